What follows belongs to an exercise in optimizing a design on an open flow for small area; a production flow would make more cautious choices.
Only simulation tests tie the RTL to the original design; equivalence was not proved.
Runs are listed by start time; runs that overlapped did not see each other's results, and the first one shown may already differ from the original design.
Some runs may be left out. An edit can pass the tests and still lose a function that they never use.
No activity file was given, so power comes from the tool's default toggle rates.

==> flow/config.mk <==
export PLATFORM = sky130hd
export DESIGN_NAME = VGATopModule
export DESIGN_NICKNAME = VGATopModule
export VERILOG_FILES = /design/flow/design.v
export SDC_FILE = /design/flow/constraint.sdc
export NUM_CORES = 4
export LEC_CHECK = 0
export CAP_MARGIN = 20
export CORE_MARGIN = 2
export CORE_UTILIZATION = 40
export PLACE_DENSITY = 0.6
export SLEW_MARGIN = 20
==> flow/constraint.sdc <==
create_clock -name core_clock -period 20.0 [get_ports {clk}]
set_input_delay 4.0000 -clock core_clock [delete_from_list [all_inputs] [get_ports {clk}]]
set_output_delay 4.0000 -clock core_clock [all_outputs]
set_load 0.01 [all_outputs]
==> flow/design.v <==
`timescale 1ns / 1ps
module clk_div (clk, rst, clk_d, clk_en);
parameter div_value = 1;
input clk;
input rst;
output clk_d;
output clk_en;
reg clk_d; reg count;
assign clk_en = (count == div_value) & ~clk_d;
always @(posedge clk)
begin
if (rst)
count <= 0;
else if (count ==div_value)
count <= 0; 
else
count <= count + 1; 
end
always @(posedge clk)
begin
if (rst)
clk_d <= 0;
else if (count == div_value)
clk_d <= ~ clk_d; 
end endmodule
`timescale 1ns / 1ps
module h_counter(clk,rst,en,count,trig_v_signal);
input clk;
input rst;
input en;
output [9:0] count;
output trig_v_signal;
reg [9:0] count;
reg trig_v_signal;
always @(posedge clk)
begin
    if (rst)
    begin
        count <= 0;
        trig_v_signal <= 0;
    end
    else if (en)
    begin
    if (count < 799)
    begin
        count <= count + 1;
        trig_v_signal <= 0;
    end
    else
    begin
        count <= 0;
        trig_v_signal <= 1;
    end
    end
end 
endmodule
`timescale 1ns / 1ps
module v_counter(clk, rst, en, enable_v, v_count);
input clk;
input rst;
input en;
input enable_v;
output [9:0] v_count;
reg [9:0] v_count;
always @ (posedge clk)
begin
if (rst)
v_count <= 0;
else if (en && enable_v == 1)
begin
if (v_count < 524)
begin
v_count <= v_count + 1;
end
else
begin 
v_count <= 0;
end
end
end
endmodule
`timescale 1ns / 1ps
module vga_sync(
    input [9:0] h_count,
    input [9:0] v_count,
    output h_sync,
    output v_sync,
    output video_on,
    output [9:0]x_loc,
    output [9:0]y_loc
    );
    localparam HF = 16; 
    localparam HB = 48; 
    localparam HR = 96; 
    localparam HD = 640;  
    localparam VD = 480; 
    localparam VF = 10; 
    localparam VB = 33; 
    localparam VR = 2; 
    assign x_loc = h_count;
    assign y_loc = v_count;
    assign h_sync = ~((h_count >= HD + HF) & (h_count < HD + HF + HR));
    assign v_sync = ~((v_count >= VD + VF) & (v_count < VD + VF + VR));
    assign video_on = (v_count < VD & h_count < HD);
endmodule
`timescale 1ns / 1ps
module TopLevelModule(
input clk,
input rst,
output [9:0] h_count,
output [9:0] v_count
    );
    wire trig_v;
    wire clk_d;
    wire clk_en;
    clk_div c1(clk, rst, clk_d, clk_en);
    h_counter c2(clk, rst, clk_en, h_count, trig_v);
    v_counter c3(clk, rst, clk_en, trig_v, v_count);
endmodule
`timescale 1ns / 1ps
module TOPLEVEL(
input clk,
input rst,
output h_sync,
output v_sync,
output video_on,
output [9:0] x_loc,
output [9:0] y_loc 
    );
wire [9:0] h_count;
wire [9:0] v_count;
TopLevelModule t1(clk, rst, h_count, v_count);
vga_sync t2(h_count, v_count, h_sync, v_sync, video_on, x_loc, y_loc);
endmodule
module new_binary_clock #(
    parameter TICK_CYCLES = 5000    
) (
    input  clk_100MHz,
    input  reset,           
    input  enable,          
    output reg tick_1Hz,        
    output reg [3:0] sec_1s,
    output reg [3:0] sec_10s,
    output reg [3:0] min_1s,
    output reg [3:0] min_10s,
    output reg clock_stopped
);
    reg [12:0] cnt;
    always @(posedge clk_100MHz) begin
        if (reset) begin
            cnt <= 0;
            tick_1Hz <= 0;
        end else if (enable && !clock_stopped) begin
            if (cnt == TICK_CYCLES - 1) begin   
                cnt <= 0;
                tick_1Hz <= 1;
            end else begin
                cnt <= cnt + 1;
                tick_1Hz <= 0;
            end
        end else begin
            tick_1Hz <= 0;
        end
    end
    always @(posedge clk_100MHz) begin
        if (reset) begin
            sec_1s  <= 4'd9;
            sec_10s <= 4'd5;
            min_1s  <= 4'd1;
            min_10s <= 4'd0;
            clock_stopped <= 1'b0;
        end
        else if (enable && tick_1Hz && !clock_stopped) begin
            if (min_10s == 0 && min_1s == 0 && sec_10s == 0 && sec_1s == 0) begin
                clock_stopped <= 1'b1;   
            end
            else begin
                if (sec_1s == 0) begin
                    sec_1s <= 4'd9;
                    if (sec_10s == 0) begin
                        sec_10s <= 4'd5;
                        if (min_1s == 0) begin
                            min_1s <= 4'd9;
                            if (min_10s > 0) begin
                                min_10s <= min_10s - 1;
                            end
                        end else begin
                            min_1s <= min_1s - 1;
                        end
                    end else begin
                        sec_10s <= sec_10s - 1;
                    end
                end else begin
                    sec_1s <= sec_1s - 1;
                end
            end
        end
    end
endmodule
`timescale 1ns / 1ps
module clock_digit_rom(
    input clk,
    input en,
    input rst,
    input [10:0] addr,
    output reg [7:0] data
);
    always @(posedge clk) begin
        if (rst)
            data <= 8'b00000000;
        else if (en)
        case(addr[10:4])   
            7'h30: case(addr[3:0])
                4'h0: data <= 8'b00111100;
                4'h1: data <= 8'b01100110;
                4'h2: data <= 8'b01101110;
                4'h3: data <= 8'b01110110;
                4'h4: data <= 8'b01100110;
                4'h5: data <= 8'b01100110;
                4'h6: data <= 8'b00111100;
                4'h7: data <= 8'b00000000;
                4'h8: data <= 8'b00000000;
                4'h9: data <= 8'b00000000;
                4'ha: data <= 8'b00000000;
                4'hb: data <= 8'b00000000;
                4'hc: data <= 8'b00000000;
                4'hd: data <= 8'b00000000;
                4'he: data <= 8'b00000000;
                4'hf: data <= 8'b00000000;
            endcase
            7'h31: case(addr[3:0])
                4'h0: data <= 8'b00011000;
                4'h1: data <= 8'b00111000;
                4'h2: data <= 8'b00011000;
                4'h3: data <= 8'b00011000;
                4'h4: data <= 8'b00011000;
                4'h5: data <= 8'b00011000;
                4'h6: data <= 8'b01111110;
                4'h7: data <= 8'b00000000;
                4'h8: data <= 8'b00000000;
                4'h9: data <= 8'b00000000;
                4'ha: data <= 8'b00000000;
                4'hb: data <= 8'b00000000;
                4'hc: data <= 8'b00000000;
                4'hd: data <= 8'b00000000;
                4'he: data <= 8'b00000000;
                4'hf: data <= 8'b00000000;
            endcase
            7'h32: case(addr[3:0])
                4'h0: data <= 8'b00111100;
                4'h1: data <= 8'b01100110;
                4'h2: data <= 8'b00000110;
                4'h3: data <= 8'b00001100;
                4'h4: data <= 8'b00011000;
                4'h5: data <= 8'b00110000;
                4'h6: data <= 8'b01111110;
                4'h7: data <= 8'b00000000;
                4'h8: data <= 8'b00000000;
                4'h9: data <= 8'b00000000;
                4'ha: data <= 8'b00000000;
                4'hb: data <= 8'b00000000;
                4'hc: data <= 8'b00000000;
                4'hd: data <= 8'b00000000;
                4'he: data <= 8'b00000000;
                4'hf: data <= 8'b00000000;
            endcase
            7'h33: case(addr[3:0])
                4'h0: data <= 8'b00111100;
                4'h1: data <= 8'b01100110;
                4'h2: data <= 8'b00000110;
                4'h3: data <= 8'b00011100;
                4'h4: data <= 8'b00000110;
                4'h5: data <= 8'b01100110;
                4'h6: data <= 8'b00111100;
                4'h7: data <= 8'b00000000;
                4'h8: data <= 8'b00000000;
                4'h9: data <= 8'b00000000;
                4'ha: data <= 8'b00000000;
                4'hb: data <= 8'b00000000;
                4'hc: data <= 8'b00000000;
                4'hd: data <= 8'b00000000;
                4'he: data <= 8'b00000000;
                4'hf: data <= 8'b00000000;
            endcase
            7'h34: case(addr[3:0])
                4'h0: data <= 8'b00001100;
                4'h1: data <= 8'b00011100;
                4'h2: data <= 8'b00111100;
                4'h3: data <= 8'b01101100;
                4'h4: data <= 8'b01111110;
                4'h5: data <= 8'b00001100;
                4'h6: data <= 8'b00001100;
                4'h7: data <= 8'b00000000;
                4'h8: data <= 8'b00000000;
                4'h9: data <= 8'b00000000;
                4'ha: data <= 8'b00000000;
                4'hb: data <= 8'b00000000;
                4'hc: data <= 8'b00000000;
                4'hd: data <= 8'b00000000;
                4'he: data <= 8'b00000000;
                4'hf: data <= 8'b00000000;
            endcase
            7'h35: case(addr[3:0])
                4'h0: data <= 8'b01111110;
                4'h1: data <= 8'b01100000;
                4'h2: data <= 8'b01111100;
                4'h3: data <= 8'b00000110;
                4'h4: data <= 8'b00000110;
                4'h5: data <= 8'b01100110;
                4'h6: data <= 8'b00111100;
                4'h7: data <= 8'b00000000;
                4'h8: data <= 8'b00000000;
                4'h9: data <= 8'b00000000;
                4'ha: data <= 8'b00000000;
                4'hb: data <= 8'b00000000;
                4'hc: data <= 8'b00000000;
                4'hd: data <= 8'b00000000;
                4'he: data <= 8'b00000000;
                4'hf: data <= 8'b00000000;
            endcase
            7'h36: case(addr[3:0])
                4'h0: data <= 8'b00111100;
                4'h1: data <= 8'b01100000;
                4'h2: data <= 8'b01111100;
                4'h3: data <= 8'b01100110;
                4'h4: data <= 8'b01100110;
                4'h5: data <= 8'b01100110;
                4'h6: data <= 8'b00111100;
                4'h7: data <= 8'b00000000;
                4'h8: data <= 8'b00000000;
                4'h9: data <= 8'b00000000;
                4'ha: data <= 8'b00000000;
                4'hb: data <= 8'b00000000;
                4'hc: data <= 8'b00000000;
                4'hd: data <= 8'b00000000;
                4'he: data <= 8'b00000000;
                4'hf: data <= 8'b00000000;
            endcase
            7'h37: case(addr[3:0])
                4'h0: data <= 8'b01111110;
                4'h1: data <= 8'b00000110;
                4'h2: data <= 8'b00001100;
                4'h3: data <= 8'b00011000;
                4'h4: data <= 8'b00110000;
                4'h5: data <= 8'b00110000;
                4'h6: data <= 8'b00110000;
                4'h7: data <= 8'b00000000;
                4'h8: data <= 8'b00000000;
                4'h9: data <= 8'b00000000;
                4'ha: data <= 8'b00000000;
                4'hb: data <= 8'b00000000;
                4'hc: data <= 8'b00000000;
                4'hd: data <= 8'b00000000;
                4'he: data <= 8'b00000000;
                4'hf: data <= 8'b00000000;
            endcase
            7'h38: case(addr[3:0])
                4'h0: data <= 8'b00111100;
                4'h1: data <= 8'b01100110;
                4'h2: data <= 8'b01100110;
                4'h3: data <= 8'b00111100;
                4'h4: data <= 8'b01100110;
                4'h5: data <= 8'b01100110;
                4'h6: data <= 8'b00111100;
                4'h7: data <= 8'b00000000;
                4'h8: data <= 8'b00000000;
                4'h9: data <= 8'b00000000;
                4'ha: data <= 8'b00000000;
                4'hb: data <= 8'b00000000;
                4'hc: data <= 8'b00000000;
                4'hd: data <= 8'b00000000;
                4'he: data <= 8'b00000000;
                4'hf: data <= 8'b00000000;
            endcase
            7'h39: case(addr[3:0])
                4'h0: data <= 8'b00111100;
                4'h1: data <= 8'b01100110;
                4'h2: data <= 8'b01100110;
                4'h3: data <= 8'b00111110;
                4'h4: data <= 8'b00000110;
                4'h5: data <= 8'b00001100;
                4'h6: data <= 8'b00111100;
                4'h7: data <= 8'b00000000;
                4'h8: data <= 8'b00000000;
                4'h9: data <= 8'b00000000;
                4'ha: data <= 8'b00000000;
                4'hb: data <= 8'b00000000;
                4'hc: data <= 8'b00000000;
                4'hd: data <= 8'b00000000;
                4'he: data <= 8'b00000000;
                4'hf: data <= 8'b00000000;
            endcase
            7'h3a: case(addr[3:0])
                4'h0: data <= 8'b00000000;
                4'h1: data <= 8'b00000000;
                4'h2: data <= 8'b00011000;
                4'h3: data <= 8'b00011000;
                4'h4: data <= 8'b00000000;
                4'h5: data <= 8'b00011000;
                4'h6: data <= 8'b00011000;
                4'h7: data <= 8'b00000000;
                4'h8: data <= 8'b00000000;
                4'h9: data <= 8'b00000000;
                4'ha: data <= 8'b00000000;
                4'hb: data <= 8'b00000000;
                4'hc: data <= 8'b00000000;
                4'hd: data <= 8'b00000000;
                4'he: data <= 8'b00000000;
                4'hf: data <= 8'b00000000;
            endcase
            default: data <= 8'b00000000;
        endcase
    end
endmodule
`timescale 1ns / 1ps
module pixel_main #(
    parameter FLASH_DURATION = 5000  
) (
    input [2:0] ir_sensor_p1,    
    input [2:0] ir_sensor_p2,    
    input clk,
    input pix_en,                
    input reset,                 
    input video_on,
    input [9:0] x, y,
    input [3:0] sec_1s, sec_10s,
    input [3:0] min_1s, min_10s,
    input [5:0] score_p1,        
    input [5:0] score_p2,        
    output reg [3:0] red,
    output reg [3:0] green,
    output reg [3:0] blue
    );
    localparam M10_X_L = 256;
    localparam M10_X_R = 287;
    localparam M10_Y_T = 30;
    localparam M10_Y_B = 93;
    localparam M1_X_L = 288;
    localparam M1_X_R = 319;
    localparam M1_Y_T = 30;
    localparam M1_Y_B = 93;
    localparam COLON_X_L = 320;
    localparam COLON_X_R = 351;
    localparam COLON_Y_T = 30;
    localparam COLON_Y_B = 93;
    localparam S10_X_L = 352;
    localparam S10_X_R = 383;
    localparam S10_Y_T = 30;
    localparam S10_Y_B = 93;
    localparam S1_X_L = 384;
    localparam S1_X_R = 415;
    localparam S1_Y_T = 30;
    localparam S1_Y_B = 93;
    localparam SCORE1_10_X_L = 160;
    localparam SCORE1_10_X_R = 191;
    localparam SCORE1_10_Y_T = 192;
    localparam SCORE1_10_Y_B = 255;
    localparam SCORE1_1_X_L = 192;
    localparam SCORE1_1_X_R = 223;
    localparam SCORE1_1_Y_T = 192;
    localparam SCORE1_1_Y_B = 255;
    localparam SCORE2_10_X_L = 416;
    localparam SCORE2_10_X_R = 447;
    localparam SCORE2_10_Y_T = 192;
    localparam SCORE2_10_Y_B = 255;
    localparam SCORE2_1_X_L = 448;
    localparam SCORE2_1_X_R = 479;
    localparam SCORE2_1_Y_T = 192;
    localparam SCORE2_1_Y_B = 255;
    localparam CIRCLE_RADIUS = 30;
    localparam P1_CIRCLE1_X = 130;
    localparam P1_CIRCLE1_Y = 350;
    localparam P1_CIRCLE2_X = 190;
    localparam P1_CIRCLE2_Y = 350;
    localparam P1_CIRCLE3_X = 160;
    localparam P1_CIRCLE3_Y = 280;
    localparam P2_CIRCLE1_X = 450;
    localparam P2_CIRCLE1_Y = 350;
    localparam P2_CIRCLE2_X = 510;
    localparam P2_CIRCLE2_Y = 350;
    localparam P2_CIRCLE3_X = 480;
    localparam P2_CIRCLE3_Y = 280;
    reg p1_circle1_green;
    reg p1_circle2_green;
    reg p1_circle3_green;
    reg p2_circle1_green;
    reg p2_circle2_green;
    reg p2_circle3_green;
    reg [12:0] p1_circle1_timer;
    reg [12:0] p1_circle2_timer;
    reg [12:0] p1_circle3_timer;
    reg [12:0] p2_circle1_timer;
    reg [12:0] p2_circle2_timer;
    reg [12:0] p2_circle3_timer;
    reg [2:0] ir_sensor_p1_prev;
    reg [2:0] ir_sensor_p2_prev;
    always @(posedge clk) begin
        if (reset) begin
            p1_circle1_green <= 0;
            p1_circle2_green <= 0;
            p1_circle3_green <= 0;
            p2_circle1_green <= 0;
            p2_circle2_green <= 0;
            p2_circle3_green <= 0;
            p1_circle1_timer <= 0;
            p1_circle2_timer <= 0;
            p1_circle3_timer <= 0;
            p2_circle1_timer <= 0;
            p2_circle2_timer <= 0;
            p2_circle3_timer <= 0;
            ir_sensor_p1_prev <= 0;
            ir_sensor_p2_prev <= 0;
        end else if (pix_en) begin
            ir_sensor_p1_prev <= ir_sensor_p1;
            ir_sensor_p2_prev <= ir_sensor_p2;
            if (ir_sensor_p1[0] && !ir_sensor_p1_prev[0]) begin
                p1_circle1_green <= 1;
                p1_circle1_timer <= FLASH_DURATION;
            end else if (p1_circle1_timer > 0) begin
                p1_circle1_timer <= p1_circle1_timer - 1;
            end else begin
                p1_circle1_green <= 0;
            end
            if (ir_sensor_p1[1] && !ir_sensor_p1_prev[1]) begin
                p1_circle2_green <= 1;
                p1_circle2_timer <= FLASH_DURATION;
            end else if (p1_circle2_timer > 0) begin
                p1_circle2_timer <= p1_circle2_timer - 1;
            end else begin
                p1_circle2_green <= 0;
            end
            if (ir_sensor_p1[2] && !ir_sensor_p1_prev[2]) begin
                p1_circle3_green <= 1;
                p1_circle3_timer <= FLASH_DURATION;
            end else if (p1_circle3_timer > 0) begin
                p1_circle3_timer <= p1_circle3_timer - 1;
            end else begin
                p1_circle3_green <= 0;
            end
            if (ir_sensor_p2[0] && !ir_sensor_p2_prev[0]) begin
                p2_circle1_green <= 1;
                p2_circle1_timer <= FLASH_DURATION;
            end else if (p2_circle1_timer > 0) begin
                p2_circle1_timer <= p2_circle1_timer - 1;
            end else begin
                p2_circle1_green <= 0;
            end
            if (ir_sensor_p2[1] && !ir_sensor_p2_prev[1]) begin
                p2_circle2_green <= 1;
                p2_circle2_timer <= FLASH_DURATION;
            end else if (p2_circle2_timer > 0) begin
                p2_circle2_timer <= p2_circle2_timer - 1;
            end else begin
                p2_circle2_green <= 0;
            end
            if (ir_sensor_p2[2] && !ir_sensor_p2_prev[2]) begin
                p2_circle3_green <= 1;
                p2_circle3_timer <= FLASH_DURATION;
            end else if (p2_circle3_timer > 0) begin
                p2_circle3_timer <= p2_circle3_timer - 1;
            end else begin
                p2_circle3_green <= 0;
            end
        end
    end
    wire COLON_on, M10_on, M1_on, S10_on, S1_on;
    wire SCORE1_10_on, SCORE1_1_on, SCORE2_10_on, SCORE2_1_on;
    wire [10:0] rom_addr;
    reg [6:0] char_addr;
    wire [6:0] char_addr_m10, char_addr_m1, char_addr_s10, char_addr_s1;
    wire [6:0] char_addr_score1_10, char_addr_score1_1;
    wire [6:0] char_addr_score2_10, char_addr_score2_1;
    wire [6:0] char_addr_colon;
    reg [3:0] row_addr;
    wire [3:0] row_addr_m10, row_addr_m1, row_addr_s10, row_addr_s1;
    wire [3:0] row_addr_score1_10, row_addr_score1_1;
    wire [3:0] row_addr_score2_10, row_addr_score2_1;
    wire [3:0] row_addr_colon;
    reg [2:0] bit_addr;
    wire [2:0] bit_addr_m10, bit_addr_m1, bit_addr_s10, bit_addr_s1;
    wire [2:0] bit_addr_score1_10, bit_addr_score1_1;
    wire [2:0] bit_addr_score2_10, bit_addr_score2_1;
    wire [2:0] bit_addr_colon;
    wire [7:0] digit_word;
    wire digit_bit;
    wire [3:0] score1_ones = score_p1 % 10;
    wire [3:0] score1_tens = score_p1 / 10;
    wire [3:0] score2_ones = score_p2 % 10;
    wire [3:0] score2_tens = score_p2 / 10;
    assign char_addr_m10 = {3'b011, min_10s};
    assign row_addr_m10 = y[5:2];
    assign bit_addr_m10 = x[4:2];
    assign char_addr_m1 = {3'b011, min_1s};
    assign row_addr_m1 = y[5:2];
    assign bit_addr_m1 = x[4:2];
    assign char_addr_colon = 7'h3a;
    assign row_addr_colon = y[5:2];
    assign bit_addr_colon = x[4:2];
    assign char_addr_s10 = {3'b011, sec_10s};
    assign row_addr_s10 = y[5:2];
    assign bit_addr_s10 = x[4:2];
    assign char_addr_s1 = {3'b011, sec_1s};
    assign row_addr_s1 = y[5:2];
    assign bit_addr_s1 = x[4:2];
    assign char_addr_score1_10 = {3'b011, score1_tens};
    assign row_addr_score1_10 = y[5:2];
    assign bit_addr_score1_10 = x[4:2];
    assign char_addr_score1_1 = {3'b011, score1_ones};
    assign row_addr_score1_1 = y[5:2];
    assign bit_addr_score1_1 = x[4:2];
    assign char_addr_score2_10 = {3'b011, score2_tens};
    assign row_addr_score2_10 = y[5:2];
    assign bit_addr_score2_10 = x[4:2];
    assign char_addr_score2_1 = {3'b011, score2_ones};
    assign row_addr_score2_1 = y[5:2];
    assign bit_addr_score2_1 = x[4:2];
    clock_digit_rom cdr(.clk(clk), .en(pix_en), .rst(reset), .addr(rom_addr), .data(digit_word));
    assign COLON_on = (COLON_X_L <= x) && (x <= COLON_X_R) &&
                      (COLON_Y_T <= y) && (y <= COLON_Y_B);
    assign M10_on = (M10_X_L <= x) && (x <= M10_X_R) &&
                    (M10_Y_T <= y) && (y <= M10_Y_B);
    assign M1_on =  (M1_X_L <= x) && (x <= M1_X_R) &&
                    (M1_Y_T <= y) && (y <= M1_Y_B);
    assign S10_on = (S10_X_L <= x) && (x <= S10_X_R) &&
                    (S10_Y_T <= y) && (y <= S10_Y_B);
    assign S1_on =  (S1_X_L <= x) && (x <= S1_X_R) &&
                    (S1_Y_T <= y) && (y <= S1_Y_B);
    assign SCORE1_10_on = (SCORE1_10_X_L <= x) && (x <= SCORE1_10_X_R) &&
                          (SCORE1_10_Y_T <= y) && (y <= SCORE1_10_Y_B);
    assign SCORE1_1_on =  (SCORE1_1_X_L <= x) && (x <= SCORE1_1_X_R) &&
                          (SCORE1_1_Y_T <= y) && (y <= SCORE1_1_Y_B);
    assign SCORE2_10_on = (SCORE2_10_X_L <= x) && (x <= SCORE2_10_X_R) &&
                          (SCORE2_10_Y_T <= y) && (y <= SCORE2_10_Y_B);
    assign SCORE2_1_on =  (SCORE2_1_X_L <= x) && (x <= SCORE2_1_X_R) &&
                          (SCORE2_1_Y_T <= y) && (y <= SCORE2_1_Y_B);
    function in_circle_fixed;
        input signed [10:0] px, py, cx, cy;
        input [10:0] radius;
        reg signed [10:0] dx, dy;
        reg [21:0] dist_sq, radius_sq;
        begin
            dx = px - cx;
            dy = py - cy;
            dist_sq = (dx * dx) + (dy * dy);
            radius_sq = radius * radius;
            in_circle_fixed = (dist_sq <= radius_sq);
        end
    endfunction
    wire p1_circle1 = in_circle_fixed(x, y, P1_CIRCLE1_X, P1_CIRCLE1_Y, CIRCLE_RADIUS);
    wire p1_circle2 = in_circle_fixed(x, y, P1_CIRCLE2_X, P1_CIRCLE2_Y, CIRCLE_RADIUS);
    wire p1_circle3 = in_circle_fixed(x, y, P1_CIRCLE3_X, P1_CIRCLE3_Y, CIRCLE_RADIUS);
    wire p2_circle1 = in_circle_fixed(x, y, P2_CIRCLE1_X, P2_CIRCLE1_Y, CIRCLE_RADIUS);
    wire p2_circle2 = in_circle_fixed(x, y, P2_CIRCLE2_X, P2_CIRCLE2_Y, CIRCLE_RADIUS);
    wire p2_circle3 = in_circle_fixed(x, y, P2_CIRCLE3_X, P2_CIRCLE3_Y, CIRCLE_RADIUS);
    reg [11:0] rgb_reg;
    always @* begin
        rgb_reg = 12'h0FF;      
        char_addr = 7'h00;
        row_addr = 4'h0;
        bit_addr = 3'h0;
        if(M10_on) begin
            char_addr = char_addr_m10;
            row_addr = row_addr_m10;
            bit_addr = bit_addr_m10;
            if(digit_bit)
                rgb_reg = 12'hFA0;
        end
        else if(M1_on) begin
            char_addr = char_addr_m1;
            row_addr = row_addr_m1;
            bit_addr = bit_addr_m1;
            if(digit_bit)
                rgb_reg = 12'hFA0;
        end
        else if(COLON_on) begin
            char_addr = char_addr_colon;
            row_addr = row_addr_colon;
            bit_addr = bit_addr_colon;
            if(digit_bit)
                rgb_reg = 12'hFA0;
        end
        else if(S10_on) begin
            char_addr = char_addr_s10;
            row_addr = row_addr_s10;
            bit_addr = bit_addr_s10;
            if(digit_bit)
                rgb_reg = 12'hFA0;
        end
        else if(S1_on) begin
            char_addr = char_addr_s1;
            row_addr = row_addr_s1;
            bit_addr = bit_addr_s1;
            if(digit_bit)
                rgb_reg = 12'hFA0;
        end 
        else if(SCORE1_10_on) begin
            char_addr = char_addr_score1_10;
            row_addr = row_addr_score1_10;
            bit_addr = bit_addr_score1_10;
            if(digit_bit)
                rgb_reg = 12'hFA0;
        end
        else if(SCORE1_1_on) begin
            char_addr = char_addr_score1_1;
            row_addr = row_addr_score1_1;
            bit_addr = bit_addr_score1_1;
            if(digit_bit)
                rgb_reg = 12'hFA0;
        end
        else if(SCORE2_10_on) begin
            char_addr = char_addr_score2_10;
            row_addr = row_addr_score2_10;
            bit_addr = bit_addr_score2_10;
            if(digit_bit)
                rgb_reg = 12'hFA0;
        end
        else if(SCORE2_1_on) begin
            char_addr = char_addr_score2_1;
            row_addr = row_addr_score2_1;
            bit_addr = bit_addr_score2_1;
            if(digit_bit)
                rgb_reg = 12'hFA0;
        end
        else begin 
            rgb_reg = 12'h0FF;   
            if (
                (x >= 100 && x <= 120 && y >= 120 && y <= 130)||
                (x >= 100 && x <= 105 && y >= 130 && y <= 160)||
                (x >= 115 && x <= 120 && y >= 130 && y <= 145)||
                (x >= 100 && x <= 115 && y >= 145 && y <= 150)||
                (x >= 125 && x <= 140 && y >= 120 && y <= 160)
            ) begin
                rgb_reg = 12'hFA0;   
            end
            else if (
                (x >= 500 && x <= 520 && y >= 120 && y <= 130)||
                (x >= 500 && x <= 505 && y >= 130 && y <= 160)||
                (x >= 515 && x <= 520 && y >= 130 && y <= 145)||
                (x >= 500 && x <= 515 && y >= 145 && y <= 150)||
                (x >= 525 && x <= 545 && y >= 120 && y <= 130)||
                (x >= 540 && x <= 545 && y >= 130 && y <= 145)||
                (x >= 525 && x <= 545 && y >= 145 && y <= 150)||
                (x >= 525 && x <= 530 && y >= 150 && y <= 160)||
                (x >= 525 && x <= 545 && y >= 155 && y <= 160)
            ) begin
                rgb_reg = 12'hFA0;   
            end
            else if (p1_circle1) rgb_reg = p1_circle1_green ? 12'h0F0 : 12'hF00;
            else if (p1_circle2) rgb_reg = p1_circle2_green ? 12'h0F0 : 12'hF00;
            else if (p1_circle3) rgb_reg = p1_circle3_green ? 12'h0F0 : 12'hF00;
            else if (p2_circle1) rgb_reg = p2_circle1_green ? 12'h0F0 : 12'hF00;
            else if (p2_circle2) rgb_reg = p2_circle2_green ? 12'h0F0 : 12'hF00;
            else if (p2_circle3) rgb_reg = p2_circle3_green ? 12'h0F0 : 12'hF00;
        end
    end
    always @* begin
        if (video_on) begin
            red = rgb_reg[11:8];
            green = rgb_reg[7:4];
            blue = rgb_reg[3:0];
        end else begin
            red = 4'h0;
            green = 4'h0;
            blue = 4'h0;
        end
    end
    assign rom_addr = {char_addr, row_addr};
    assign digit_bit = digit_word[~bit_addr];    
endmodule
`timescale 1ns / 1ps
module buzzer #(
    parameter HALF_PERIOD = 10
) (
    input clk_100MHz,
    input rst,
    input enable,
    output reg buzzer_out
);
    reg [7:0] tone_cnt;
    always @(posedge clk_100MHz) begin
        if (rst || !enable) begin
            tone_cnt <= 0;
            buzzer_out <= 1'b0;
        end else if (tone_cnt == 0) begin
            tone_cnt <= HALF_PERIOD - 1;
            buzzer_out <= ~buzzer_out;
        end else begin
            tone_cnt <= tone_cnt - 1;
        end
    end
endmodule
module game_screen #(
    parameter TICK_CYCLES = 5000,
    parameter FLASH_DURATION = 5000,
    parameter BUZZER_HALF_PERIOD = 10
) (
    input clk,
    input clk_25MHz,               
    input reset,               
    input enable,              
    input [2:0] ir_sensor_p1,  
    input [2:0] ir_sensor_p2,  
    input [5:0] score_p1,      
    input [5:0] score_p2,      
    input video_on,
    input [9:0] x_loc,
    input [9:0] y_loc,
    output [3:0] red,
    output [3:0] green,
    output [3:0] blue,
    output clock_stopped,      
    output buzzer_out          
);
    wire [3:0] sec_1s;
    wire [3:0] sec_10s;
    wire [3:0] min_1s;
    wire [3:0] min_10s;
    wire tick_1Hz;
    reg timer_enable;
    always @(posedge clk) begin
        if (reset) begin
            timer_enable <= 1'b0;
        end else begin
            if (!clock_stopped) begin
                timer_enable <= 1'b1;   
            end else begin
                timer_enable <= 1'b0;   
            end
        end
    end
    new_binary_clock #(.TICK_CYCLES(TICK_CYCLES)) timer(
        .clk_100MHz(clk),
        .reset(reset),
        .enable(timer_enable),   
        .tick_1Hz(tick_1Hz),
        .sec_1s(sec_1s),
        .sec_10s(sec_10s),
        .min_1s(min_1s),
        .min_10s(min_10s),
        .clock_stopped(clock_stopped)
    );
    pixel_main #(.FLASH_DURATION(FLASH_DURATION)) pixel_gen(
        .ir_sensor_p1(ir_sensor_p1),
        .ir_sensor_p2(ir_sensor_p2),
        .clk(clk),
        .pix_en(clk_25MHz),
        .reset(reset),
        .video_on(video_on),
        .x(x_loc),
        .y(y_loc),
        .sec_1s(sec_1s),
        .sec_10s(sec_10s),
        .min_1s(min_1s),
        .min_10s(min_10s),
        .score_p1(score_p1),
        .score_p2(score_p2),
        .red(red),
        .green(green),
        .blue(blue)
    );
    buzzer #(.HALF_PERIOD(BUZZER_HALF_PERIOD)) game_buzzer(
        .clk_100MHz(clk),
        .rst(reset),
        .enable(clock_stopped),
        .buzzer_out(buzzer_out)
    );
endmodule
`timescale 1ns / 1ps
module ir_score_counter_multi #(
    parameter LOCKOUT_DURATION = 25000,   
    parameter DEBOUNCE_DELAY = 50         
) (
    input clk_100MHz,
    input sys_rst,              
    input reset,
    input [2:0] ir_sensors,     
    output [6:0] seg,
    output [3:0] an,
    output [5:0] score_out
    );
    wire [2:0] ir_stable;
    wire [2:0] ir_edge;
    reg [14:0] lockout_counter;      
    reg is_locked;                   
    genvar i;
    generate
        for (i = 0; i < 3; i = i + 1) begin : sensor_processing
            debounce #(.DELAY(DEBOUNCE_DELAY)) db(
                .clk(clk_100MHz),
                .rst(sys_rst),
                .btn_in(ir_sensors[i]),
                .btn_out(ir_stable[i])
            );
            edge_detector ed(
                .clk(clk_100MHz),
                .rst(sys_rst),
                .signal_in(ir_stable[i]),
                .edge_out(ir_edge[i])
            );
        end
    endgenerate
    reg [5:0] score;
    wire valid_trigger = (|ir_edge) && !is_locked;
    always @(posedge clk_100MHz) begin
        if (reset) begin
            score <= 6'd0;
            lockout_counter <= 0;
            is_locked <= 0;
        end else begin
            if (is_locked) begin
                if (lockout_counter < LOCKOUT_DURATION) begin
                    lockout_counter <= lockout_counter + 1;
                end else begin
                    is_locked <= 0;
                    lockout_counter <= 0;
                end
            end else if (valid_trigger && score < 6'd50) begin
                score <= score + 1;
                is_locked <= 1;
                lockout_counter <= 0;
            end
        end
    end
    assign score_out = score;
    wire [3:0] ones, tens;
    assign ones = score % 10;
    assign tens = score / 10;
    seven_seg_controller ssc(
        .clk(clk_100MHz),
        .digit0(ones),
        .digit1(tens),
        .digit2(4'd0),
        .digit3(4'd0),
        .seg(seg),
        .an(an)
    );
endmodule
module debounce(
    input clk,
    input rst,
    input btn_in,
    output reg btn_out
    );
    parameter DELAY = 50;  
    reg [5:0] counter;
    reg btn_sync_0, btn_sync_1;
    always @(posedge clk) begin
        if (rst) begin
            btn_sync_0 <= 1'b0;
            btn_sync_1 <= 1'b0;
            btn_out <= 1'b0;
            counter <= 0;
        end else begin
        btn_sync_0 <= btn_in;
        btn_sync_1 <= btn_sync_0;
        if (btn_sync_1 == btn_out) begin
            counter <= 0;
        end else begin
            counter <= counter + 1;
            if (counter >= DELAY) begin
                btn_out <= btn_sync_1;
                counter <= 0;
            end
        end
        end
    end
endmodule
module edge_detector(
    input clk,
    input rst,
    input signal_in,
    output edge_out
    );
    reg signal_d;
    always @(posedge clk) begin
        if (rst)
            signal_d <= 1'b0;
        else
            signal_d <= signal_in;
    end
    assign edge_out = signal_in & ~signal_d;
endmodule
module seven_seg_controller(
    input clk,
    input [3:0] digit0,
    input [3:0] digit1,
    input [3:0] digit2,
    input [3:0] digit3,
    output reg [6:0] seg,
    output reg [3:0] an
    );
    reg [1:0] digit_select;
    reg [16:0] refresh_counter;
    reg [3:0] current_digit;
    always @(posedge clk) begin
        refresh_counter <= refresh_counter + 1;
        if (refresh_counter == 0) begin
            digit_select <= digit_select + 1;
        end
    end
    always @* begin
        case (digit_select)
            2'd0: begin an = 4'b1110; current_digit = digit0; end
            2'd1: begin an = 4'b1101; current_digit = digit1; end
            2'd2: begin an = 4'b1011; current_digit = digit2; end
            2'd3: begin an = 4'b0111; current_digit = digit3; end
            default: begin an = 4'b1111; current_digit = 4'd0; end
        endcase
    end
    always @* begin
        case (current_digit)
            4'd0: seg = 7'b1000000;
            4'd1: seg = 7'b1111001;
            4'd2: seg = 7'b0100100;
            4'd3: seg = 7'b0110000;
            4'd4: seg = 7'b0011001;
            4'd5: seg = 7'b0010010;
            4'd6: seg = 7'b0000010;
            4'd7: seg = 7'b1111000;
            4'd8: seg = 7'b0000000;
            4'd9: seg = 7'b0010000;
            default: seg = 7'b1111111;
        endcase
    end
endmodule
`timescale 1ns / 1ps
module start_screen(
    input clk,
    input rst,
    input en,     
    input [9:0] pixel_x,
    input [9:0] pixel_y,
    input video_on,
    output reg [3:0] red,
    output reg [3:0] green,
    output reg [3:0] blue
);
function in_cup;
    input [9:0] px, py;
    input [9:0] top_left, top_right, bottom_left, bottom_right, top_y, bottom_y;
    reg [9:0] left_edge, right_edge;
    begin
        if (py >= top_y && py <= bottom_y) begin
            left_edge = top_left + ((bottom_left - top_left) * (py - top_y)) / (bottom_y - top_y);
            right_edge = top_right + ((bottom_right - top_right) * (py - top_y)) / (bottom_y - top_y);
            in_cup = (px >= left_edge && px <= right_edge);
        end else begin
            in_cup = 0;
        end
    end
endfunction
always @(posedge clk) begin
    if (rst) begin
        red <= 4'h0;
        green <= 4'h0;
        blue <= 4'h0;
    end
    else if (!en) begin
    end
    else if (video_on) begin
        red <= 4'h0;
        green <= 4'hF;
        blue <= 4'hF;
        if (in_cup(pixel_x, pixel_y, 40, 90, 50, 80, 50, 150)) begin
            red <= 4'hF; 
            green <= 4'h0; 
            blue <= 4'h0;
        end
        else if (in_cup(pixel_x, pixel_y, 550, 600, 560, 590, 250, 350)) begin
            red <= 4'h0; 
            green <= 4'h5; 
            blue <= 4'hF;
        end
        else if (
            ((pixel_x - 575) * (pixel_x - 575) + (pixel_y - 220) * (pixel_y - 220) <= 225)
        ) begin
            red <= 4'hF; 
            green <= 4'hF; 
            blue <= 4'hF;
        end
        else if(
            (pixel_x >= 120 && pixel_x <= 140 && pixel_y >= 20 && pixel_y <= 190) || 
            (pixel_x >= 190 && pixel_x <= 210 && pixel_y >= 20 && pixel_y <= 95) || 
            (pixel_x >= 140 && pixel_x <= 190 && pixel_y >= 20 && pixel_y <= 40) || 
            (pixel_x >= 140 && pixel_x <= 190 && pixel_y >= 85 && pixel_y <= 95) || 
            (pixel_x >= 230 && pixel_x <= 250 && pixel_y >= 20 && pixel_y <= 190) || 
            (pixel_x >= 290 && pixel_x <= 310 && pixel_y >= 20 && pixel_y <= 190) || 
            (pixel_x >= 250 && pixel_x <= 290 && pixel_y >= 20 && pixel_y <= 40) || 
            (pixel_x >= 250 && pixel_x <= 290 && pixel_y >= 170 && pixel_y <= 190) || 
            (pixel_x >= 320 && pixel_x <= 340 && pixel_y >= 20 && pixel_y <= 190) || 
            (pixel_x >= 390 && pixel_x <= 410 && pixel_y >= 20 && pixel_y <= 190) || 
            (pixel_x >= 340 && pixel_x <= 390 && pixel_y >= 20 && pixel_y <= 40) || 
            (pixel_x >= 420 && pixel_x <= 440 && pixel_y >= 20 && pixel_y <= 190) || 
            (pixel_x >= 490 && pixel_x <= 510 && pixel_y >= 85 && pixel_y <= 190) || 
            (pixel_x >= 440 && pixel_x <= 490 && pixel_y >= 20 && pixel_y <= 40) || 
            (pixel_x >= 440 && pixel_x <= 490 && pixel_y >= 85 && pixel_y <= 95) || 
            (pixel_x >= 440 && pixel_x <= 490 && pixel_y >= 170 && pixel_y <= 190) || 
            (pixel_x >= 130 && pixel_x <= 190 && pixel_y >= 200 && pixel_y <= 220) || 
            (pixel_x >= 150 && pixel_x <= 170 && pixel_y >= 220 && pixel_y <= 390) || 
            (pixel_x >= 210 && pixel_x <= 230 && pixel_y >= 200 && pixel_y <= 390) || 
            (pixel_x >= 270 && pixel_x <= 290 && pixel_y >= 200 && pixel_y <= 390) || 
            (pixel_x >= 230 && pixel_x <= 270 && pixel_y >= 200 && pixel_y <= 220) || 
            (pixel_x >= 230 && pixel_x <= 270 && pixel_y >= 370 && pixel_y <= 390) || 
            (pixel_x >= 310 && pixel_x <= 370 && pixel_y >= 200 && pixel_y <= 220) || 
            (pixel_x >= 310 && pixel_x <= 330 && pixel_y >= 220 && pixel_y <= 300) || 
            (pixel_x >= 310 && pixel_x <= 370 && pixel_y >= 300 && pixel_y <= 320) || 
            (pixel_x >= 350 && pixel_x <= 370 && pixel_y >= 320 && pixel_y <= 390) || 
            (pixel_x >= 310 && pixel_x <= 370 && pixel_y >= 370 && pixel_y <= 390) || 
            (pixel_x >= 390 && pixel_x <= 450 && pixel_y >= 200 && pixel_y <= 220) || 
            (pixel_x >= 390 && pixel_x <= 410 && pixel_y >= 220 && pixel_y <= 300) || 
            (pixel_x >= 390 && pixel_x <= 450 && pixel_y >= 300 && pixel_y <= 320) || 
            (pixel_x >= 430 && pixel_x <= 450 && pixel_y >= 320 && pixel_y <= 390) || 
            (pixel_x >= 390 && pixel_x <= 450 && pixel_y >= 370 && pixel_y <= 390) ||
            (pixel_x >= 20 && pixel_x <= 80 && pixel_y >= 400 && pixel_y <= 410) ||
            (pixel_x >= 20 && pixel_x <= 30 && pixel_y >= 410 && pixel_y <= 425) ||
            (pixel_x >= 20 && pixel_x <= 80 && pixel_y >= 425 && pixel_y <= 435) ||
            (pixel_x >= 70 && pixel_x <= 80 && pixel_y >= 435 && pixel_y <= 450) ||
            (pixel_x >= 20 && pixel_x <= 80 && pixel_y >= 450 && pixel_y <= 460) ||
            (pixel_x >= 90 && pixel_x <= 130 && pixel_y >= 400 && pixel_y <= 410) ||
            (pixel_x >= 105 && pixel_x <= 115 && pixel_y >= 410 && pixel_y <= 460) ||
            (pixel_x >= 140 && pixel_x <= 150 && pixel_y >= 400 && pixel_y <= 460) ||
            (pixel_x >= 150 && pixel_x <= 180 && pixel_y >= 400 && pixel_y <= 410) ||
            (pixel_x >= 150 && pixel_x <= 180 && pixel_y >= 425 && pixel_y <= 435) ||
            (pixel_x >= 180 && pixel_x <= 190 && pixel_y >= 400 && pixel_y <= 460) ||
            (pixel_x >= 200 && pixel_x <= 210 && pixel_y >= 400 && pixel_y <= 460) ||
            (pixel_x >= 210 && pixel_x <= 250 && pixel_y >= 400 && pixel_y <= 410) ||
            (pixel_x >= 210 && pixel_x <= 250 && pixel_y >= 425 && pixel_y <= 435) ||
            (pixel_x >= 250 && pixel_x <= 260 && pixel_y >= 410 && pixel_y <= 425) ||
            (pixel_x >= 250 && pixel_x <= 260 && pixel_y >= 435 && pixel_y <= 460) ||
            (pixel_x >= 270 && pixel_x <= 310 && pixel_y >= 400 && pixel_y <= 410) ||
            (pixel_x >= 285 && pixel_x <= 295 && pixel_y >= 410 && pixel_y <= 460) ||
            (pixel_x >= 380 && pixel_x <= 430 && pixel_y >= 400 && pixel_y <= 410) ||
            (pixel_x >= 380 && pixel_x <= 430 && pixel_y >= 450 && pixel_y <= 460) ||
            (pixel_x >= 380 && pixel_x <= 390 && pixel_y >= 410 && pixel_y <= 450) ||
            (pixel_x >= 420 && pixel_x <= 430 && pixel_y >= 435 && pixel_y <= 450) ||
            (pixel_x >= 400 && pixel_x <= 430 && pixel_y >= 425 && pixel_y <= 435) ||
            (pixel_x >= 450 && pixel_x <= 460 && pixel_y >= 400 && pixel_y <= 460) ||
            (pixel_x >= 460 && pixel_x <= 480 && pixel_y >= 400 && pixel_y <= 410) ||
            (pixel_x >= 460 && pixel_x <= 480 && pixel_y >= 425 && pixel_y <= 435) ||
            (pixel_x >= 480 && pixel_x <= 490 && pixel_y >= 400 && pixel_y <= 460) ||
            (pixel_x >= 500 && pixel_x <= 560 && pixel_y >= 400 && pixel_y <= 410) ||
            (pixel_x >= 500 && pixel_x <= 510 && pixel_y >= 410 && pixel_y <= 460) ||
            (pixel_x >= 525 && pixel_x <= 535 && pixel_y >= 410 && pixel_y <= 460) ||
            (pixel_x >= 550 && pixel_x <= 560 && pixel_y >= 410 && pixel_y <= 460) ||
            (pixel_x >= 570 && pixel_x <= 580 && pixel_y >= 400 && pixel_y <= 460) ||
            (pixel_x >= 580 && pixel_x <= 620 && pixel_y >= 400 && pixel_y <= 410) ||
            (pixel_x >= 580 && pixel_x <= 620 && pixel_y >= 425 && pixel_y <= 435) ||
            (pixel_x >= 580 && pixel_x <= 620 && pixel_y >= 450 && pixel_y <= 460)
        ) begin
            red <= 4'hF; 
            green <= 4'hA; 
            blue <= 4'h0;
        end
    end
    else begin
        red <= 4'h0;
        green <= 4'h0;
        blue <= 4'h0;
    end
end
endmodule
`timescale 1ns / 1ps
module end_screen(
    input clk,
    input rst,
    input en,                  
    input [9:0] pixel_x,
    input [9:0] pixel_y,
    input video_on,
    input player1_win,         
    input player2_win,         
    input draw,                
    output reg [3:0] red,
    output reg [3:0] green,
    output reg [3:0] blue
);
    always @(posedge clk) begin
        if (rst) begin
            red <= 4'h0;
            green <= 4'h0;
            blue <= 4'h0;
        end
        else if (!en) begin
        end
        else if (video_on) begin
            red <= 4'h0;
            green <= 4'hF;
            blue <= 4'hF;
            if (player1_win) begin
                if (
                    (pixel_x >= 80 && pixel_x <= 100 && pixel_y >= 80 && pixel_y <= 210) ||
                    (pixel_x >= 100 && pixel_x <= 140 && pixel_y >= 80 && pixel_y <= 100) ||
                    (pixel_x >= 100 && pixel_x <= 140 && pixel_y >= 135 && pixel_y <= 145) ||
                    (pixel_x >= 140 && pixel_x <= 160 && pixel_y >= 100 && pixel_y <= 135) ||
                    (pixel_x >= 170 && pixel_x <= 190 && pixel_y >= 80 && pixel_y <= 210) ||
                    (pixel_x >= 170 && pixel_x <= 230 && pixel_y >= 190 && pixel_y <= 210) ||
                    (pixel_x >= 240 && pixel_x <= 260 && pixel_y >= 80 && pixel_y <= 210) ||
                    (pixel_x >= 300 && pixel_x <= 320 && pixel_y >= 80 && pixel_y <= 210) ||
                    (pixel_x >= 260 && pixel_x <= 300 && pixel_y >= 80 && pixel_y <= 100) ||
                    (pixel_x >= 260 && pixel_x <= 300 && pixel_y >= 135 && pixel_y <= 145) ||
                    (pixel_x >= 330 && pixel_x <= 350 && pixel_y >= 80 && pixel_y <= 135) ||
                    (pixel_x >= 390 && pixel_x <= 410 && pixel_y >= 80 && pixel_y <= 135) ||
                    (pixel_x >= 330 && pixel_x <= 410 && pixel_y >= 135 && pixel_y <= 145) ||
                    (pixel_x >= 360 && pixel_x <= 380 && pixel_y >= 145 && pixel_y <= 210) ||
                    (pixel_x >= 420 && pixel_x <= 440 && pixel_y >= 80 && pixel_y <= 210) ||
                    (pixel_x >= 420 && pixel_x <= 480 && pixel_y >= 80 && pixel_y <= 100) ||
                    (pixel_x >= 420 && pixel_x <= 480 && pixel_y >= 135 && pixel_y <= 145) ||
                    (pixel_x >= 420 && pixel_x <= 480 && pixel_y >= 190 && pixel_y <= 210) ||
                    (pixel_x >= 490 && pixel_x <= 510 && pixel_y >= 80 && pixel_y <= 210) ||
                    (pixel_x >= 490 && pixel_x <= 550 && pixel_y >= 80 && pixel_y <= 100) ||
                    (pixel_x >= 490 && pixel_x <= 550 && pixel_y >= 135 && pixel_y <= 145) ||
                    (pixel_x >= 530 && pixel_x <= 550 && pixel_y >= 100 && pixel_y <= 135) ||
                    (pixel_x >= 510 && pixel_x <= 550 && pixel_y >= 145 && pixel_y <= 210) ||
                    (pixel_x >= 580 && pixel_x <= 600 && pixel_y >= 80 && pixel_y <= 210) ||
                    (pixel_x >= 600 && pixel_x <= 620 && pixel_y >= 190 && pixel_y <= 210)
                ) begin
                    red <= 4'hF;
                    green <= 4'hA;
                    blue <= 4'h0;
                end
                else if (
                    (pixel_x >= 120 && pixel_x <= 140 && pixel_y >= 300 && pixel_y <= 400) ||
                    (pixel_x >= 160 && pixel_x <= 180 && pixel_y >= 300 && pixel_y <= 370) ||
                    (pixel_x >= 200 && pixel_x <= 220 && pixel_y >= 300 && pixel_y <= 400) ||
                    (pixel_x >= 120 && pixel_x <= 220 && pixel_y >= 380 && pixel_y <= 400) ||
                    (pixel_x >= 240 && pixel_x <= 300 && pixel_y >= 300 && pixel_y <= 310) ||
                    (pixel_x >= 270 && pixel_x <= 280 && pixel_y >= 310 && pixel_y <= 390) ||
                    (pixel_x >= 240 && pixel_x <= 300 && pixel_y >= 390 && pixel_y <= 400) ||
                    (pixel_x >= 320 && pixel_x <= 340 && pixel_y >= 300 && pixel_y <= 400) ||
                    (pixel_x >= 400 && pixel_x <= 420 && pixel_y >= 300 && pixel_y <= 400) ||
                    (pixel_x >= 340 && pixel_x <= 400 && pixel_y >= 300 && pixel_y <= 320) ||
                    (pixel_x >= 440 && pixel_x <= 500 && pixel_y >= 300 && pixel_y <= 310) ||
                    (pixel_x >= 440 && pixel_x <= 460 && pixel_y >= 300 && pixel_y <= 340) ||
                    (pixel_x >= 440 && pixel_x <= 500 && pixel_y >= 330 && pixel_y <= 340) ||
                    (pixel_x >= 480 && pixel_x <= 500 && pixel_y >= 340 && pixel_y <= 390) ||
                    (pixel_x >= 440 && pixel_x <= 500 && pixel_y >= 390 && pixel_y <= 400) ||
                    (pixel_x >= 520 && pixel_x <= 530 && pixel_y >= 300 && pixel_y <= 380) ||
                    (pixel_x >= 520 && pixel_x <= 530 && pixel_y >= 390 && pixel_y <= 400)
                ) begin
                    red <= 4'hF;
                    green <= 4'hA;
                    blue <= 4'h0;
                end
            end else if (player2_win) begin
                if (
                    (pixel_x >= 80 && pixel_x <= 100 && pixel_y >= 80 && pixel_y <= 210) ||
                    (pixel_x >= 100 && pixel_x <= 140 && pixel_y >= 80 && pixel_y <= 100) ||
                    (pixel_x >= 100 && pixel_x <= 140 && pixel_y >= 135 && pixel_y <= 145) ||
                    (pixel_x >= 140 && pixel_x <= 160 && pixel_y >= 100 && pixel_y <= 135) ||
                    (pixel_x >= 170 && pixel_x <= 190 && pixel_y >= 80 && pixel_y <= 210) ||
                    (pixel_x >= 170 && pixel_x <= 230 && pixel_y >= 190 && pixel_y <= 210) ||
                    (pixel_x >= 240 && pixel_x <= 260 && pixel_y >= 80 && pixel_y <= 210) ||
                    (pixel_x >= 300 && pixel_x <= 320 && pixel_y >= 80 && pixel_y <= 210) ||
                    (pixel_x >= 260 && pixel_x <= 300 && pixel_y >= 80 && pixel_y <= 100) ||
                    (pixel_x >= 260 && pixel_x <= 300 && pixel_y >= 135 && pixel_y <= 145) ||
                    (pixel_x >= 330 && pixel_x <= 350 && pixel_y >= 80 && pixel_y <= 135) ||
                    (pixel_x >= 390 && pixel_x <= 410 && pixel_y >= 80 && pixel_y <= 135) ||
                    (pixel_x >= 330 && pixel_x <= 410 && pixel_y >= 135 && pixel_y <= 145) ||
                    (pixel_x >= 360 && pixel_x <= 380 && pixel_y >= 145 && pixel_y <= 210) ||
                    (pixel_x >= 420 && pixel_x <= 440 && pixel_y >= 80 && pixel_y <= 210) ||
                    (pixel_x >= 420 && pixel_x <= 480 && pixel_y >= 80 && pixel_y <= 100) ||
                    (pixel_x >= 420 && pixel_x <= 480 && pixel_y >= 135 && pixel_y <= 145) ||
                    (pixel_x >= 420 && pixel_x <= 480 && pixel_y >= 190 && pixel_y <= 210) ||
                    (pixel_x >= 490 && pixel_x <= 510 && pixel_y >= 80 && pixel_y <= 210) ||
                    (pixel_x >= 490 && pixel_x <= 550 && pixel_y >= 80 && pixel_y <= 100) ||
                    (pixel_x >= 490 && pixel_x <= 550 && pixel_y >= 135 && pixel_y <= 145) ||
                    (pixel_x >= 530 && pixel_x <= 550 && pixel_y >= 100 && pixel_y <= 135) ||
                    (pixel_x >= 510 && pixel_x <= 550 && pixel_y >= 145 && pixel_y <= 210) ||
                    (pixel_x >= 580 && pixel_x <= 620 && pixel_y >= 80 && pixel_y <= 100) ||
                    (pixel_x >= 600 && pixel_x <= 620 && pixel_y >= 100 && pixel_y <= 145) ||
                    (pixel_x >= 580 && pixel_x <= 620 && pixel_y >= 135 && pixel_y <= 145) ||
                    (pixel_x >= 580 && pixel_x <= 600 && pixel_y >= 145 && pixel_y <= 190) ||
                    (pixel_x >= 580 && pixel_x <= 620 && pixel_y >= 190 && pixel_y <= 210)
                ) begin
                    red <= 4'hF;
                    green <= 4'hA;
                    blue <= 4'h0;
                end
                else if (
                    (pixel_x >= 120 && pixel_x <= 140 && pixel_y >= 300 && pixel_y <= 400) ||
                    (pixel_x >= 160 && pixel_x <= 180 && pixel_y >= 300 && pixel_y <= 370) ||
                    (pixel_x >= 200 && pixel_x <= 220 && pixel_y >= 300 && pixel_y <= 400) ||
                    (pixel_x >= 120 && pixel_x <= 220 && pixel_y >= 380 && pixel_y <= 400) ||
                    (pixel_x >= 240 && pixel_x <= 300 && pixel_y >= 300 && pixel_y <= 310) ||
                    (pixel_x >= 270 && pixel_x <= 280 && pixel_y >= 310 && pixel_y <= 390) ||
                    (pixel_x >= 240 && pixel_x <= 300 && pixel_y >= 390 && pixel_y <= 400) ||
                    (pixel_x >= 320 && pixel_x <= 340 && pixel_y >= 300 && pixel_y <= 400) ||
                    (pixel_x >= 400 && pixel_x <= 420 && pixel_y >= 300 && pixel_y <= 400) ||
                    (pixel_x >= 340 && pixel_x <= 400 && pixel_y >= 300 && pixel_y <= 320) ||
                    (pixel_x >= 440 && pixel_x <= 500 && pixel_y >= 300 && pixel_y <= 310) ||
                    (pixel_x >= 440 && pixel_x <= 460 && pixel_y >= 300 && pixel_y <= 340) ||
                    (pixel_x >= 440 && pixel_x <= 500 && pixel_y >= 330 && pixel_y <= 340) ||
                    (pixel_x >= 480 && pixel_x <= 500 && pixel_y >= 340 && pixel_y <= 390) ||
                    (pixel_x >= 440 && pixel_x <= 500 && pixel_y >= 390 && pixel_y <= 400) ||
                    (pixel_x >= 520 && pixel_x <= 530 && pixel_y >= 300 && pixel_y <= 380) ||
                    (pixel_x >= 520 && pixel_x <= 530 && pixel_y >= 390 && pixel_y <= 400)
                ) begin
                    red <= 4'hF;
                    green <= 4'hA;
                    blue <= 4'h0;
                end
            end else if (draw) begin
                if (
                    (pixel_x >= 80 && pixel_x <= 100 && pixel_y >= 180 && pixel_y <= 300) ||
                    (pixel_x >= 80 && pixel_x <= 160 && pixel_y >= 180 && pixel_y <= 200) ||
                    (pixel_x >= 80 && pixel_x <= 160 && pixel_y >= 280 && pixel_y <= 300) ||
                    (pixel_x >= 140 && pixel_x <= 160 && pixel_y >= 200 && pixel_y <= 280) ||
                    (pixel_x >= 180 && pixel_x <= 200 && pixel_y >= 180 && pixel_y <= 300) ||
                    (pixel_x >= 180 && pixel_x <= 260 && pixel_y >= 180 && pixel_y <= 200) ||
                    (pixel_x >= 180 && pixel_x <= 260 && pixel_y >= 230 && pixel_y <= 250) ||
                    (pixel_x >= 240 && pixel_x <= 260 && pixel_y >= 200 && pixel_y <= 230) ||
                    (pixel_x >= 240 && pixel_x <= 260 && pixel_y >= 250 && pixel_y <= 270) ||
                    (pixel_x >= 220 && pixel_x <= 240 && pixel_y >= 270 && pixel_y <= 290) ||
                    (pixel_x >= 200 && pixel_x <= 220 && pixel_y >= 290 && pixel_y <= 300) ||
                    (pixel_x >= 280 && pixel_x <= 300 && pixel_y >= 180 && pixel_y <= 300) ||
                    (pixel_x >= 360 && pixel_x <= 380 && pixel_y >= 180 && pixel_y <= 300) ||
                    (pixel_x >= 300 && pixel_x <= 360 && pixel_y >= 180 && pixel_y <= 200) ||
                    (pixel_x >= 300 && pixel_x <= 360 && pixel_y >= 230 && pixel_y <= 250) ||
                    (pixel_x >= 400 && pixel_x <= 420 && pixel_y >= 180 && pixel_y <= 300) ||
                    (pixel_x >= 440 && pixel_x <= 460 && pixel_y >= 180 && pixel_y <= 270) ||
                    (pixel_x >= 480 && pixel_x <= 500 && pixel_y >= 180 && pixel_y <= 300) ||
                    (pixel_x >= 400 && pixel_x <= 500 && pixel_y >= 280 && pixel_y <= 300) ||
                    (pixel_x >= 520 && pixel_x <= 540 && pixel_y >= 180 && pixel_y <= 260) ||
                    (pixel_x >= 520 && pixel_x <= 540 && pixel_y >= 280 && pixel_y <= 300)
                ) begin
                    red <= 4'hF;
                    green <= 4'hA;
                    blue <= 4'h0;
                end
            end
        end
        else begin
            red <= 4'h0;
            green <= 4'h0;
            blue <= 4'h0;
        end
    end
endmodule
`timescale 1ns / 1ps
module VGATopModule #(
    parameter TICK_CYCLES = 5000,          
    parameter LOCKOUT_DURATION = 25000,    
    parameter DEBOUNCE_DELAY = 50,         
    parameter FLASH_DURATION = 5000,       
    parameter BUZZER_DURATION = 15000,     
    parameter BUZZER_HALF_PERIOD = 10      
) (
    input clk,
    input sys_rst,             
    input reset,               
    input start_button,        
    input enable,              
    input [2:0] ir_sensor_p1,  
    input [2:0] ir_sensor_p2,  
    output h_sync,
    output v_sync,
    output [3:0] red,
    output [3:0] green,
    output [3:0] blue,
    output buzzer_out          
);
    wire video_on;
    wire [9:0] x_loc;
    wire [9:0] y_loc;
    wire c_div;
    wire pix_en;
    reg [1:0] game_state;
    localparam STATE_START = 2'b00;
    localparam STATE_GAME  = 2'b01;
    localparam STATE_END   = 2'b10;
    reg game_reset;        
    wire game_rst = game_reset | sys_rst;
    wire clock_stopped;
    wire [5:0] score_p1;
    wire [5:0] score_p2;
    reg player1_win;
    reg player2_win;
    reg draw;
    wire game_over;
    reg buzzer_enable;
    reg [13:0] buzzer_timer;
    assign game_over = clock_stopped;
    wire start_button_stable;
    wire start_button_edge;
    wire reset_stable;
    wire reset_edge;
    TOPLEVEL t1(
        .clk(clk),
        .rst(sys_rst),
        .h_sync(h_sync),
        .v_sync(v_sync),
        .video_on(video_on),
        .x_loc(x_loc),
        .y_loc(y_loc)
    );
    clk_div t2(clk, sys_rst, c_div, pix_en);
    debounce #(.DELAY(DEBOUNCE_DELAY)) start_db(
        .clk(clk),
        .rst(sys_rst),
        .btn_in(start_button),
        .btn_out(start_button_stable)
    );
    edge_detector start_ed(
        .clk(clk),
        .rst(sys_rst),
        .signal_in(start_button_stable),
        .edge_out(start_button_edge)
    );
    debounce #(.DELAY(DEBOUNCE_DELAY)) reset_db(
        .clk(clk),
        .rst(sys_rst),
        .btn_in(reset),
        .btn_out(reset_stable)
    );
    edge_detector reset_ed(
        .clk(clk),
        .rst(sys_rst),
        .signal_in(reset_stable),
        .edge_out(reset_edge)
    );
    always @(posedge clk) begin
        if (sys_rst || reset_edge || game_state == STATE_START || game_state == STATE_GAME) begin
            buzzer_timer <= 0;
            buzzer_enable <= 0;
        end else if (game_state == STATE_END) begin
            if (buzzer_timer < BUZZER_DURATION) begin
                buzzer_timer <= buzzer_timer + 1;
                buzzer_enable <= 1;
            end else begin
                buzzer_enable <= 0;
            end
        end
    end
    always @(posedge clk) begin
        if (sys_rst || reset_edge) begin
            game_state <= STATE_START;
            game_reset <= 1;   
            player1_win <= 0;
            player2_win <= 0;
            draw <= 0;
        end else begin
            case (game_state)
                STATE_START: begin
                    game_reset <= 1;   
                    if (start_button_edge) begin
                        game_state <= STATE_GAME;
                        game_reset <= 0;   
                    end
                end
                STATE_GAME: begin
                    game_reset <= 0;   
                    if (game_over) begin
                        game_state <= STATE_END;
                        if (score_p1 > score_p2) begin
                            player1_win <= 1;
                            player2_win <= 0;
                            draw <= 0;
                        end else if (score_p2 > score_p1) begin
                            player1_win <= 0;
                            player2_win <= 1;
                            draw <= 0;
                        end else begin
                            player1_win <= 0;
                            player2_win <= 0;
                            draw <= 1;
                        end
                    end
                end
                STATE_END: begin
                    game_reset <= 1;   
                end
                default: begin
                    game_state <= STATE_START;
                    game_reset <= 1;
                end
            endcase
        end
    end
    wire [3:0] start_red, start_green, start_blue;
    wire [3:0] game_red, game_green, game_blue;
    wire [3:0] end_red, end_green, end_blue;
    start_screen start_scr(
        .clk(clk),
        .rst(sys_rst),
        .en(pix_en),
        .pixel_x(x_loc),
        .pixel_y(y_loc),
        .video_on(video_on),
        .red(start_red),
        .green(start_green),
        .blue(start_blue)
    );
    game_screen #(
        .TICK_CYCLES(TICK_CYCLES),
        .FLASH_DURATION(FLASH_DURATION),
        .BUZZER_HALF_PERIOD(BUZZER_HALF_PERIOD)
    ) game_scr(
        .clk(clk),
        .clk_25MHz(pix_en),
        .reset(game_rst),
        .enable(1'b1),                  
        .ir_sensor_p1(ir_sensor_p1),
        .ir_sensor_p2(ir_sensor_p2),
        .score_p1(score_p1),            
        .score_p2(score_p2),            
        .video_on(video_on),
        .x_loc(x_loc),
        .y_loc(y_loc),
        .red(game_red),
        .green(game_green),
        .blue(game_blue),
        .clock_stopped(clock_stopped),
        .buzzer_out()                   
    );
    ir_score_counter_multi #(
        .LOCKOUT_DURATION(LOCKOUT_DURATION),
        .DEBOUNCE_DELAY(DEBOUNCE_DELAY)
    ) score_counter_p1(
        .clk_100MHz(clk),
        .sys_rst(sys_rst),
        .reset(game_rst),
        .ir_sensors(ir_sensor_p1),
        .seg(),
        .an(),
        .score_out(score_p1)
    );
    ir_score_counter_multi #(
        .LOCKOUT_DURATION(LOCKOUT_DURATION),
        .DEBOUNCE_DELAY(DEBOUNCE_DELAY)
    ) score_counter_p2(
        .clk_100MHz(clk),
        .sys_rst(sys_rst),
        .reset(game_rst),
        .ir_sensors(ir_sensor_p2),
        .seg(),
        .an(),
        .score_out(score_p2)
    );
    end_screen end_scr(
        .clk(clk),
        .rst(sys_rst),
        .en(pix_en),
        .pixel_x(x_loc),
        .pixel_y(y_loc),
        .video_on(video_on),
        .player1_win(player1_win),
        .player2_win(player2_win),
        .draw(draw),
        .red(end_red),
        .green(end_green),
        .blue(end_blue)
    );
    buzzer #(.HALF_PERIOD(BUZZER_HALF_PERIOD)) end_buzzer(
        .clk_100MHz(clk),
        .rst(sys_rst),
        .enable(buzzer_enable),
        .buzzer_out(buzzer_out)
    );
    assign red   = (game_state == STATE_START) ? start_red   :
                   (game_state == STATE_GAME)  ? game_red    :
                   (game_state == STATE_END)   ? end_red     : 4'h0;
    assign green = (game_state == STATE_START) ? start_green :
                   (game_state == STATE_GAME)  ? game_green  :
                   (game_state == STATE_END)   ? end_green   : 4'h0;
    assign blue  = (game_state == STATE_START) ? start_blue  :
                   (game_state == STATE_GAME)  ? game_blue   :
                   (game_state == STATE_END)   ? end_blue    : 4'h0;
endmodule
==> flow/run.sh <==
#!/bin/bash
# synth_recipe.tcl (not shown) runs the flow's synth.tcl, then flattens the netlist and writes it again
# the make line also repeats each setting of config.mk as NAME=value (left out here)
make -C /OpenROAD-flow-scripts/flow DESIGN_CONFIG=/design/flow/config.mk WORK_HOME=/design/flow/orfs CLKGATE_MAP_FILE= SYNTH_SCRIPT=/design/flow/synth_recipe.tcl finish
==> results of run 1 <==
-- synth_stat cells, drive strengths merged, types with 132 or more instances --
cell type | instances | area (µm²)
inv | 2170 | 8150
xnor2 | 375 | 3280
nor3 | 141 | 716
nor2 | 775 | 2920
dfxtp | 313 | 6270
xor2 | 132 | 1160
o21ai | 312 | 1560
a21oi | 372 | 1870
fa | 1459 | 29200
clkbuf | 180 | 676
ha | 794 | 9930
nand2 | 698 | 2620
-- worst max-delay path by stage --
stage              to  depth (start not counted)
2_1_floorplan  red[1]                         45
3_3_place_gp   red[2]                         44
3_5_place_dp   red[1]                         44
4_1_cts        red[1]                         44
5_1_grt        red[0]                         44
6_report       red[1]                         44
-- per-layer routing --
metal	routed length, µm	global-route usage [%]
met3	12400	2.51
met5	0	0
met4	7460	6.33
met1	104000	31.7
met2	110000	38.9
-- sequential cells by signal, summed over array words and instances, names as in the netlist, 14 cells and up --
name / flops
score_counter_p1.sensor_processing.db.counter: 18
score_counter_p2.sensor_processing.db.counter: 18
score_counter_p1.lockout_counter: 15
score_counter_p2.lockout_counter: 15
buzzer_timer: 14
-- cells by family after synthesis --
logic type	Yosys count	share of synthesized area, %
buffers and inverters	2458	11.8
and+or+nand+nor	2316	13.4
AOI/OAI and AO/OA	1342	11.0
muxes	61	0.786
adders and majority gates	2257	49.4
xor gates and xnor gates	512	5.74
DFF	313	7.89
-- final cells by class --
cell class,count,area share (%)
clock buffers,49,1.25
clock inverters,18,0.298
inverters,2194,9.79
well taps,2640,3.93
diodes,3,0.00893
repair buffers,139,1.33
flip-flops and latches,313,7.47
multi-input cells,6488,75.9
-- per-stage QoR --
stage	cell area [µm²]	setup WS (ns)	util [%]	hold WS [ns]	instances
5_1_grt	84100	0.215	42.6	0.458	11800
3_3_place_gp	82800	1.50	42.0	0.416	11800
6_report	84100	0.922	42.6	0.442	11800
2_1_floorplan	79400	4.03	-	0.414	9259
3_5_place_dp	82800	1.43	42.0	0.426	11800
4_1_cts	84100	0.764	42.6	0.446	11800
==> results.py, run 1 <==
metrics = {
    "outcome": {
        "run_status": "finished clean",
    },
    "synth": {
        "synth_ff_type": "dfxtp_1",
        "seq_area_frac_synth_pct": 7.89,
        "ys_warn_count": 15,
        "synth_area_um2": 79400,
        "synthArstFlopShare_pct": 0,
        "synth_cells": 9259,
        "ys_ff_latch": 313,
        "syn_nets": 11500,
        "synth_edf_count": 0,
        "synth_cell_types": 116,
        "avgSynthCellArea_um2": 8.57,
    },
    "route": {
        "drtAntennaViolNets": 0,
        "viasPerCell": 5.25,
        "wl_per_cell_um": 19.8,
        "first_pass_iters": 6,
        "route.detailed.drc": 0,
        "drtIter0Drc": 4174,
        "routed_wl_um": 234000,
        "num_vias": 62200,
    },
    "final_layout": {
        "multi_input_area_um2": 63900,
        "layout_common_cells": "2,166 x inv_1, 1,459 x fa_1, 794 x ha_1, 770 x nor2_1, 698 x nand2_1",
        "nFillCells": 19700,
        "layout.cells.most_common": "inv_1",
        "area_growth_pct": 5.94,
        "final_layout_size_suffix_gt1_share_pct": 3.21,
        "fin_nets": 11400,
        "regArea_um2": 6280,
    },
    "critical_path": {
        "slowest_stage": "dfxtp_1",
        "cp_data_required_time_ns": 16.00,
        "path_buf_inv": 8,
        "startpoint": "t1.t1.c3.v_count[3]",
        "cpLargestDelayFamily": "adder cells",
        "startpoint_type": "flop",
        "slowest_delay_ns": 0.83,
        "crit_type": "reg -> out",
        "reg2reg_from": "t1.t1.c2.count[6]",
        "r2r-end": "start_scr.red[2]",
        "r2r_setup_slack_ns": 5.79,
        "cp_common_cell": "fa_1",
        "crit_path_end_kind": "output port",
        "reg2regPathDepth": 35,
        "worst_ep_arrival_time_ns": 15.08,
        "worstPathMaxFanout": 14,
    },
    "place": {
        "port_buffers": 24,
        "routabilityCongestion": 1.01,
        "dp_hpwl_um": 195000,
    },
    "die": {
        "fp.dieW_um": 450,
        "fp-row-count": 163,
        "io_pins": 26,
        "fp.dieArea_um2": 202000,
        "core_area_um2": 197000,
        "die_h_um": 450,
        "initial_utilization_pct": 40.3,
    },
    "sta": {
        "finalSetupViolCount": 0,
        "fin_setup_tns_ns": 0,
        "hold_violations": 0,
        "fmax_mhz": 52.4,
        "rsz0062_at_grt": "false",
        "slew_headroom_pct": 19.6,
        "tightest_slew_ns": 1.20,
        "min_period_ns": 19.08,
        "skew_ns": 0.0202,
        "drv_slew": 0,
        "period_share_pct": 95.4,
    },
    "clock_tree": {
        "clock_sinks": 313,
        "cts_tree": "yes",
        "root_buffer": "clkbuf_16",
        "cts_hold_buf": 0,
        "clk_pin_slew_ns": 0.06,
        "cts-resized-gates": 0,
        "cts_setup_buffers": 0,
        "clk_path_buf_depth": 3,
        "insertion_delay_ns": 0.57,
        "htree_levels": 2,
        "cts_buffers": 37,
    },
    "grt": {
        "grt_overflow": 0,
        "grt_max_degree": 82,
        "track_usage_pct": 23.2,
        "grt_pass1_vias": 65100,
        "grt_first_pass_wirelength_um": 371000,
        "grt_antenna_before_repair": 2,
    },
    "min_path": {
        "hp-class": "reg -> reg",
        "whs_path_depth": 1,
    },
    "run": {
        "drv_cap": 0,
    },
}
Power of run 1 is not shown: the default activity estimate is doubtful for this run.
==> run 2: changes to the inputs <==
==> flow/design.v (replaced) <==
module pong_start_text(input [9:0] x, input [9:0] y, output text);
  assign text = ((x >= 10'd121) & (x <= 10'd141) & (y >= 10'd20) & (y <= 10'd190)) |
    ((x >= 10'd191) & (x <= 10'd211) & (y >= 10'd20) & (y <= 10'd95)) |
    ((x >= 10'd141) & (x <= 10'd191) & (y >= 10'd20) & (y <= 10'd40)) |
    ((x >= 10'd141) & (x <= 10'd191) & (y >= 10'd85) & (y <= 10'd95)) |
    ((x >= 10'd231) & (x <= 10'd251) & (y >= 10'd20) & (y <= 10'd190)) |
    ((x >= 10'd291) & (x <= 10'd311) & (y >= 10'd20) & (y <= 10'd190)) |
    ((x >= 10'd251) & (x <= 10'd291) & (y >= 10'd20) & (y <= 10'd40)) |
    ((x >= 10'd251) & (x <= 10'd291) & (y >= 10'd170) & (y <= 10'd190)) |
    ((x >= 10'd321) & (x <= 10'd341) & (y >= 10'd20) & (y <= 10'd190)) |
    ((x >= 10'd391) & (x <= 10'd411) & (y >= 10'd20) & (y <= 10'd190)) |
    ((x >= 10'd341) & (x <= 10'd391) & (y >= 10'd20) & (y <= 10'd40)) |
    ((x >= 10'd421) & (x <= 10'd441) & (y >= 10'd20) & (y <= 10'd190)) |
    ((x >= 10'd491) & (x <= 10'd511) & (y >= 10'd85) & (y <= 10'd190)) |
    ((x >= 10'd441) & (x <= 10'd491) & (y >= 10'd20) & (y <= 10'd40)) |
    ((x >= 10'd441) & (x <= 10'd491) & (y >= 10'd85) & (y <= 10'd95)) |
    ((x >= 10'd441) & (x <= 10'd491) & (y >= 10'd170) & (y <= 10'd190)) |
    ((x >= 10'd131) & (x <= 10'd191) & (y >= 10'd200) & (y <= 10'd220)) |
    ((x >= 10'd151) & (x <= 10'd171) & (y >= 10'd220) & (y <= 10'd390)) |
    ((x >= 10'd211) & (x <= 10'd231) & (y >= 10'd200) & (y <= 10'd390)) |
    ((x >= 10'd271) & (x <= 10'd291) & (y >= 10'd200) & (y <= 10'd390)) |
    ((x >= 10'd231) & (x <= 10'd271) & (y >= 10'd200) & (y <= 10'd220)) |
    ((x >= 10'd231) & (x <= 10'd271) & (y >= 10'd370) & (y <= 10'd390)) |
    ((x >= 10'd311) & (x <= 10'd371) & (y >= 10'd200) & (y <= 10'd220)) |
    ((x >= 10'd311) & (x <= 10'd331) & (y >= 10'd220) & (y <= 10'd300)) |
    ((x >= 10'd311) & (x <= 10'd371) & (y >= 10'd300) & (y <= 10'd320)) |
    ((x >= 10'd351) & (x <= 10'd371) & (y >= 10'd320) & (y <= 10'd390)) |
    ((x >= 10'd311) & (x <= 10'd371) & (y >= 10'd370) & (y <= 10'd390)) |
    ((x >= 10'd391) & (x <= 10'd451) & (y >= 10'd200) & (y <= 10'd220)) |
    ((x >= 10'd391) & (x <= 10'd411) & (y >= 10'd220) & (y <= 10'd300)) |
    ((x >= 10'd391) & (x <= 10'd451) & (y >= 10'd300) & (y <= 10'd320)) |
    ((x >= 10'd431) & (x <= 10'd451) & (y >= 10'd320) & (y <= 10'd390)) |
    ((x >= 10'd391) & (x <= 10'd451) & (y >= 10'd370) & (y <= 10'd390)) |
    ((x >= 10'd21) & (x <= 10'd81) & (y >= 10'd400) & (y <= 10'd410)) |
    ((x >= 10'd21) & (x <= 10'd31) & (y >= 10'd410) & (y <= 10'd425)) |
    ((x >= 10'd21) & (x <= 10'd81) & (y >= 10'd425) & (y <= 10'd435)) |
    ((x >= 10'd71) & (x <= 10'd81) & (y >= 10'd435) & (y <= 10'd450)) |
    ((x >= 10'd21) & (x <= 10'd81) & (y >= 10'd450) & (y <= 10'd460)) |
    ((x >= 10'd91) & (x <= 10'd131) & (y >= 10'd400) & (y <= 10'd410)) |
    ((x >= 10'd106) & (x <= 10'd116) & (y >= 10'd410) & (y <= 10'd460)) |
    ((x >= 10'd141) & (x <= 10'd151) & (y >= 10'd400) & (y <= 10'd460)) |
    ((x >= 10'd151) & (x <= 10'd181) & (y >= 10'd400) & (y <= 10'd410)) |
    ((x >= 10'd151) & (x <= 10'd181) & (y >= 10'd425) & (y <= 10'd435)) |
    ((x >= 10'd181) & (x <= 10'd191) & (y >= 10'd400) & (y <= 10'd460)) |
    ((x >= 10'd201) & (x <= 10'd211) & (y >= 10'd400) & (y <= 10'd460)) |
    ((x >= 10'd211) & (x <= 10'd251) & (y >= 10'd400) & (y <= 10'd410)) |
    ((x >= 10'd211) & (x <= 10'd251) & (y >= 10'd425) & (y <= 10'd435)) |
    ((x >= 10'd251) & (x <= 10'd261) & (y >= 10'd410) & (y <= 10'd425)) |
    ((x >= 10'd251) & (x <= 10'd261) & (y >= 10'd435) & (y <= 10'd460)) |
    ((x >= 10'd271) & (x <= 10'd311) & (y >= 10'd400) & (y <= 10'd410)) |
    ((x >= 10'd286) & (x <= 10'd296) & (y >= 10'd410) & (y <= 10'd460)) |
    ((x >= 10'd381) & (x <= 10'd431) & (y >= 10'd400) & (y <= 10'd410)) |
    ((x >= 10'd381) & (x <= 10'd431) & (y >= 10'd450) & (y <= 10'd460)) |
    ((x >= 10'd381) & (x <= 10'd391) & (y >= 10'd410) & (y <= 10'd450)) |
    ((x >= 10'd421) & (x <= 10'd431) & (y >= 10'd435) & (y <= 10'd450)) |
    ((x >= 10'd401) & (x <= 10'd431) & (y >= 10'd425) & (y <= 10'd435)) |
    ((x >= 10'd451) & (x <= 10'd461) & (y >= 10'd400) & (y <= 10'd460)) |
    ((x >= 10'd461) & (x <= 10'd481) & (y >= 10'd400) & (y <= 10'd410)) |
    ((x >= 10'd461) & (x <= 10'd481) & (y >= 10'd425) & (y <= 10'd435)) |
    ((x >= 10'd481) & (x <= 10'd491) & (y >= 10'd400) & (y <= 10'd460)) |
    ((x >= 10'd501) & (x <= 10'd561) & (y >= 10'd400) & (y <= 10'd410)) |
    ((x >= 10'd501) & (x <= 10'd511) & (y >= 10'd410) & (y <= 10'd460)) |
    ((x >= 10'd526) & (x <= 10'd536) & (y >= 10'd410) & (y <= 10'd460)) |
    ((x >= 10'd551) & (x <= 10'd561) & (y >= 10'd410) & (y <= 10'd460)) |
    ((x >= 10'd571) & (x <= 10'd581) & (y >= 10'd400) & (y <= 10'd460)) |
    ((x >= 10'd581) & (x <= 10'd621) & (y >= 10'd400) & (y <= 10'd410)) |
    ((x >= 10'd581) & (x <= 10'd621) & (y >= 10'd425) & (y <= 10'd435)) |
    ((x >= 10'd581) & (x <= 10'd621) & (y >= 10'd450) & (y <= 10'd460));
endmodule
module pong_end_shapes(input [9:0] x, input [9:0] y, output t1, output t2, output td);
  assign t1 = ((x >= 10'd81) & (x <= 10'd101) & (y >= 10'd80) & (y <= 10'd210)) |
    ((x >= 10'd101) & (x <= 10'd141) & (y >= 10'd80) & (y <= 10'd100)) |
    ((x >= 10'd101) & (x <= 10'd141) & (y >= 10'd135) & (y <= 10'd145)) |
    ((x >= 10'd141) & (x <= 10'd161) & (y >= 10'd100) & (y <= 10'd135)) |
    ((x >= 10'd171) & (x <= 10'd191) & (y >= 10'd80) & (y <= 10'd210)) |
    ((x >= 10'd171) & (x <= 10'd231) & (y >= 10'd190) & (y <= 10'd210)) |
    ((x >= 10'd241) & (x <= 10'd261) & (y >= 10'd80) & (y <= 10'd210)) |
    ((x >= 10'd301) & (x <= 10'd321) & (y >= 10'd80) & (y <= 10'd210)) |
    ((x >= 10'd261) & (x <= 10'd301) & (y >= 10'd80) & (y <= 10'd100)) |
    ((x >= 10'd261) & (x <= 10'd301) & (y >= 10'd135) & (y <= 10'd145)) |
    ((x >= 10'd331) & (x <= 10'd351) & (y >= 10'd80) & (y <= 10'd135)) |
    ((x >= 10'd391) & (x <= 10'd411) & (y >= 10'd80) & (y <= 10'd135)) |
    ((x >= 10'd331) & (x <= 10'd411) & (y >= 10'd135) & (y <= 10'd145)) |
    ((x >= 10'd361) & (x <= 10'd381) & (y >= 10'd145) & (y <= 10'd210)) |
    ((x >= 10'd421) & (x <= 10'd441) & (y >= 10'd80) & (y <= 10'd210)) |
    ((x >= 10'd421) & (x <= 10'd481) & (y >= 10'd80) & (y <= 10'd100)) |
    ((x >= 10'd421) & (x <= 10'd481) & (y >= 10'd135) & (y <= 10'd145)) |
    ((x >= 10'd421) & (x <= 10'd481) & (y >= 10'd190) & (y <= 10'd210)) |
    ((x >= 10'd491) & (x <= 10'd511) & (y >= 10'd80) & (y <= 10'd210)) |
    ((x >= 10'd491) & (x <= 10'd551) & (y >= 10'd80) & (y <= 10'd100)) |
    ((x >= 10'd491) & (x <= 10'd551) & (y >= 10'd135) & (y <= 10'd145)) |
    ((x >= 10'd531) & (x <= 10'd551) & (y >= 10'd100) & (y <= 10'd135)) |
    ((x >= 10'd511) & (x <= 10'd551) & (y >= 10'd145) & (y <= 10'd210)) |
    ((x >= 10'd581) & (x <= 10'd601) & (y >= 10'd80) & (y <= 10'd210)) |
    ((x >= 10'd601) & (x <= 10'd621) & (y >= 10'd190) & (y <= 10'd210)) |
    ((x >= 10'd121) & (x <= 10'd141) & (y >= 10'd300) & (y <= 10'd400)) |
    ((x >= 10'd161) & (x <= 10'd181) & (y >= 10'd300) & (y <= 10'd370)) |
    ((x >= 10'd201) & (x <= 10'd221) & (y >= 10'd300) & (y <= 10'd400)) |
    ((x >= 10'd121) & (x <= 10'd221) & (y >= 10'd380) & (y <= 10'd400)) |
    ((x >= 10'd241) & (x <= 10'd301) & (y >= 10'd300) & (y <= 10'd310)) |
    ((x >= 10'd271) & (x <= 10'd281) & (y >= 10'd310) & (y <= 10'd390)) |
    ((x >= 10'd241) & (x <= 10'd301) & (y >= 10'd390) & (y <= 10'd400)) |
    ((x >= 10'd321) & (x <= 10'd341) & (y >= 10'd300) & (y <= 10'd400)) |
    ((x >= 10'd401) & (x <= 10'd421) & (y >= 10'd300) & (y <= 10'd400)) |
    ((x >= 10'd341) & (x <= 10'd401) & (y >= 10'd300) & (y <= 10'd320)) |
    ((x >= 10'd441) & (x <= 10'd501) & (y >= 10'd300) & (y <= 10'd310)) |
    ((x >= 10'd441) & (x <= 10'd461) & (y >= 10'd300) & (y <= 10'd340)) |
    ((x >= 10'd441) & (x <= 10'd501) & (y >= 10'd330) & (y <= 10'd340)) |
    ((x >= 10'd481) & (x <= 10'd501) & (y >= 10'd340) & (y <= 10'd390)) |
    ((x >= 10'd441) & (x <= 10'd501) & (y >= 10'd390) & (y <= 10'd400)) |
    ((x >= 10'd521) & (x <= 10'd531) & (y >= 10'd300) & (y <= 10'd380)) |
    ((x >= 10'd521) & (x <= 10'd531) & (y >= 10'd390) & (y <= 10'd400));
  assign t2 = ((x >= 10'd81) & (x <= 10'd101) & (y >= 10'd80) & (y <= 10'd210)) |
    ((x >= 10'd101) & (x <= 10'd141) & (y >= 10'd80) & (y <= 10'd100)) |
    ((x >= 10'd101) & (x <= 10'd141) & (y >= 10'd135) & (y <= 10'd145)) |
    ((x >= 10'd141) & (x <= 10'd161) & (y >= 10'd100) & (y <= 10'd135)) |
    ((x >= 10'd171) & (x <= 10'd191) & (y >= 10'd80) & (y <= 10'd210)) |
    ((x >= 10'd171) & (x <= 10'd231) & (y >= 10'd190) & (y <= 10'd210)) |
    ((x >= 10'd241) & (x <= 10'd261) & (y >= 10'd80) & (y <= 10'd210)) |
    ((x >= 10'd301) & (x <= 10'd321) & (y >= 10'd80) & (y <= 10'd210)) |
    ((x >= 10'd261) & (x <= 10'd301) & (y >= 10'd80) & (y <= 10'd100)) |
    ((x >= 10'd261) & (x <= 10'd301) & (y >= 10'd135) & (y <= 10'd145)) |
    ((x >= 10'd331) & (x <= 10'd351) & (y >= 10'd80) & (y <= 10'd135)) |
    ((x >= 10'd391) & (x <= 10'd411) & (y >= 10'd80) & (y <= 10'd135)) |
    ((x >= 10'd331) & (x <= 10'd411) & (y >= 10'd135) & (y <= 10'd145)) |
    ((x >= 10'd361) & (x <= 10'd381) & (y >= 10'd145) & (y <= 10'd210)) |
    ((x >= 10'd421) & (x <= 10'd441) & (y >= 10'd80) & (y <= 10'd210)) |
    ((x >= 10'd421) & (x <= 10'd481) & (y >= 10'd80) & (y <= 10'd100)) |
    ((x >= 10'd421) & (x <= 10'd481) & (y >= 10'd135) & (y <= 10'd145)) |
    ((x >= 10'd421) & (x <= 10'd481) & (y >= 10'd190) & (y <= 10'd210)) |
    ((x >= 10'd491) & (x <= 10'd511) & (y >= 10'd80) & (y <= 10'd210)) |
    ((x >= 10'd491) & (x <= 10'd551) & (y >= 10'd80) & (y <= 10'd100)) |
    ((x >= 10'd491) & (x <= 10'd551) & (y >= 10'd135) & (y <= 10'd145)) |
    ((x >= 10'd531) & (x <= 10'd551) & (y >= 10'd100) & (y <= 10'd135)) |
    ((x >= 10'd511) & (x <= 10'd551) & (y >= 10'd145) & (y <= 10'd210)) |
    ((x >= 10'd581) & (x <= 10'd621) & (y >= 10'd80) & (y <= 10'd100)) |
    ((x >= 10'd601) & (x <= 10'd621) & (y >= 10'd100) & (y <= 10'd145)) |
    ((x >= 10'd581) & (x <= 10'd621) & (y >= 10'd135) & (y <= 10'd145)) |
    ((x >= 10'd581) & (x <= 10'd601) & (y >= 10'd145) & (y <= 10'd190)) |
    ((x >= 10'd581) & (x <= 10'd621) & (y >= 10'd190) & (y <= 10'd210)) |
    ((x >= 10'd121) & (x <= 10'd141) & (y >= 10'd300) & (y <= 10'd400)) |
    ((x >= 10'd161) & (x <= 10'd181) & (y >= 10'd300) & (y <= 10'd370)) |
    ((x >= 10'd201) & (x <= 10'd221) & (y >= 10'd300) & (y <= 10'd400)) |
    ((x >= 10'd121) & (x <= 10'd221) & (y >= 10'd380) & (y <= 10'd400)) |
    ((x >= 10'd241) & (x <= 10'd301) & (y >= 10'd300) & (y <= 10'd310)) |
    ((x >= 10'd271) & (x <= 10'd281) & (y >= 10'd310) & (y <= 10'd390)) |
    ((x >= 10'd241) & (x <= 10'd301) & (y >= 10'd390) & (y <= 10'd400)) |
    ((x >= 10'd321) & (x <= 10'd341) & (y >= 10'd300) & (y <= 10'd400)) |
    ((x >= 10'd401) & (x <= 10'd421) & (y >= 10'd300) & (y <= 10'd400)) |
    ((x >= 10'd341) & (x <= 10'd401) & (y >= 10'd300) & (y <= 10'd320)) |
    ((x >= 10'd441) & (x <= 10'd501) & (y >= 10'd300) & (y <= 10'd310)) |
    ((x >= 10'd441) & (x <= 10'd461) & (y >= 10'd300) & (y <= 10'd340)) |
    ((x >= 10'd441) & (x <= 10'd501) & (y >= 10'd330) & (y <= 10'd340)) |
    ((x >= 10'd481) & (x <= 10'd501) & (y >= 10'd340) & (y <= 10'd390)) |
    ((x >= 10'd441) & (x <= 10'd501) & (y >= 10'd390) & (y <= 10'd400)) |
    ((x >= 10'd521) & (x <= 10'd531) & (y >= 10'd300) & (y <= 10'd380)) |
    ((x >= 10'd521) & (x <= 10'd531) & (y >= 10'd390) & (y <= 10'd400));
  assign td = ((x >= 10'd81) & (x <= 10'd101) & (y >= 10'd180) & (y <= 10'd300)) |
    ((x >= 10'd81) & (x <= 10'd161) & (y >= 10'd180) & (y <= 10'd200)) |
    ((x >= 10'd81) & (x <= 10'd161) & (y >= 10'd280) & (y <= 10'd300)) |
    ((x >= 10'd141) & (x <= 10'd161) & (y >= 10'd200) & (y <= 10'd280)) |
    ((x >= 10'd181) & (x <= 10'd201) & (y >= 10'd180) & (y <= 10'd300)) |
    ((x >= 10'd181) & (x <= 10'd261) & (y >= 10'd180) & (y <= 10'd200)) |
    ((x >= 10'd181) & (x <= 10'd261) & (y >= 10'd230) & (y <= 10'd250)) |
    ((x >= 10'd241) & (x <= 10'd261) & (y >= 10'd200) & (y <= 10'd230)) |
    ((x >= 10'd241) & (x <= 10'd261) & (y >= 10'd250) & (y <= 10'd270)) |
    ((x >= 10'd221) & (x <= 10'd241) & (y >= 10'd270) & (y <= 10'd290)) |
    ((x >= 10'd201) & (x <= 10'd221) & (y >= 10'd290) & (y <= 10'd300)) |
    ((x >= 10'd281) & (x <= 10'd301) & (y >= 10'd180) & (y <= 10'd300)) |
    ((x >= 10'd361) & (x <= 10'd381) & (y >= 10'd180) & (y <= 10'd300)) |
    ((x >= 10'd301) & (x <= 10'd361) & (y >= 10'd180) & (y <= 10'd200)) |
    ((x >= 10'd301) & (x <= 10'd361) & (y >= 10'd230) & (y <= 10'd250)) |
    ((x >= 10'd401) & (x <= 10'd421) & (y >= 10'd180) & (y <= 10'd300)) |
    ((x >= 10'd441) & (x <= 10'd461) & (y >= 10'd180) & (y <= 10'd270)) |
    ((x >= 10'd481) & (x <= 10'd501) & (y >= 10'd180) & (y <= 10'd300)) |
    ((x >= 10'd401) & (x <= 10'd501) & (y >= 10'd280) & (y <= 10'd300)) |
    ((x >= 10'd521) & (x <= 10'd541) & (y >= 10'd180) & (y <= 10'd260)) |
    ((x >= 10'd521) & (x <= 10'd541) & (y >= 10'd280) & (y <= 10'd300));
endmodule
module pong_game_text(input [9:0] x, input [9:0] y, output text);
  assign text = ((x >= 10'd100) & (x <= 10'd120) & (y >= 10'd120) & (y <= 10'd130)) |
    ((x >= 10'd100) & (x <= 10'd105) & (y >= 10'd130) & (y <= 10'd160)) |
    ((x >= 10'd115) & (x <= 10'd120) & (y >= 10'd130) & (y <= 10'd145)) |
    ((x >= 10'd100) & (x <= 10'd115) & (y >= 10'd145) & (y <= 10'd150)) |
    ((x >= 10'd125) & (x <= 10'd140) & (y >= 10'd120) & (y <= 10'd160)) |
    ((x >= 10'd500) & (x <= 10'd520) & (y >= 10'd120) & (y <= 10'd130)) |
    ((x >= 10'd500) & (x <= 10'd505) & (y >= 10'd130) & (y <= 10'd160)) |
    ((x >= 10'd515) & (x <= 10'd520) & (y >= 10'd130) & (y <= 10'd145)) |
    ((x >= 10'd500) & (x <= 10'd515) & (y >= 10'd145) & (y <= 10'd150)) |
    ((x >= 10'd525) & (x <= 10'd545) & (y >= 10'd120) & (y <= 10'd130)) |
    ((x >= 10'd540) & (x <= 10'd545) & (y >= 10'd130) & (y <= 10'd145)) |
    ((x >= 10'd525) & (x <= 10'd545) & (y >= 10'd145) & (y <= 10'd150)) |
    ((x >= 10'd525) & (x <= 10'd530) & (y >= 10'd150) & (y <= 10'd160)) |
    ((x >= 10'd525) & (x <= 10'd545) & (y >= 10'd155) & (y <= 10'd160));
endmodule
module pong_circles(input [9:0] x, input [9:0] y, output [5:0] circ);
    wire up = (y >= 10'd250) & (y <= 10'd310);      
    wire lo = (y >= 10'd320) & (y <= 10'd380);      
    wire [5:0] d6 = y[5:0] - (up ? 6'd24 : 6'd30);  
    wire [4:0] dy = d6[5] ? (5'd0 - d6[4:0]) : d6[4:0];
    reg [4:0] w;
    always @* begin
        case (dy)
            5'd0: w = 5'd30;
            5'd1, 5'd2, 5'd3, 5'd4, 5'd5, 5'd6, 5'd7: w = 5'd29;
            5'd8, 5'd9, 5'd10: w = 5'd28;
            5'd11, 5'd12, 5'd13: w = 5'd27;
            5'd14: w = 5'd26;
            5'd15, 5'd16: w = 5'd25;
            5'd17, 5'd18: w = 5'd24;
            5'd19: w = 5'd23;
            5'd20: w = 5'd22;
            5'd21: w = 5'd21;
            5'd22: w = 5'd20;
            5'd23: w = 5'd19;
            5'd24: w = 5'd18;
            5'd25: w = 5'd16;
            5'd26: w = 5'd14;
            5'd27: w = 5'd13;
            5'd28: w = 5'd10;
            5'd29: w = 5'd7;
            default: w = 5'd0;
        endcase
    end
    wire r = (x >= 10'd320);
    wire [9:0] t = {x[9:5] - (r ? 5'd15 : 5'd5), x[4:0]};
    wire near = (t[9:6] == 4'b0000) | (t[9:6] == 4'b1111);
    wire [6:0] a = t[9] ? (7'd0 - t[6:0]) : t[6:0];
    wire le0 = t[9] | (t == 10'd0);
    wire hit_up = near & up & (a <= {2'b00, w});
    wire hit_lo = near & lo & (a + {2'b00, w} >= 7'd30) & (a <= 7'd30 + {2'b00, w});
    assign circ[0] = ~r & hit_lo & le0;
    assign circ[1] = ~r & hit_lo & ~le0;
    assign circ[2] = ~r & hit_up;
    assign circ[3] = r & hit_lo & le0;
    assign circ[4] = r & hit_lo & ~le0;
    assign circ[5] = r & hit_up;
endmodule
module pong_cups_ball(input [9:0] x, input [9:0] y, output cup_l, output cup_r, output ball);
    wire yl = (y >= 10'd50) & (y <= 10'd150);
    wire yr = (y >= 10'd250) & (y <= 10'd350);
    wire [6:0] d = y[6:0] - (yr ? 7'd122 : 7'd50);    
    reg [3:0] q1, q2;
    always @* begin
        q1 = 4'd10; q2 = 4'd10;
        if (d < 7'd10) q1 = 4'd0; else if (d < 7'd20) q1 = 4'd1; else if (d < 7'd30) q1 = 4'd2;
        else if (d < 7'd40) q1 = 4'd3; else if (d < 7'd50) q1 = 4'd4; else if (d < 7'd60) q1 = 4'd5;
        else if (d < 7'd70) q1 = 4'd6; else if (d < 7'd80) q1 = 4'd7; else if (d < 7'd90) q1 = 4'd8;
        else if (d < 7'd100) q1 = 4'd9;
        if (d == 7'd0) q2 = 4'd10; else if (d < 7'd3) q2 = 4'd0; else if (d < 7'd13) q2 = 4'd1;
        else if (d < 7'd23) q2 = 4'd2; else if (d < 7'd33) q2 = 4'd3; else if (d < 7'd43) q2 = 4'd4;
        else if (d < 7'd53) q2 = 4'd5; else if (d < 7'd63) q2 = 4'd6; else if (d < 7'd73) q2 = 4'd7;
        else if (d < 7'd83) q2 = 4'd8; else if (d < 7'd93) q2 = 4'd9;
    end
    wire [5:0] lo_t = (yr ? 6'd39 : 6'd41) + {2'b00, q1};
    wire [5:0] hi_t = (yr ? 6'd35 : 6'd37) - {2'b00, q2};
    wire x_lo = (x[5:0] >= lo_t);
    wire x_hi = (x[5:0] <= hi_t);
    assign cup_l = yl & (((x[9:6] == 4'd0) & x_lo) | ((x[9:6] == 4'd1) & x_hi));
    assign cup_r = yr & (((x[9:6] == 4'd8) & x_lo) | ((x[9:6] == 4'd9) & x_hi));
    wire [5:0] dy6 = y[5:0] - 6'd28;                  
    wire [4:0] dy = dy6[5] ? (5'd0 - dy6[4:0]) : dy6[4:0];
    wire yb = (y >= 10'd205) & (y <= 10'd235);
    reg [3:0] w;
    always @* begin
        case (dy)
            5'd0: w = 4'd15;
            5'd1, 5'd2, 5'd3, 5'd4, 5'd5: w = 4'd14;
            5'd6, 5'd7: w = 4'd13;
            5'd8, 5'd9: w = 4'd12;
            5'd10: w = 4'd11;
            5'd11: w = 4'd10;
            5'd12: w = 4'd9;
            5'd13: w = 4'd7;
            5'd14: w = 4'd5;
            default: w = 4'd0;
        endcase
    end
    wire [6:0] dx = x[6] ? {1'b0, x[5:0]} : (7'd64 - {1'b0, x[5:0]});
    assign ball = yb & (x[9:7] == 3'b100) & (dx <= {3'b000, w});
endmodule
module pong_glyph(input [3:0] ch, input [2:0] row, input [2:0] col, output bit_o);
  function glyph(input [3:0] ch, input [2:0] row, input [2:0] col);
    reg [7:0] d;
    begin
      case ({ch, row})
        7'h00: d = 8'b00111100;
        7'h01: d = 8'b01100110;
        7'h02: d = 8'b01101110;
        7'h03: d = 8'b01110110;
        7'h04: d = 8'b01100110;
        7'h05: d = 8'b01100110;
        7'h06: d = 8'b00111100;
        7'h08: d = 8'b00011000;
        7'h09: d = 8'b00111000;
        7'h0a: d = 8'b00011000;
        7'h0b: d = 8'b00011000;
        7'h0c: d = 8'b00011000;
        7'h0d: d = 8'b00011000;
        7'h0e: d = 8'b01111110;
        7'h10: d = 8'b00111100;
        7'h11: d = 8'b01100110;
        7'h12: d = 8'b00000110;
        7'h13: d = 8'b00001100;
        7'h14: d = 8'b00011000;
        7'h15: d = 8'b00110000;
        7'h16: d = 8'b01111110;
        7'h18: d = 8'b00111100;
        7'h19: d = 8'b01100110;
        7'h1a: d = 8'b00000110;
        7'h1b: d = 8'b00011100;
        7'h1c: d = 8'b00000110;
        7'h1d: d = 8'b01100110;
        7'h1e: d = 8'b00111100;
        7'h20: d = 8'b00001100;
        7'h21: d = 8'b00011100;
        7'h22: d = 8'b00111100;
        7'h23: d = 8'b01101100;
        7'h24: d = 8'b01111110;
        7'h25: d = 8'b00001100;
        7'h26: d = 8'b00001100;
        7'h28: d = 8'b01111110;
        7'h29: d = 8'b01100000;
        7'h2a: d = 8'b01111100;
        7'h2b: d = 8'b00000110;
        7'h2c: d = 8'b00000110;
        7'h2d: d = 8'b01100110;
        7'h2e: d = 8'b00111100;
        7'h30: d = 8'b00111100;
        7'h31: d = 8'b01100000;
        7'h32: d = 8'b01111100;
        7'h33: d = 8'b01100110;
        7'h34: d = 8'b01100110;
        7'h35: d = 8'b01100110;
        7'h36: d = 8'b00111100;
        7'h38: d = 8'b01111110;
        7'h39: d = 8'b00000110;
        7'h3a: d = 8'b00001100;
        7'h3b: d = 8'b00011000;
        7'h3c: d = 8'b00110000;
        7'h3d: d = 8'b00110000;
        7'h3e: d = 8'b00110000;
        7'h40: d = 8'b00111100;
        7'h41: d = 8'b01100110;
        7'h42: d = 8'b01100110;
        7'h43: d = 8'b00111100;
        7'h44: d = 8'b01100110;
        7'h45: d = 8'b01100110;
        7'h46: d = 8'b00111100;
        7'h48: d = 8'b00111100;
        7'h49: d = 8'b01100110;
        7'h4a: d = 8'b01100110;
        7'h4b: d = 8'b00111110;
        7'h4c: d = 8'b00000110;
        7'h4d: d = 8'b00001100;
        7'h4e: d = 8'b00111100;
        7'h52: d = 8'b00011000;
        7'h53: d = 8'b00011000;
        7'h55: d = 8'b00011000;
        7'h56: d = 8'b00011000;
        default: d = 8'b00000000;
      endcase
      glyph = d[~col];
    end
  endfunction
  assign bit_o = glyph(ch, row, col);
endmodule
`timescale 1ns / 1ps
module VGATopModule #(
    parameter TICK_CYCLES = 5000,          
    parameter LOCKOUT_DURATION = 25000,    
    parameter DEBOUNCE_DELAY = 50,         
    parameter FLASH_DURATION = 5000,       
    parameter BUZZER_DURATION = 15000,     
    parameter BUZZER_HALF_PERIOD = 10      
) (
    input clk,
    input sys_rst,             
    input reset,               
    input start_button,        
    input enable,              
    input [2:0] ir_sensor_p1,  
    input [2:0] ir_sensor_p2,  
    output h_sync,
    output v_sync,
    output [3:0] red,
    output [3:0] green,
    output [3:0] blue,
    output buzzer_out          
);
    function [31:0] lf_taps(input integer w);
        case (w)
            2: lf_taps = 32'h3;     3: lf_taps = 32'h5;     4: lf_taps = 32'h9;
            5: lf_taps = 32'h12;    6: lf_taps = 32'h21;    7: lf_taps = 32'h41;
            8: lf_taps = 32'hc3;    9: lf_taps = 32'h108;   10: lf_taps = 32'h204;
            11: lf_taps = 32'h402;  12: lf_taps = 32'h883;  13: lf_taps = 32'h1013;
            14: lf_taps = 32'h2803; 15: lf_taps = 32'h4001; 16: lf_taps = 32'h8805;
            17: lf_taps = 32'h10004; 18: lf_taps = 32'h20040; 19: lf_taps = 32'h40023;
            20: lf_taps = 32'h80004; default: lf_taps = 32'h0;
        endcase
    endfunction
    function [31:0] lf_next(input [31:0] s, input integer w);
        lf_next = ((s << 1) | {31'd0, ~^(s & lf_taps(w))}) & ((32'd1 << w) - 32'd1);
    endfunction
    function [31:0] lf_adv(input integer n, input integer w);
        integer i, j;
        reg [31:0] sv;
        begin
            if (n == 50 && w == 6) lf_adv = 32'h27;
            if (n == 25001 && w == 15) lf_adv = 32'h195;
            if (n == 5001 && w == 13) lf_adv = 32'hee7;
            if (n == 1500 && w == 11) lf_adv = 32'h5bd;
            if (n == 9 && w == 4) lf_adv = 32'hd;
            if (n == 1 && w == 4) lf_adv = 32'h1;
            if (n == 2 && w == 13) lf_adv = 32'h2;
            sv = 32'd0;
            if (!((n == 50 && w == 6) || (n == 25001 && w == 15) || (n == 5001 && w == 13) ||
                  (n == 1500 && w == 11) || (n == 9 && w == 4) || (n == 1 && w == 4) || (n == 2 && w == 13))) begin
                for (j = 0; j < n; j = j + 4096)
                    for (i = j; i < n && i < j + 4096; i = i + 1)
                        sv = lf_next(sv, w);
                lf_adv = sv;
            end
        end
    endfunction
    function integer lf_clog2(input integer v);
        integer k;
        begin
            lf_clog2 = 0;
            for (k = 1; k < 31; k = k + 1)
                if ((32'd1 << k) < v) lf_clog2 = k;
            lf_clog2 = lf_clog2 + 1;
        end
    endfunction
    function [31:0] lf_prev(input [31:0] s, input integer w);
        reg [31:0] low;
        reg b;
        begin
            low = s >> 1;
            b = ~s[0] ^ (^(low & lf_taps(w) & ~(32'd1 << (w - 1))));
            lf_prev = low | ({31'd0, b} << (w - 1));
        end
    endfunction
    function [31:0] lf_load(input integer n, input integer w);
        integer i, j;
        reg [31:0] sv;
        begin
            if (n == 20003 && w == 15) lf_load = 32'h2ab8;
            else if (n == 25000 && w == 15) lf_load = 32'h6b39;
            else begin
                sv = (32'd1 << (w - 1)) - 32'd1;
                for (j = 0; j < n; j = j + 4096)
                    for (i = j; i < n && i < j + 4096; i = i + 1)
                        sv = lf_prev(sv, w);
                lf_load = sv;
            end
        end
    endfunction
    localparam ST_START = 2'd0, ST_GAME = 2'd1, ST_END = 2'd2;
    reg [9:0] x, y;
    reg [1:0] p;
    reg fl;
    wire pix_en = (p == 2'd3);
    wire x_end = x[9] & x[8] & (&x[4:0]);    
    wire y_end = y[9] & y[3] & y[2];         
    wire x_zero = ~|x;
    always @(posedge clk) begin
        if (sys_rst) begin
            {x, p} <= 12'd2;
            y <= 10'd0;
            fl <= 1'b1;
        end else begin
            {x, p} <= (pix_en & x_end) ? 12'd0 : {x, p} + 12'd1;
            if (pix_en) begin
                if (x_end) fl <= 1'b0;
                if (x_zero & ~fl) y <= y_end ? 10'd0 : y + 10'd1;
            end
        end
    end
    assign h_sync = ~((x >= 10'd656) & (x < 10'd752));
    assign v_sync = ~((y >= 10'd490) & (y < 10'd492));
    wire video_on = (x < 10'd640) & (y < 10'd480);
    wire start_edge, reset_edge;
    pong_db #(.DELAY(DEBOUNCE_DELAY)) start_db(
        .clk(clk), .rst(sys_rst), .in(start_button), .out(), .rise(start_edge));
    pong_db #(.DELAY(DEBOUNCE_DELAY)) reset_db(
        .clk(clk), .rst(sys_rst), .in(reset), .out(), .rise(reset_edge));
    reg [1:0] st;
    wire stopped;
    always @(posedge clk) begin
        if (sys_rst | reset_edge)
            st <= ST_START;
        else case (st)
            ST_START: if (start_edge) st <= ST_GAME;
            ST_GAME:  if (stopped) st <= ST_END;
            ST_END:   ;
            default:  st <= ST_START;
        endcase
    end
    wire in_game = (st == ST_GAME);
    wire in_end = (st == ST_END);
    wire grst = sys_rst | ~in_game;
    wire [2:0] s1t, s2t;
    wire [3:0] s1o, s2o;
    pong_score #(.LOCKOUT(LOCKOUT_DURATION), .DELAY(DEBOUNCE_DELAY)) sc1(
        .clk(clk), .sys_rst(sys_rst), .grst(grst), .ir(ir_sensor_p1), .tens(s1t), .ones(s1o));
    pong_score #(.LOCKOUT(LOCKOUT_DURATION), .DELAY(DEBOUNCE_DELAY)) sc2(
        .clk(clk), .sys_rst(sys_rst), .grst(grst), .ir(ir_sensor_p2), .tens(s2t), .ones(s2o));
    reg [1:0] res;    
    reg ev;
    always @(posedge clk) begin
        if (in_game) res <= {{s1t, s1o} > {s2t, s2o}, {s2t, s2o} > {s1t, s1o}};
        ev <= ~sys_rst & in_end & (ev | pix_en);
    end
    localparam TW = lf_clog2(TICK_CYCLES + 3);
    localparam [TW-1:0] T_TICK = lf_adv(TICK_CYCLES + 1, TW);
    localparam [TW-1:0] T_C1 = lf_adv(2, TW);
    reg [TW-1:0] tc;
    wire tick = (tc == T_TICK);
    reg m1;              
    reg [2:0] s10;
    reg [3:0] s1;
    reg stop_r;
    assign stopped = stop_r;
    always @(posedge clk) begin
        if (grst) begin
            tc <= {TW{1'b0}};
            m1 <= 1'b1;
            s10 <= 3'd5;
            s1 <= 4'd9;
            stop_r <= 1'b0;
        end else begin
            tc <= tick ? T_C1 : lf_next(tc, TW);
            if (tick & ~stop_r) begin
                if (!m1 && s10 == 3'd0 && s1 == 4'd0)
                    stop_r <= 1'b1;
                else if (s1 == 4'd0) begin
                    s1 <= 4'd9;
                    if (s10 == 3'd0) begin
                        s10 <= 3'd5;
                        m1 <= 1'b0;
                    end else
                        s10 <= s10 - 3'd1;
                end else
                    s1 <= s1 - 4'd1;
            end
        end
    end
    wire [5:0] cup_green;
    genvar gi;
    generate
        for (gi = 0; gi < 6; gi = gi + 1) begin : flash
            pong_flash #(.DURATION(FLASH_DURATION)) f(
                .clk(clk), .rst(grst), .en(pix_en),
                .ir(gi < 3 ? ir_sensor_p1[gi % 3] : ir_sensor_p2[gi % 3]),
                .green(cup_green[gi]));
        end
    endgenerate
    wire band_t = (y >= 10'd64) & (y <= 10'd91);
    wire band_s = (y >= 10'd192) & (y <= 10'd219);
    reg [3:0] ch;
    reg ch_ok;
    always @* begin
        ch = 4'd0;
        ch_ok = 1'b0;
        case (x[9:5])
            5'd5:  begin ch = {1'b0, s1t}; ch_ok = band_s; end
            5'd6:  begin ch = s1o;         ch_ok = band_s; end
            5'd8:  begin ch = 4'd0;        ch_ok = band_t; end
            5'd9:  begin ch = {3'd0, m1};  ch_ok = band_t; end
            5'd10: begin ch = 4'd10;       ch_ok = band_t; end
            5'd11: begin ch = {1'b0, s10}; ch_ok = band_t; end
            5'd12: begin ch = s1;          ch_ok = band_t; end
            5'd13: begin ch = {1'b0, s2t}; ch_ok = band_s; end
            5'd14: begin ch = s2o;         ch_ok = band_s; end
            default: ;
        endcase
    end
    wire [2:0] ncol = x[4:2] + {2'b00, &x[1:0]};
    wire gbit;
    pong_glyph glyph_rom(.ch(ch), .row(y[4:2]), .col(ncol), .bit_o(gbit));
    reg nb;
    always @(posedge clk)
        if (grst) nb <= 1'b0;
        else if (pix_en) nb <= ch_ok & gbit;
    wire digit_area = ((y >= 10'd30) & (y <= 10'd93) & (x >= 10'd256) & (x <= 10'd415)) |
                      ((y >= 10'd192) & (y <= 10'd255) &
                       (((x >= 10'd160) & (x <= 10'd223)) | ((x >= 10'd416) & (x <= 10'd479))));
    wire g_text;
    wire [5:0] circ;
    pong_game_text gtext(.x(x), .y(y), .text(g_text));
    pong_circles circles(.x(x), .y(y), .circ(circ));
    reg [3:0] g_c;    
    always @* begin
        if (digit_area)      g_c = nb ? 4'b1100 : 4'b0111;
        else if (g_text)     g_c = 4'b1100;
        else if (circ[0])    g_c = cup_green[0] ? 4'b0110 : 4'b1000;
        else if (circ[1])    g_c = cup_green[1] ? 4'b0110 : 4'b1000;
        else if (circ[2])    g_c = cup_green[2] ? 4'b0110 : 4'b1000;
        else if (circ[3])    g_c = cup_green[3] ? 4'b0110 : 4'b1000;
        else if (circ[4])    g_c = cup_green[4] ? 4'b0110 : 4'b1000;
        else if (circ[5])    g_c = cup_green[5] ? 4'b0110 : 4'b1000;
        else                 g_c = 4'b0111;
        if (!video_on)       g_c = 4'b0000;
    end
    wire prev_vis = (x == 10'd1) ? (fl | ((y != 10'd0) & (y <= 10'd480)))
                                 : ((x != 10'd0) & (x <= 10'd640) & (y < 10'd480));
    wire cup_l, cup_r, ball, s_text;
    pong_start_text stext(.x(x), .y(y), .text(s_text));
    pong_cups_ball cups(.x(x), .y(y), .cup_l(cup_l), .cup_r(cup_r), .ball(ball));
    reg [3:0] s_c;
    always @* begin
        if (cup_l)       s_c = 4'b1000;
        else if (cup_r)  s_c = 4'b0011;
        else if (ball)   s_c = 4'b1111;
        else if (s_text) s_c = 4'b1100;
        else             s_c = 4'b0111;
        if (!prev_vis)   s_c = 4'b0000;
    end
    wire e_t1, e_t2, e_td;
    pong_end_shapes eshapes(.x(x), .y(y), .t1(e_t1), .t2(e_t2), .td(e_td));
    wire e_on = ev & (res[1] ? e_t1 : res[0] ? e_t2 : e_td);
    wire [3:0] e_c = !prev_vis ? 4'b0000 : e_on ? 4'b1100 : 4'b0111;
    wire [3:0] c = (st == ST_START) ? s_c : in_game ? g_c : in_end ? e_c : 4'b0000;
    assign red = {4{c[3]}};
    assign green = {c[2], c[1], c[2], c[1]};
    assign blue = {4{c[0]}};
    localparam BQ = (BUZZER_DURATION + 1) / BUZZER_HALF_PERIOD;
    localparam BR = (BUZZER_DURATION + 1) % BUZZER_HALF_PERIOD;
    localparam QW = lf_clog2(BQ + 2);
    localparam RW = lf_clog2(BUZZER_HALF_PERIOD + 2);
    localparam [QW-1:0] Q_DONE = lf_adv(BQ, QW);
    localparam [RW-1:0] R_DONE = lf_adv(BR, RW);
    localparam [RW-1:0] R_ONE = lf_adv(1, RW);
    localparam [RW-1:0] R_LAST = lf_adv(BUZZER_HALF_PERIOD - 1, RW);
    reg [QW-1:0] bq;
    reg [RW-1:0] br;
    reg bz;
    wire b_done = (bq == Q_DONE) & (br == R_DONE);
    wire b_zero = (bq == {QW{1'b0}}) & (br == {RW{1'b0}});
    wire b_en = in_end & ~b_zero & ~b_done;
    always @(posedge clk) begin
        if (!in_end) begin
            bq <= {QW{1'b0}};
            br <= {RW{1'b0}};
        end else if (!b_done) begin
            if (br == R_LAST) begin
                br <= {RW{1'b0}};
                bq <= lf_next(bq, QW);
            end else
                br <= lf_next(br, RW);
        end
        if (sys_rst || !b_en) bz <= 1'b0;
        else if (br == R_ONE) bz <= ~bz;
    end
    assign buzzer_out = bz;
endmodule
module pong_db #(parameter DELAY = 50) (
    input clk,
    input rst,
    input in,
    output reg out,
    output rise
);
    function [31:0] lf_taps(input integer w);
        case (w)
            2: lf_taps = 32'h3;     3: lf_taps = 32'h5;     4: lf_taps = 32'h9;
            5: lf_taps = 32'h12;    6: lf_taps = 32'h21;    7: lf_taps = 32'h41;
            8: lf_taps = 32'hc3;    9: lf_taps = 32'h108;   10: lf_taps = 32'h204;
            11: lf_taps = 32'h402;  12: lf_taps = 32'h883;  13: lf_taps = 32'h1013;
            14: lf_taps = 32'h2803; 15: lf_taps = 32'h4001; 16: lf_taps = 32'h8805;
            17: lf_taps = 32'h10004; 18: lf_taps = 32'h20040; 19: lf_taps = 32'h40023;
            20: lf_taps = 32'h80004; default: lf_taps = 32'h0;
        endcase
    endfunction
    function [31:0] lf_next(input [31:0] s, input integer w);
        lf_next = ((s << 1) | {31'd0, ~^(s & lf_taps(w))}) & ((32'd1 << w) - 32'd1);
    endfunction
    function [31:0] lf_adv(input integer n, input integer w);
        integer i, j;
        reg [31:0] sv;
        begin
            if (n == 50 && w == 6) lf_adv = 32'h27;
            if (n == 25001 && w == 15) lf_adv = 32'h195;
            if (n == 5001 && w == 13) lf_adv = 32'hee7;
            if (n == 1500 && w == 11) lf_adv = 32'h5bd;
            if (n == 9 && w == 4) lf_adv = 32'hd;
            if (n == 1 && w == 4) lf_adv = 32'h1;
            if (n == 2 && w == 13) lf_adv = 32'h2;
            sv = 32'd0;
            if (!((n == 50 && w == 6) || (n == 25001 && w == 15) || (n == 5001 && w == 13) ||
                  (n == 1500 && w == 11) || (n == 9 && w == 4) || (n == 1 && w == 4) || (n == 2 && w == 13))) begin
                for (j = 0; j < n; j = j + 4096)
                    for (i = j; i < n && i < j + 4096; i = i + 1)
                        sv = lf_next(sv, w);
                lf_adv = sv;
            end
        end
    endfunction
    function integer lf_clog2(input integer v);
        integer k;
        begin
            lf_clog2 = 0;
            for (k = 1; k < 31; k = k + 1)
                if ((32'd1 << k) < v) lf_clog2 = k;
            lf_clog2 = lf_clog2 + 1;
        end
    endfunction
    function [31:0] lf_prev(input [31:0] s, input integer w);
        reg [31:0] low;
        reg b;
        begin
            low = s >> 1;
            b = ~s[0] ^ (^(low & lf_taps(w) & ~(32'd1 << (w - 1))));
            lf_prev = low | ({31'd0, b} << (w - 1));
        end
    endfunction
    function [31:0] lf_load(input integer n, input integer w);
        integer i, j;
        reg [31:0] sv;
        begin
            if (n == 20003 && w == 15) lf_load = 32'h2ab8;
            else if (n == 25000 && w == 15) lf_load = 32'h6b39;
            else begin
                sv = (32'd1 << (w - 1)) - 32'd1;
                for (j = 0; j < n; j = j + 4096)
                    for (i = j; i < n && i < j + 4096; i = i + 1)
                        sv = lf_prev(sv, w);
                lf_load = sv;
            end
        end
    endfunction
    localparam W = lf_clog2(DELAY + 3);
    localparam [W-1:0] C_END = lf_adv(DELAY, W);
    localparam [W-1:0] J = {1'b1, {(W-1){1'b0}}};    
    reg s0, s1;
    reg [W-1:0] c;
    wire is_j = (c == J);
    wire [W-1:0] nx = lf_next(c, W) | {{(W-1){1'b0}}, is_j};
    always @(posedge clk) begin
        if (rst) begin
            s0 <= 1'b0;
            s1 <= 1'b0;
            out <= 1'b0;
            c <= {W{1'b0}};
        end else begin
            s0 <= in;
            s1 <= s0;
            if (s1 == out)
                c <= {W{1'b0}};
            else if (c == C_END) begin
                c <= J;
                out <= s1;
            end else
                c <= nx;
        end
    end
    assign rise = out & is_j;
endmodule
module pong_score #(parameter LOCKOUT = 25000, parameter DELAY = 50) (
    input clk,
    input sys_rst,
    input grst,
    input [2:0] ir,
    output reg [2:0] tens,
    output reg [3:0] ones
);
    function [31:0] lf_taps(input integer w);
        case (w)
            2: lf_taps = 32'h3;     3: lf_taps = 32'h5;     4: lf_taps = 32'h9;
            5: lf_taps = 32'h12;    6: lf_taps = 32'h21;    7: lf_taps = 32'h41;
            8: lf_taps = 32'hc3;    9: lf_taps = 32'h108;   10: lf_taps = 32'h204;
            11: lf_taps = 32'h402;  12: lf_taps = 32'h883;  13: lf_taps = 32'h1013;
            14: lf_taps = 32'h2803; 15: lf_taps = 32'h4001; 16: lf_taps = 32'h8805;
            17: lf_taps = 32'h10004; 18: lf_taps = 32'h20040; 19: lf_taps = 32'h40023;
            20: lf_taps = 32'h80004; default: lf_taps = 32'h0;
        endcase
    endfunction
    function [31:0] lf_next(input [31:0] s, input integer w);
        lf_next = ((s << 1) | {31'd0, ~^(s & lf_taps(w))}) & ((32'd1 << w) - 32'd1);
    endfunction
    function [31:0] lf_adv(input integer n, input integer w);
        integer i, j;
        reg [31:0] sv;
        begin
            if (n == 50 && w == 6) lf_adv = 32'h27;
            if (n == 25001 && w == 15) lf_adv = 32'h195;
            if (n == 5001 && w == 13) lf_adv = 32'hee7;
            if (n == 1500 && w == 11) lf_adv = 32'h5bd;
            if (n == 9 && w == 4) lf_adv = 32'hd;
            if (n == 1 && w == 4) lf_adv = 32'h1;
            if (n == 2 && w == 13) lf_adv = 32'h2;
            sv = 32'd0;
            if (!((n == 50 && w == 6) || (n == 25001 && w == 15) || (n == 5001 && w == 13) ||
                  (n == 1500 && w == 11) || (n == 9 && w == 4) || (n == 1 && w == 4) || (n == 2 && w == 13))) begin
                for (j = 0; j < n; j = j + 4096)
                    for (i = j; i < n && i < j + 4096; i = i + 1)
                        sv = lf_next(sv, w);
                lf_adv = sv;
            end
        end
    endfunction
    function integer lf_clog2(input integer v);
        integer k;
        begin
            lf_clog2 = 0;
            for (k = 1; k < 31; k = k + 1)
                if ((32'd1 << k) < v) lf_clog2 = k;
            lf_clog2 = lf_clog2 + 1;
        end
    endfunction
    function [31:0] lf_prev(input [31:0] s, input integer w);
        reg [31:0] low;
        reg b;
        begin
            low = s >> 1;
            b = ~s[0] ^ (^(low & lf_taps(w) & ~(32'd1 << (w - 1))));
            lf_prev = low | ({31'd0, b} << (w - 1));
        end
    endfunction
    function [31:0] lf_load(input integer n, input integer w);
        integer i, j;
        reg [31:0] sv;
        begin
            if (n == 20003 && w == 15) lf_load = 32'h2ab8;
            else if (n == 25000 && w == 15) lf_load = 32'h6b39;
            else begin
                sv = (32'd1 << (w - 1)) - 32'd1;
                for (j = 0; j < n; j = j + 4096)
                    for (i = j; i < n && i < j + 4096; i = i + 1)
                        sv = lf_prev(sv, w);
                lf_load = sv;
            end
        end
    endfunction
    localparam W = lf_clog2(LOCKOUT + 3);
    localparam [W-1:0] LOAD = lf_load(LOCKOUT, W);
    localparam [W-1:0] LAST = {1'b0, {(W-1){1'b1}}};
    wire [2:0] e;
    genvar i;
    generate
        for (i = 0; i < 3; i = i + 1) begin : s
            pong_db #(.DELAY(DELAY)) db(.clk(clk), .rst(sys_rst), .in(ir[i]), .out(), .rise(e[i]));
        end
    endgenerate
    reg [W-1:0] lk;
    wire idle = &lk;
    wire [W-1:0] lk_nx = lf_next(lk, W) | {{(W-1){1'b0}}, lk == LAST};
    wire hit = idle & (|e) & (tens != 3'd5);
    always @(posedge clk) begin
        if (grst) begin
            lk <= {W{1'b1}};
            tens <= 3'd0;
            ones <= 4'd0;
        end else begin
            lk <= hit ? LOAD : lk_nx;
            if (hit) begin
                if (ones == 4'd9) begin
                    ones <= 4'd0;
                    tens <= tens + 3'd1;
                end else
                    ones <= ones + 4'd1;
            end
        end
    end
endmodule
module pong_flash #(parameter DURATION = 5000) (
    input clk,
    input rst,
    input en,
    input ir,
    output green
);
    function [31:0] lf_taps(input integer w);
        case (w)
            2: lf_taps = 32'h3;     3: lf_taps = 32'h5;     4: lf_taps = 32'h9;
            5: lf_taps = 32'h12;    6: lf_taps = 32'h21;    7: lf_taps = 32'h41;
            8: lf_taps = 32'hc3;    9: lf_taps = 32'h108;   10: lf_taps = 32'h204;
            11: lf_taps = 32'h402;  12: lf_taps = 32'h883;  13: lf_taps = 32'h1013;
            14: lf_taps = 32'h2803; 15: lf_taps = 32'h4001; 16: lf_taps = 32'h8805;
            17: lf_taps = 32'h10004; 18: lf_taps = 32'h20040; 19: lf_taps = 32'h40023;
            20: lf_taps = 32'h80004; default: lf_taps = 32'h0;
        endcase
    endfunction
    function [31:0] lf_next(input [31:0] s, input integer w);
        lf_next = ((s << 1) | {31'd0, ~^(s & lf_taps(w))}) & ((32'd1 << w) - 32'd1);
    endfunction
    function [31:0] lf_adv(input integer n, input integer w);
        integer i, j;
        reg [31:0] sv;
        begin
            if (n == 50 && w == 6) lf_adv = 32'h27;
            if (n == 25001 && w == 15) lf_adv = 32'h195;
            if (n == 5001 && w == 13) lf_adv = 32'hee7;
            if (n == 1500 && w == 11) lf_adv = 32'h5bd;
            if (n == 9 && w == 4) lf_adv = 32'hd;
            if (n == 1 && w == 4) lf_adv = 32'h1;
            if (n == 2 && w == 13) lf_adv = 32'h2;
            sv = 32'd0;
            if (!((n == 50 && w == 6) || (n == 25001 && w == 15) || (n == 5001 && w == 13) ||
                  (n == 1500 && w == 11) || (n == 9 && w == 4) || (n == 1 && w == 4) || (n == 2 && w == 13))) begin
                for (j = 0; j < n; j = j + 4096)
                    for (i = j; i < n && i < j + 4096; i = i + 1)
                        sv = lf_next(sv, w);
                lf_adv = sv;
            end
        end
    endfunction
    function integer lf_clog2(input integer v);
        integer k;
        begin
            lf_clog2 = 0;
            for (k = 1; k < 31; k = k + 1)
                if ((32'd1 << k) < v) lf_clog2 = k;
            lf_clog2 = lf_clog2 + 1;
        end
    endfunction
    function [31:0] lf_prev(input [31:0] s, input integer w);
        reg [31:0] low;
        reg b;
        begin
            low = s >> 1;
            b = ~s[0] ^ (^(low & lf_taps(w) & ~(32'd1 << (w - 1))));
            lf_prev = low | ({31'd0, b} << (w - 1));
        end
    endfunction
    function [31:0] lf_load(input integer n, input integer w);
        integer i, j;
        reg [31:0] sv;
        begin
            if (n == 20003 && w == 15) lf_load = 32'h2ab8;
            else if (n == 25000 && w == 15) lf_load = 32'h6b39;
            else begin
                sv = (32'd1 << (w - 1)) - 32'd1;
                for (j = 0; j < n; j = j + 4096)
                    for (i = j; i < n && i < j + 4096; i = i + 1)
                        sv = lf_prev(sv, w);
                lf_load = sv;
            end
        end
    endfunction
    localparam N = 4 * (DURATION + 1);
    localparam W = lf_clog2(N + 2);
    localparam [W-1:0] LOAD = lf_load(N - 1, W);
    localparam [W-1:0] LAST = {1'b0, {(W-1){1'b1}}};
    reg prev;
    reg [W-1:0] t;
    assign green = ~&t;
    wire load = en & ir & ~prev;
    always @(posedge clk) begin
        if (rst) begin
            prev <= 1'b0;
            t <= {W{1'b1}};
        end else begin
            if (en) prev <= ir;
            t <= load ? LOAD : (lf_next(t, W) | {{(W-1){1'b0}}, t == LAST});
        end
    end
endmodule
==> flow/flow/run.sh (new file) <==
#!/bin/bash
# Layout flow: the standard flow (standard.sh), with an area-oriented ABC
# script (deep AIG resynthesis, then area-oriented mapping) in place of
# ORFS's mapping script. Everything else, including the synthesis script,
# is ORFS's own.
set -euo pipefail
HERE=$(pwd)
rm -rf "$HERE/orfs_scripts"
cp -r "$FLOW_HOME/scripts" "$HERE/orfs_scripts"
cp "$HERE/flow/abc_deep.script" "$HERE/orfs_scripts/abc_speed.script"
cp "$HERE/flow/abc_deep.script" "$HERE/orfs_scripts/abc_area.script"
bash standard.sh SCRIPTS_DIR="$HERE/orfs_scripts" finish > "$HERE/flow_make.log" 2>&1
==> flow/flow/abc_deep.script (new file) <==
strash
&get -n
&deepsyn -T 120
&put
&get -n
&dch -f
&nf -R 1000
&put
topo
stime -c
==> flow/standard.sh (new file) <==
#!/bin/bash
# synth_recipe.tcl (not shown) runs the flow's synth.tcl, then flattens the netlist and writes it again
# the make line also repeats each setting of config.mk as NAME=value (left out here)
make -C /OpenROAD-flow-scripts/flow DESIGN_CONFIG=/design/flow/config.mk WORK_HOME=/design/flow/orfs CLKGATE_MAP_FILE= SYNTH_SCRIPT=/design/flow/synth_recipe.tcl "${@:-finish}"
--- a/flow/config.mk
+++ b/flow/config.mk
@@ -10,3 +10,3 @@
 export CORE_UTILIZATION = 40
 export PLACE_DENSITY = 0.6
-export SLEW_MARGIN = 20
+export SLEW_MARGIN = 40
removed: flow/run.sh
==> results.py, run 2 <==
metrics = {
    "pwr": {
        "power_density_nw_per_um2": 66.9,
        "irDropWorstVdd_mv": 0.0680,
        "p_leak_nw": 6.45,
    },
    "clock_tree": {
        "root_buffer": "clkbuf_16",
        "htree_levels": 1,
        "insertion_delay_ns": 0.56,
        "cts_tree": "yes",
        "cts-resized-gates": 0,
        "clk_pin_slew_ns": 0.06,
        "cts_hold_buf": 0,
        "clock_sinks": 279,
        "cts_setup_buffers": 0,
        "clk_path_buf_depth": 3,
        "cts_buffers": 30,
    },
    "critical_path": {
        "slowest_delay_ns": 0.72,
        "cp_data_required_time_ns": 16.00,
        "crit_type": "reg -> out",
        "r2r_setup_slack_ns": 15.35,
        "cp_common_cell": "a21oi_1",
        "reg2regPathDepth": 15,
        "startpoint_type": "flop",
        "worstPathMaxFanout": 12,
        "crit_path_end_kind": "output port",
        "r2r-end": "nb",
        "slowest_stage": "dfxtp_1",
        "reg2reg_from": "x[7]",
        "worst_ep_arrival_time_ns": 9.27,
    },
    "synth": {
        "synthTopCellsByCount": "344 x nor2_1, 277 x dfxtp_1, 229 x nand2_1",
        "yosysMostFrequentCell": "nor2_1",
        "synth_cell_types": 64,
        "synth_edf_count": 2,
        "avgSynthCellArea_um2": 7.78,
        "synth_top_family_by_area": "simple AND/OR/NAND/NOR gates",
        "synth_cells": 1964,
        "yosys-mux-area-fraction_pct": 0.786,
        "synthArstFlopShare_pct": 0,
        "synth_area_leaders": "dfxtp_1 36%, nor2_1 8.5%, ha_1 6.7%, nand2_1 5.6%, a21oi_1 3.8%",
        "synth-xor-area-share_pct": 2.75,
        "syn_nets": 2062,
        "yosysTopAreaCell": "dfxtp_1",
        "synth_ff_type": "dfxtp_1",
        "seq_area_frac_synth_pct": 36.7,
        "synth_top_area_share_pct": 36.3,
        "ys_ff_latch": 279,
        "synth_area_um2": 15300,
        "ys_warn_count": 7,
        "synth_compound_area_share_pct": 19.4,
        "synth-simple-area-share_pct": 31.1,
        "synthAdderAreaFrac_pct": 7.37,
    },
    "grt": {
        "grt_first_pass_wirelength_um": 79800,
        "track_usage_pct": 25.6,
        "grtUsageMet3_pct": 3.68,
        "grt-busiest-layer": "met2",
        "grt_max_degree": 108,
        "grt_use_met2_pct": 41.4,
        "grt_use_met1_pct": 35.0,
        "grt_pass1_vias": 14300,
        "grt_overflow": 0,
        "grt_antenna_before_repair": 0,
    },
    "sta": {
        "fin_setup_tns_ns": 0,
        "period_share_pct": 66.4,
        "finalSetupViolCount": 0,
        "tightest_slew_ns": 0.903,
        "setup_ws_ns": 6.73,
        "rsz0062_at_grt": "false",
        "skew_ns": 0.0238,
        "slew_headroom_pct": 39.8,
        "hold_violations": 0,
        "fmax_mhz": 75.4,
        "drv_slew": 0,
        "min_period_ns": 13.27,
    },
    "final_layout": {
        "multi_input_area_um2": 9420,
        "area_growth_pct": 13.3,
        "final_core_utilization_pct": 46.0,
        "top_register": "flash.f.t",
        "largest_register_ffs": 90,
        "final_layout_size_suffix_gt1_share_pct": 4.04,
        "regArea_um2": 5610,
        "nFillCells": 3834,
        "layout.cells.most_common": "nor2_1",
        "layout_common_cells": "338 x nor2_1, 277 x dfxtp_1, 228 x nand2_1, 117 x a21oi_1, 115 x o21ai_0",
        "top_regs": "flash.f.t x90, sc1.s.db.c x18, sc2.s.db.c x18",
        "antenna_cells": 0,
        "fin_nets": 2136,
    },
    "route": {
        "wl_per_cell_um": 19.9,
        "drtAntennaViolNets": 0,
        "drtIter0Drc": 1341,
        "num_vias": 15200,
        "first_pass_iters": 8,
        "route.detailed.drc": 0,
        "routed_wl_um": 51100,
        "viasPerCell": 5.94,
    },
    "min_path": {
        "hp-class": "reg -> reg",
        "min_to": "reset_db.s1",
        "whs_path_depth": 1,
        "min_from": "reset_db.s0",
    },
    "die": {
        "initial_utilization_pct": 40.5,
        "io_pins": 26,
        "fp-row-count": 71,
        "die_h_um": 199,
        "fp.dieW_um": 199,
        "core_area_um2": 37700,
        "fp.dieArea_um2": 39800,
    },
    "place": {
        "dp_hpwl_um": 37900,
        "routabilityCongestion": 1.02,
        "port_buffers": 24,
        "place_ws_ns": 7.51,
    },
    "run": {
        "drv_cap": 0,
    },
    "outcome": {
        "run_status": "finished clean",
    },
}
==> run 2: cell count changes in the layout (fill, tap and decap cells not counted), moves of 183 or more <==
cell | previous run | this run
o21ai_0 | 298 | 115
ha_1 | 794 | 82
nand2_1 | 698 | 228
a21oi_1 | 370 | 117
xnor2_1 | 372 | 32
fa_1 | 1459 | 5
inv_1 | 2166 | 0
nor2_1 | 770 | 338
==> run 2: per-layer routing <==
layer / routed length (µm) / part of all wire, %
met5: 0 / 0
met4: 1800 / 3.5
met3: 3620 / 7.1
met2: 22900 / 45
met1: 22800 / 45
==> run 2: worst max-delay path by stage <==
stage	start	end	slack, ns	depth (start not counted)
5_1_grt	y[2]	red[0]	6.12	33
2_1_floorplan	y[4]	red[1]	9.23	31
3_3_place_gp	y[2]	red[0]	7.66	33
3_5_place_dp	y[2]	red[2]	7.51	33
4_1_cts	y[2]	red[2]	6.86	33
6_report	y[2]	red[2]	6.73	33
==> run 2: cell type report <==
class,count,area share [%]
clock buffer,48,5.55
clock inverter,3,0.130
inverter,60,1.30
multi-input combinational,1617,54.4
sequential,279,32.4
tap,511,3.69
timing repair buffer,50,2.51
==> run 2: power breakdown <==
| group | total (mW) | internal, mW | switching [mW] |
|---|---|---|---|
| combinational | 0.0559 | 0.0233 | 0.0327 |
| clock | 0.540 | 0.325 | 0.215 |
| sequential | 0.562 | 0.559 | 0.00286 |
| total | 1.16 | 0.908 | 0.251 |
==> run 2: kinds of logic (layout without fill, tap and decap cells) <==
| kind of cell | Yosys count | after routing |
|---|---|---|
| compound gates | 467 | 467 |
| xor+xnor | 48 | 48 |
| fa+ha+maj | 87 | 87 |
| buf+inv | 68 | 161 |
| flops | 279 | 279 |
| mux | 12 | 12 |
| simple gates | 1003 | 1003 |
==> run 2: worst max-delay path, delay by kind of cell, from the launching register on <==
kind | cells | cell delay (ns)
AOI/OAI and AO/OA | 14 | 2.86
xor gates and xnor gates | 1 | 0.58
adders and majority gates | 5 | 1.91
buffers and inverters | 3 | 1.36
DFF | 1 | 0.72
and+or+nand+nor | 10 | 1.27
==> run 2: per-stage QoR <==
step | area [µm²] | power [mW] | std cells | hold WS [ns]
5_1_grt | 17300 | 1.20 | 2568 | 0.446
3_5_place_dp | 16300 | 0.629 | 2517 | 0.426
2_1_floorplan | 15300 | 0.609 | 1964 | 0.414
3_3_place_gp | 16300 | 0.629 | 2517 | 0.418
4_1_cts | 17300 | 1.17 | 2568 | 0.440
6_report | 17300 | 1.16 | 2568 | 0.436
==> run 3: changes to the inputs <==
--- a/flow/design.v
+++ b/flow/design.v
@@ -69,5 +69,5 @@
 endmodule
 module pong_end_shapes(input [9:0] x, input [9:0] y, output t1, output t2, output td);
-  assign t1 = ((x >= 10'd81) & (x <= 10'd101) & (y >= 10'd80) & (y <= 10'd210)) |
+  wire common = ((x >= 10'd81) & (x <= 10'd101) & (y >= 10'd80) & (y <= 10'd210)) |
     ((x >= 10'd101) & (x <= 10'd141) & (y >= 10'd80) & (y <= 10'd100)) |
     ((x >= 10'd101) & (x <= 10'd141) & (y >= 10'd135) & (y <= 10'd145)) |
@@ -92,6 +92,4 @@
     ((x >= 10'd531) & (x <= 10'd551) & (y >= 10'd100) & (y <= 10'd135)) |
     ((x >= 10'd511) & (x <= 10'd551) & (y >= 10'd145) & (y <= 10'd210)) |
-    ((x >= 10'd581) & (x <= 10'd601) & (y >= 10'd80) & (y <= 10'd210)) |
-    ((x >= 10'd601) & (x <= 10'd621) & (y >= 10'd190) & (y <= 10'd210)) |
     ((x >= 10'd121) & (x <= 10'd141) & (y >= 10'd300) & (y <= 10'd400)) |
     ((x >= 10'd161) & (x <= 10'd181) & (y >= 10'd300) & (y <= 10'd370)) |
@@ -111,49 +109,11 @@
     ((x >= 10'd521) & (x <= 10'd531) & (y >= 10'd300) & (y <= 10'd380)) |
     ((x >= 10'd521) & (x <= 10'd531) & (y >= 10'd390) & (y <= 10'd400));
-  assign t2 = ((x >= 10'd81) & (x <= 10'd101) & (y >= 10'd80) & (y <= 10'd210)) |
-    ((x >= 10'd101) & (x <= 10'd141) & (y >= 10'd80) & (y <= 10'd100)) |
-    ((x >= 10'd101) & (x <= 10'd141) & (y >= 10'd135) & (y <= 10'd145)) |
-    ((x >= 10'd141) & (x <= 10'd161) & (y >= 10'd100) & (y <= 10'd135)) |
-    ((x >= 10'd171) & (x <= 10'd191) & (y >= 10'd80) & (y <= 10'd210)) |
-    ((x >= 10'd171) & (x <= 10'd231) & (y >= 10'd190) & (y <= 10'd210)) |
-    ((x >= 10'd241) & (x <= 10'd261) & (y >= 10'd80) & (y <= 10'd210)) |
-    ((x >= 10'd301) & (x <= 10'd321) & (y >= 10'd80) & (y <= 10'd210)) |
-    ((x >= 10'd261) & (x <= 10'd301) & (y >= 10'd80) & (y <= 10'd100)) |
-    ((x >= 10'd261) & (x <= 10'd301) & (y >= 10'd135) & (y <= 10'd145)) |
-    ((x >= 10'd331) & (x <= 10'd351) & (y >= 10'd80) & (y <= 10'd135)) |
-    ((x >= 10'd391) & (x <= 10'd411) & (y >= 10'd80) & (y <= 10'd135)) |
-    ((x >= 10'd331) & (x <= 10'd411) & (y >= 10'd135) & (y <= 10'd145)) |
-    ((x >= 10'd361) & (x <= 10'd381) & (y >= 10'd145) & (y <= 10'd210)) |
-    ((x >= 10'd421) & (x <= 10'd441) & (y >= 10'd80) & (y <= 10'd210)) |
-    ((x >= 10'd421) & (x <= 10'd481) & (y >= 10'd80) & (y <= 10'd100)) |
-    ((x >= 10'd421) & (x <= 10'd481) & (y >= 10'd135) & (y <= 10'd145)) |
-    ((x >= 10'd421) & (x <= 10'd481) & (y >= 10'd190) & (y <= 10'd210)) |
-    ((x >= 10'd491) & (x <= 10'd511) & (y >= 10'd80) & (y <= 10'd210)) |
-    ((x >= 10'd491) & (x <= 10'd551) & (y >= 10'd80) & (y <= 10'd100)) |
-    ((x >= 10'd491) & (x <= 10'd551) & (y >= 10'd135) & (y <= 10'd145)) |
-    ((x >= 10'd531) & (x <= 10'd551) & (y >= 10'd100) & (y <= 10'd135)) |
-    ((x >= 10'd511) & (x <= 10'd551) & (y >= 10'd145) & (y <= 10'd210)) |
-    ((x >= 10'd581) & (x <= 10'd621) & (y >= 10'd80) & (y <= 10'd100)) |
+  assign t1 = common | ((x >= 10'd581) & (x <= 10'd601) & (y >= 10'd80) & (y <= 10'd210)) |
+    ((x >= 10'd601) & (x <= 10'd621) & (y >= 10'd190) & (y <= 10'd210));
+  assign t2 = common | ((x >= 10'd581) & (x <= 10'd621) & (y >= 10'd80) & (y <= 10'd100)) |
     ((x >= 10'd601) & (x <= 10'd621) & (y >= 10'd100) & (y <= 10'd145)) |
     ((x >= 10'd581) & (x <= 10'd621) & (y >= 10'd135) & (y <= 10'd145)) |
     ((x >= 10'd581) & (x <= 10'd601) & (y >= 10'd145) & (y <= 10'd190)) |
-    ((x >= 10'd581) & (x <= 10'd621) & (y >= 10'd190) & (y <= 10'd210)) |
-    ((x >= 10'd121) & (x <= 10'd141) & (y >= 10'd300) & (y <= 10'd400)) |
-    ((x >= 10'd161) & (x <= 10'd181) & (y >= 10'd300) & (y <= 10'd370)) |
-    ((x >= 10'd201) & (x <= 10'd221) & (y >= 10'd300) & (y <= 10'd400)) |
-    ((x >= 10'd121) & (x <= 10'd221) & (y >= 10'd380) & (y <= 10'd400)) |
-    ((x >= 10'd241) & (x <= 10'd301) & (y >= 10'd300) & (y <= 10'd310)) |
-    ((x >= 10'd271) & (x <= 10'd281) & (y >= 10'd310) & (y <= 10'd390)) |
-    ((x >= 10'd241) & (x <= 10'd301) & (y >= 10'd390) & (y <= 10'd400)) |
-    ((x >= 10'd321) & (x <= 10'd341) & (y >= 10'd300) & (y <= 10'd400)) |
-    ((x >= 10'd401) & (x <= 10'd421) & (y >= 10'd300) & (y <= 10'd400)) |
-    ((x >= 10'd341) & (x <= 10'd401) & (y >= 10'd300) & (y <= 10'd320)) |
-    ((x >= 10'd441) & (x <= 10'd501) & (y >= 10'd300) & (y <= 10'd310)) |
-    ((x >= 10'd441) & (x <= 10'd461) & (y >= 10'd300) & (y <= 10'd340)) |
-    ((x >= 10'd441) & (x <= 10'd501) & (y >= 10'd330) & (y <= 10'd340)) |
-    ((x >= 10'd481) & (x <= 10'd501) & (y >= 10'd340) & (y <= 10'd390)) |
-    ((x >= 10'd441) & (x <= 10'd501) & (y >= 10'd390) & (y <= 10'd400)) |
-    ((x >= 10'd521) & (x <= 10'd531) & (y >= 10'd300) & (y <= 10'd380)) |
-    ((x >= 10'd521) & (x <= 10'd531) & (y >= 10'd390) & (y <= 10'd400));
+    ((x >= 10'd581) & (x <= 10'd621) & (y >= 10'd190) & (y <= 10'd210));
   assign td = ((x >= 10'd81) & (x <= 10'd101) & (y >= 10'd180) & (y <= 10'd300)) |
     ((x >= 10'd81) & (x <= 10'd161) & (y >= 10'd180) & (y <= 10'd200)) |
@@ -448,4 +408,5 @@
             if (n == 20003 && w == 15) lf_load = 32'h2ab8;
             else if (n == 25000 && w == 15) lf_load = 32'h6b39;
+            else if (n == 15000 && w == 15) lf_load = 32'h4670;
             else begin
                 sv = (32'd1 << (w - 1)) - 32'd1;
@@ -498,19 +459,22 @@
         endcase
     end
+    wire in_start = (st == ST_START);
     wire in_game = (st == ST_GAME);
     wire in_end = (st == ST_END);
     wire grst = sys_rst | ~in_game;
+    wire clr = sys_rst | in_start;
     wire [2:0] s1t, s2t;
     wire [3:0] s1o, s2o;
-    pong_score #(.LOCKOUT(LOCKOUT_DURATION), .DELAY(DEBOUNCE_DELAY)) sc1(
-        .clk(clk), .sys_rst(sys_rst), .grst(grst), .ir(ir_sensor_p1), .tens(s1t), .ones(s1o));
-    pong_score #(.LOCKOUT(LOCKOUT_DURATION), .DELAY(DEBOUNCE_DELAY)) sc2(
-        .clk(clk), .sys_rst(sys_rst), .grst(grst), .ir(ir_sensor_p2), .tens(s2t), .ones(s2o));
-    reg [1:0] res;    
+    wire lk_last, lk_idle;
+    pong_score #(.LOCKOUT(LOCKOUT_DURATION), .DELAY(DEBOUNCE_DELAY), .BUZZ(BUZZER_DURATION)) sc1(
+        .clk(clk), .sys_rst(sys_rst), .clr(clr), .run(in_game & ~stopped), .bload(in_game & stopped),
+        .ir(ir_sensor_p1), .tens(s1t), .ones(s1o), .last(lk_last), .idle(lk_idle));
+    pong_score #(.LOCKOUT(LOCKOUT_DURATION), .DELAY(DEBOUNCE_DELAY), .BUZZ(BUZZER_DURATION)) sc2(
+        .clk(clk), .sys_rst(sys_rst), .clr(clr), .run(in_game & ~stopped), .bload(1'b0),
+        .ir(ir_sensor_p2), .tens(s2t), .ones(s2o), .last(), .idle());
+    wire [1:0] res = {{s1t, s1o} > {s2t, s2o}, {s2t, s2o} > {s1t, s1o}};
     reg ev;
-    always @(posedge clk) begin
-        if (in_game) res <= {{s1t, s1o} > {s2t, s2o}, {s2t, s2o} > {s1t, s1o}};
+    always @(posedge clk)
         ev <= ~sys_rst & in_end & (ev | pix_en);
-    end
     localparam TW = lf_clog2(TICK_CYCLES + 3);
     localparam [TW-1:0] T_TICK = lf_adv(TICK_CYCLES + 1, TW);
@@ -520,7 +484,6 @@
     reg m1;              
     reg [2:0] s10;
-    reg [3:0] s1;
-    reg stop_r;
-    assign stopped = stop_r;
+    reg [3:0] s1;        
+    assign stopped = s1[3] & s1[2];
     always @(posedge clk) begin
         if (grst) begin
@@ -529,10 +492,9 @@
             s10 <= 3'd5;
             s1 <= 4'd9;
-            stop_r <= 1'b0;
         end else begin
             tc <= tick ? T_C1 : lf_next(tc, TW);
-            if (tick & ~stop_r) begin
+            if (tick & ~stopped) begin
                 if (!m1 && s10 == 3'd0 && s1 == 4'd0)
-                    stop_r <= 1'b1;
+                    s1 <= 4'd15;
                 else if (s1 == 4'd0) begin
                     s1 <= 4'd9;
@@ -626,31 +588,19 @@
     assign green = {c[2], c[1], c[2], c[1]};
     assign blue = {4{c[0]}};
-    localparam BQ = (BUZZER_DURATION + 1) / BUZZER_HALF_PERIOD;
-    localparam BR = (BUZZER_DURATION + 1) % BUZZER_HALF_PERIOD;
-    localparam QW = lf_clog2(BQ + 2);
     localparam RW = lf_clog2(BUZZER_HALF_PERIOD + 2);
-    localparam [QW-1:0] Q_DONE = lf_adv(BQ, QW);
-    localparam [RW-1:0] R_DONE = lf_adv(BR, RW);
-    localparam [RW-1:0] R_ONE = lf_adv(1, RW);
-    localparam [RW-1:0] R_LAST = lf_adv(BUZZER_HALF_PERIOD - 1, RW);
-    reg [QW-1:0] bq;
+    localparam [RW-1:0] R_ZERO = lf_adv(BUZZER_HALF_PERIOD - 1, RW);
+    reg ben;
     reg [RW-1:0] br;
     reg bz;
-    wire b_done = (bq == Q_DONE) & (br == R_DONE);
-    wire b_zero = (bq == {QW{1'b0}}) & (br == {RW{1'b0}});
-    wire b_en = in_end & ~b_zero & ~b_done;
     always @(posedge clk) begin
-        if (!in_end) begin
-            bq <= {QW{1'b0}};
+        ben <= ~sys_rst & ~reset_edge & in_end & ~lk_last & ~lk_idle;
+        if (sys_rst || !ben) begin
+            br <= R_ZERO;
+            bz <= 1'b0;
+        end else if (br == R_ZERO) begin
             br <= {RW{1'b0}};
-        end else if (!b_done) begin
-            if (br == R_LAST) begin
-                br <= {RW{1'b0}};
-                bq <= lf_next(bq, QW);
-            end else
-                br <= lf_next(br, RW);
-        end
-        if (sys_rst || !b_en) bz <= 1'b0;
-        else if (br == R_ONE) bz <= ~bz;
+            bz <= ~bz;
+        end else
+            br <= lf_next(br, RW);
     end
     assign buzzer_out = bz;
@@ -722,4 +672,5 @@
             if (n == 20003 && w == 15) lf_load = 32'h2ab8;
             else if (n == 25000 && w == 15) lf_load = 32'h6b39;
+            else if (n == 15000 && w == 15) lf_load = 32'h4670;
             else begin
                 sv = (32'd1 << (w - 1)) - 32'd1;
@@ -758,11 +709,15 @@
     assign rise = out & is_j;
 endmodule
-module pong_score #(parameter LOCKOUT = 25000, parameter DELAY = 50) (
+module pong_score #(parameter LOCKOUT = 25000, parameter DELAY = 50, parameter BUZZ = 15000) (
     input clk,
     input sys_rst,
-    input grst,
+    input clr,
+    input run,
+    input bload,
     input [2:0] ir,
     output reg [2:0] tens,
-    output reg [3:0] ones
+    output reg [3:0] ones,
+    output last,
+    output idle
 );
     function [31:0] lf_taps(input integer w);
@@ -825,4 +780,5 @@
             if (n == 20003 && w == 15) lf_load = 32'h2ab8;
             else if (n == 25000 && w == 15) lf_load = 32'h6b39;
+            else if (n == 15000 && w == 15) lf_load = 32'h4670;
             else begin
                 sv = (32'd1 << (w - 1)) - 32'd1;
@@ -836,4 +792,5 @@
     localparam W = lf_clog2(LOCKOUT + 3);
     localparam [W-1:0] LOAD = lf_load(LOCKOUT, W);
+    localparam [W-1:0] BLOAD = lf_load(BUZZ, W);
     localparam [W-1:0] LAST = {1'b0, {(W-1){1'b1}}};
     wire [2:0] e;
@@ -845,14 +802,15 @@
     endgenerate
     reg [W-1:0] lk;
-    wire idle = &lk;
-    wire [W-1:0] lk_nx = lf_next(lk, W) | {{(W-1){1'b0}}, lk == LAST};
-    wire hit = idle & (|e) & (tens != 3'd5);
+    assign idle = &lk;
+    assign last = (lk == LAST);
+    wire [W-1:0] lk_nx = lf_next(lk, W) | {{(W-1){1'b0}}, last};
+    wire hit = run & idle & (|e) & (tens != 3'd5);
     always @(posedge clk) begin
-        if (grst) begin
+        if (clr) begin
             lk <= {W{1'b1}};
             tens <= 3'd0;
             ones <= 4'd0;
         end else begin
-            lk <= hit ? LOAD : lk_nx;
+            lk <= bload ? BLOAD : hit ? LOAD : lk_nx;
             if (hit) begin
                 if (ones == 4'd9) begin
@@ -931,4 +889,5 @@
             if (n == 20003 && w == 15) lf_load = 32'h2ab8;
             else if (n == 25000 && w == 15) lf_load = 32'h6b39;
+            else if (n == 15000 && w == 15) lf_load = 32'h4670;
             else begin
                 sv = (32'd1 << (w - 1)) - 32'd1;
==> flow/flow/run.sh (replaced) <==
#!/bin/bash
# Layout flow: the standard flow (standard.sh), with an area-oriented ABC
# script (deep AIG resynthesis, then area-oriented mapping) in place of
# ORFS's mapping script, and with adders left to ABC instead of mapped to
# full and half adder cells. Everything else, including the synthesis script,
# is ORFS's own.
set -euo pipefail
HERE=$(pwd)
rm -rf "$HERE/orfs_scripts"
cp -r "$FLOW_HOME/scripts" "$HERE/orfs_scripts"
cp "$HERE/flow/abc_deep.script" "$HERE/orfs_scripts/abc_speed.script"
cp "$HERE/flow/abc_deep.script" "$HERE/orfs_scripts/abc_area.script"
bash standard.sh SCRIPTS_DIR="$HERE/orfs_scripts" ADDER_MAP_FILE= finish > "$HERE/flow_make.log" 2>&1
==> results.py, run 3 <==
metrics = {
    "place": {
        "dp_hpwl_um": 38700,
        "port_buffers": 24,
        "routabilityCongestion": 0.984,
        "place_ws_ns": 5.61,
        "placed_cells": 2233,
    },
    "die": {
        "fp.dieW_um": 186,
        "core_area_um2": 32600,
        "fp-row-count": 66,
        "io_pins": 26,
        "die_h_um": 186,
        "initial_utilization_pct": 40.8,
        "fp.dieArea_um2": 34700,
    },
    "sta": {
        "rsz0062_at_grt": "false",
        "min_period_ns": 14.58,
        "finalSetupViolCount": 0,
        "setup_ws_ns": 5.42,
        "period_share_pct": 72.9,
        "tightest_slew_ns": 0.930,
        "hold_violations": 0,
        "whs_ns": 0.434,
        "skew_ns": 0.0148,
        "fmax_mhz": 68.6,
        "drv_slew": 0,
        "slew_headroom_pct": 37.2,
        "fin_setup_tns_ns": 0,
    },
    "clock_tree": {
        "cts-resized-gates": 0,
        "cts_hold_buf": 0,
        "insertion_delay_ns": 0.57,
        "cts_tree": "yes",
        "clk_pin_slew_ns": 0.06,
        "cts_setup_buffers": 0,
        "htree_levels": 1,
        "cts_buffers": 29,
        "root_buffer": "clkbuf_16",
        "clock_sinks": 266,
        "clk_path_buf_depth": 3,
    },
    "synth": {
        "synth_cell_types": 61,
        "syn_nets": 1751,
        "ys_warn_count": 7,
        "avgSynthCellArea_um2": 7.65,
        "synth_cells": 1740,
        "synth_top_area_share_pct": 40.0,
        "synthTopCellsByCount": "266 x dfxtp_1, 265 x nand2_1, 241 x nor2_1",
        "synthArstFlopShare_pct": 0,
        "synth_edf_count": 0,
        "ys_ff_latch": 266,
        "yosysMostFrequentCell": "dfxtp_1",
        "synth_ff_type": "dfxtp_1",
        "synth_area_um2": 13300,
        "synth_area_leaders": "dfxtp_1 40%, nand2_1 7.5%, nor2_1 6.8%, a21oi_1 4.3%, o21ai_0 4.2%",
        "seq_area_frac_synth_pct": 40.0,
        "yosysTopAreaCell": "dfxtp_1",
    },
    "critical_path": {
        "slowest_delay_ns": 0.67,
        "startpoint_type": "flop",
        "cp-endpoint": "red[0]",
        "r2r_setup_slack_ns": 15.29,
        "cp_common_cell": "a21oi_1",
        "crit_type": "reg -> out",
        "reg2reg_from": "x[8]",
        "crit_path_end_kind": "output port",
        "worst_ep_arrival_time_ns": 10.58,
        "reg2regPathDepth": 16,
        "r2r-end": "nb",
        "cp_data_required_time_ns": 16.00,
        "slowest_stage": "xnor2_1",
        "worstPathMaxFanout": 30,
        "startpoint": "y[2]",
    },
    "grt": {
        "track_usage_pct": 29.1,
        "grt_first_pass_wirelength_um": 79300,
        "grt_overflow": 0,
        "grt_pass1_vias": 13000,
        "grt_antenna_before_repair": 1,
        "grt_max_degree": 56,
    },
    "final_layout": {
        "area_growth_pct": 15.3,
        "top_register": "flash.f.t",
        "final_layout_size_suffix_gt1_share_pct": 5.15,
        "top_regs": "flash.f.t x90, sc1.s.db.c x18, sc2.s.db.c x18",
        "largest_register_ffs": 90,
        "layout_common_cells": "265 x nand2_1, 264 x dfxtp_1, 237 x nor2_1, 113 x a21oi_1, 109 x o21ai_0",
        "fin_cells": 2288,
        "layout.cells.most_common": "nand2_1",
        "fin_nets": 1833,
    },
    "route": {
        "wl_per_cell_um": 22.7,
        "drtAntennaViolNets": 0,
        "num_vias": 13900,
        "first_pass_iters": 9,
        "drtIter0Drc": 1219,
        "route.detailed.drc": 0,
        "viasPerCell": 6.07,
        "routed_wl_um": 52000,
    },
    "min_path": {
        "hp-class": "reg -> reg",
    },
    "pwr": {
        "power_density_nw_per_um2": 72.7,
        "irDropWorstVdd_mv": 0.0600,
        "power.share.switching_pct": 21.8,
        "seq_power_share_pct": 47.9,
        "p_comb_share_pct": 3.5,
        "p_sw_mw": 0.243,
        "p_int_mw": 0.872,
        "p_leak_nw": 5.53,
        "power_frac_clock_pct": 48.6,
    },
    "outcome": {
        "run_status": "finished clean",
    },
    "run": {
        "drv_cap": 0,
    },
}
## run 3: changes by cell type in the layout (fill, tap and decap cells not counted), moves of 13 or more
| cell | previous run | this run |
|---|---|---|
| dfxtp_1 | 277 | 264 |
| nor3_1 | 58 | 79 |
| ha_1 | 82 | 0 |
| nor2_1 | 338 | 237 |
| nand2_1 | 228 | 265 |
| or3_1 | 66 | 40 |
| or2_0 | 10 | 36 |
| nand3_1 | 65 | 42 |
| clkinv_1 | 60 | 40 |
| nor3b_1 | 6 | 21 |
## run 3: layer usage
layer | share of wire, % | vias up | track usage, %
li1 | - | 6520 | -
met1 | 44 | 6611 | 39.4
met2 | 45 | 611 | 46.9
met3 | 7.2 | 151 | 4.70
met4 | 4.2 | 0 | 10.5
met5 | 0 | - | 0
## run 3: cell type report
class / count / area, µm²
fill: 3313 / 17300
multi-input combinational: 1426 / 7800
sequential: 266 / 5330
clock buffer: 42 / 855
tap: 442 / 553
timing repair buffer: 59 / 498
inverter: 40 / 150
clock inverter: 12 / 144
antenna: 1 / 2.50
## run 3: logic make-up (layout without fill, tap and decap cells)
kind of cell               Yosys count  count (layout)  share of synthesized area [%]
DFF                                266             266                           40.0
AOI/OAI and AO/OA                  432             432                           20.5
adders and majority gates            4               4                          0.301
buffers and inverters               48             153                           1.58
xor gates and xnor gates            38              38                           2.50
other                                0               1                              0
and+or+nand+nor                    941             941                           34.2
muxes                               11              11                          0.837
## run 3: power by group through the flow
stage                     logic (mW)  registers (mW)  clock network [mW]
after floorplan               0.0215           0.546                   0
after global placement        0.0381           0.545                   0
after detailed placement      0.0383           0.546                   0
after CTS                     0.0386           0.534               0.555
after global routing          0.0422           0.534               0.581
final                         0.0389           0.534               0.542
## run 3: stage by stage
step | instance area, µm² | util (%) | power (mW)
2_1_floorplan | 13300 | - | 0.568
3_3_place_gp | 14300 | 43.9 | 0.584
3_5_place_dp | 14300 | 43.9 | 0.584
4_1_cts | 15300 | 47.0 | 1.13
5_1_grt | 15300 | 47.0 | 1.16
6_report | 15300 | 47.0 | 1.11
## run 3: how the worst min path moves through the flow
stage	startpoint	cells after the start	end	slack [ns]
after floorplan	p[0]	1	p[0]	0.41
after global placement	p[0]	1	p[0]	0.42
after detailed placement	sc1.s[1].db.s0	1	sc1.s[1].db.s1	0.42
after CTS	sc1.s[1].db.s0	1	sc1.s[1].db.s1	0.44
after global routing	flash[0].f.t[3]	1	flash[0].f.t[4]	0.45
final	sc1.s[1].db.s0	1	sc1.s[1].db.s1	0.43
## run 3: critical path: cells and delay by family, from the launching register on
family / cells / cell delay [ns]
flops: 1 / 0.31
xor+xnor: 1 / 0.67
buf+inv: 4 / 1.28
simple gates: 13 / 3.19
compound gates: 15 / 4.17
fa+ha+maj: 1 / 0.40
==> run 4: changes to the inputs <==
==> flow/flow/run.sh (replaced) <==
#!/bin/bash
# Layout flow: the standard flow (standard.sh) with these changes, all
# aimed at cell area (the clock period is met with several ns to spare):
#  - synthesis: an area-oriented ABC script (deep AIG resynthesis, then
#    area-oriented mapping) in place of ORFS's mapping script, and adders
#    left to ABC instead of being mapped to full and half adder cells.
#    Registers are untouched: ABC only sees the logic between them.
#  - port buffers: the smallest buffer cell.
#  - clock tree: clkbuf_8 buffers, sinks clustered by 20, no dummy loads.
# Everything else is ORFS's own.
set -euo pipefail
HERE=$(pwd)
rm -rf "$HERE/orfs_scripts"
cp -r "$FLOW_HOME/scripts" "$HERE/orfs_scripts"
cp "$HERE/flow/abc_deep.script" "$HERE/orfs_scripts/abc_speed.script"
cp "$HERE/flow/abc_deep.script" "$HERE/orfs_scripts/abc_area.script"
bash standard.sh SCRIPTS_DIR="$HERE/orfs_scripts" ADDER_MAP_FILE= \
  GPL_TIMING_DRIVEN=0 \
  BUFFER_PORTS_ARGS="-buffer_cell sky130_fd_sc_hd__buf_1" \
  CTS_ARGS="-sink_clustering_enable -repair_clock_nets -dont_use_dummy_load -buf_list sky130_fd_sc_hd__clkbuf_8 -root_buf sky130_fd_sc_hd__clkbuf_8 -sink_clustering_size 20 -sink_clustering_max_diameter 120" \
  finish > "$HERE/flow_make.log" 2>&1
==> flow/flow/abc_deep.script (replaced) <==
strash
&get -n
&deepsyn -T 300
&put
&get -n
&dch -f
&nf -R 1000
&put
topo
stime -c
--- a/flow/config.mk
+++ b/flow/config.mk
@@ -9,4 +9,5 @@
 export CORE_MARGIN = 2
 export CORE_UTILIZATION = 40
+export GPL_TIMING_DRIVEN = 0
 export PLACE_DENSITY = 0.6
 export SLEW_MARGIN = 40
==> results.py, run 4 <==
metrics = {
    "critical_path": {
        "r2r_setup_slack_ns": 15.79,
        "worstPathMaxFanout": 20,
        "slowest_delay_ns": 0.86,
        "slowest_stage": "dfxtp_1",
        "cp_common_cell": "o21ai_0",
        "crit_path_end_kind": "output port",
        "cpLargestDelayFamily": "compound AO/OA/AOI/OAI gates",
        "startpoint_type": "flop",
        "cp_data_required_time_ns": 16.00,
        "worst_ep_arrival_time_ns": 8.74,
        "path_buf_inv": 3,
        "crit_type": "reg -> out",
    },
    "sta": {
        "hold_violations": 0,
        "min_period_ns": 12.74,
        "slew_headroom_pct": 34.4,
        "fin_setup_tns_ns": 0,
        "rsz0062_at_grt": "false",
        "skew_ns": 0.112,
        "tightest_slew_ns": 0.981,
        "finalSetupViolCount": 0,
        "period_share_pct": 63.7,
        "fmax_mhz": 78.5,
        "drv_slew": 0,
    },
    "synth": {
        "synth_cells": 1709,
        "synth_cell_types": 59,
        "yosysTopAreaCell": "dfxtp_1",
        "seq_area_frac_synth_pct": 40.7,
        "synth_area_leaders": "dfxtp_1 41%, nor2_1 7.3%, nand2_1 7.0%, o21ai_0 4.6%, a21oi_1 4.1%",
        "yosysMostFrequentCell": "dfxtp_1",
        "synthTopCellsByCount": "266 x dfxtp_1, 254 x nor2_1, 244 x nand2_1",
        "avgSynthCellArea_um2": 7.65,
        "synth_area_um2": 13100,
        "synth_ff_type": "dfxtp_1",
        "synth_edf_count": 0,
        "syn_nets": 1720,
        "synth_top_area_share_pct": 40.7,
        "ys_warn_count": 7,
        "synthArstFlopShare_pct": 0,
        "ys_ff_latch": 266,
    },
    "grt": {
        "grt_pass1_vias": 12200,
        "grt_first_pass_wirelength_um": 69600,
        "track_usage_pct": 26.1,
        "grt_overflow": 0,
        "grt_antenna_before_repair": 0,
        "grt_max_degree": 40,
    },
    "final_layout": {
        "fin_nets": 1774,
        "antenna_cells": 0,
        "top_register": "flash.f.t",
        "layout_common_cells": "255 x dfxtp_1, 249 x nor2_1, 244 x nand2_1, 118 x o21ai_0, 107 x a21oi_1",
        "top_regs": "flash.f.t x90, sc1.s.db.c x18, sc2.s.db.c x18",
        "layout.cells.most_common": "dfxtp_1",
        "nFillCells": 3316,
        "largest_register_ffs": 90,
        "final_layout_size_suffix_gt1_share_pct": 3.63,
        "area_growth_pct": 8.79,
    },
    "pwr": {
        "total_power_mw": 0.805,
        "irDropWorstVdd_mv": 0.0406,
        "p_leak_nw": 5.13,
        "power_density_nw_per_um2": 56.6,
    },
    "die": {
        "fp.dieW_um": 185,
        "core_area_um2": 32400,
        "fp-row-count": 66,
        "fp.dieArea_um2": 34200,
        "initial_utilization_pct": 40.4,
        "io_pins": 26,
        "die_h_um": 185,
    },
    "outcome": {
        "run_status": "finished clean",
    },
    "route": {
        "routed_wl_um": 45000,
        "route.detailed.drc": 0,
        "first_pass_iters": 6,
        "drtAntennaViolNets": 0,
        "wl_per_cell_um": 20.4,
        "drtIter0Drc": 1602,
        "viasPerCell": 6.03,
        "num_vias": 13300,
    },
    "place": {
        "port_buffers": 24,
        "dp_hpwl_um": 33500,
        "routabilityCongestion": 1.10,
    },
    "clock_tree": {
        "cts_tree": "yes",
        "clk_pin_slew_ns": 0.12,
        "htree_levels": 1,
        "root_buffer": "clkbuf_8",
        "cts_buffers": 18,
        "insertion_delay_ns": 0.55,
        "cts_setup_buffers": 0,
        "clk_path_buf_depth": 3,
        "clock_sinks": 266,
        "cts-resized-gates": 0,
        "cts_hold_buf": 0,
    },
    "run": {
        "drv_cap": 0,
    },
    "min_path": {
        "hp-class": "reg -> reg",
    },
}
## run 4: changes by cell type after synthesis, sizes merged, moves of 9 or more
cell	before	now
or2	36	27
xnor2	29	15
and3	14	36
nand4	40	49
nor2	241	254
nand2b	24	34
nor3	79	61
nand2	265	244
## run 4: worst reg2reg max path: stages (launching register included)
cell     delay [ns]
dfxtp_1        0.91
nor2b_1        0.31
nor2b_1        0.25
nand2_1        0.38
nor2_1         0.07
a21oi_1        0.12
nand3_1        0.27
and2_0         0.42
or3_1          0.45
nand3_1        0.14
a21oi_1        0.09
a31oi_1        0.17
a31oi_1        0.10
nor4_1         0.32
o21ai_0        0.14
## run 4: layout make-up
class	count	area, µm²	share of cell area, %
flip-flops and latches	266	5340	37.5
multi-input cells	1399	7620	53.6
clock buffers	18	248	1.74
inverters	36	135	0.950
repair buffers	34	268	1.88
plain buffers	8	60.1	0.422
well taps	442	553	3.89
## run 4: cells by family (layout without fill, tap and decap cells)
kind of cell	count (synthesis)	in the layout	synth area share, %
multiplexers	10	10	0.775
AO/OA/AOI/OAI	411	411	19.6
AND/OR/NAND/NOR	952	952	35.7
buffers and inverters	44	96	1.49
XOR/XNOR	26	26	1.74
flip-flops	266	266	40.7
## run 4: path summary, 6_finish.rpt
path               startpoint               end  cells after the start
min reg2reg  flash[4].f.t[11]  flash[4].f.t[12]                      2
max reg2reg              x[9]                nb                     14
min          flash[4].f.t[11]  flash[4].f.t[12]                      2
max                      y[3]            red[1]                     32
## run 4: stage by stage
step           setup slack [ns]  hold WS [ns]  area [µm²]  util, %  std cells
3_3_place_gp               7.05         0.419       13700     42.4       2175
3_5_place_dp               7.92         0.425       14000     43.1       2185
4_1_cts                    7.26         0.391       14200     43.9       2203
2_1_floorplan              9.44         0.407       13100        -       1709
5_1_grt                    6.67         0.420       14200     44.0       2203
6_report                   7.26         0.385       14200     44.0       2203
## run 4: metal layers
metal | global-route usage [%] | part of all wire (%) | vias up
li1 | - | - | 6317
met5 | 0 | 0 | -
met2 | 40.6 | 43 | 618
met1 | 35.7 | 44 | 6208
met4 | 11.5 | 4.9 | 0
met3 | 4.05 | 8.0 | 149
## run 4: where the power goes
| group | switching, mW | total (mW) | internal, mW |
|---|---|---|---|
| Combinational | 0.0203 | 0.0318 | 0.0114 |
| Clock | 0.157 | 0.238 | 0.0815 |
| Sequential | 0.00300 | 0.535 | 0.532 |
| Total | 0.180 | 0.805 | 0.625 |
==> run 5: changes to the inputs <==
--- a/flow/design.v
+++ b/flow/design.v
@@ -443,8 +443,10 @@
     wire video_on = (x < 10'd640) & (y < 10'd480);
     wire start_edge, reset_edge;
+    reg rst_d;
+    always @(posedge clk) rst_d <= sys_rst;
     pong_db #(.DELAY(DEBOUNCE_DELAY)) start_db(
-        .clk(clk), .rst(sys_rst), .in(start_button), .out(), .rise(start_edge));
+        .clk(clk), .rst(sys_rst), .rst_d(rst_d), .in(start_button), .out(), .rise(start_edge));
     pong_db #(.DELAY(DEBOUNCE_DELAY)) reset_db(
-        .clk(clk), .rst(sys_rst), .in(reset), .out(), .rise(reset_edge));
+        .clk(clk), .rst(sys_rst), .rst_d(rst_d), .in(reset), .out(), .rise(reset_edge));
     reg [1:0] st;
     wire stopped;
@@ -468,8 +470,8 @@
     wire lk_last, lk_idle;
     pong_score #(.LOCKOUT(LOCKOUT_DURATION), .DELAY(DEBOUNCE_DELAY), .BUZZ(BUZZER_DURATION)) sc1(
-        .clk(clk), .sys_rst(sys_rst), .clr(clr), .run(in_game & ~stopped), .bload(in_game & stopped),
+        .clk(clk), .sys_rst(sys_rst), .rst_d(rst_d), .clr(clr), .run(in_game & ~stopped), .bload(in_game & stopped),
         .ir(ir_sensor_p1), .tens(s1t), .ones(s1o), .last(lk_last), .idle(lk_idle));
     pong_score #(.LOCKOUT(LOCKOUT_DURATION), .DELAY(DEBOUNCE_DELAY), .BUZZ(BUZZER_DURATION)) sc2(
-        .clk(clk), .sys_rst(sys_rst), .clr(clr), .run(in_game & ~stopped), .bload(1'b0),
+        .clk(clk), .sys_rst(sys_rst), .rst_d(rst_d), .clr(clr), .run(in_game & ~stopped), .bload(1'b0),
         .ir(ir_sensor_p2), .tens(s2t), .ones(s2o), .last(), .idle());
     wire [1:0] res = {{s1t, s1o} > {s2t, s2o}, {s2t, s2o} > {s1t, s1o}};
@@ -609,4 +611,5 @@
     input clk,
     input rst,
+    input rst_d,       
     input in,
     output reg out,
@@ -690,12 +693,10 @@
     wire [W-1:0] nx = lf_next(c, W) | {{(W-1){1'b0}}, is_j};
     always @(posedge clk) begin
+        s0 <= in;
+        s1 <= (rst | rst_d) ? 1'b0 : s0;
         if (rst) begin
-            s0 <= 1'b0;
-            s1 <= 1'b0;
             out <= 1'b0;
             c <= {W{1'b0}};
         end else begin
-            s0 <= in;
-            s1 <= s0;
             if (s1 == out)
                 c <= {W{1'b0}};
@@ -712,4 +713,5 @@
     input clk,
     input sys_rst,
+    input rst_d,
     input clr,
     input run,
@@ -798,5 +800,5 @@
     generate
         for (i = 0; i < 3; i = i + 1) begin : s
-            pong_db #(.DELAY(DELAY)) db(.clk(clk), .rst(sys_rst), .in(ir[i]), .out(), .rise(e[i]));
+            pong_db #(.DELAY(DELAY)) db(.clk(clk), .rst(sys_rst), .rst_d(rst_d), .in(ir[i]), .out(), .rise(e[i]));
         end
     endgenerate
@@ -899,20 +901,30 @@
         end
     endfunction
-    localparam N = 4 * (DURATION + 1);
-    localparam W = lf_clog2(N + 2);
-    localparam [W-1:0] LOAD = lf_load(N - 1, W);
-    localparam [W-1:0] LAST = {1'b0, {(W-1){1'b1}}};
     reg prev;
-    reg [W-1:0] t;
-    assign green = ~&t;
     wire load = en & ir & ~prev;
-    always @(posedge clk) begin
-        if (rst) begin
-            prev <= 1'b0;
-            t <= {W{1'b1}};
-        end else begin
-            if (en) prev <= ir;
-            t <= load ? LOAD : (lf_next(t, W) | {{(W-1){1'b0}}, t == LAST});
+    always @(posedge clk)
+        if (rst) prev <= 1'b0;
+        else if (en) prev <= ir;
+    generate
+        if (DURATION == 5000) begin : rot
+            localparam [12:0] LOAD = 13'h16ce;
+            localparam [12:0] Q = 13'h0fff;
+            reg [12:0] t;
+            assign green = ~&t;
+            wire b0 = en ? (~(t[12] ^ t[0]) | (t == Q)) : t[12];
+            always @(posedge clk)
+                if (rst) t <= 13'h1fff;
+                else t <= load ? LOAD : {t[11:0], b0};
+        end else begin : plain
+            localparam N = 4 * (DURATION + 1);
+            localparam W = lf_clog2(N + 2);
+            localparam [W-1:0] LOAD = lf_load(N - 1, W);
+            localparam [W-1:0] LAST = {1'b0, {(W-1){1'b1}}};
+            reg [W-1:0] t;
+            assign green = ~&t;
+            always @(posedge clk)
+                if (rst) t <= {W{1'b1}};
+                else t <= load ? LOAD : (lf_next(t, W) | {{(W-1){1'b0}}, t == LAST});
         end
-    end
+    endgenerate
 endmodule
--- a/flow/flow/run.sh
+++ b/flow/flow/run.sh
@@ -7,5 +7,5 @@
 #    Registers are untouched: ABC only sees the logic between them.
 #  - port buffers: the smallest buffer cell.
-#  - clock tree: clkbuf_8 buffers, sinks clustered by 20, no dummy loads.
+#  - clock tree: clkbuf_8 buffers, sinks clustered by 16, no dummy loads.
 # Everything else is ORFS's own.
 set -euo pipefail
@@ -18,4 +18,4 @@
   GPL_TIMING_DRIVEN=0 \
   BUFFER_PORTS_ARGS="-buffer_cell sky130_fd_sc_hd__buf_1" \
-  CTS_ARGS="-sink_clustering_enable -repair_clock_nets -dont_use_dummy_load -buf_list sky130_fd_sc_hd__clkbuf_8 -root_buf sky130_fd_sc_hd__clkbuf_8 -sink_clustering_size 20 -sink_clustering_max_diameter 120" \
+  CTS_ARGS="-sink_clustering_enable -repair_clock_nets -dont_use_dummy_load -buf_list sky130_fd_sc_hd__clkbuf_8 -root_buf sky130_fd_sc_hd__clkbuf_16 -sink_clustering_size 16 -sink_clustering_max_diameter 100" \
   finish > "$HERE/flow_make.log" 2>&1
==> results.py, run 5 <==
metrics = {
    "sta": {
        "finalSetupViolCount": 0,
        "skew_ns": 0.0857,
        "tightest_slew_ns": 0.932,
        "period_share_pct": 68.2,
        "slew_headroom_pct": 37.4,
        "hold_violations": 0,
        "min_period_ns": 13.64,
        "fmax_mhz": 73.3,
        "whs_ns": 0.434,
        "rsz0062_at_grt": "false",
        "drv_slew": 0,
        "fin_setup_tns_ns": 0,
    },
    "run": {
        "drv_cap": 0,
    },
    "clock_tree": {
        "clk_path_buf_depth": 3,
        "root_buffer": "clkbuf_16",
        "cts_buffers": 20,
        "cts_hold_buf": 0,
        "insertion_delay_ns": 0.50,
        "cts_tree": "yes",
        "cts-resized-gates": 0,
        "htree_levels": 1,
        "cts_setup_buffers": 0,
        "clock_sinks": 255,
        "clk_pin_slew_ns": 0.10,
    },
    "die": {
        "initial_utilization_pct": 40.6,
        "fp.dieArea_um2": 33500,
        "fp-row-count": 65,
        "die_h_um": 183,
        "fp.dieW_um": 183,
        "core_area_um2": 31600,
        "io_pins": 26,
    },
    "final_layout": {
        "regArea_um2": 5130,
        "area_growth_pct": 8.64,
        "final_layout_size_suffix_gt1_share_pct": 3.67,
        "multi_input_area_um2": 7520,
        "fin_nets": 1729,
        "largest_register_ffs": 78,
        "nFillCells": 3240,
        "top_register": "flash.f.rot.t",
        "layout.cells.most_common": "dfxtp_1",
        "layout_common_cells": "241 x dfxtp_1, 221 x nor2_1, 211 x nand2_1, 112 x a21oi_1, 110 x o21ai_0",
        "final_core_utilization_pct": 44.1,
        "top_regs": "flash.f.rot.t x78, sc1.s.db.c x18, sc2.s.db.c x18",
        "antenna_cells": 0,
    },
    "route": {
        "route.detailed.drc": 0,
        "drtAntennaViolNets": 0,
        "drtIter0Drc": 1641,
        "wl_per_cell_um": 21.7,
        "routed_wl_um": 46100,
        "num_vias": 13300,
        "first_pass_iters": 6,
        "viasPerCell": 6.26,
    },
    "outcome": {
        "run_status": "finished clean",
    },
    "pwr": {
        "total_power_mw": 0.816,
        "irDropWorstVdd_mv": 0.0395,
        "p_leak_nw": 4.92,
        "power_density_nw_per_um2": 58.6,
    },
    "critical_path": {
        "worst_ep_arrival_time_ns": 9.64,
        "crit_type": "reg -> out",
        "startpoint_type": "flop",
        "crit_path_end_kind": "output port",
        "slowest_stage": "dfxtp_2",
        "worstPathMaxFanout": 27,
        "cp_common_cell": "nand2_1",
        "slowest_delay_ns": 0.73,
        "cp_data_required_time_ns": 16.00,
    },
    "synth": {
        "ys_ff_latch": 255,
        "synth_edf_count": 0,
        "synth_area_leaders": "dfxtp_1 40%, nor2_1 6.6%, nand2_1 6.2%, o21ai_0 4.5%, a21oi_1 4.4%",
        "synth_area_um2": 12800,
        "yosysTopAreaCell": "dfxtp_1",
        "synth_ff_type": "dfxtp_1",
        "yosysMostFrequentCell": "dfxtp_1",
        "synthTopCellsByCount": "255 x dfxtp_1, 226 x nor2_1, 211 x nand2_1",
        "synth_top_area_share_pct": 39.9,
        "synth_cells": 1665,
        "ys_warn_count": 7,
        "synth_cell_types": 61,
        "synthArstFlopShare_pct": 0,
        "avgSynthCellArea_um2": 7.69,
        "syn_nets": 1676,
        "seq_area_frac_synth_pct": 39.9,
    },
    "place": {
        "dp_hpwl_um": 34400,
        "routabilityCongestion": 1.07,
        "port_buffers": 24,
    },
    "min_path": {
        "hp-class": "reg -> reg",
    },
    "grt": {
        "track_usage_pct": 27.0,
        "grt_antenna_before_repair": 0,
        "grt_overflow": 0,
        "grt_first_pass_wirelength_um": 71100,
        "grt_pass1_vias": 12200,
        "grt_max_degree": 48,
    },
}
[run 5: worst max-delay path: cells and delay by family (launching register included)]
family	cells	cell delay (ns)
and+or+nand+nor	12	2.67
AOI/OAI and AO/OA	13	4.39
DFF	1	0.73
xor gates and xnor gates	1	0.25
buffers and inverters	4	1.10
[run 5: power breakdown]
group / internal, mW / switching [mW]
clock network: 0.104 / 0.157
registers: 0.510 / 0.00514
logic: 0.0145 / 0.0256
total: 0.628 / 0.187
[run 5: final cells by class]
cell class	instances	share of cell area, %
Timing Repair Buffer	31	1.56
Clock buffer	20	2.22
Buffer	8	0.432
Tap cell	402	3.62
Multi-Input combinational cell	1355	54.0
Inverter	47	1.27
Sequential cell	255	36.9
[run 5: cell families after synthesis]
logic type / count (synthesis) / share of synthesized area, %
flops: 255 / 39.9
buf+inv: 55 / 1.85
simple gates: 849 / 32.2
compound gates: 464 / 23.1
xor+xnor: 33 / 2.26
mux: 9 / 0.713
[run 5: path summary, 6_finish.rpt]
kind                            cells after the start              to  slack, ns           start
worst min-delay path                                1  sc1.s[1].db.s1       0.43  sc1.s[1].db.s0
worst max-delay path                               30        green[2]       6.36            y[3]
worst max register to register                     17              nb      15.30            x[6]
worst min register to register                      1  sc1.s[1].db.s1       0.43  sc1.s[1].db.s0
[run 5: layer usage]
metal	GRT usage, %	vias up	wire [µm]
li1	-	6182	-
met5	0	-	0
met1	37.1	6224	20100
met4	13.0	0	2540
met2	40.5	700	18900
met3	5.72	156	4500
[run 5: metrics by stage]
stage | cells | setup slack [ns] | cell area [µm²]
floorplan | 1665 | 9.76 | 12800
global placement | 2091 | 6.71 | 13400
detailed placement | 2098 | 7.18 | 13600
CTS | 2118 | 6.61 | 13900
global route | 2118 | 5.69 | 13900
finish | 2118 | 6.36 | 13900
==> run 6: changes to the inputs <==
--- a/flow/flow/run.sh
+++ b/flow/flow/run.sh
@@ -6,5 +6,6 @@
 #    left to ABC instead of being mapped to full and half adder cells.
 #    Registers are untouched: ABC only sees the logic between them.
-#  - port buffers: the smallest buffer cell.
+#  - port buffers, and the buffers synthesis puts on outputs that share a
+#    net: the smallest buffer cell.
 #  - clock tree: clkbuf_8 buffers, sinks clustered by 16, no dummy loads.
 # Everything else is ORFS's own.
@@ -17,4 +18,5 @@
 bash standard.sh SCRIPTS_DIR="$HERE/orfs_scripts" ADDER_MAP_FILE= \
   GPL_TIMING_DRIVEN=0 \
+  MIN_BUF_CELL_AND_PORTS="sky130_fd_sc_hd__buf_1 A X" \
   BUFFER_PORTS_ARGS="-buffer_cell sky130_fd_sc_hd__buf_1" \
   CTS_ARGS="-sink_clustering_enable -repair_clock_nets -dont_use_dummy_load -buf_list sky130_fd_sc_hd__clkbuf_8 -root_buf sky130_fd_sc_hd__clkbuf_16 -sink_clustering_size 16 -sink_clustering_max_diameter 100" \
--- a/flow/config.mk
+++ b/flow/config.mk
@@ -8,6 +8,6 @@
 export CAP_MARGIN = 20
 export CORE_MARGIN = 2
-export CORE_UTILIZATION = 40
+export CORE_UTILIZATION = 55
 export GPL_TIMING_DRIVEN = 0
-export PLACE_DENSITY = 0.6
-export SLEW_MARGIN = 40
+export PLACE_DENSITY = 0.75
+export SLEW_MARGIN = 30
==> results.py, run 6 <==
metrics = {
    "outcome": {
        "run_status": "finished clean",
    },
    "synth": {
        "synthTopCellsByCount": "255 x dfxtp_1, 226 x nor2_1, 211 x nand2_1",
        "synth_cell_types": 61,
        "ys_ff_latch": 255,
        "synth_edf_count": 0,
        "synth_top_area_share_pct": 40.0,
        "ys_warn_count": 7,
        "syn_nets": 1676,
        "synthArstFlopShare_pct": 0,
        "synth_ff_type": "dfxtp_1",
        "synth_area_um2": 12800,
        "yosysTopAreaCell": "dfxtp_1",
        "synth_area_leaders": "dfxtp_1 40%, nor2_1 6.6%, nand2_1 6.2%, o21ai_0 4.5%, a21oi_1 4.4%",
        "synth_cells": 1665,
        "yosysMostFrequentCell": "dfxtp_1",
        "avgSynthCellArea_um2": 7.67,
        "seq_area_frac_synth_pct": 40.0,
    },
    "min_path": {
        "min_to": "sc2.s[2].db.s1",
        "min_from": "sc2.s[2].db.s0",
        "hp-class": "reg -> reg",
        "whs_path_depth": 1,
    },
    "pwr": {
        "p_int_mw": 0.622,
        "p_comb_share_pct": 4.6,
        "power_density_nw_per_um2": 58.5,
        "seq_power_share_pct": 64.4,
        "total_power_mw": 0.800,
        "irDropWorstVdd_mv": 0.0650,
        "power_frac_clock_pct": 31.0,
        "p_sw_mw": 0.179,
        "power.share.switching_pct": 22.3,
        "p_leak_nw": 4.87,
    },
    "place": {
        "routabilityCongestion": 1.06,
        "place_ws_ns": 7.39,
        "port_buffers": 24,
        "dp_hpwl_um": 35500,
        "placed_cells": 1981,
        "dpl_cell_area_um2": 13400,
    },
    "grt": {
        "grt_max_degree": 37,
        "grt_pass1_vias": 12800,
        "grt_antenna_before_repair": 1,
        "grt_first_pass_wirelength_um": 72600,
        "track_usage_pct": 38.3,
        "grt_overflow": 0,
    },
    "route": {
        "route.detailed.drc": 0,
        "routed_wl_um": 47300,
        "wl_per_cell_um": 23.6,
        "num_vias": 13500,
        "first_pass_iters": 6,
        "drtIter0Drc": 1848,
        "viasPerCell": 6.77,
        "drtAntennaViolNets": 0,
    },
    "final_layout": {
        "layout.cells.most_common": "dfxtp_1",
        "nFillCells": 2036,
        "fin_nets": 1728,
        "top_regs": "flash.f.rot.t x78, sc1.s.db.c x18, sc2.s.db.c x18",
        "largest_register_ffs": 78,
        "antenna_cells": 0,
        "top_register": "flash.f.rot.t",
        "layout_common_cells": "245 x dfxtp_1, 226 x nor2_1, 211 x nand2_1, 112 x o21ai_0, 112 x a21oi_1",
        "final_cell_area_um2": 13700,
        "area_growth_pct": 7.10,
        "final_layout_size_suffix_gt1_share_pct": 2.45,
        "fin_cells": 2000,
    },
    "sta": {
        "min_period_ns": 13.61,
        "period_share_pct": 68.1,
        "tightest_slew_ns": 1.03,
        "finalSetupViolCount": 0,
        "fin_setup_tns_ns": 0,
        "slew_headroom_pct": 31.3,
        "setup_ws_ns": 6.39,
        "hold_violations": 0,
        "drv_slew": 0,
        "fmax_mhz": 73.5,
        "skew_ns": 0.0442,
        "rsz0062_at_grt": "false",
    },
    "clock_tree": {
        "clk_pin_slew_ns": 0.09,
        "cts_hold_buf": 0,
        "cts_buffers": 19,
        "cts_tree": "yes",
        "clk_path_buf_depth": 3,
        "clock_sinks": 255,
        "insertion_delay_ns": 0.49,
        "htree_levels": 1,
        "cts-resized-gates": 0,
        "cts_setup_buffers": 0,
        "root_buffer": "clkbuf_16",
    },
    "die": {
        "fp.dieW_um": 156,
        "die_h_um": 156,
        "core_area_um2": 22700,
        "fp-row-count": 55,
        "fp.dieArea_um2": 24500,
        "io_pins": 26,
        "initial_utilization_pct": 56.2,
    },
    "critical_path": {
        "startpoint_type": "flop",
        "slowest_delay_ns": 0.74,
        "worst_ep_arrival_time_ns": 9.61,
        "slowest_stage": "dfxtp_2",
        "crit_path_end_kind": "output port",
        "worstPathMaxFanout": 27,
        "r2r-end": "nb",
        "cp_data_required_time_ns": 16.00,
        "reg2reg_from": "x[6]",
        "reg2regPathDepth": 16,
        "crit_type": "reg -> out",
        "r2r_setup_slack_ns": 15.52,
    },
    "run": {
        "drv_cap": 0,
    },
}
## run 6: cells by family (layout without fill, tap and decap cells)
group,Yosys count,in the layout,share of synthesized area (%)
buf+inv,55,105,1.62
mux,9,9,0.715
xor+xnor,33,33,2.26
flops,255,255,40.0
simple gates,849,849,32.3
compound gates,464,464,23.2
## run 6: critical path: cells and delay by family, from the launching register on
family | cells | cell delay, ns
xor+xnor | 1 | 0.26
compound gates | 14 | 4.30
simple gates | 13 | 2.80
buf+inv | 4 | 1.04
flops | 1 | 0.74
## run 6: power by group through the flow
stage / combinational, mW / clock, mW / sequential (mW)
final: 0.0372 / 0.248 / 0.515
after global routing: 0.0412 / 0.268 / 0.516
after CTS: 0.0362 / 0.252 / 0.515
after detailed placement: 0.0360 / 0 / 0.527
after global placement: 0.0351 / 0 / 0.527
after floorplan: 0.0226 / 0 / 0.525
## run 6: how the worst max path moves through the flow
stage               start  endpoint  slack, ns  cells past startpoint
finish               y[3]  green[2]       6.39                     32
floorplan            y[3]  green[2]       9.78                     31
global route         y[2]  green[2]       5.81                     30
detailed placement   y[3]  green[2]       7.39                     32
CTS                  y[3]  green[2]       6.83                     32
global placement     y[3]  green[2]       6.93                     30
## run 6: metal layers
layer	global-route usage [%]	wire [µm]	share of wire (%)	up-vias
li1	-	-	-	6181
met1	49.7	19400	41	6381
met2	59.8	20400	43	802
met3	9.17	4790	10	182
met4	18.9	2670	5.7	2
met5	0	15	0.032	-
## run 6: area by class of cell
cell class / instances / area, µm² / area share [%]
sequential: 255 / 5120 / 37.4
tap: 285 / 357 / 2.61
inverter: 47 / 176 / 1.29
multi-input combinational: 1355 / 7480 / 54.7
timing repair buffer: 31 / 221 / 1.62
clock buffer: 19 / 295 / 2.16
buffer: 8 / 30.0 / 0.219
## run 6: through the flow
| stage | util, % | hold slack (ns) |
|---|---|---|
| floorplan | - | 0.407 |
| global placement | 58.2 | 0.413 |
| detailed placement | 58.9 | 0.422 |
| CTS | 60.2 | 0.420 |
| global route | 60.2 | 0.429 |
| finish | 60.2 | 0.421 |
==> run 7: changes to the inputs <==
==> flow/flow/run.sh (replaced) <==
#!/bin/bash
# Layout flow: the standard flow (standard.sh) with these changes, all
# aimed at cell area (the clock period is met with several ns to spare):
#  - synthesis: an area-oriented ABC script (deep AIG resynthesis, then
#    area-oriented mapping) in place of ORFS's mapping script, and adders
#    left to ABC instead of being mapped to full and half adder cells.
#    Registers are untouched: ABC only sees the logic between them.
#    Synthesis runs with four ABC random seeds at once (seed 0 in the main
#    work area through standard.sh, seeds 1-3 in work areas of their own);
#    the layout continues from the netlist with the smallest cell area.
#  - port buffers, and the buffers synthesis puts on outputs that share a
#    net: the smallest buffer cell.
#  - clock tree: clkbuf_8 buffers, sinks clustered by 16, no dummy loads.
# Everything else is ORFS's own. Each make run logs to a file of its own.
set -euo pipefail
HERE=$(pwd)
ARGS=(ADDER_MAP_FILE= GPL_TIMING_DRIVEN=0
  "MIN_BUF_CELL_AND_PORTS=sky130_fd_sc_hd__buf_1 A X"
  "BUFFER_PORTS_ARGS=-buffer_cell sky130_fd_sc_hd__buf_1"
  "CTS_ARGS=-sink_clustering_enable -repair_clock_nets -dont_use_dummy_load -buf_list sky130_fd_sc_hd__clkbuf_8 -root_buf sky130_fd_sc_hd__clkbuf_16 -sink_clustering_size 16 -sink_clustering_max_diameter 100")
prep_scripts() {
  rm -rf "$1"
  cp -r "$FLOW_HOME/scripts" "$1"
  sed "s/&deepsyn -T 300/\&deepsyn -T 300 -S $2/" "$HERE/flow/abc_deep.script" > "$1/abc_speed.script"
  cp "$1/abc_speed.script" "$1/abc_area.script"
}
area_of() {
  awk '/Chip area for module/ {print $NF}' "$1/reports/sky130hd/VGATopModule/base/synth_stat.txt" 2>/dev/null || true
}
pids=()
for s in 1 2 3; do
  mkdir -p "$HERE/seed$s"
  prep_scripts "$HERE/seed$s/scripts" "$s"
  make -C "$FLOW_HOME" DESIGN_CONFIG="$FLOW_CONFIG" WORK_HOME="$HERE/seed$s/orfs" \
    CLKGATE_MAP_FILE= SYNTH_SCRIPT="$HERE/synth_recipe.tcl" SCRIPTS_DIR="$HERE/seed$s/scripts" \
    "${ARGS[@]}" synth > "$HERE/seed$s/make_synth.log" 2>&1 &
  pids+=($!)
done
prep_scripts "$HERE/orfs_scripts" 0
bash standard.sh SCRIPTS_DIR="$HERE/orfs_scripts" "${ARGS[@]}" synth > "$HERE/flow_make_synth.log" 2>&1
for p in "${pids[@]}"; do wait "$p" || true; done

MAIN="$HERE/orfs"
best=0
best_area=$(area_of "$MAIN")
for s in 1 2 3; do
  a=$(area_of "$HERE/seed$s/orfs")
  if [[ -n "$a" && -f "$HERE/seed$s/orfs/results/sky130hd/VGATopModule/base/1_synth.odb" ]] &&
     awk -v a="$a" -v b="$best_area" 'BEGIN { exit !(a < b) }'; then
    best=$s
    best_area=$a
  fi
done
echo "synthesis areas: seed0 $(area_of "$MAIN") seed1 $(area_of "$HERE/seed1/orfs") seed2 $(area_of "$HERE/seed2/orfs") seed3 $(area_of "$HERE/seed3/orfs"); using seed $best" > "$HERE/seed_choice.log"
if [[ $best != 0 ]]; then
  SRC="$HERE/seed$best/orfs"
  for d in results logs reports objects; do
    cp -r "$SRC/$d/sky130hd/VGATopModule/base/." "$MAIN/$d/sky130hd/VGATopModule/base/"
  done
  # keep make's view of the synthesis steps up to date, in step order
  R="$MAIN/results/sky130hd/VGATopModule/base"
  for f in 1_1_yosys_canonicalize.rtlil 1_2_yosys.v 1_2_yosys.sdc 1_synth.odb 1_synth.sdc; do
    [[ -f "$R/$f" ]] && touch "$R/$f"
    sleep 1
  done
fi
bash standard.sh SCRIPTS_DIR="$HERE/orfs_scripts" "${ARGS[@]}" finish > "$HERE/flow_make.log" 2>&1
==> results.py, run 7 <==
metrics = {
    "synth": {
        "synth_edf_count": 0,
        "synth_cell_types": 63,
        "avgSynthCellArea_um2": 7.74,
        "ys_ff_latch": 255,
        "syn_nets": 1647,
        "synth_area_um2": 12700,
        "synthTopCellsByCount": "255 x dfxtp_1, 237 x nand2_1, 184 x nor2_1",
        "synth_area_leaders": "dfxtp_1 40%, nand2_1 7.0%, nor2_1 5.5%, a21oi_1 4.8%, o21ai_0 4.1%",
        "synthArstFlopShare_pct": 0,
        "yosysMostFrequentCell": "dfxtp_1",
        "yosysTopAreaCell": "dfxtp_1",
        "seq_area_frac_synth_pct": 40.3,
        "synth_ff_type": "dfxtp_1",
        "synth_top_area_share_pct": 40.3,
        "ys_warn_count": 7,
        "synth_cells": 1636,
    },
    "pwr": {
        "power_density_nw_per_um2": 58.7,
        "power.share.switching_pct": 22.0,
        "p_leak_nw": 4.95,
        "p_comb_share_pct": 3.8,
        "power_frac_clock_pct": 31.6,
        "irDropWorstVdd_mv": 0.0581,
        "p_int_mw": 0.620,
        "p_sw_mw": 0.175,
        "seq_power_share_pct": 64.6,
    },
    "route": {
        "drtIter0Drc": 1705,
        "drtAntennaViolNets": 0,
        "wl_per_cell_um": 20.7,
        "viasPerCell": 6.58,
        "first_pass_iters": 12,
        "routed_wl_um": 40800,
        "num_vias": 13000,
        "route.detailed.drc": 0,
    },
    "grt": {
        "grt_pass1_vias": 12000,
        "grt_first_pass_wirelength_um": 64300,
        "grt_antenna_before_repair": 0,
        "track_usage_pct": 33.2,
        "grt_overflow": 0,
        "grt_max_degree": 36,
    },
    "sta": {
        "fmax_mhz": 82.9,
        "skew_ns": 0.0292,
        "fin_setup_tns_ns": 0,
        "hold_violations": 0,
        "rsz0062_at_grt": "false",
        "finalSetupViolCount": 0,
        "slew_headroom_pct": 34.5,
        "drv_slew": 0,
        "min_period_ns": 12.06,
        "whs_ns": 0.431,
        "period_share_pct": 60.3,
        "tightest_slew_ns": 0.982,
    },
    "place": {
        "dp_hpwl_um": 30100,
        "routabilityCongestion": 1.08,
        "port_buffers": 24,
        "placed_cells": 1952,
        "dpl_cell_area_um2": 13200,
    },
    "critical_path": {
        "slowest_stage": "dfxtp_2",
        "crit_path_end_kind": "output port",
        "startpoint": "y[6]",
        "cp_data_required_time_ns": 16.00,
        "reg2reg_from": "x[6]",
        "startpoint_type": "flop",
        "r2r-end": "nb",
        "reg2regPathDepth": 13,
        "cp_common_cell": "a21oi_1",
        "slowest_delay_ns": 0.80,
        "r2r_setup_slack_ns": 15.35,
        "worstPathMaxFanout": 29,
        "cp-endpoint": "red[1]",
        "crit_type": "reg -> out",
        "worst_ep_arrival_time_ns": 8.06,
    },
    "clock_tree": {
        "cts_buffers": 19,
        "cts_hold_buf": 0,
        "cts_tree": "yes",
        "root_buffer": "clkbuf_16",
        "cts_setup_buffers": 0,
        "insertion_delay_ns": 0.48,
        "cts-resized-gates": 0,
        "clk_path_buf_depth": 3,
        "clk_pin_slew_ns": 0.12,
        "clock_sinks": 255,
        "htree_levels": 1,
    },
    "final_layout": {
        "fin_cells": 1971,
        "area_growth_pct": 6.85,
        "final_core_utilization_pct": 59.8,
        "layout.cells.most_common": "dfxtp_1",
        "top_regs": "flash.f.rot.t x78, sc1.s.db.c x18, sc2.s.db.c x18",
        "antenna_cells": 0,
        "largest_register_ffs": 78,
        "fin_nets": 1699,
        "nFillCells": 2093,
        "top_register": "flash.f.rot.t",
        "layout_common_cells": "245 x dfxtp_1, 237 x nand2_1, 181 x nor2_1, 122 x a21oi_1, 102 x o21ai_0",
        "final_layout_size_suffix_gt1_share_pct": 2.49,
        "final_cell_area_um2": 13500,
    },
    "min_path": {
        "hp-class": "reg -> reg",
        "min_from": "flash[1].f.rot.t[7]",
    },
    "die": {
        "core_area_um2": 22600,
        "fp.dieArea_um2": 24300,
        "initial_utilization_pct": 55.9,
        "io_pins": 26,
        "fp.dieW_um": 156,
        "fp-row-count": 55,
        "die_h_um": 156,
    },
    "outcome": {
        "run_status": "finished clean",
    },
    "run": {
        "drv_cap": 0,
    },
}
run 7: cell types whose count changed after synthesis, sizes merged, moves of 10 or more:
| cell | change |
|---|---|
| o21a | -18 |
| o21ai | -12 |
| nand2 | +26 |
| or2 | +42 |
| or3 | -11 |
| a21oi | +10 |
| nand2b | -32 |
| nor2 | -42 |
run 7: area by class of cell:
| type | instances | area [µm²] | area share, % |
|---|---|---|---|
| well taps | 285 | 357 | 2.64 |
| clock buffers | 19 | 295 | 2.18 |
| inverters | 42 | 158 | 1.17 |
| flip-flops and latches | 255 | 5120 | 37.8 |
| plain buffers | 8 | 30.0 | 0.222 |
| multi-input cells | 1331 | 7390 | 54.6 |
| repair buffers | 31 | 184 | 1.36 |
run 7: power by group through the flow:
stage	clock (mW)	combinational, mW	sequential [mW]
finish	0.251	0.0303	0.513
global route	0.276	0.0338	0.514
CTS	0.258	0.0299	0.513
detailed placement	0	0.0297	0.525
global placement	0	0.0287	0.525
floorplan	0	0.0194	0.524
run 7: worst min path at each step:
| stage | endpoint | slack (ns) | depth (start not counted) |
|---|---|---|---|
| 2_1_floorplan | p[0] | 0.41 | 1 |
| 3_3_place_gp | sc1.s[1].db.s1 | 0.42 | 1 |
| 3_5_place_dp | sc1.s[1].db.s1 | 0.42 | 1 |
| 4_1_cts | tc[9] | 0.43 | 1 |
| 5_1_grt | flash[3].f.rot.t[5] | 0.46 | 2 |
| 6_report | flash[1].f.rot.t[8] | 0.43 | 2 |
run 7: metrics by stage:
stage	worst slack (ns)	power [mW]
floorplan	10.18	0.543
global placement	8.25	0.554
detailed placement	8.43	0.555
CTS	7.86	0.801
global route	7.57	0.823
finish	7.94	0.795
run 7: routing by layer:
| layer | routed length (µm) | vias up | GRT usage, % | part of all wire, % |
|---|---|---|---|---|
| met4 | 2310 | 0 | 14.5 | 5.7 |
| met2 | 16800 | 779 | 51.1 | 41 |
| li1 | - | 6071 | - | - |
| met3 | 4630 | 208 | 8.42 | 11 |
| met5 | 0 | - | 0 | 0 |
| met1 | 17100 | 5918 | 44.3 | 42 |
run 7: critical path: cells and delay by family, from the launching register on:
family | cells | cell delay, ns
mux | 1 | 0.17
buf+inv | 2 | 0.29
simple gates | 7 | 1.86
flops | 1 | 0.80
xor+xnor | 1 | 0.65
compound gates | 14 | 3.78
run 7: kinds of logic (layout without fill, tap and decap cells):
kind of cell,count (synthesis),count (layout),synth area share [%]
simple gates,838,838,32.4
buf+inv,50,100,1.48
xor+xnor,40,40,2.77
fa+ha+maj,2,2,0.158
mux,11,11,0.870
flops,255,255,40.3
compound gates,440,440,22.0
==> run 8: changes to the inputs <==
--- a/flow/flow/run.sh
+++ b/flow/flow/run.sh
@@ -6,6 +6,6 @@
 #    left to ABC instead of being mapped to full and half adder cells.
 #    Registers are untouched: ABC only sees the logic between them.
-#    Synthesis runs with four ABC random seeds at once (seed 0 in the main
-#    work area through standard.sh, seeds 1-3 in work areas of their own);
+#    Synthesis runs with seven ABC random seeds at once (seed 0 in the main
+#    work area through standard.sh, seeds 1-6 in work areas of their own);
 #    the layout continues from the netlist with the smallest cell area.
 #  - port buffers, and the buffers synthesis puts on outputs that share a
@@ -29,5 +29,5 @@
 }
 pids=()
-for s in 1 2 3; do
+for s in 1 2 3 4 5 6; do
   mkdir -p "$HERE/seed$s"
   prep_scripts "$HERE/seed$s/scripts" "$s"
@@ -44,5 +44,5 @@
 best=0
 best_area=$(area_of "$MAIN")
-for s in 1 2 3; do
+for s in 1 2 3 4 5 6; do
   a=$(area_of "$HERE/seed$s/orfs")
   if [[ -n "$a" && -f "$HERE/seed$s/orfs/results/sky130hd/VGATopModule/base/1_synth.odb" ]] &&
@@ -52,5 +52,5 @@
   fi
 done
-echo "synthesis areas: seed0 $(area_of "$MAIN") seed1 $(area_of "$HERE/seed1/orfs") seed2 $(area_of "$HERE/seed2/orfs") seed3 $(area_of "$HERE/seed3/orfs"); using seed $best" > "$HERE/seed_choice.log"
+{ echo "synthesis areas: seed0 $(area_of "$MAIN")"; for s in 1 2 3 4 5 6; do echo "seed$s $(area_of "$HERE/seed$s/orfs")"; done; echo "using seed $best"; } > "$HERE/seed_choice.log"
 if [[ $best != 0 ]]; then
   SRC="$HERE/seed$best/orfs"
==> results.py, run 8 <==
metrics = {
    "outcome": {
        "run_status": "finished clean",
    },
    "sta": {
        "tightest_slew_ns": 0.982,
        "fin_setup_tns_ns": 0,
        "slew_headroom_pct": 34.5,
        "skew_ns": 0.0292,
        "hold_violations": 0,
        "finalSetupViolCount": 0,
        "min_period_ns": 12.06,
        "period_share_pct": 60.3,
        "fmax_mhz": 82.9,
        "drv_slew": 0,
        "rsz0062_at_grt": "false",
    },
    "clock_tree": {
        "insertion_delay_ns": 0.48,
        "htree_levels": 1,
        "clock_sinks": 255,
        "cts-resized-gates": 0,
        "cts_tree": "yes",
        "cts_setup_buffers": 0,
        "cts_buffers": 19,
        "clk_path_buf_depth": 3,
        "cts_hold_buf": 0,
        "root_buffer": "clkbuf_16",
        "clk_pin_slew_ns": 0.12,
    },
    "synth": {
        "synth_area_leaders": "dfxtp_1 40%, nand2_1 7.0%, nor2_1 5.5%, a21oi_1 4.8%, o21ai_0 4.1%",
        "ys_ff_latch": 255,
        "synthArstFlopShare_pct": 0,
        "syn_nets": 1647,
        "synth_cell_types": 63,
        "seq_area_frac_synth_pct": 40.3,
        "synth_ff_type": "dfxtp_1",
        "synth_area_um2": 12700,
        "avgSynthCellArea_um2": 7.74,
        "synthTopCellsByCount": "255 x dfxtp_1, 237 x nand2_1, 184 x nor2_1",
        "yosysMostFrequentCell": "dfxtp_1",
        "ys_warn_count": 7,
        "synth_top_area_share_pct": 40.3,
        "yosysTopAreaCell": "dfxtp_1",
        "synth_cells": 1636,
        "synth_edf_count": 0,
    },
    "die": {
        "fp-row-count": 55,
        "core_area_um2": 22600,
        "fp.dieArea_um2": 24300,
        "die_h_um": 156,
        "initial_utilization_pct": 55.9,
        "io_pins": 26,
        "fp.dieW_um": 156,
    },
    "final_layout": {
        "nFillCells": 2093,
        "antenna_cells": 0,
        "final_core_utilization_pct": 59.8,
        "layout_common_cells": "245 x dfxtp_1, 237 x nand2_1, 181 x nor2_1, 122 x a21oi_1, 102 x o21ai_0",
        "largest_register_ffs": 78,
        "layout.cells.most_common": "dfxtp_1",
        "fin_nets": 1699,
        "final_layout_size_suffix_gt1_share_pct": 2.49,
        "top_register": "flash.f.rot.t",
        "area_growth_pct": 6.85,
        "top_regs": "flash.f.rot.t x78, sc1.s.db.c x18, sc2.s.db.c x18",
    },
    "place": {
        "routabilityCongestion": 1.08,
        "port_buffers": 24,
        "dp_hpwl_um": 30100,
    },
    "critical_path": {
        "reg2reg_from": "x[6]",
        "cp_data_required_time_ns": 16.00,
        "worstPathMaxFanout": 29,
        "crit_type": "reg -> out",
        "startpoint": "y[6]",
        "crit_path_end_kind": "output port",
        "worst_ep_arrival_time_ns": 8.06,
        "startpoint_type": "flop",
    },
    "grt": {
        "grt_pass1_vias": 12000,
        "track_usage_pct": 33.2,
        "grt_max_degree": 36,
        "grt_antenna_before_repair": 0,
        "grt_first_pass_wirelength_um": 64300,
        "grt_overflow": 0,
    },
    "min_path": {
        "hp-class": "reg -> reg",
        "min_from": "flash[1].f.rot.t[7]",
    },
    "pwr": {
        "power_density_nw_per_um2": 58.7,
        "p_leak_nw": 4.95,
        "irDropWorstVdd_mv": 0.0581,
    },
    "route": {
        "first_pass_iters": 12,
        "viasPerCell": 6.58,
        "wl_per_cell_um": 20.7,
        "routed_wl_um": 40800,
        "drtAntennaViolNets": 0,
        "route.detailed.drc": 0,
        "drtIter0Drc": 1705,
        "num_vias": 13000,
    },
    "run": {
        "drv_cap": 0,
    },
}
run 8: layer usage:
layer | track usage [%] | up-vias | part of all wire (%)
li1 | - | 6071 | -
met5 | 0 | - | 0
met2 | 51.1 | 779 | 41
met3 | 8.42 | 208 | 11
met1 | 44.3 | 5918 | 42
met4 | 14.5 | 0 | 5.7
run 8: worst max-delay path: stages (launching register included):
cell,delay [ns]
dfxtp_2,0.80
nand2_1,0.38
nand2b_1,0.37
a31oi_1,0.10
o21a_1,0.36
xnor2_1,0.65
o21ai_0,0.44
a21oi_1,0.22
nor3_1,0.07
a21oi_1,0.33
o21ai_0,0.34
a31o_1,0.35
a211oi_1,0.32
mux2i_1,0.17
nor2_1,0.23
o22ai_1,0.10
a32o_1,0.22
or4_1,0.42
a21oi_1,0.17
o22ai_1,0.10
a21oi_1,0.37
nand4_1,0.20
and3_1,0.19
o22ai_1,0.36
buf_1,0.14
buf_1,0.15
run 8: worst paths after layout:
kind	to	cells after the start	slack [ns]
hold reg to reg	flash[1].f.rot.t[8]	2	0.43
hold / removal	flash[1].f.rot.t[8]	2	0.43
setup reg to reg	nb	13	15.35
setup / recovery	red[1]	25	7.94
run 8: report_power, final:
| part | leakage, nW | internal [mW] | total, mW | switching [mW] |
|---|---|---|---|---|
| registers | 2.07 | 0.510 | 0.513 | 0.00347 |
| clock network | 0.152 | 0.0995 | 0.251 | 0.151 |
| logic | 2.73 | 0.0102 | 0.0303 | 0.0202 |
| total | 4.95 | 0.620 | 0.795 | 0.175 |
run 8: cells by family after synthesis:
family                   Yosys count  share of synthesized area, %
AND/OR/NAND/NOR                  838                          32.4
multiplexers                      11                         0.870
XOR/XNOR                          40                          2.77
buffers and inverters             50                          1.48
flip-flops                       255                          40.3
adder cells (fa/ha/maj)            2                         0.158
AO/OA/AOI/OAI                    440                          22.0
run 8: final cells by class:
| cell class | instances | area, µm² | area share (%) |
|---|---|---|---|
| plain buffers | 8 | 30.0 | 0.222 |
| clock buffers | 19 | 295 | 2.18 |
| inverters | 42 | 158 | 1.17 |
| multi-input cells | 1331 | 7390 | 54.6 |
| flip-flops and latches | 255 | 5120 | 37.8 |
| well taps | 285 | 357 | 2.64 |
| repair buffers | 31 | 184 | 1.36 |
run 8: per-stage QoR:
step                      hold WS (ns)  cell area [µm²]  total power, mW  cells  setup WS (ns)
after floorplan                  0.407            12700            0.543   1636          10.18
after CTS                        0.434            13500            0.801   1971           7.86
final                            0.431            13500            0.795   1971           7.94
after detailed placement         0.422            13200            0.555   1952           8.43
after global routing             0.461            13500            0.823   1971           7.57
after global placement           0.415            13100            0.554   1945           8.25
==> run 9: changes to the inputs <==
--- a/flow/design.v
+++ b/flow/design.v
@@ -252,4 +252,5 @@
         7'h05: d = 8'b01100110;
         7'h06: d = 8'b00111100;
+        7'h07: d = 8'b00111100;
         7'h08: d = 8'b00011000;
         7'h09: d = 8'b00111000;
@@ -259,4 +260,5 @@
         7'h0d: d = 8'b00011000;
         7'h0e: d = 8'b01111110;
+        7'h0f: d = 8'b01111110;
         7'h10: d = 8'b00111100;
         7'h11: d = 8'b01100110;
@@ -266,4 +268,5 @@
         7'h15: d = 8'b00110000;
         7'h16: d = 8'b01111110;
+        7'h17: d = 8'b01111110;
         7'h18: d = 8'b00111100;
         7'h19: d = 8'b01100110;
@@ -273,4 +276,5 @@
         7'h1d: d = 8'b01100110;
         7'h1e: d = 8'b00111100;
+        7'h1f: d = 8'b00111100;
         7'h20: d = 8'b00001100;
         7'h21: d = 8'b00011100;
@@ -280,4 +284,5 @@
         7'h25: d = 8'b00001100;
         7'h26: d = 8'b00001100;
+        7'h27: d = 8'b00001100;
         7'h28: d = 8'b01111110;
         7'h29: d = 8'b01100000;
@@ -287,4 +292,5 @@
         7'h2d: d = 8'b01100110;
         7'h2e: d = 8'b00111100;
+        7'h2f: d = 8'b00111100;
         7'h30: d = 8'b00111100;
         7'h31: d = 8'b01100000;
@@ -294,4 +300,5 @@
         7'h35: d = 8'b01100110;
         7'h36: d = 8'b00111100;
+        7'h37: d = 8'b00111100;
         7'h38: d = 8'b01111110;
         7'h39: d = 8'b00000110;
@@ -301,4 +308,5 @@
         7'h3d: d = 8'b00110000;
         7'h3e: d = 8'b00110000;
+        7'h3f: d = 8'b00110000;
         7'h40: d = 8'b00111100;
         7'h41: d = 8'b01100110;
@@ -308,4 +316,5 @@
         7'h45: d = 8'b01100110;
         7'h46: d = 8'b00111100;
+        7'h47: d = 8'b00111100;
         7'h48: d = 8'b00111100;
         7'h49: d = 8'b01100110;
@@ -315,8 +324,35 @@
         7'h4d: d = 8'b00001100;
         7'h4e: d = 8'b00111100;
+        7'h4f: d = 8'b00111100;
         7'h52: d = 8'b00011000;
         7'h53: d = 8'b00011000;
         7'h55: d = 8'b00011000;
         7'h56: d = 8'b00011000;
+        7'h57: d = 8'b00011000;
+        7'h5a: d = 8'b00011000;
+        7'h5b: d = 8'b00011000;
+        7'h5d: d = 8'b00011000;
+        7'h5e: d = 8'b00011000;
+        7'h5f: d = 8'b00011000;
+        7'h62: d = 8'b00011000;
+        7'h63: d = 8'b00011000;
+        7'h65: d = 8'b00011000;
+        7'h66: d = 8'b00011000;
+        7'h67: d = 8'b00011000;
+        7'h6a: d = 8'b00011000;
+        7'h6b: d = 8'b00011000;
+        7'h6d: d = 8'b00011000;
+        7'h6e: d = 8'b00011000;
+        7'h6f: d = 8'b00011000;
+        7'h72: d = 8'b00011000;
+        7'h73: d = 8'b00011000;
+        7'h75: d = 8'b00011000;
+        7'h76: d = 8'b00011000;
+        7'h77: d = 8'b00011000;
+        7'h7a: d = 8'b00011000;
+        7'h7b: d = 8'b00011000;
+        7'h7d: d = 8'b00011000;
+        7'h7e: d = 8'b00011000;
+        7'h7f: d = 8'b00011000;
         default: d = 8'b00000000;
       endcase
==> results.py, run 9 <==
metrics = {
    "outcome": {
        "run_status": "finished clean",
    },
    "place": {
        "dp_hpwl_um": 31200,
        "routabilityCongestion": 1.10,
        "port_buffers": 24,
        "placed_cells": 1928,
    },
    "min_path": {
        "min_to": "flash[3].f.rot.t[12]",
        "min_from": "flash[3].f.rot.t[11]",
        "whs_path_depth": 1,
        "hp-class": "reg -> reg",
    },
    "clock_tree": {
        "cts-resized-gates": 0,
        "clk_pin_slew_ns": 0.11,
        "insertion_delay_ns": 0.50,
        "cts_hold_buf": 0,
        "cts_buffers": 20,
        "root_buffer": "clkbuf_16",
        "cts_setup_buffers": 0,
        "cts_tree": "yes",
        "clock_sinks": 255,
        "clk_path_buf_depth": 3,
        "htree_levels": 1,
    },
    "die": {
        "core_area_um2": 22600,
        "die_h_um": 155,
        "fp.dieW_um": 155,
        "io_pins": 26,
        "initial_utilization_pct": 55.8,
        "fp-row-count": 55,
        "fp.dieArea_um2": 24100,
    },
    "final_layout": {
        "regArea_um2": 5110,
        "nFillCells": 2087,
        "fin_nets": 1676,
        "layout.cells.most_common": "dfxtp_1",
        "area_growth_pct": 7.07,
        "largest_register_ffs": 78,
        "fin_cells": 1948,
        "antenna_cells": 0,
        "top_regs": "flash.f.rot.t x78, sc1.s.db.c x18, sc2.s.db.c x18",
        "multi_input_area_um2": 7330,
        "layout_common_cells": "250 x dfxtp_1, 215 x nor2_1, 192 x nand2_1, 119 x a21oi_1, 95 x o21ai_0",
        "top_register": "flash.f.rot.t",
        "final_layout_size_suffix_gt1_share_pct": 2.22,
    },
    "synth": {
        "ys_ff_latch": 255,
        "yosysMostFrequentCell": "dfxtp_1",
        "synthTopCellsByCount": "255 x dfxtp_1, 215 x nor2_1, 192 x nand2_1",
        "synth_ff_type": "dfxtp_1",
        "yosysTopAreaCell": "dfxtp_1",
        "synth_area_um2": 12600,
        "synth_cells": 1614,
        "avgSynthCellArea_um2": 7.81,
        "synth_top_area_share_pct": 40.5,
        "synth_area_leaders": "dfxtp_1 41%, nor2_1 6.4%, nand2_1 5.7%, a21oi_1 4.8%, o21ai_0 3.8%",
        "synthArstFlopShare_pct": 0,
        "synth_edf_count": 0,
        "synth_cell_types": 65,
        "seq_area_frac_synth_pct": 40.5,
        "ys_warn_count": 7,
        "syn_nets": 1625,
    },
    "route": {
        "wl_per_cell_um": 21.3,
        "num_vias": 12700,
        "first_pass_iters": 8,
        "drtAntennaViolNets": 0,
        "drtIter0Drc": 1596,
        "routed_wl_um": 41500,
        "route.detailed.drc": 0,
        "viasPerCell": 6.53,
    },
    "sta": {
        "drv_slew": 0,
        "rsz0062_at_grt": "false",
        "min_period_ns": 12.44,
        "hold_violations": 0,
        "period_share_pct": 62.2,
        "slew_headroom_pct": 27.0,
        "fin_setup_tns_ns": 0,
        "fmax_mhz": 80.4,
        "tightest_slew_ns": 1.08,
        "finalSetupViolCount": 0,
        "skew_ns": 0.0731,
    },
    "grt": {
        "grt_antenna_before_repair": 0,
        "track_usage_pct": 34.0,
        "grt_first_pass_wirelength_um": 65500,
        "grt_overflow": 0,
        "grt_max_degree": 43,
        "grt_pass1_vias": 11800,
    },
    "critical_path": {
        "startpoint_type": "flop",
        "r2r_setup_slack_ns": 15.19,
        "reg2regPathDepth": 14,
        "startpoint": "y[4]",
        "cp_data_required_time_ns": 16.00,
        "crit_type": "reg -> out",
        "reg2reg_from": "x[7]",
        "worstPathMaxFanout": 24,
        "worst_ep_arrival_time_ns": 8.44,
        "r2r-end": "nb",
        "crit_path_end_kind": "output port",
    },
    "pwr": {
        "total_power_mw": 0.793,
        "power_density_nw_per_um2": 58.8,
        "p_leak_nw": 4.89,
        "irDropWorstVdd_mv": 0.0743,
    },
    "run": {
        "drv_cap": 0,
    },
}
==> run 9: cell type report <==
class | instances | area share [%]
plain buffers | 8 | 0.223
clock buffers | 20 | 2.29
inverters | 45 | 1.25
multi-input cells | 1306 | 54.3
flip-flops and latches | 255 | 37.9
well taps | 285 | 2.64
repair buffers | 29 | 1.41
==> run 9: cells by family after synthesis <==
kind of cell | count (synthesis) | share of synthesized area, %
muxes | 14 | 1.14
AOI/OAI and AO/OA | 448 | 22.9
xor gates and xnor gates | 33 | 2.29
DFF | 255 | 40.5
buffers and inverters | 53 | 1.58
adders and majority gates | 1 | 0.0794
and+or+nand+nor | 810 | 31.5
==> run 9: worst max-delay path by stage <==
stage / end / slack (ns) / cells past startpoint
2_1_floorplan: blue[1] / 10.35 / 25
3_3_place_gp: red[1] / 8.29 / 25
3_5_place_dp: red[1] / 8.38 / 25
4_1_cts: red[1] / 7.83 / 25
5_1_grt: red[1] / 7.12 / 27
6_report: red[1] / 7.56 / 25
==> run 9: layer usage <==
metal / vias to the layer above / wire [µm] / global-route usage, %
met4: 0 / 2070 / 14.4
met2: 685 / 17700 / 52.5
met1: 5893 / 17800 / 47.1
met3: 150 / 3850 / 5.63
met5: - / 0 / 0
li1: 5998 / - / -
==> run 9: critical path, cell delays in order (launching register included) <==
cell,delay [ns]
dfxtp_1,1.01
clkinv_1,0.58
nor2_1,0.56
xnor2_1,0.17
o21ai_0,0.14
o21ai_0,0.52
o21ai_0,0.38
o31ai_1,0.35
xor2_1,0.38
nor2b_1,0.21
a21oi_1,0.05
nor2_1,0.47
nor2_1,0.08
o211ai_1,0.43
nor2_1,0.19
or3_1,0.41
a21oi_1,0.14
nor3_1,0.08
or4_1,0.56
nor3_1,0.26
nor2_1,0.07
o21ai_0,0.14
a21oi_1,0.12
a21oi_1,0.34
buf_1,0.14
buf_1,0.15
==> run 9: power breakdown <==
part | leakage (nW) | total, mW | internal (mW) | switching, mW
clock network | 0.159 | 0.258 | 0.104 | 0.154
registers | 2.07 | 0.513 | 0.510 | 0.00310
logic | 2.66 | 0.0220 | 0.00696 | 0.0151
==> run 9: per-stage QoR <==
stage               setup WS [ns]  hold slack, ns  instance area [µm²]  utilization (%)
CTS                          7.83           0.419                13500             59.7
detailed placement           8.38           0.417                13200             58.4
floorplan                   10.35           0.407                12600                -
global route                 7.12           0.434                13500             59.8
finish                       7.56           0.420                13500             59.8
global placement             8.29           0.410                13100             57.8

-- separate check: timing with driven ports --
The results above use ideal ports. As a check the final layouts listed here were re-extracted and re-timed, cells and wires unchanged. Step 1, drivers: a clkbuf_16 drives clk and a buf_2 each remaining input, both assumed. Step 2, shift: input delay + t, output delay - t, t = (earliest + latest rising clock arrival at the registers) / 2. This alone moves slack from input paths to output paths. Three values: no drivers, after step 1, after step 2; two values: the first two.
| run | shift t [ns] | setup WS [ns] | worst setup path after step 2 |
|---|---|---|---|
| run 1 | 0.615 | 0.922 / 0.862 / 1.477 | register to output |
| run 2 | 0.605 | 6.729 / 6.673 / 7.278 | register to output |
| run 3 | 0.614 | 5.416 / 5.365 / 5.979 | register to output |
| run 4 | 0.546 | 7.260 / 7.208 / 7.754 | register to output |
| run 5 | 0.497 | 6.360 / 6.316 / 6.813 | register to output |
| run 6 | 0.518 | 6.390 / 6.337 / 6.855 | register to output |
| run 7 | 0.517 | 7.940 / 7.888 / 8.405 | register to output |
| run 8 | 0.517 | 7.940 / 7.888 / 8.405 | register to output |
| run 9 | 0.516 | 7.563 / 7.513 / 8.028 | register to output |
After both steps setup and hold are still met in every run listed.
